This design comes from an exercise in tuning for small area, a short achievable clock period and few clock cycles per item on the open sky130 flow, not from production work. The RTL was checked by simulation tests, not by an equivalence proof against the original design. The runs stand in the order in which they began. Some may have run side by side, so a run need not build on the results above it, and the first need not be the original design. The series may have gaps, and a smaller design here may also do less where the tests do not look.

File: flow/design.v
`default_nettype none
module sram_control 
    #(parameter N=8) (
    clk, 
    reset,
    start,
    write_op,
    read_data,
    write_data_in,
    mem_addr_in,
    finished,
    write_enable,         
    read_data_reg,
    write_data_out,    
    mem_addr_out      
    );
    input logic clk;
    input logic reset;
    input logic start;
    input logic write_op;
    input logic [N-1:0] read_data;           
    input logic [N-1:0] write_data_in;       
    input logic [N-1:0] mem_addr_in;         
    output logic finished;
    output logic write_enable;               
    output logic [N-1:0] read_data_reg;      
    output logic [N-1:0] write_data_out;     
    output logic [N-1:0] mem_addr_out;       
    logic read_reg_en;                       
    logic [5:0] state;
    localparam [5:0] idle           = 6'b000_000;
    localparam [5:0] write_state    = 6'b001_010;
    localparam [5:0] read_state     = 6'b010_000;
    localparam [5:0] wait_read      = 6'b011_100;
    localparam [5:0] done           = 6'b100_001;
    assign finished = state[0];
    assign write_enable = state[1];
    assign read_reg_en = state[2];
    assign write_data_out = write_data_in;
    assign mem_addr_out = mem_addr_in;
    always_ff @(posedge clk or posedge reset) begin
        if (reset) read_data_reg <= 0;
        else if (read_reg_en)
            read_data_reg <= read_data;        
    end
    always_ff @(posedge clk or posedge reset) begin
        if (reset) state <= idle;                        
        else begin
            case(state)      
                idle: begin 
                        if (start && write_op)
                            state <= write_state;        
                        else if (start && !write_op)
                            state <= read_state;         
                end
                write_state: state <= done;
                read_state: state <= wait_read;          
                wait_read: state <= done;
                done: state <= idle;
                default: state <= idle;
            endcase    
        end
    end
endmodule
module decrypted_ram_control 
    #(parameter N=8,                     
        parameter M=5,                   
        parameter CHAR_MAX=122,          
        parameter CHAR_MIN=97,           
        parameter CHAR_SPACE=32)         
    (
    clk, 
    reset,
    start,
    write_data_in,
    mem_addr_in,
    finished,
    data_invalid,
    write_enable,
    write_data_out,    
    mem_addr_out      
    );
    input logic clk;
    input logic reset;
    input logic start;
    input logic [N-1:0] write_data_in;       
    input logic [M-1:0] mem_addr_in;         
    output logic finished;                   
    output logic data_invalid;               
    output logic write_enable;               
    output logic [N-1:0] write_data_out;     
    output logic [M-1:0] mem_addr_out;       
    logic check_data;                        
    logic [3:0] state;
    localparam [3:0] idle           = 4'b00_00;
    localparam [3:0] write_state    = 4'b01_00;
    localparam [3:0] check_write    = 4'b10_10;
    localparam [3:0] done           = 4'b11_01;
    assign finished = state[0];
    assign check_data = state[1];
    assign write_data_out = write_data_in;
    assign mem_addr_out = mem_addr_in;
    assign write_enable = 1'b1;              
    always_ff @(posedge clk or posedge reset) begin
        if (reset) data_invalid <= 0;
        else if (check_data) begin
            data_invalid <= (write_data_in > CHAR_MAX) ||        
                            (write_data_in < CHAR_MIN) &&        
                            (write_data_in != CHAR_SPACE);       
        end   
    end
    always_ff @(posedge clk or posedge reset) begin
        if (reset) state <= idle;    
        else begin
            case(state)      
                idle: begin 
                        if (start)
                            state <= write_state;        
                end   
                write_state: state <= check_write;
                check_write: state <= done;              
                done: state <= idle;
                default: state <= idle;         
            endcase    
        end
    end
endmodule
module initialize_sram 
    #(parameter N = 8) (
    clk,
    reset,
    start,
    finished,
    sram_fsm_finished,
    sram_fsm_start,
    write_sram,
    sram_addr,
    sram_write_data
    );
    input logic clk;
    input logic reset;
    input logic start;
    output logic finished;
    input logic sram_fsm_finished;
    output logic sram_fsm_start;
    output logic write_sram;
    output logic [N-1:0] sram_addr;
    output logic [N-1:0] sram_write_data;
    logic max_tick;                
    logic [N-1:0] addr_counter;
    logic counter_en;
    logic counter_reset;
    counter_to_max #(
        .MAX_COUNT(8'hFF), 
        .N(8)
        ) 
        i_counter (
            .clk(clk), 
            .reset(counter_reset),
            .en(counter_en),                     
            .max_tick(max_tick),                 
            .out_count(addr_counter)
        );
    logic [7:0] state;
    localparam [7:0] idle           = 8'b000_00100;
    localparam [7:0] fill_sram      = 8'b001_11000;
    localparam [7:0] wait_fill      = 8'b011_01000;
    localparam [7:0] incr_counter   = 8'b010_00010;
    localparam [7:0] done           = 8'b100_00001;
    assign finished = state[0];
    assign counter_en = state[1];
    assign counter_reset = state[2];           
    assign write_sram = state[3];
    assign sram_fsm_start = state[4];
    always_ff @(posedge clk or posedge reset) begin
        if (reset) sram_addr <= 0;
        else sram_addr <= addr_counter;   
    end
    always_ff @(posedge clk or posedge reset) begin
        if (reset) sram_write_data <= 0;
        else sram_write_data <= addr_counter;         
    end
    always_ff @(posedge clk or posedge reset) begin
        if (reset) state <= idle;    
        else begin
            case (state)      
                idle: begin 
                        if (start)
                            state <= fill_sram;
                end
                fill_sram: state <= wait_fill;
                wait_fill: begin
                    if (sram_fsm_finished && max_tick)          
                        state <= done;                           
                    else if (sram_fsm_finished)
                        state <= incr_counter;                   
                end
                incr_counter: state <= fill_sram;               
                done: state <= idle;
                default: state <= idle;     
            endcase    
        end
    end
endmodule
module sram_swap_control
    #(parameter N = 8) (
    clk, 
    reset,
    start,
    finished,
    addr_select, 
    data_select,   
    sram_write,        
    sram_fsm_finished,
    read_data, 
    sram_fsm_start,
    write_data,
    si_reg,
    sj_reg
    );
    input logic clk; 
    input logic reset;
    input logic start;
    output logic finished;
    output logic addr_select;            
    output logic data_select;            
    output logic sram_write;             
    input logic sram_fsm_finished;
    input logic [N-1:0] read_data;       
    output logic sram_fsm_start;
    output logic [N-1:0] write_data;             
    output logic [N-1:0] si_reg, sj_reg;        
    logic si_reg_en, sj_reg_en;          
    logic [10:0] state;
    localparam idle             = 11'b0000_00_00_00_0;
    localparam read_si          = 11'b0001_00_10_00_0;
    localparam wait_read_si     = 11'b0010_01_00_00_0;
    localparam read_sj          = 11'b0011_00_10_01_0;
    localparam wait_read_sj     = 11'b0100_10_00_01_0;
    localparam swap_1           = 11'b0101_00_11_01_0;          
    localparam wait_swap_1      = 11'b0110_00_01_01_0;
    localparam swap_2           = 11'b0111_00_11_10_0;          
    localparam wait_swap_2      = 11'b1000_00_01_10_0;
    localparam done             = 11'b1111_00_00_00_1;
    assign finished = state[0];
    assign addr_select = state[1];
    assign data_select = state[2];
    assign sram_write = state[3];
    assign sram_fsm_start = state[4];
    assign si_reg_en = state[5];
    assign sj_reg_en = state[6];
    always_ff @(posedge clk or posedge reset) begin
        if (reset) si_reg <= 0;
        else if (si_reg_en)
            si_reg <= read_data;  
    end
    always_ff @(posedge clk or posedge reset) begin
        if (reset) sj_reg <= 0;
        else if (sj_reg_en)
            sj_reg <= read_data;
    end
    always_comb begin
        case (data_select)
            0: write_data <= si_reg;
            1: write_data <= sj_reg;
        endcase     
    end
    always_ff @(posedge clk or posedge reset) begin
        if (reset) state <= idle;    
        else begin
            case (state)      
                idle: begin 
                    if (start)
                        state <= read_si;
                end
                read_si: state <= wait_read_si;
                wait_read_si: begin
                    if (sram_fsm_finished)
                        state <= read_sj;
                end
                read_sj: state <= wait_read_sj;
                wait_read_sj: begin
                    if (sram_fsm_finished)
                        state <= swap_1;
                end
                swap_1: state <= wait_swap_1;
                wait_swap_1: begin
                    if (sram_fsm_finished)
                        state <= swap_2;
                end
                swap_2: state <= wait_swap_2;
                wait_swap_2: begin
                    if (sram_fsm_finished)
                        state <= done;
                end
                done: state <= idle;            
                default: state <= idle;
            endcase    
        end
    end
endmodule
module control_swap (
    clk,
    reset,
    start_task2,
    secret_key,
    done,
    memory_finish,
    memory_data,      
    sram_control_start,           
    sram_write_op,   
    address,
    sram_write_data,     
    swap_done,
    addr_select,
    swap_start_mem,             
    swap_sram_write,        
    swap_write_data,
    start_swap
    );
    input logic clk;
    input logic reset;
    input logic start_task2;
    input logic [23:0] secret_key;
    output logic done;
    input logic memory_finish;
    input logic [7:0] memory_data;               
    output logic sram_control_start;
    output logic sram_write_op;   
    output logic [7:0] address;
    output logic [7:0] sram_write_data;          
    input logic swap_done;
    input logic addr_select;
    input logic swap_start_mem;              
    input logic swap_sram_write;             
    input logic [7:0] swap_write_data;
    output logic start_swap;
    logic start_mem;
    logic swap_control;
    logic write_op;
    logic [7:0] which_key_byte;                    
    logic [7:0] counter;  
    logic [7:0] j;
    assign address = addr_select ? j : counter;
    always_comb begin
        case(swap_control)
            0: {sram_control_start, sram_write_op} = {start_mem, write_op};
            1: {sram_control_start, sram_write_op} = {swap_start_mem, swap_sram_write};
        endcase 
    end
    assign sram_write_data = swap_write_data;
    logic [11:0] state;
    localparam [11:0] idle              = 12'b00000_0000001;
    localparam [11:0] read_ram          = 12'b00100_0000010;
    localparam [11:0] wait_read         = 12'b00000_0000100;
    localparam [11:0] add_all           = 12'b10010_0001000;
    localparam [11:0] wait_done         = 12'b10000_0010000;
    localparam [11:0] done_encoding     = 12'b00001_0100000;
    localparam [11:0] add_i             = 12'b00000_1000000;
    assign swap_control = state[11];
    assign write_op = state[10];
    assign start_mem = state[9];
    assign start_swap = state[8];
    assign done = state[7];
    always_comb begin
     case(counter%3)
        0: which_key_byte = secret_key[23:16];
        1: which_key_byte = secret_key[15:8];
        2: which_key_byte = secret_key[7:0];
        default: which_key_byte = 8'hFF;         
     endcase
    end
    always_ff @(posedge clk or posedge reset) begin
        if (reset) begin
        state <= idle;
        counter <= 8'b0;
        j <= 8'b0;
        end
        else begin
            case(state)  
                    idle: begin 
                        if (start_task2)
                            state <= read_ram;
                        counter <= counter;
                        j <= j;
                    end
                    read_ram: begin 
                        state <= wait_read;
                        counter <= counter;
                        j <= j;
                    end
                    wait_read: begin 
                        if (memory_finish)
                            state <= add_all;
                        counter <= counter;
                        j <= j;
                    end
                    add_all: begin 
                        state <= wait_done;
                        counter <= counter;
                        j <= j + memory_data + which_key_byte;
                    end
                    wait_done: begin 
                        j <= j;
                        if(!swap_done)
                            state <= wait_done;
                        else if (swap_done &&(counter !== 255))
                            state <= add_i;
                        else 
                            state <= done_encoding;
                        counter <= counter;
                    end
                    done_encoding: begin 
                        j <= j;
                        state <= idle;       
                        counter <= counter;
                    end
                    add_i: begin
                        j <= j;
                        state <= read_ram;
                        counter <= counter + 1'b1;
                    end
                    default: begin state <= idle; j <= 0; counter <= 0; end
            endcase
        end
    end
endmodule
module decrypt_message (
    reset,
    clk,
    start,
    memory_done,
    swap_done,
    ROM_done,
    RAM_done,
    MEM_read,
    encrypted_input_ROM,
    swap_start_mem,             
    swap_sram_write,            
    Si,
    Sj,
    swap_write_data,
    swap_select_address,
    start_ROM,
    start_RAM,
    start_swap,
    sram_control_start,
    write_op,
    addr_MEM,
    addr_RAM,
    addr_ROM,
    done,
    decrypted_output_to_RAM,
    sram_write_data
    );
    input logic reset;
    input logic clk;
    input logic start;
    input logic memory_done;
    input logic swap_done;
    input logic ROM_done;
    input logic RAM_done;
    input logic [7:0] MEM_read;
    input logic [7:0] encrypted_input_ROM;
    input logic swap_start_mem;              
    input logic swap_sram_write;             
    input logic [7:0] Si;
    input logic [7:0] Sj;
    input logic [7:0] swap_write_data;
    input logic swap_select_address;
    output logic start_ROM;
    output logic start_RAM;
    output logic start_swap;
    output logic sram_control_start;
    output logic write_op;
    output logic [7:0] addr_MEM;
    output logic [4:0] addr_RAM;
    output logic [4:0] addr_ROM;
    output logic done;
    output logic [7:0] decrypted_output_to_RAM;
    output logic [7:0] sram_write_data;
    logic mux_select_address;
    logic swap_control;                      
    logic start_MEM;                         
    logic [20:0]state ;
    logic [7:0] added_value ;
    logic [7:0] i;
    logic [7:0] j;
    logic [4:0] k;
    localparam [20:0] idle          = 21'b000000_0000_0001_0000000;
    localparam [20:0] addi          = 21'b000000_0000_0010_0000000;
    localparam [20:0] readSi        = 21'b000000_0000_0100_0010000;
    localparam [20:0] wait_MEM_1    = 21'b000000_0000_1000_0000000;
    localparam [20:0] addj          = 21'b000000_0001_0000_0100010;
    localparam [20:0] wait_swap     = 21'b000000_0010_0000_0100000;
    localparam [20:0] readSiSj      = 21'b000000_0100_0000_0010001;
    localparam [20:0] wait_MEM_2    = 21'b000000_1000_0000_0000001;
    localparam [20:0] read_ROM      = 21'b000001_0000_0000_0000100;
    localparam [20:0] wait_ROM      = 21'b000010_0000_0000_0000000;
    localparam [20:0] write_RAM     = 21'b000100_0000_0000_0001000;
    localparam [20:0] wait_RAM      = 21'b001000_0000_0000_0000000;
    localparam [20:0] add_k         = 21'b010000_0000_0000_0000000;
    localparam [20:0] DONE          = 21'b100000_0000_0000_1000000;
    assign mux_select_address = state[0];
    assign start_swap = state [1];
    assign start_ROM = state[2];
    assign start_RAM = state[3];
    assign start_MEM = state[4];
    assign swap_control = state[5];
    assign done = state[6];
    assign write_op = swap_sram_write;   
    assign addr_RAM = k;
    assign addr_ROM = k;
    always_comb begin
        if(mux_select_address)
            addr_MEM = (Si+Sj);
        else if (swap_select_address)
            addr_MEM = j;    
        else
            addr_MEM = i;
    end
    always_comb begin
        case(swap_control)
            0: sram_control_start = start_MEM;           
            1: sram_control_start = swap_start_mem;      
        endcase 
    end
    always_ff @(posedge clk or posedge reset) begin
        if(reset) begin
        state <= idle; k <= 5'b0 ; i <= 8'b0; j <= 8'b0; decrypted_output_to_RAM <= 8'b0;end
        else
        case(state)   
                idle : begin 
                    if(start)
                        state <= addi;
                end
                addi  : begin 
                    state <= readSi;
                    i <= i+1;
                end
                readSi : begin 
                    state <= wait_MEM_1;
                end 
                wait_MEM_1 : begin 
                    if(memory_done)
                        state <= addj;
                end 
                addj : begin 
                    state <= wait_swap;
                    j <= j + MEM_read;
                end 
                wait_swap : begin 
                    if(swap_done)
                        state <= readSiSj;
                end 
                readSiSj : begin
                    state <= wait_MEM_2;
                end 
                wait_MEM_2 : begin 
                    if(memory_done)
                        state <= read_ROM;
                end
                read_ROM : begin 
                    state <= wait_ROM;
                end
                wait_ROM : begin 
                    decrypted_output_to_RAM <= encrypted_input_ROM ^ MEM_read;
                    if(ROM_done)
                        state <= write_RAM;
                end
                write_RAM : begin 
                    state <= wait_RAM;
                end 
                wait_RAM : begin 
                    if(RAM_done)
                        state <= add_k;
                end 
                add_k : begin 
                    if(k !== 31) begin    
                        k <= k + 1;
                        state <= addi;
                    end
                    else
                        state <= DONE;
                end 
                DONE : begin 
                    state <= idle;
                end 
            default: begin  state <= idle; k <= 5'b0 ; i <= 8'b0; j <= 8'b0; decrypted_output_to_RAM <= 8'b0; end
        endcase
    end
    assign sram_write_data = swap_write_data;
endmodule
module counter_to_max 
    #( parameter N = 8, 
        parameter MAX_COUNT = 8'hFF,     
        parameter MIN_COUNT = 8'h00)     
    (
    clk, reset,
    en,
    max_tick,
    out_count
    );
    input logic clk, reset;
    input logic en;
    output logic max_tick;
    output logic [N-1:0] out_count;
    logic [N-1:0] count_next;
    always_ff @(posedge clk, posedge reset) begin
        if (reset) out_count <= MIN_COUNT;
        else if (en) out_count <= count_next;        
    end
    assign count_next = (out_count==(MAX_COUNT)) ? MIN_COUNT : (out_count+1);
    assign max_tick = (out_count==(MAX_COUNT)) ? 1'b1 : 1'b0;        
endmodule
`default_nettype none
module master_fsm (
    clk,
	reset,
	start,
    finished,
    initialize_finished,
    initialize_start,             
    initialize_reset,
    shuffle_finished,
    shuffle_start,             
    shuffle_reset,
    compute_finished,
	data_invalid,
    compute_start,
    compute_reset,
    swap_reset,
    sram_reset,
	decr_ram_reset,
	encr_rom_reset,
    control_select,
	max_key,
	en_next_key,
	reset_key,
	key_not_found
	);
    input logic clk;
	input logic reset;
	input logic start;
    output logic finished;
    input logic initialize_finished;
    output logic initialize_start;             
    output logic initialize_reset;
    input logic shuffle_finished;
    output logic shuffle_start;             
    output logic shuffle_reset;
    input logic compute_finished;
	input logic data_invalid;
    output logic compute_start;
    output logic compute_reset;
    output logic swap_reset;
    output logic sram_reset;
	output logic decr_ram_reset;
	output logic encr_rom_reset;
    output logic [1:0] control_select;
	input logic max_key;
	output logic en_next_key;
	output logic reset_key;
	output logic key_not_found;
    logic [19:0] state;
	localparam [19:0] idle                  = 20'b0000_100_000_00_1111111_0;
	localparam [19:0] begin_initialize      = 20'b0001_000_001_01_0000000_0;
	localparam [19:0] wait_initialize       = 20'b0010_000_000_01_0000000_0;
	localparam [19:0] begin_shuffle         = 20'b0011_000_010_10_0000000_0;    
	localparam [19:0] wait_shuffle          = 20'b0100_000_000_10_0000000_0;    
	localparam [19:0] begin_compute         = 20'b0101_000_100_11_0000000_0;    
	localparam [19:0] wait_compute          = 20'b0110_000_000_11_0000000_0;    
	localparam [19:0] done_succ             = 20'b0111_000_000_00_0000000_1;
	localparam [19:0] change_key			= 20'b1000_010_000_00_1111111_0;
	localparam [19:0] done_fail				= 20'b1001_001_000_00_0000000_0;
	assign finished = state[0];
	assign initialize_reset = state[1];
	assign shuffle_reset = state[2];
	assign compute_reset = state[3];
	assign swap_reset = state[4];
    assign sram_reset = state[5];
	assign decr_ram_reset = state[6];
	assign encr_rom_reset = state[7];
	assign control_select = state[9:8];
	assign initialize_start = state[10];
	assign shuffle_start = state[11];
	assign compute_start = state[12];
	assign key_not_found = state[13];
	assign en_next_key = state[14];
	assign reset_key = state[15];
	always_ff @(posedge clk or posedge reset) begin
		if (reset) state <= idle;    
		else begin
			case (state)      
				idle: begin 
				    if (start)
						state <= begin_initialize;
				end
				begin_initialize: state <= wait_initialize;
                wait_initialize: begin					 
                    if (initialize_finished)
                        state <= begin_shuffle;
                end
                begin_shuffle: state <= wait_shuffle;
                wait_shuffle: begin						 
                    if (shuffle_finished)
                        state <= begin_compute;   
                end
				begin_compute: state <= wait_compute;
                wait_compute: begin						 
					if (data_invalid)					 
						state <= change_key;
                    else if (compute_finished)
                        state <= done_succ;				 
                end
				change_key: begin
					if (max_key)
						state <= done_fail;				 
					else 
						state <= begin_initialize;		 
				end
				done_fail: state <= done_fail;
				done_succ: state <= done_succ;   
				default: state <= idle;
			endcase    
		end
	end
endmodule
`default_nettype none
module top_level(
    clk,
    reset,
    start,
    key_start,
    sram_read_data,
    sram_write_enable,
    sram_write_data,
    sram_addr,
	ram_addr,			
	ram_write_data,		
	ram_write_enable,	
	ram_read_data,	
	rom_addr,			
	rom_read_data,
    key_not_found,
    key_found,
    secret_key_0,
    secret_key_1,
    secret_key_2,
    secret_key_3,
    secret_key_4,
    secret_key_5
	);
	input logic clk;
	input logic reset;
	input logic start;
	input logic [23:0] key_start;        
	input logic [7:0] sram_read_data;
	output logic sram_write_enable;     
	output logic [7:0] sram_write_data;
	output logic [7:0] sram_addr;  
    output logic [4:0] ram_addr;			
	output logic [7:0] ram_write_data;		
	output logic ram_write_enable;	
	input logic [7:0] ram_read_data;
    output logic [4:0] rom_addr;			
    input logic [7:0] rom_read_data;
    output logic key_not_found;
    output logic key_found;
    output logic [3:0] secret_key_0;
    output logic [3:0] secret_key_1;
    output logic [3:0] secret_key_2;
    output logic [3:0] secret_key_3;
    output logic [3:0] secret_key_4;
    output logic [3:0] secret_key_5;
    logic initialize_start;             
    logic initialize_reset;
    logic initialize_finished;
    logic initialize_sram_control_start;
    logic initialize_write_sram;
    logic [7:0] initialize_sram_addr;
    logic [7:0] initialize_sram_write_data;
    logic shuffle_start;             
    logic shuffle_reset;
    logic shuffle_finished;
    logic shuffle_sram_control_start;        
    logic shuffle_write_sram;                
    logic shuffle_start_swap;                
    logic [7:0] shuffle_sram_addr;           
    logic [7:0] shuffle_sram_write_data;     
    logic compute_start;             
    logic compute_reset;
    logic compute_finished;
    logic compute_sram_control_start;        
    logic compute_write_sram;                
    logic compute_start_swap;                
    logic [7:0] compute_sram_addr;           
    logic [7:0] compute_sram_write_data;     
    logic [1:0] control_select;
	logic sram_control_reset;
	logic sram_control_start;         
	logic sram_write_op;              
	logic [7:0] sram_write_data_in;      
	logic [7:0] sram_addr_in;        
	logic sram_finished;         
	logic [7:0] sram_read_data_reg;          
    logic encrypted_rom_control_start;
    logic encrypted_rom_control_reset;
    logic rom_finished;                     
    logic [4:0] rom_addr_in;
    logic [7:0] rom_read_data_reg;
    logic decrypted_ram_control_start;
    logic decrypted_ram_control_reset;
    logic ram_finished;
    logic ram_data_invalid;    
    logic [4:0] ram_addr_in;
    logic [7:0] ram_write_data_in;
    logic swap_reset;
    logic swap_start;
    logic swap_finished;
    logic swap_addr_select;                      
    logic swap_data_select;                      
    logic swap_sram_write;                       
    logic swap_sram_fsm_start;                   
    logic [7:0] swap_write_data;                 
    logic [7:0] swap_si_reg, swap_sj_reg;        
    logic reset_key;
    logic en_next_key;
    logic max_key;
    logic [24:0] secret_key; 
    assign secret_key_0 = secret_key[3:0];
    assign secret_key_1 = secret_key[7:4];
    assign secret_key_2 = secret_key[11:8];
    assign secret_key_3 = secret_key[15:12];
    assign secret_key_4 = secret_key[19:16];
    assign secret_key_5 = secret_key[23:20];
    master_fsm master_fsm0 (
        .clk(clk),
        .reset(reset),
        .start(start),
        .finished(key_found),
        .initialize_finished(initialize_finished),
        .initialize_start(initialize_start),             
        .initialize_reset(initialize_reset),
        .shuffle_finished(shuffle_finished),
        .shuffle_start(shuffle_start),             
        .shuffle_reset(shuffle_reset),
        .compute_finished(compute_finished),
        .compute_start(compute_start),
        .compute_reset(compute_reset),
        .data_invalid(ram_data_invalid),
        .swap_reset(swap_reset),
        .sram_reset(sram_control_reset),
        .decr_ram_reset(decrypted_ram_control_reset),
	    .encr_rom_reset(encrypted_rom_control_reset),
        .max_key(max_key),
	    .en_next_key(en_next_key),
	    .reset_key(reset_key),
	    .key_not_found(key_not_found),
        .control_select(control_select)
    );
    initialize_sram #(
        .N(8) 
        )
        initialize_stage (
            .clk(clk),
            .reset(initialize_reset),
            .start(initialize_start),
            .finished(initialize_finished),
            .sram_fsm_finished(sram_finished),
            .sram_fsm_start(initialize_sram_control_start),
            .write_sram(initialize_write_sram),
            .sram_addr(initialize_sram_addr),
            .sram_write_data(initialize_sram_write_data)
        );
    control_swap shuffle_stage (           
        .clk(clk),
        .reset(shuffle_reset),
        .start_task2(shuffle_start),
        .secret_key(secret_key[23:0]),                       
        .done(shuffle_finished),
        .memory_finish(sram_finished),
        .memory_data(sram_read_data_reg),      
        .sram_control_start(shuffle_sram_control_start),           
        .sram_write_op(shuffle_write_sram),   
        .address(shuffle_sram_addr),
        .sram_write_data(shuffle_sram_write_data),     
        .swap_done(swap_finished),
        .addr_select(swap_addr_select),
        .swap_start_mem(swap_sram_fsm_start),             
        .swap_sram_write(swap_sram_write),        
        .swap_write_data(swap_write_data),
        .start_swap(shuffle_start_swap)  
    );
    decrypt_message compute_stage (
        .clk(clk),
        .reset(compute_reset),
        .start(compute_start),
        .done(compute_finished),   
        .memory_done(sram_finished),                         
        .MEM_read(sram_read_data_reg),                       
        .sram_control_start(compute_sram_control_start),     
        .write_op(compute_write_sram),                       
        .addr_MEM(compute_sram_addr),                        
        .sram_write_data(compute_sram_write_data),
        .swap_done(swap_finished),                   
        .swap_start_mem(swap_sram_fsm_start),        
        .swap_sram_write(swap_sram_write),           
        .Si(swap_si_reg),                            
        .Sj(swap_sj_reg),                            
        .swap_select_address(swap_addr_select),      
        .swap_write_data(swap_write_data),            
        .start_swap(compute_start_swap),             
        .ROM_done(rom_finished),                     
        .encrypted_input_ROM(rom_read_data_reg),     
        .start_ROM(encrypted_rom_control_start),     
        .addr_ROM(rom_addr_in),                      
        .RAM_done(ram_finished),                     
        .start_RAM(decrypted_ram_control_start),     
        .addr_RAM(ram_addr_in),                      
        .decrypted_output_to_RAM(ram_write_data_in)  
    );
	sram_control sram_control0 (
		.clk(clk),
		.reset(sram_control_reset),
		.start(sram_control_start),                
		.write_op(sram_write_op),                  
		.read_data(sram_read_data),                
		.write_data_in(sram_write_data_in),        
		.mem_addr_in(sram_addr_in),                
		.finished(sram_finished),                  
		.write_enable(sram_write_enable),          
		.read_data_reg(sram_read_data_reg),        
		.write_data_out(sram_write_data),          
		.mem_addr_out(sram_addr)                   
	);
    always_comb begin
        case(control_select)
            2'b00: {sram_control_start, sram_write_op, sram_write_data_in, sram_addr_in} = {1'b0,1'b0,8'hAA,8'hBB};
            2'b01: {sram_control_start, sram_write_op, sram_write_data_in, sram_addr_in} = {initialize_sram_control_start, initialize_write_sram, initialize_sram_write_data, initialize_sram_addr};
            2'b10: {sram_control_start, sram_write_op, sram_write_data_in, sram_addr_in} = {shuffle_sram_control_start, shuffle_write_sram, shuffle_sram_write_data, shuffle_sram_addr};
            2'b11: {sram_control_start, sram_write_op, sram_write_data_in, sram_addr_in} = {compute_sram_control_start, compute_write_sram, compute_sram_write_data, compute_sram_addr};
        endcase  
    end
    decrypted_ram_control #(
        .N(8),       
        .M(5),       
        .CHAR_MAX(122),      
        .CHAR_MIN(97),       
        .CHAR_SPACE(32)      
        )
        decrypted_ram_control_instance (
            .clk(clk), 
            .reset(decrypted_ram_control_reset),
            .start(decrypted_ram_control_start),     
            .write_data_in(ram_write_data_in),       
            .mem_addr_in(ram_addr_in),               
            .finished(ram_finished),                 
            .data_invalid(ram_data_invalid),         
            .write_enable(ram_write_enable),         
            .write_data_out(ram_write_data),         
            .mem_addr_out (ram_addr)                 
        );
    sram_control encrypted_rom_control (
		.clk(clk),
		.reset(encrypted_rom_control_reset),
		.start(encrypted_rom_control_start),         
		.write_op(1'b0),                             
		.read_data(rom_read_data),                   
		.mem_addr_in(rom_addr_in),                   
		.finished(rom_finished),                     
		.read_data_reg(rom_read_data_reg),           
		.mem_addr_out(rom_addr)                      
	);
    sram_swap_control #(
        .N(8)
        )
        sram_swap_control0 (
            .clk(clk),                               
            .reset(swap_reset),                      
            .start(swap_start),                      
            .finished(swap_finished),                
            .addr_select(swap_addr_select),          
            .data_select(swap_data_select),          
            .sram_write(swap_sram_write),            
            .sram_fsm_finished(sram_finished),       
            .read_data(sram_read_data_reg),          
            .sram_fsm_start(swap_sram_fsm_start),    
            .write_data(swap_write_data),            
            .si_reg(swap_si_reg),                    
            .sj_reg(swap_sj_reg)                     
        );
    always_comb begin
        case(control_select[0])      
            0: swap_start = shuffle_start_swap;      
            1: swap_start = compute_start_swap;      
        endcase  
    end
    localparam [24:0] MAX_KEY = 25'b0_01000000_00000000_00000000;
    always_ff @(posedge clk) begin
        if (reset_key) secret_key <= {1'b0, key_start};
        else if (en_next_key) secret_key <= max_key ? {1'b0, key_start} : (secret_key + 1'b1);
    end
    assign max_key = (secret_key == MAX_KEY);
endmodule
File: flow/run.sh
#!/bin/bash
# synth_recipe.tcl (not shown) runs the flow's synth.tcl, then flattens the netlist and writes it again
# the make line also repeats each setting of config.mk as NAME=value (left out here)
make -C /OpenROAD-flow-scripts/flow DESIGN_CONFIG=/design/flow/config.mk WORK_HOME=/design/flow/orfs CLKGATE_MAP_FILE= SYNTH_SCRIPT=/design/flow/synth_recipe.tcl finish
File: flow/config.mk
export PLATFORM = sky130hd
export DESIGN_NAME = top_level
export DESIGN_NICKNAME = top_level
export VERILOG_FILES = /design/flow/design.v
export SDC_FILE = /design/flow/constraint.sdc
export NUM_CORES = 4
export LEC_CHECK = 0
export CAP_MARGIN = 20
export CORE_MARGIN = 2
export CORE_UTILIZATION = 40
export SLEW_MARGIN = 20
File: flow/constraint.sdc
create_clock -name core_clock -period 10.0 [get_ports {clk}]
set_input_delay 2.0000 -clock core_clock [delete_from_list [all_inputs] [get_ports {clk}]]
set_output_delay 2.0000 -clock core_clock [all_outputs]
set_load 0.01 [all_outputs]
==> results.txt, run 1 <==
* Status: no timing/DRC/antenna violations
* CTS H-tree depth at 4
* Cts repair resizes at 0
* WP data arrival at 8.74 ns
* Die height at 174 um
* Ys Warns at 11
* Min-Delay Path Class: register to async pin
* Slowest-stage cell, CP: dfrtp_1
* Crit path max fanout at 17
* Gr usage total at 19.8%
* Sink Count at 187
* Share of cells above drive strength 1 at 8.26%
* Postcts setup bufs at 0
* Slew Limit Fails at 0
* Vias in the first global route at 9,072
* Post-synth EDFFs at 24
* CTS clk-pin slew, worst paths at 0.07 ns
* Vias per cell at 5.50
* Post-synthesis cell count at 1,258
* Biggest register: secret_key
* First-pass GRT wire length at 48.2 mm
* Count of cell types in the netlist at 89
* Final setup TNS at 0 ns
* Fraction of registers with async set or reset after synthesis at 86.6%
* Ant diodes at 0
* Period minus WS final at 8.44 ns
* Top Registers: secret_key x25, compute_stage.state x17, master_fsm0.state x14
* Post-DRT Antenna Nets at 0
* Final Hold Vio Count at 0
* Total CTS buffers at 17
* Quantity of I/O buffers inserted on ports at 103
* Clk latency of the worst-skew pair at 0.44 ns
* Mapped Avg Cell Area at 9.21 um^2
* Most frequent cells in the layout: 157 x dfrtp_1, 132 x nand2_1, 105 x nor2_1, 103 x clkdlybuf4s50_1, 88 x o21ai_0
* Mapped Nets at 1,351
* Ys flop type: dfrtp_1
* Layout area overhead at 14.6%
* Placer Congestion at 0.916
* Slew of the pin with the lowest slew margin at 1.08 ns
* CP endpoint kind: register
* First DRT Iteration DRCs at 669
* Die ar. at 30,300 um^2
* CTS Root Cell: clkbuf_16
* Sequential element share of the synthesized area at 41.4%
* DRC viols at 0
* GR met1 Demand/Resource at 27.0%
* IO Pins at 113
* Placed inst area at 12,700 um^2
* Remaining Overflow, GRT at 0
* CP Class: register to register
* Hold buffer count at cts at 0
* TritonCTS clock tree: yes
* Crit path launch type: register
* Largest stage delay on the critical path at 0.67 ns
* Clk buf depth at 2
* Met2 usage at 31.3%
* Yosys reg bits at 187
* Final period util at 84.4%
* M3 GR Usage at 4.07%
* Drt wl/cell at 17.4 um
* Slew headroom at 28.2%
* GRT Max-Usage Layer: met2
* Effective utilization at floorplan at 40.5%
* Clk_skew at 0.0141 ns
* Std-Cell Rows at 62
* Final wirelength at 29.6 mm
* Via count at 9,380
* Number of max-cap violations at 0
* Unrepaired setup endpoints after global routing: false
* Max reg flops at 25
* WP data required at 10.31 ns
* NumNets Final at 1,402
* DRT Pass-1 Iters at 6
* Design Area, Final at 13,300 um^2
* Synthesized cell area at 11,600 um^2
* Core ar. at 28,600 um^2
* Most common cell after layout, fill and taps aside: dfrtp_1
* Fmax at 119 MHz
* Post-DP HPWL at 22.0 mm
* Final setup viols at 0
* Initial antenna violation count at 0
* Die Wd at 174 um
* Largest net degree at the start of global routing at 77
## final cells by class
class / count / area (um^2)
clock buffers: 20 / 460
clock inverters: 10 / 93.8
fillers: 2756 / 15300
inverters: 69 / 264
multi-input cells: 927 / 6120
flip-flops and latches: 187 / 4800
well taps: 384 / 480
repair buffers: 107 / 1060
## metal layers
layer / routed length, um / vias to the layer above / part of all wire, %
li1: - / 4558 / -
met1: 13800 / 4531 / 47
met2: 13500 / 253 / 46
met3: 1450 / 38 / 4.9
met4: 845 / 0 / 2.9
met5: 0 / - / 0
## cell families after synthesis
group / share of synthesized area, %
AO/OA/AOI/OAI: 14.9
XOR/XNOR: 4.91
adder cells (fa/ha/maj): 5.18
buffers and inverters: 5.81
flip-flops: 41.4
multiplexers: 5.86
other: 0.0324
AND/OR/NAND/NOR: 21.9
## synthesized netlist by cell type (5+ instances only)
master,count,share of area [%]
or2_2,14,0.76
buf_4,32,2.1
a31oi_1,8,0.43
edfxtp_1,24,6.2
or3_1,5,0.27
a21oi_1,54,2.3
and2_1,9,0.49
o211ai_1,13,0.84
nor4_1,16,0.86
a21o_1,8,0.52
nor2b_1,16,0.86
nor3b_1,7,0.45
nand4b_1,6,0.45
nand3b_1,9,0.58
o21ai_0,88,3.8
ha_1,32,3.5
a22oi_1,6,0.39
nand4_1,19,1.0
dfstp_2,5,1.1
mux2_2,35,3.4
fa_1,10,1.7
and3_1,17,0.92
nor3_1,32,1.4
o31ai_1,5,0.32
nor2_1,105,3.4
or4_1,9,0.58
a211oi_1,9,0.58
dfrtp_1,157,34
nand3_1,51,2.2
nor4b_1,6,0.45
xor2_1,27,2.0
inv_1,66,2.1
o22ai_1,5,0.27
xnor2_1,38,2.9
a22o_1,16,1.2
o21bai_1,9,0.58
nand2_1,132,4.3
nand2b_1,15,0.81
clkbuf_1,34,1.1
a221o_1,6,0.52
mux2i_1,27,2.3
## per-stage QoR
| stage | worst slack, ns | utilization, % | cells | hold WS, ns |
|---|---|---|---|---|
| floorplan | 2.61 | - | 1258 | 0.178 |
| finish | 1.56 | 46.4 | 1704 | 0.221 |
| global route | 0.982 | 46.4 | 1704 | 0.266 |
| CTS | 1.66 | 46.4 | 1704 | 0.249 |
| global placement | 1.80 | 44.4 | 1674 | 0.241 |
| detailed placement | 1.68 | 44.4 | 1674 | 0.242 |
## worst max-delay path: cells and delay by family (launching register included)
kind,cells,cell delay [ns]
compound gates,15,3.53
fa+ha+maj,5,2.00
mux,1,0.37
buf+inv,3,0.22
xor+xnor,1,0.23
flops,1,0.67
simple gates,6,1.30
## path summary, 6_finish.rpt
check / slack (ns) / cells after the start / end / startpoint
worst max-delay path: 1.56 / 31 / shuffle_stage.j[7] / shuffle_stage.counter[6]
min in group core_clock: 0.43 / 0 / initialize_stage.sram_write_data[5] / initialize_stage.i_counter.out_count[5]
worst min-delay path: 0.22 / 1 / initialize_stage.i_counter.out_count[5] / initialize_stage.state[2]
max in group asynchronous: 7.74 / 2 / master_fsm0.state[15] / reset
worst max register to register: 1.56 / 31 / shuffle_stage.j[7] / shuffle_stage.counter[6]
worst min register to register: 0.22 / 1 / initialize_stage.i_counter.out_count[5] / initialize_stage.state[2]
Testbench counts, summed over its fixed seeds: cycles 2,677,902, keys 408.
Power of run 1 is not shown: the default activity estimate is doubtful for this run.
==> inputs of run 2 (changes only) <==
==> flow/design.v (replaced) <==
`default_nettype none
module top_level(
    clk,
    reset,
    start,
    key_start,
    sram_read_data,
    sram_write_enable,
    sram_write_data,
    sram_addr,
    ram_addr,
    ram_write_data,
    ram_write_enable,
    ram_read_data,
    rom_addr,
    rom_read_data,
    key_not_found,
    key_found,
    secret_key_0,
    secret_key_1,
    secret_key_2,
    secret_key_3,
    secret_key_4,
    secret_key_5
    );
    input  logic clk;
    input  logic reset;
    input  logic start;
    input  logic [23:0] key_start;
    input  logic [7:0] sram_read_data;
    output logic sram_write_enable;
    output logic [7:0] sram_write_data;
    output logic [7:0] sram_addr;
    output logic [4:0] ram_addr;
    output logic [7:0] ram_write_data;
    output logic ram_write_enable;
    input  logic [7:0] ram_read_data;
    output logic [4:0] rom_addr;
    input  logic [7:0] rom_read_data;
    output logic key_not_found;
    output logic key_found;
    output logic [3:0] secret_key_0;
    output logic [3:0] secret_key_1;
    output logic [3:0] secret_key_2;
    output logic [3:0] secret_key_3;
    output logic [3:0] secret_key_4;
    output logic [3:0] secret_key_5;
    localparam [2:0] ST_IDLE  = 3'b000;
    localparam [2:0] ST_INIT  = 3'b001;
    localparam [2:0] ST_KSA   = 3'b010;
    localparam [2:0] ST_PRGA  = 3'b011;
    localparam [2:0] ST_FOUND = 3'b100;
    localparam [2:0] ST_FAIL  = 3'b101;
    logic [2:0]  st;
    logic [22:0] key;        
    logic [8:0]  ctr;        
    logic [3:0]  ph;         
    logic [1:0]  km;         
    logic [7:0]  j, si, sj;
    logic        h2;         
    logic [7:0]  rd;         
    logic [7:0]  romr;       
    logic [7:0]  a_r, wd_r;
    logic        we_r;
    assign sram_addr = a_r;
    assign sram_write_data = wd_r;
    assign sram_write_enable = we_r;
    assign secret_key_0 = key[3:0];
    assign secret_key_1 = key[7:4];
    assign secret_key_2 = key[11:8];
    assign secret_key_3 = key[15:12];
    assign secret_key_4 = key[19:16];
    assign secret_key_5 = {1'b0, key[22:20]};
    assign key_found = (st == ST_FOUND);
    assign key_not_found = (st == ST_FAIL);
    logic [7:0] plain;
    assign plain = rd ^ romr;
    assign rom_addr = ctr[4:0];
    assign ram_addr = ctr[4:0];
    assign ram_write_data = plain;
    assign ram_write_enable = (st == ST_PRGA) && (ph == 4'd9);
    logic plain_ok;
    assign plain_ok = (plain >= 8'd97 && plain <= 8'd122) || plain == 8'd32;
    logic [8:0] ctr_inc;
    assign ctr_inc = ctr + 9'd1;
    logic [7:0] ctr_m2;
    assign ctr_m2 = ctr[7:0] - 8'd2;
    logic [7:0] kbyte;
    always_comb begin
        case (km)
            2'd0: kbyte = {1'b0, key[22:16]};
            2'd1: kbyte = key[15:8];
            default: kbyte = key[7:0];
        endcase
    end
    logic h1;                        
    assign h1 = (j == ctr[7:0]);
    logic eq2;                       
    assign eq2 = (j == ctr_m2);
    logic [7:0] si_new;
    assign si_new = h1 ? si : rd;
    logic last_blk;                  
    assign last_blk = ctr[8] & ctr[0];
    logic m_ge1, m_ge2;
    assign m_ge1 = (ctr != 9'd0);
    assign m_ge2 = ctr[8] | (ctr[7:1] != 7'd0);
    always_ff @(posedge clk or posedge reset) begin
        if (reset) st <= ST_IDLE;
        else begin
            case (st)
                ST_IDLE: if (start) st <= ST_INIT;
                ST_INIT: if (ctr[7:0] == 8'd255) st <= ST_KSA;
                ST_KSA:  if (ph == 4'd2 && last_blk) st <= ST_PRGA;
                ST_PRGA: if (ph == 4'd9) begin
                    if (!plain_ok) st <= key[22] ? ST_FAIL : ST_INIT;
                    else if (ctr[4:0] == 5'd31) st <= ST_FOUND;
                end
                default: st <= st;
            endcase
        end
    end
    always_ff @(posedge clk) begin
        rd <= sram_read_data;
        romr <= rom_read_data;
    end
    always_ff @(posedge clk) begin
        case (st)
            ST_IDLE: begin
                key <= key_start[22:0];
                ctr <= 9'd0;
                a_r <= 8'd0;
                wd_r <= 8'd0;
                we_r <= start;
            end
            ST_INIT: begin
                a_r <= ctr_inc[7:0];
                wd_r <= ctr_inc[7:0];
                we_r <= (ctr[7:0] != 8'd255);
                ctr <= (ctr[7:0] == 8'd255) ? 9'd0 : ctr_inc;
                ph <= 4'd0;
                km <= 2'd0;
                j <= 8'd0;
                si <= 8'd0;      
                sj <= 8'd255;    
            end
            ST_KSA: begin
                case (ph)
                    4'd0: begin
                        a_r <= j;
                        wd_r <= si;
                        we_r <= m_ge1 && !last_blk;
                        if (m_ge2) sj <= h2 ? sj : rd;    
                        ph <= 4'd1;
                    end
                    4'd1: begin
                        a_r <= ctr_m2;
                        wd_r <= sj;
                        we_r <= m_ge2 && !(eq2 && !last_blk);
                        h2 <= eq2;
                        ph <= 4'd2;
                    end
                    default: begin
                        si <= si_new;
                        j <= j + kbyte + si_new;
                        km <= (km == 2'd2) ? 2'd0 : km + 2'd1;
                        ph <= 4'd0;
                        we_r <= 1'b0;
                        if (last_blk) begin
                            a_r <= 8'd1;
                            ctr <= 9'd0;
                            j <= 8'd0;
                        end else begin
                            a_r <= ctr_inc[7:0];
                            ctr <= ctr_inc;
                        end
                    end
                endcase
            end
            ST_PRGA: begin
                case (ph)
                    4'd2: begin
                        j <= j + rd;
                        si <= rd;
                        a_r <= j + rd;
                        wd_r <= rd;
                        we_r <= 1'b1;
                    end
                    4'd5: begin
                        wd_r <= rd;
                        a_r <= {2'd0, ctr[5:0] + 6'd1};
                        we_r <= 1'b1;
                    end
                    4'd6: begin
                        a_r <= si + wd_r;
                        we_r <= 1'b0;
                    end
                    4'd9: begin
                        if (!plain_ok) begin
                            key <= key + 23'd1;
                            ctr <= 9'd0;
                            a_r <= 8'd0;
                            wd_r <= 8'd0;
                            we_r <= 1'b1;
                        end else begin
                            ctr <= ctr_inc;
                            a_r <= {2'd0, ctr[5:0] + 6'd2};
                            we_r <= 1'b0;
                        end
                    end
                    default: we_r <= 1'b0;
                endcase
                ph <= (ph == 4'd9) ? 4'd0 : ph + 4'd1;
            end
            default: begin
                we_r <= 1'b0;
            end
        endcase
    end
endmodule
==> run 2 against run 1 <==
Effect of this change: non-clock buffer count increased by 3; cell count decreased by 40%; utilization increased by 3.2 points; synthesized area decreased by 41%; critical path type is now register to output port; cell area decreased by 38%; worst setup slack improved by 3.7 ns; die area decreased by 41%; first-iteration DRC count decreased by 35%; critical path depth decreased by 27; routed wire length decreased by 31%; highest routed layer unchanged; hold slack improved by 0.41 ns; synthesized cell count decreased by 43%.
==> results.txt, run 2 <==
* Largest net degree at the start of global routing at 59
* Post-DRT Antenna Nets at 0
* Status: no timing/DRC/antenna violations
* Slew Limit Fails at 0
* Share of cells above drive strength 1 at 5.29%
* Crit path max fanout at 11
* Clk_skew at 0.00848 ns
* Ys Warns at 1
* Post-DP HPWL at 15.7 mm
* Placer Congestion at 0.965
* TritonCTS clock tree: yes
* Unrepaired setup endpoints after global routing: false
* Quantity of I/O buffers inserted on ports at 102
* CP endpoint kind: output port
* Top-count cell post-synth: nand2_1
* WP data required at 8.00 ns
* Final wirelength at 20.5 mm
* Sequential element share of the synthesized area at 41.1%
* Sink Count at 99
* Most frequent cells in the layout: 102 x clkdlybuf4s50_1, 81 x nand2_1, 79 x edfxtp_1, 56 x o21ai_0, 45 x nor2_1
* Fmax at 213 MHz
* Ant diodes at 0
* Synth top area cells: edfxtp_1 35%, ha_1 5.5%, xnor2_1 5.2%
* Top Registers: key x23, ctr x9
* Final setup viols at 0
* Final Hold Vio Count at 0
* Std-Cell Rows at 47
* Design Area, Final at 8230 um^2
* Hold buffer count at cts at 0
* Min-Delay Path Class: register to register
* Biggest register: key
* Die height at 134 um
* CTS clk-pin slew, worst paths at 0.07 ns
* Slew headroom at 39.5%
* CP Class: register to output port
* Die Wd at 134 um
* Effective utilization at floorplan at 40.9%
* Vias in the first global route at 5,612
* Core ar. at 16,600 um^2
* IO Pins at 113
* Layout area overhead at 21.2%
* Clk buf depth at 2
* Postcts setup bufs at 0
* Mapped Nets at 803
* CTS Root Cell: clkbuf_16
* Slew of the pin with the lowest slew margin at 0.903 ns
* Most common cell after layout, fill and taps aside: clkdlybuf4s50_1
* Post-synthesis cell count at 712
* Proportion of netlist area held by the largest area contributor at 35.0%
* DRC viols at 0
* Final period util at 46.9%
* Final setup TNS at 0 ns
* CTS H-tree depth at 3
* DRT Pass-1 Iters at 6
* Cts repair resizes at 0
* Via count at 5,606
* Initial antenna violation count at 0
* First DRT Iteration DRCs at 437
* Max reg flops at 23
* Synthesized cell area at 6790 um^2
* Drt wl/cell at 20.2 um
* WP data arrival at 2.69 ns
* Period minus WS final at 4.69 ns
* First-pass GRT wire length at 31.7 mm
* Count of cell types in the netlist at 66
* Yosys reg bits at 99
* Worst hold slack at 0.629 ns
* Cell taking the most area after synthesis: edfxtp_1
* Fraction of registers with async set or reset after synthesis at 3.03%
* Mapped Avg Cell Area at 9.53 um^2
* Crit path launch type: register
* Placed inst area at 7920 um^2
* Vias per cell at 5.53
* NumNets Final at 880
* Clk latency of the worst-skew pair at 0.36 ns
* Remaining Overflow, GRT at 0
* Ys flop type: edfxtp_1
* Total CTS buffers at 9
* Commonest cells in the netlist: 81 x nand2_1, 79 x edfxtp_1, 56 x o21ai_0
* Die ar. at 18,000 um^2
* Post-synth EDFFs at 79
* Number of max-cap violations at 0
* Gr usage total at 23.1%
[run 2: changes by cell type in the layout (fill, tap and decap cells not counted), sizes merged, moves of 13 or more]
cell and delta:
dfrtp -154, nor2 -58, edfxtp +55, nand2 -52, nand3 -37, mux2 -35, inv -30, o21ai -23
a21oi -19, dfxtp +16, nor3 -16, or2 -15, nor4 -14, mux2i -13
[run 2: layout make-up]
type,count,area (um^2)
Multi-Input combinational cell,532,3630
Timing Repair Buffer,110,1080
Tap cell,220,275
Clock buffer,12,279
Inverter,37,139
Clock inverter,4,27.5
Fill cell,1549,8360
Sequential cell,99,2790
[run 2: cells by family (layout without fill, tap and decap cells)]
family / Yosys count / after routing / synth area share, %
other cells: 1 / 1 / 0.0553
flops: 99 / 99 / 41.1
mux: 15 / 15 / 2.23
compound gates: 174 / 174 / 15.8
xor+xnor: 75 / 75 / 9.96
simple gates: 227 / 227 / 16.7
fa+ha+maj: 40 / 40 / 8.48
buf+inv: 81 / 163 / 5.72
[run 2: path summary, 6_finish.rpt]
path,from,end,slack (ns),cells after the start
setup / recovery,st[1],ram_write_enable,5.31,4
hold / removal,km[0],km[0],0.63,1
setup reg to reg,ctr[0],j[7],5.91,17
hold reg to reg,km[0],km[0],0.63,1
max in group asynchronous,reset,st[1],8.07,2
min in group asynchronous,reset,st[2],1.80,2
[run 2: stage by stage]
stage	setup WS (ns)	instances	util, %
2_1_floorplan	6.57	712	-
3_3_place_gp	5.76	997	47.7
3_5_place_dp	5.72	998	47.8
4_1_cts	5.32	1014	49.6
5_1_grt	5.20	1014	49.6
6_report	5.31	1014	49.6
[run 2: routing by layer]
metal,wire [um],track usage (%),vias up
met5,0,0,-
met4,537,8.30,0
met3,1200,4.20,37
met2,9670,37.0,211
met1,9120,31.5,2674
li1,-,-,2684
[run 2: worst max-delay path: stages, from the launching register on]
cell,delay [ns]
dfrtp_1,0.59
inv_1,0.26
or2_2,0.36
nor2_1,0.46
clkdlybuf4s50_1,0.65
Testbench counts for the RTL of run 2, summed over its fixed seeds: cycles 439,518, keys 408.
Power of run 2 is not shown: the default activity estimate is doubtful for this run.
==> inputs of run 3 (changes only) <==
==> flow/design.v (replaced) <==
`default_nettype none
module top_level(
    clk,
    reset,
    start,
    key_start,
    sram_read_data,
    sram_write_enable,
    sram_write_data,
    sram_addr,
    ram_addr,
    ram_write_data,
    ram_write_enable,
    ram_read_data,
    rom_addr,
    rom_read_data,
    key_not_found,
    key_found,
    secret_key_0,
    secret_key_1,
    secret_key_2,
    secret_key_3,
    secret_key_4,
    secret_key_5
    );
    input  logic clk;
    input  logic reset;
    input  logic start;
    input  logic [23:0] key_start;
    input  logic [7:0] sram_read_data;
    output logic sram_write_enable;
    output logic [7:0] sram_write_data;
    output logic [7:0] sram_addr;
    output logic [4:0] ram_addr;
    output logic [7:0] ram_write_data;
    output logic ram_write_enable;
    input  logic [7:0] ram_read_data;
    output logic [4:0] rom_addr;
    input  logic [7:0] rom_read_data;
    output logic key_not_found;
    output logic key_found;
    output logic [3:0] secret_key_0;
    output logic [3:0] secret_key_1;
    output logic [3:0] secret_key_2;
    output logic [3:0] secret_key_3;
    output logic [3:0] secret_key_4;
    output logic [3:0] secret_key_5;
    localparam [2:0] ST_IDLE = 3'd0;
    localparam [2:0] ST_INIT = 3'd1;
    localparam [2:0] ST_KSA  = 3'd2;
    localparam [2:0] ST_PRGA = 3'd3;
    localparam [2:0] ST_DONE = 3'd4;
    logic [2:0]  st;
    logic        found, fail;
    logic [22:0] key;        
    logic [8:0]  ctr;        
    logic [3:0]  ph;         
    logic [1:0]  km;         
    logic [7:0]  j, jk, si, sj;
    logic        h1r, h2;    
    logic [7:0]  rd;         
    logic [7:0]  ramd;       
    logic [4:0]  nr;         
    logic        ramwe;
    logic [7:0]  a_r, wd_r;
    logic        we_r;
    assign sram_addr = a_r;
    assign sram_write_data = wd_r;
    assign sram_write_enable = we_r;
    assign rom_addr = nr;
    assign ram_addr = nr;
    assign ram_write_data = ramd;
    assign ram_write_enable = ramwe;
    assign key_found = found;
    assign key_not_found = fail;
    assign secret_key_0 = key[3:0];
    assign secret_key_1 = key[7:4];
    assign secret_key_2 = key[11:8];
    assign secret_key_3 = key[15:12];
    assign secret_key_4 = key[19:16];
    assign secret_key_5 = {1'b0, key[22:20]};
    logic in_ksa, in_prga;
    assign in_ksa = (st == ST_KSA);
    assign in_prga = (st == ST_PRGA);
    logic plain_ok;
    assign plain_ok = (ramd >= 8'd97 && ramd <= 8'd122) || ramd == 8'd32;
    logic [8:0] ctr_inc;
    assign ctr_inc = ctr + 9'd1;
    logic [7:0] ctr_m2;
    assign ctr_m2 = ctr[7:0] - 8'd2;
    logic [7:0] kbyte;
    always_comb begin
        case (km)
            2'd0: kbyte = {1'b0, key[22:16]};
            2'd1: kbyte = key[15:8];
            2'd2: kbyte = key[7:0];
            default: kbyte = 8'd0;
        endcase
    end
    logic eq2;                       
    assign eq2 = (j == ctr_m2);
    logic [7:0] si_new;              
    assign si_new = h1r ? si : rd;
    logic [7:0] j_new;
    assign j_new = jk + si_new;
    logic blk256, last_blk;
    assign blk256 = ctr[8] & ~ctr[0];
    assign last_blk = ctr[8] & ctr[0];    
    logic m_ge1, m_ge2;
    assign m_ge1 = (ctr != 9'd0);
    assign m_ge2 = ctr[8] | (ctr[7:1] != 7'd0);
    always_ff @(posedge clk or posedge reset) begin
        if (reset) begin
            st <= ST_IDLE;
            found <= 1'b0;
            fail <= 1'b0;
        end else begin
            case (st)
                ST_IDLE: if (start) st <= ST_INIT;
                ST_INIT: if (ctr == 9'd255) st <= ST_KSA;
                ST_KSA:  if (ph == 4'd2 && last_blk) st <= ST_PRGA;
                ST_PRGA: begin
                    if (ph == 4'd0 && ramwe && nr == 5'd31) begin
                        st <= ST_DONE;
                        found <= 1'b1;
                    end
                    if (ph == 4'd11 && !plain_ok) begin
                        if (key[22]) begin
                            st <= ST_DONE;
                            fail <= 1'b1;
                        end else st <= ST_INIT;
                    end
                end
                default: st <= st;
            endcase
        end
    end
    always_ff @(posedge clk) begin
        rd <= sram_read_data;
        ramd <= sram_read_data ^ rom_read_data;
        jk <= j + kbyte;
        h1r <= in_ksa && (j == ctr[7:0]);
    end
    always_ff @(posedge clk) begin
        ramwe <= 1'b0;
        case (st)
            ST_IDLE: begin
                key <= key_start[22:0];
                ctr <= 9'h1ff;
                we_r <= 1'b0;
            end
            ST_INIT: begin
                a_r <= ctr_inc[7:0];
                wd_r <= ctr_inc[7:0];
                we_r <= (ctr != 9'd255);
                ctr <= (ctr == 9'd255) ? 9'd0 : ctr_inc;
                ph <= 4'd0;
                km <= 2'd0;
                j <= 8'd0;
                si <= 8'd0;      
                sj <= 8'd255;    
            end
            ST_KSA: begin
                case (ph)
                    4'd0: begin
                        a_r <= j;
                        wd_r <= si;
                        we_r <= m_ge1 && !last_blk;
                        if (m_ge2) sj <= h2 ? sj : rd;    
                        ph <= 4'd1;
                    end
                    4'd1: begin
                        a_r <= ctr_m2;
                        wd_r <= sj;
                        we_r <= m_ge2 && !(eq2 && !last_blk);
                        h2 <= eq2;
                        ph <= 4'd2;
                    end
                    default: begin
                        a_r <= ctr_inc[7:0];
                        we_r <= 1'b0;
                        si <= si_new;
                        if (blk256) begin
                            j <= 8'd0;
                            km <= 2'd3;
                        end else begin
                            j <= j_new;
                            if (!last_blk) km <= (km == 2'd2) ? 2'd0 : km + 2'd1;
                        end
                        if (last_blk) begin
                            ctr <= 9'd0;
                            ph <= 4'd3;
                        end else begin
                            ctr <= ctr_inc;
                            ph <= 4'd0;
                        end
                    end
                endcase
            end
            ST_PRGA: begin
                case (ph)
                    4'd2: begin
                        si <= rd;
                        j <= j_new;
                        we_r <= 1'b0;
                    end
                    4'd3: begin
                        a_r <= j;
                        wd_r <= si;
                        we_r <= 1'b1;
                        nr <= ctr[4:0];
                    end
                    4'd6: begin
                        sj <= rd;
                        we_r <= 1'b0;
                    end
                    4'd7: begin
                        a_r <= ctr_inc[7:0];
                        wd_r <= sj;
                        we_r <= 1'b1;
                    end
                    4'd8: begin
                        a_r <= si + sj;
                        we_r <= 1'b0;
                        ctr <= ctr_inc;
                    end
                    4'd11: begin
                        if (!plain_ok) begin
                            key <= key + 23'd1;
                            ctr <= 9'h1ff;
                            we_r <= 1'b0;
                        end else begin
                            a_r <= ctr_inc[7:0];
                            we_r <= 1'b0;
                            ramwe <= 1'b1;
                        end
                    end
                    default: we_r <= 1'b0;
                endcase
                ph <= (ph == 4'd11) ? 4'd0 : ph + 4'd1;
            end
            default: begin
                we_r <= 1'b0;
            end
        endcase
    end
endmodule
==> run 3 against run 2 <==
Effect of this change: maximum frequency is 31% higher; critical path type unchanged; global-route usage fell by 2.7 points; still clean; critical endpoint is now secret_key_2[0]; cell area increased by 6.4%.
==> results.txt, run 3 <==
* Status: no timing/DRC/antenna violations
* Ys Warns at 1
* Biggest register: key
* Sink Count at 116
* Fraction of registers with async set or reset after synthesis at 4.31%
* CTS clk-pin slew, worst paths at 0.06 ns
* Delay-heaviest family, CP: buffers and inverters
* Final period util at 35.7%
* Sequential element share of the synthesized area at 45.5%
* Proportion of netlist area held by the largest area contributor at 36.0%
* Crit path max fanout at 5
* Most common cell after layout, fill and taps aside: clkdlybuf4s50_1
* Total CTS buffers at 17
* Post-synthesis cell count at 691
* WP data arrival at 1.57 ns
* Commonest cells in the netlist: 84 x edfxtp_1, 66 x nand2_1, 55 x o21ai_0
* Std-Cell Rows at 48
* Max reg flops at 23
* Drt wl/cell at 18.0 um
* Mapped Avg Cell Area at 10.1 um^2
* Number of max-cap violations at 0
* Final wirelength at 18.3 mm
* Final Hold Vio Count at 0
* Post-DP HPWL at 13.8 mm
* Synth top area cells: edfxtp_1 36%, dfxtp_1 7.7%, ha_1 5.9%
* Final setup TNS at 0 ns
* Initial antenna violation count at 0
* CTS H-tree depth at 4
* Cell taking the most area after synthesis: edfxtp_1
* DRT Pass-1 Iters at 5
* Gr usage total at 20.4%
* Period minus WS final at 3.57 ns
* Slew of the pin with the lowest slew margin at 1.02 ns
* Cts repair resizes at 0
* Vias in the first global route at 5,529
* Largest net degree at the start of global routing at 54
* Layout area overhead at 25.0%
* Fmax at 280 MHz
* CP Class: register to output port
* Ant diodes at 0
* Postcts setup bufs at 0
* Top-count cell post-synth: edfxtp_1
* Post-DRT Antenna Nets at 0
* Worst Path Buf+Inv at 1
* Ordered cell list for the critical path: clkdlybuf4s50_1
* Most frequent cells in the layout: 102 x clkdlybuf4s50_1, 84 x edfxtp_1, 66 x nand2_1, 54 x o21ai_0, 43 x inv_1
* Unrepaired setup endpoints after global routing: false
* Count of cell types in the netlist at 70
* Clk latency of the worst-skew pair at 0.42 ns
* Die height at 136 um
* Hold buffer count at cts at 0
* Mapped Nets at 778
* Synthesized cell area at 7000 um^2
* Min-Delay Path Class: register to register
* Placer Congestion at 0.931
* TritonCTS clock tree: yes
* WP data required at 8.00 ns
* Largest stage delay on the critical path at 0.63 ns
* CTS Root Cell: clkbuf_16
* DRC viols at 0
* First-pass GRT wire length at 29.2 mm
* Final setup viols at 0
* CP endpoint kind: output port
* Core ar. at 17,200 um^2
* Clk_skew at 0.0138 ns
* IO Pins at 113
* Share of cells above drive strength 1 at 8.20%
* Quantity of I/O buffers inserted on ports at 102
* Vias per cell at 5.50
* Die ar. at 18,600 um^2
* Clk buf depth at 2
* Post-synth EDFFs at 84
* Yosys reg bits at 116
* Die Wd at 136 um
* Effective utilization at floorplan at 40.7%
* Slew Limit Fails at 0
* Slew headroom at 31.6%
* Crit path launch type: register
* First DRT Iteration DRCs at 489
* Via count at 5,601
* Slowest-stage cell, CP: clkdlybuf4s50_1
* NumNets Final at 867
* Remaining Overflow, GRT at 0
* Ys flop type: edfxtp_1
* Top Registers: key x23, ctr x9
[run 3: path summary, 6_finish.rpt]
| check | start | end | slack (ns) | depth (start not counted) |
|---|---|---|---|---|
| worst min-delay path | found | found | 0.46 | 1 |
| min in group asynchronous | reset | fail | 1.78 | 2 |
| worst max-delay path | key[8] | secret_key_2[0] | 6.43 | 1 |
| worst min register to register | found | found | 0.46 | 1 |
| worst max register to register | ph[3] | ctr[7] | 6.88 | 4 |
| max in group asynchronous | reset | st[1] | 8.06 | 2 |
[run 3: worst reg2reg max path, delay by kind of cell (launching register included)]
family	cells	cell delay, ns
AO/OA/AOI/OAI	1	0.69
AND/OR/NAND/NOR	2	1.15
flip-flops	1	0.72
buffers and inverters	1	0.28
[run 3: logic make-up after synthesis]
kind of cell | count (synthesis) | share of synthesized area (%)
mux | 16 | 2.40
xor+xnor | 70 | 8.76
compound gates | 168 | 15.9
simple gates | 203 | 15.6
fa+ha+maj | 36 | 6.76
buf+inv | 81 | 5.01
other cells | 1 | 0.0536
flops | 116 | 45.5
[run 3: routing by layer]
layer  GRT usage [%]  vias to the layer above  share of wire, %
met5               0                        -                 0
met4            7.64                        0               2.2
met3            4.70                       25               6.3
met2            31.9                      189                47
met1            27.6                     2695                44
li1                -                     2692                 -
[run 3: per-stage QoR]
stage	cells	setup slack, ns	area, um^2	hold WS, ns	util, %
3_5_place_dp	986	6.85	8170	0.456	47.6
5_1_grt	1018	6.37	8750	0.483	51.0
3_3_place_gp	986	6.81	8160	0.450	47.5
4_1_cts	1018	6.40	8750	0.467	51.0
2_1_floorplan	691	6.77	7000	0.421	-
6_report	1018	6.43	8750	0.462	51.0
[run 3: cell type report]
cell class                 count  area (um^2)
timing repair buffer         107         1060
fill                        1593         8420
clock inverter                 7         42.5
sequential                   116         3190
inverter                      44          165
tap                          225          282
clock buffer                  25          539
multi-input combinational    494         3480
Testbench counts for the RTL of run 3, summed over its fixed seeds: cycles 442,596, keys 408.
Power of run 3 is not shown: the default activity estimate is doubtful for this run.
==> inputs of run 4 (changes only) <==
==> flow/flow/run.sh (new file) <==
#!/bin/bash
# The standard layout, with the port buffers made from the smallest buffer
# cell instead of the flow's default choice.
set -euo pipefail
export BUFFER_PORTS_ARGS="-buffer_cell sky130_fd_sc_hd__buf_1"
bash standard.sh > standard_make.log 2>&1
==> flow/standard.sh (new file) <==
#!/bin/bash
# synth_recipe.tcl (not shown) runs the flow's synth.tcl, then flattens the netlist and writes it again
# the make line also repeats each setting of config.mk as NAME=value (left out here)
make -C /OpenROAD-flow-scripts/flow DESIGN_CONFIG=/design/flow/config.mk WORK_HOME=/design/flow/orfs CLKGATE_MAP_FILE= SYNTH_SCRIPT=/design/flow/synth_recipe.tcl "${@:-finish}"
removed: flow/run.sh
==> run 4 against run 3 <==
Effect of this change: synthesized area is the same; non-clock buffer count grew 1; utilization shrank 3.5 points; register-to-register slack gained 0.31 ns; maximum frequency grew 12%; cell count is essentially flat; synthesized cell count is the same; die area is the same; clock skew shrank 0.0025 ns; sequential cell count is the same; worst setup slack gained 0.39 ns; sequential share of layout area grew 2.7 points; largest cell class unchanged; highest routed layer unchanged.
==> results.txt, run 4 <==
* IO Pins at 113
* Largest stage delay on the critical path at 0.54 ns
* Ant diodes at 0
* Post-Layout Cell Count at 1,019
* Post-synthesis cell count at 691
* Synth top area cells: edfxtp_1 36%, dfxtp_1 7.7%, ha_1 5.9%
* First DRT Iteration DRCs at 498
* CTS Root Cell: clkbuf_16
* Total CTS buffers at 17
* Top-count cell post-synth: edfxtp_1
* Status: no timing/DRC/antenna violations
* Worst hold slack at 0.465 ns
* Share of cells above drive strength 1 at 8.31%
* Sink Count at 116
* First-pass GRT wire length at 28.6 mm
* TritonCTS clock tree: yes
* Count of cell types in the netlist at 70
* CTS H-tree depth at 4
* CTS clk-pin slew, worst paths at 0.06 ns
* Sequential element share of the synthesized area at 45.5%
* Design Area, Final at 8140 um^2
* Slowest-stage cell, CP: edfxtp_1
* Clk buf depth at 2
* DRT Pass-1 Iters at 6
* WP data arrival at 1.18 ns
* CP Class: register to output port
* Slew Limit Fails at 0
* Placer Congestion at 0.915
* Die height at 136 um
* Largest net degree at the start of global routing at 54
* Ordered cell list for the critical path: buf_1
* Delay-heaviest family, CP: flip-flops
* Cts repair resizes at 0
* Crit path max fanout at 5
* Most common cell after layout, fill and taps aside: buf_1
* Ys Warns at 1
* Clk_skew at 0.0112 ns
* Cell taking the most area after synthesis: edfxtp_1
* Period minus WS final at 3.18 ns
* Via count at 5,677
* Initial antenna violation count at 0
* Number of max-cap violations at 0
* Final wirelength at 18.3 mm
* Top Registers: key x23, ctr x9
* Yosys reg bits at 116
* Gr usage total at 20.1%
* CP endpoint kind: output port
* Min-Delay Path Class: register to register
* Max reg flops at 23
* Postcts setup bufs at 0
* Mapped Nets at 778
* Placed inst area at 7530 um^2
* Clk latency of the worst-skew pair at 0.43 ns
* Post-synth EDFFs at 84
* Biggest register: key
* DP Cell Count at 987
* Core ar. at 17,200 um^2
* Synthesized cell area at 7000 um^2
* Std-Cell Rows at 48
* Vias per cell at 5.57
* Effective utilization at floorplan at 40.7%
* Die Wd at 136 um
* Remaining Overflow, GRT at 0
* Final period util at 31.8%
* Ys flop type: edfxtp_1
* NumNets Final at 868
* Die ar. at 18,600 um^2
* Slew headroom at 36.3%
* Fraction of registers with async set or reset after synthesis at 4.31%
* DRC viols at 0
* Post-DRT Antenna Nets at 0
* Final setup TNS at 0 ns
* Commonest cells in the netlist: 84 x edfxtp_1, 66 x nand2_1, 55 x o21ai_0
* Fmax at 315 MHz
* Hold buffer count at cts at 0
* Most frequent cells in the layout: 102 x buf_1, 84 x edfxtp_1, 66 x nand2_1, 54 x o21ai_0, 43 x inv_1
* Final Hold Vio Count at 0
* Worst Path Buf+Inv at 1
* Layout area overhead at 16.4%
* Crit path launch type: register
* Post-DP HPWL at 13.6 mm
* Final setup viols at 0
* Drt wl/cell at 17.9 um
* Unrepaired setup endpoints after global routing: false
* Proportion of netlist area held by the largest area contributor at 36.0%
* WP data required at 8.00 ns
* Slew of the pin with the lowest slew margin at 0.951 ns
* Vias in the first global route at 5,458
* Mapped Avg Cell Area at 10.1 um^2
* Quantity of I/O buffers inserted on ports at 102
## run 4: stage by stage
stage               util (%)  setup WS, ns
floorplan                  -          6.77
global placement        43.9          7.24
detailed placement      43.9          7.21
CTS                     47.4          6.81
global route            47.4          6.76
finish                  47.4          6.82
## run 4: logic make-up after synthesis
logic type	Yosys count	share of synthesized area, %
buffers and inverters	81	5.01
DFF	116	45.5
other	1	0.0536
xor gates and xnor gates	70	8.76
AOI/OAI and AO/OA	168	15.9
and+or+nand+nor	203	15.6
muxes	16	2.40
adders and majority gates	36	6.76
## run 4: final timing paths
check / slack [ns] / endpoint / cells past startpoint / start
setup / recovery: 6.82 / secret_key_2[0] / 1 / key[8]
hold / removal: 0.47 / found / 1 / found
setup reg to reg: 7.19 / jk[6] / 11 / km[1]
hold reg to reg: 0.47 / found / 1 / found
max in group asynchronous: 8.39 / st[2] / 2 / reset
min in group asynchronous: 1.44 / fail / 2 / reset
## run 4: cell type report
class / instances / area (um^2)
fillers: 1674 / 9030
multi-input cells: 494 / 3470
flip-flops and latches: 116 / 3190
clock buffers: 27 / 578
repair buffers: 108 / 428
well taps: 225 / 282
inverters: 44 / 165
clock inverters: 5 / 31.3
## run 4: layer usage
layer	wire length [um]	GRT usage (%)
met1	7990	25.9
met4	303	7.35
met2	8810	33.1
met5	0	0
met3	1160	4.55
Power of run 4 is not shown: the default activity estimate is doubtful for this run.
==> inputs of run 5 (changes only) <==
--- a/flow/design.v
+++ b/flow/design.v
@@ -53,13 +53,11 @@
     logic [2:0]  st;
     logic        found, fail;
-    logic [22:0] key;        
+    logic [23:0] key;
     logic [8:0]  ctr;        
     logic [3:0]  ph;         
-    logic [1:0]  km;         
     logic [7:0]  j, jk, si, sj;
     logic        h1r, h2;    
     logic [7:0]  rd;         
     logic [7:0]  ramd;       
-    logic [4:0]  nr;         
     logic        ramwe;
     logic [7:0]  a_r, wd_r;
@@ -68,6 +66,6 @@
     assign sram_write_data = wd_r;
     assign sram_write_enable = we_r;
-    assign rom_addr = nr;
-    assign ram_addr = nr;
+    assign rom_addr = ctr[4:0];
+    assign ram_addr = ctr[4:0];
     assign ram_write_data = ramd;
     assign ram_write_enable = ramwe;
@@ -79,8 +77,7 @@
     assign secret_key_3 = key[15:12];
     assign secret_key_4 = key[19:16];
-    assign secret_key_5 = {1'b0, key[22:20]};
-    logic in_ksa, in_prga;
+    assign secret_key_5 = key[23:20];
+    logic in_ksa;
     assign in_ksa = (st == ST_KSA);
-    assign in_prga = (st == ST_PRGA);
     logic plain_ok;
     assign plain_ok = (ramd >= 8'd97 && ramd <= 8'd122) || ramd == 8'd32;
@@ -89,13 +86,4 @@
     logic [7:0] ctr_m2;
     assign ctr_m2 = ctr[7:0] - 8'd2;
-    logic [7:0] kbyte;
-    always_comb begin
-        case (km)
-            2'd0: kbyte = {1'b0, key[22:16]};
-            2'd1: kbyte = key[15:8];
-            2'd2: kbyte = key[7:0];
-            default: kbyte = 8'd0;
-        endcase
-    end
     logic eq2;                       
     assign eq2 = (j == ctr_m2);
@@ -110,4 +98,15 @@
     assign m_ge1 = (ctr != 9'd0);
     assign m_ge2 = ctr[8] | (ctr[7:1] != 7'd0);
+    logic key_step, key_carry;
+    assign key_step = ctr[8] & ~(ctr[1] & ctr[0]);
+    always_comb begin
+        case (ctr[1:0])
+            2'd0: key_carry = (key[15:0] == 16'hffff);
+            2'd1: key_carry = (key[15:8] == 8'hff);
+            default: key_carry = 1'b1;
+        endcase
+    end
+    logic [23:0] key_rot;
+    assign key_rot = {key[15:0], key[23:16] + {7'd0, key_carry & ~in_ksa}};
     always_ff @(posedge clk or posedge reset) begin
         if (reset) begin
@@ -120,14 +119,13 @@
                 ST_INIT: if (ctr == 9'd255) st <= ST_KSA;
                 ST_KSA:  if (ph == 4'd2 && last_blk) st <= ST_PRGA;
-                ST_PRGA: begin
-                    if (ph == 4'd0 && ramwe && nr == 5'd31) begin
-                        st <= ST_DONE;
-                        found <= 1'b1;
-                    end
-                    if (ph == 4'd11 && !plain_ok) begin
+                ST_PRGA: if (ph == 4'd12) begin
+                    if (!plain_ok) begin
                         if (key[22]) begin
                             st <= ST_DONE;
                             fail <= 1'b1;
                         end else st <= ST_INIT;
+                    end else if (ctr[4:0] == 5'd31) begin
+                        st <= ST_DONE;
+                        found <= 1'b1;
                     end
                 end
@@ -139,13 +137,15 @@
         rd <= sram_read_data;
         ramd <= sram_read_data ^ rom_read_data;
-        jk <= j + kbyte;
+        jk <= j + (key[23:16] & {8{in_ksa & ~last_blk}});
         h1r <= in_ksa && (j == ctr[7:0]);
+        ramwe <= (st == ST_PRGA) && (ph == 4'd11);
     end
     always_ff @(posedge clk) begin
-        ramwe <= 1'b0;
         case (st)
             ST_IDLE: begin
-                key <= key_start[22:0];
+                key <= key_start;
                 ctr <= 9'h1ff;
+                a_r <= ctr_inc[7:0];
+                wd_r <= ctr_inc[7:0];
                 we_r <= 1'b0;
             end
@@ -155,6 +155,6 @@
                 we_r <= (ctr != 9'd255);
                 ctr <= (ctr == 9'd255) ? 9'd0 : ctr_inc;
+                if (key_step) key <= key_rot;
                 ph <= 4'd0;
-                km <= 2'd0;
                 j <= 8'd0;
                 si <= 8'd0;      
@@ -179,16 +179,12 @@
                     default: begin
                         a_r <= ctr_inc[7:0];
+                        wd_r <= sj;
                         we_r <= 1'b0;
                         si <= si_new;
-                        if (blk256) begin
-                            j <= 8'd0;
-                            km <= 2'd3;
-                        end else begin
-                            j <= j_new;
-                            if (!last_blk) km <= (km == 2'd2) ? 2'd0 : km + 2'd1;
-                        end
+                        key <= key_rot;
+                        j <= blk256 ? 8'd0 : j_new;
                         if (last_blk) begin
                             ctr <= 9'd0;
-                            ph <= 4'd3;
+                            ph <= 4'd4;
                         end else begin
                             ctr <= ctr_inc;
@@ -199,46 +195,40 @@
             end
             ST_PRGA: begin
+                a_r <= ctr_inc[7:0];
+                wd_r <= sj;
+                we_r <= 1'b0;
                 case (ph)
-                    4'd2: begin
+                    4'd3: begin
                         si <= rd;
                         j <= j_new;
-                        we_r <= 1'b0;
-                    end
-                    4'd3: begin
+                    end
+                    4'd4: begin
                         a_r <= j;
                         wd_r <= si;
                         we_r <= 1'b1;
-                        nr <= ctr[4:0];
-                    end
-                    4'd6: begin
+                    end
+                    4'd7: begin
                         sj <= rd;
-                        we_r <= 1'b0;
-                    end
-                    4'd7: begin
-                        a_r <= ctr_inc[7:0];
-                        wd_r <= sj;
+                    end
+                    4'd8: begin
                         we_r <= 1'b1;
                     end
-                    4'd8: begin
+                    4'd9: begin
                         a_r <= si + sj;
-                        we_r <= 1'b0;
-                        ctr <= ctr_inc;
-                    end
-                    4'd11: begin
+                    end
+                    4'd12: begin
                         if (!plain_ok) begin
-                            key <= key + 23'd1;
-                            ctr <= 9'h1ff;
-                            we_r <= 1'b0;
+                            ctr <= 9'h1fc;
                         end else begin
-                            a_r <= ctr_inc[7:0];
-                            we_r <= 1'b0;
-                            ramwe <= 1'b1;
+                            ctr <= ctr_inc;
                         end
                     end
-                    default: we_r <= 1'b0;
+                    default: ;
                 endcase
-                ph <= (ph == 4'd11) ? 4'd0 : ph + 4'd1;
+                ph <= (ph == 4'd12) ? 4'd0 : ph + 4'd1;
             end
             default: begin
+                a_r <= ctr_inc[7:0];
+                wd_r <= ctr_inc[7:0];
                 we_r <= 1'b0;
             end
==> run 5 against run 4 <==
Effect of this change: clock-buffer cell count shrank 18; sequential share of layout area grew 0.24 points; routed wire length shrank 7.9%; clock skew grew 0.0017 ns; synthesized cell count shrank 6.2%; non-clock buffer count grew 2; cell count shrank 6.9%; critical path depth is the same; global-route usage shrank 0.26 points; via count shrank 8.5%; sequential cell count shrank 6; cell area shrank 11%.
==> results.txt, run 5 <==
* Slew headroom at 36.4%
* CP Class: register to output port
* Count of cell types in the netlist at 68
* Sink Count at 110
* Clk_skew at 0.0129 ns
* Largest net degree at the start of global routing at 47
* Fmax at 300 MHz
* Crit path max fanout at 16
* Largest stage delay on the critical path at 0.76 ns
* Final setup viols at 0
* First DRT Iteration DRCs at 487
* Die ar. at 17,100 um^2
* Cts repair resizes at 0
* Max reg flops at 24
* Unrepaired setup endpoints after global routing: false
* Final wirelength at 16.8 mm
* Clk latency of the worst-skew pair at 0.37 ns
* Number of max-cap violations at 0
* Final period util at 33.4%
* Effective utilization at floorplan at 40.7%
* Period minus WS final at 3.34 ns
* Postcts setup bufs at 0
* CTS Root Cell: clkbuf_16
* Std-Cell Rows at 46
* Yosys reg bits at 110
* Ys Warns at 1
* Core ar. at 15,800 um^2
* Biggest register: key
* Via count at 5,194
* CTS H-tree depth at 3
* Synth top area cells: edfxtp_1 29%, dfxtp_1 13%, ha_1 6.8%
* Die Wd at 131 um
* Slew of the pin with the lowest slew margin at 0.950 ns
* Final Hold Vio Count at 0
* First-pass GRT wire length at 25.9 mm
* Commonest cells in the netlist: 71 x nor2_1, 62 x edfxtp_1, 43 x dfxtp_1
* Delay-heaviest family, CP: flip-flops
* TritonCTS clock tree: yes
* Sequential element share of the synthesized area at 44.2%
* Proportion of netlist area held by the largest area contributor at 28.9%
* Vias in the first global route at 4,931
* Layout area overhead at 12.3%
* Initial antenna violation count at 0
* Post-DP HPWL at 12.4 mm
* CTS clk-pin slew, worst paths at 0.08 ns
* Min-Delay Path Class: register to register
* Cell taking the most area after synthesis: edfxtp_1
* Fill cell count at 1,542
* Placer Congestion at 0.895
* NumNets Final at 817
* Final setup TNS at 0 ns
* WP data required at 8.00 ns
* Ys flop type: edfxtp_1
* Share of cells above drive strength 1 at 7.78%
* Most common cell after layout, fill and taps aside: buf_1
* Crit path launch type: register
* Die height at 131 um
* Most frequent cells in the layout: 104 x buf_1, 68 x nor2_1, 62 x edfxtp_1, 43 x dfxtp_1, 42 x a21oi_1
* Multi-input gate area at 3290 um^2
* Post-synth EDFFs at 62
* Reg area at 2850 um^2
* Mapped Avg Cell Area at 9.93 um^2
* Quantity of I/O buffers inserted on ports at 104
* Synthesized cell area at 6440 um^2
* Remaining Overflow, GRT at 0
* Post-synthesis cell count at 648
* Hold buffer count at cts at 0
* Ant diodes at 0
* IO Pins at 113
* Worst Path Buf+Inv at 1
* DRC viols at 0
* Total CTS buffers at 9
* Gr usage total at 19.8%
* Ordered cell list for the critical path: buf_1
* Clk buf depth at 2
* DRT Pass-1 Iters at 7
* WP data arrival at 1.34 ns
* Drt wl/cell at 17.7 um
* Slew Limit Fails at 0
* Fraction of registers with async set or reset after synthesis at 4.55%
* CP endpoint kind: output port
* Post-DRT Antenna Nets at 0
* Mapped Nets at 737
* Vias per cell at 5.47
* Status: no timing/DRC/antenna violations
* Top-count cell post-synth: nor2_1
* Slowest-stage cell, CP: edfxtp_1
* Top Registers: key x24, ctr x9
run 5: changes by cell type after synthesis, moves of 7 or more:
cell / delta
inv_1: -15
mux2_2: +18
nand2b_1: +9
edfxtp_1: -22
nor2b_1: +7
a22o_1: -10
nand2_1: -36
o21ai_0: -35
a21oi_1: +21
dfxtp_1: +16
and2_1: +7
or2_2: -10
xnor2_1: -17
nor2_1: +30
run 5: metrics by stage:
step	cell area (um^2)	hold WS (ns)	instances	utilization (%)	setup slack, ns
2_1_floorplan	6440	0.506	648	-	7.25
3_3_place_gp	6930	0.452	932	43.8	6.94
3_5_place_dp	6940	0.467	933	43.9	6.85
4_1_cts	7220	0.481	949	45.6	6.67
5_1_grt	7230	0.509	949	45.7	6.54
6_report	7230	0.478	949	45.7	6.66
run 5: per-layer routing:
layer  up-vias  part of all wire [%]  track usage [%]
li1       2482                     -                -
met3        32                   5.4             2.97
met5         -                     0                0
met1      2500                    45             26.7
met2       180                    47             32.1
met4         0                   2.5             8.26
run 5: cell type report:
| type | count | share of cell area, % |
|---|---|---|
| repair buffers | 110 | 6.02 |
| well taps | 216 | 3.74 |
| flip-flops and latches | 110 | 39.4 |
| inverters | 28 | 1.45 |
| clock inverters | 7 | 0.762 |
| clock buffers | 9 | 3.12 |
| multi-input cells | 469 | 45.5 |
run 5: final timing paths:
path                              from          end  slack, ns  depth (start not counted)
worst max-delay path            ctr[3]  rom_addr[3]       6.66                          1
worst min-delay path              fail         fail       0.48                          1
worst max register to register  ctr[0]        jk[6]       6.76                          9
worst min register to register    fail         fail       0.48                          1
max in group asynchronous        reset        st[1]       8.33                          2
min in group asynchronous        reset        st[0]       1.49                          2
run 5: cells by family after synthesis:
family	count (synthesis)	share of synthesized area, %
buffers and inverters	69	4.92
and+or+nand+nor	207	16.1
xor gates and xnor gates	51	6.94
AOI/OAI and AO/OA	135	13.7
DFF	110	44.2
muxes	38	6.38
adders and majority gates	38	7.74
run 5: worst register-to-register path: cells and delay by family (launching register included):
kind / cells / cell delay [ns]
flip-flops: 1 / 0.65
AO/OA/AOI/OAI: 2 / 0.39
adder cells (fa/ha/maj): 1 / 0.28
AND/OR/NAND/NOR: 6 / 1.88
Testbench counts for the RTL of run 5, summed over its fixed seeds: cycles 445,143, keys 408.
Power of run 5 is not shown: the default activity estimate is doubtful for this run.
==> inputs of run 6 (changes only) <==
--- a/flow/design.v
+++ b/flow/design.v
@@ -58,4 +58,5 @@
     logic [7:0]  j, jk, si, sj;
     logic        h1r, h2;    
+    logic        kmask;      
     logic [7:0]  rd;         
     logic [7:0]  ramd;       
@@ -137,5 +138,6 @@
         rd <= sram_read_data;
         ramd <= sram_read_data ^ rom_read_data;
-        jk <= j + (key[23:16] & {8{in_ksa & ~last_blk}});
+        kmask <= in_ksa & ~last_blk;
+        jk <= j + (key[23:16] & {8{kmask}});
         h1r <= in_ksa && (j == ctr[7:0]);
         ramwe <= (st == ST_PRGA) && (ph == 4'd11);
==> flow/flow/run.sh (replaced) <==
#!/bin/bash
# The standard layout, with the port buffers made from the smallest buffer
# cell, and timing repair aiming for 7.1 ns of setup slack at the 10 ns clock.
set -euo pipefail
export BUFFER_PORTS_ARGS="-buffer_cell sky130_fd_sc_hd__buf_1"
export SETUP_SLACK_MARGIN=7.1
bash standard.sh > standard_make.log 2>&1
==> run 6 against run 5 <==
Effect of this change: non-clock buffer count increased by 37; highest routed layer unchanged; largest cell class unchanged; global-route usage decreased by 0.086 points; maximum frequency increased by 11%.
==> results.txt, run 6 <==
* Crit path launch type: register
* Number of max-cap violations at 0
* Final setup viols at 0
* R2r startpoint: ph[0]
* Ys Warns at 1
* CP endpoint kind: output port
* Cell taking the most area after synthesis: edfxtp_1
* Worst Path Buf+Inv at 1
* Top Registers: key x24, ctr x9
* Hold Crit Start: found
* Quantity of I/O buffers inserted on ports at 104
* Gr usage total at 19.8%
* Slew headroom at 27.5%
* Vias per cell at 5.45
* Most frequent cells in the layout: 73 x buf_1, 62 x edfxtp_1, 51 x nor2_1, 50 x a21oi_1, 42 x buf_4
* Period minus WS final at 3.02 ns
* Fmax at 332 MHz
* Initial antenna violation count at 0
* CTS H-tree depth at 3
* Top-count cell post-synth: edfxtp_1
* Largest net degree at the start of global routing at 37
* DP Worst Slack at 6.97 ns
* Clk buf depth at 2
* Clk latency of the worst-skew pair at 0.36 ns
* Via count at 5,306
* Largest stage delay on the critical path at 0.49 ns
* Slew Limit Fails at 0
* Crit path max fanout at 3
* Synth top area cells: edfxtp_1 29%, dfxtp_1 14%, ha_1 6.8%
* Final Hold Vio Count at 0
* Final wirelength at 17.0 mm
* Clk_skew at 0.00788 ns
* Worst hold slack at 0.474 ns
* Die Wd at 131 um
* Mapped Nets at 725
* Fraction of registers with async set or reset after synthesis at 4.50%
* NumNets Final at 842
* Ant diodes at 0
* Post-DP HPWL at 12.4 mm
* WP data required at 8.00 ns
* Synthesized cell area at 6480 um^2
* Post-synthesis cell count at 636
* First-pass GRT wire length at 27.2 mm
* Biggest register: key
* WP data arrival at 1.02 ns
* DRC viols at 0
* Drt wl/cell at 17.5 um
* Die ar. at 17,200 um^2
* Most common cell after layout, fill and taps aside: buf_1
* Min-Delay Path Class: register to register
* TritonCTS clock tree: yes
* Remaining Overflow, GRT at 0
* Share of cells above drive strength 1 at 16.2%
* Ordered cell list for the critical path: buf_1
* Layout area overhead at 17.4%
* Vias in the first global route at 5,291
* Core ar. at 15,900 um^2
* Delay-heaviest family, CP: flip-flops
* Setup ws final at 6.98 ns
* Hold buffer count at cts at 0
* Fin util at 47.9%
* Mapped Avg Cell Area at 10.2 um^2
* Std-Cell Rows at 46
* Yosys reg bits at 111
* Placer Congestion at 0.877
* Post-synth EDFFs at 62
* Commonest cells in the netlist: 62 x edfxtp_1, 55 x nor2_1, 50 x a21oi_1
* Crit path launch: ctr[1]
* Proportion of netlist area held by the largest area contributor at 28.7%
* Final setup TNS at 0 ns
* Die height at 131 um
* Effective utilization at floorplan at 40.8%
* Count of cell types in the netlist at 71
* Sink Count at 111
* IO Pins at 113
* CTS Root Cell: clkbuf_16
* Final period util at 30.2%
* Ys flop type: edfxtp_1
* DRT Pass-1 Iters at 5
* Max reg flops at 24
* Slowest-stage cell, CP: edfxtp_1
* CP Class: register to output port
* Sequential element share of the synthesized area at 44.2%
* Post-DRT Antenna Nets at 0
* Status: no timing/DRC/antenna violations
* Slew of the pin with the lowest slew margin at 1.09 ns
* Total CTS buffers at 9
* CTS clk-pin slew, worst paths at 0.08 ns
* Unrepaired setup endpoints after global routing: true
* First DRT Iteration DRCs at 432
-- run 6: through the flow --
step | area [um^2] | instances
floorplan | 6480 | 636
global placement | 6950 | 919
detailed placement | 6960 | 919
CTS | 7480 | 964
global route | 7610 | 974
finish | 7610 | 974
-- run 6: per-layer routing --
layer / part of all wire, % / track usage, %
met3: 5.6 / 3.74
met4: 2.2 / 7.55
met2: 48 / 32.8
met5: 0 / 0
met1: 44 / 25.6
-- run 6: final timing paths --
path,endpoint,slack [ns],cells after the start
worst max-delay path,rom_addr[1],6.98,1
worst min-delay path,found,0.47,1
worst max register to register,ctr[2],7.26,5
min in group asynchronous,st[1],1.50,2
max in group asynchronous,fail,8.32,2
worst min register to register,found,0.47,1
-- run 6: final cells by class --
class,instances,area [um^2]
Fill cell,1524,8270
Timing Repair Buffer,147,762
Clock inverter,6,51.3
Inverter,26,97.6
Multi-Input combinational cell,458,3330
Clock buffer,10,230
Tap cell,216,270
Sequential cell,111,2870
-- run 6: kinds of logic (layout without fill, tap and decap cells) --
| kind of cell | after synthesis | in the layout | share of synthesized area (%) |
|---|---|---|---|
| AOI/OAI and AO/OA | 140 | 140 | 13.9 |
| buffers and inverters | 67 | 189 | 5.04 |
| and+or+nand+nor | 187 | 187 | 15.4 |
| DFF | 111 | 111 | 44.2 |
| muxes | 38 | 38 | 6.35 |
| xor gates and xnor gates | 55 | 55 | 7.43 |
| adders and majority gates | 38 | 38 | 7.68 |
-- run 6: what timing repair did --
| item | in CTS | in global routing |
|---|---|---|
| buffers inserted | 29 | 10 |
| pin swaps | 0 | 1 |
| endpoints found under the hold margin | 0 | 0 |
| gates resized for setup | 10 | 36 |
| setup endpoints to repair | 47 | 64 |
Testbench counts for the RTL of run 6, summed over its fixed seeds: cycles 445,143, keys 408.
Power of run 6 is not shown: the default activity estimate is doubtful for this run.
==> inputs of run 7 (changes only) <==
==> flow/flow/run.sh (replaced) <==
#!/bin/bash
# The standard layout, with the port buffers made from the smallest buffer
# cell instead of the flow's default choice.
set -euo pipefail
export BUFFER_PORTS_ARGS="-buffer_cell sky130_fd_sc_hd__buf_1"
bash standard.sh > standard_make.log 2>&1
--- a/flow/config.mk
+++ b/flow/config.mk
@@ -9,3 +9,4 @@
 export CORE_MARGIN = 2
 export CORE_UTILIZATION = 40
+export CTS_BUF_LIST = sky130_fd_sc_hd__clkbuf_8
 export SLEW_MARGIN = 20
==> run 7 against run 6 <==
Effect of this change: via count fell by 3.0%; routed wire length fell by 2.3%; still clean on timing, DRC and antenna; cell area fell by 5.9%; worst setup slack got worse by 0.40 ns.
==> results.txt, run 7 <==
* Crit Reg-Reg Endpoint: ctr[3]
* Post-synthesis adder-cell area fraction at 7.68%
* CP Class: register to output port
* Remaining Overflow, GRT at 0
* Simple-gate share of the synthesized area at 15.4%
* Area fraction in compound gates after synthesis at 13.9%
* CTS Root Cell: clkbuf_8
* Clk_skew at 0.00825 ns
* Via count at 5,146
* Effective utilization at floorplan at 40.8%
* Clk buf depth at 2
* Core ar. at 15,900 um^2
* CTS H-tree depth at 3
* Largest family of logic cells by synthesized area: simple AND/OR/NAND/NOR gates
* Critical path endpoint: ram_addr[3]
* Post-DP HPWL at 12.5 mm
* Initial antenna violation count at 0
* Largest net degree at the start of global routing at 37
* WP data required at 8.00 ns
* Slew of the pin with the lowest slew margin at 1.02 ns
* Vias per cell at 5.50
* Clk latency of the worst-skew pair at 0.40 ns
* Unrepaired setup endpoints after global routing: false
* Worst hold slack at 0.472 ns
* Gr usage total at 19.3%
* Ordered cell list for the critical path: buf_1
* Synth top area cells: edfxtp_1 29%, dfxtp_1 14%, ha_1 6.8%
* Drt wl/cell at 17.8 um
* Fill cell count at 1,561
* R2r startpoint: ctr[0]
* Crit path launch: ctr[3]
* Mapped Nets at 725
* Largest stage delay on the critical path at 0.81 ns
* DRT Pass-1 Iters at 5
* NumNets Final at 804
* Reg2Reg Depth at 11
* Sequential element share of the synthesized area at 44.2%
* Top Registers: key x24, ctr x9
* Final setup TNS at 0 ns
* Total CTS buffers at 9
* Slew Limit Fails at 0
* Final period util at 34.1%
* Max reg flops at 24
* IO Pins at 113
* Slew headroom at 31.8%
* Ant diodes at 0
* Post-synthesis cell count at 636
* Number of max-cap violations at 0
* Ys flop type: edfxtp_1
* Die ar. at 17,200 um^2
* Die Wd at 131 um
* Vias in the first global route at 5,154
* Most common cell after layout, fill and taps aside: buf_1
* Min-Delay Path Class: register to register
* CP Depth at 1
* Post-DRT Antenna Nets at 0
* Sink Count at 111
* Flop2flop setup slack at 7.08 ns
* Commonest cells in the netlist: 62 x edfxtp_1, 55 x nor2_1, 50 x a21oi_1
* Placer Congestion at 0.873
* TritonCTS clock tree: yes
* Cell taking the most area after synthesis: edfxtp_1
* Share of cells above drive strength 1 at 5.83%
* Ys Warns at 1
* Yosys reg bits at 111
* Count of cell types in the netlist at 71
* First-pass GRT wire length at 26.6 mm
* Final wirelength at 16.6 mm
* Slowest-stage cell, CP: edfxtp_1
* Synthesized cell area at 6480 um^2
* Die height at 131 um
* Status: no timing/DRC/antenna violations
* Fmax at 293 MHz
* Postcts setup bufs at 0
* Hold buffer count at cts at 0
* Biggest register: key
* Top-count cell post-synth: edfxtp_1
* CP endpoint kind: output port
* Most frequent cells in the layout: 104 x buf_1, 62 x edfxtp_1, 53 x nor2_1, 50 x a21oi_1, 44 x dfxtp_1
* Cts repair resizes at 0
* Delay-heaviest family, CP: flip-flops
* Final Hold Vio Count at 0
* Proportion of netlist area held by the largest area contributor at 28.7%
* Hold Crit Start: found
* Mapped Avg Cell Area at 10.2 um^2
* First DRT Iteration DRCs at 382
* WP data arrival at 1.41 ns
* Quantity of I/O buffers inserted on ports at 104
* Final setup viols at 0
* Layout area overhead at 10.4%
* CTS clk-pin slew, worst paths at 0.10 ns
* DRC viols at 0
* Fraction of registers with async set or reset after synthesis at 4.50%
* Std-Cell Rows at 46
* Worst Path Buf+Inv at 1
* Synth Area in XOR/XNOR at 7.43%
* Crit path max fanout at 16
* Period minus WS final at 3.41 ns
* Mux contribution to synthesized area at 6.35%
* Crit path launch type: register
* Post-synth EDFFs at 62
## run 7: cell type report
class	instances	area, um^2	area share, %
clock inverter	7	71.3	0.996
inverter	26	97.6	1.36
sequential	111	2870	40.1
multi-input combinational	458	3300	46.1
tap	216	270	3.77
timing repair buffer	109	428	5.98
clock buffer	9	124	1.73
## run 7: cell families (layout without fill, tap and decap cells)
| group | Yosys count | in the layout |
|---|---|---|
| xor+xnor | 55 | 55 |
| fa+ha+maj | 38 | 38 |
| buf+inv | 67 | 151 |
| mux | 38 | 38 |
| simple gates | 187 | 187 |
| flops | 111 | 111 |
| compound gates | 140 | 140 |
## run 7: worst min path at each step
stage,end,cells after the start
after floorplan,sj[7],1
after global placement,fail,1
after detailed placement,found,1
after CTS,found,1
after global routing,found,1
final,found,1
## run 7: through the flow
step / std cells / utilization (%) / setup WS [ns] / instance area (um^2)
global placement: 920 / 43.8 / 6.96 / 6960
floorplan: 636 / - / 7.09 / 6480
global route: 936 / 45.1 / 6.52 / 7160
finish: 936 / 45.1 / 6.59 / 7160
detailed placement: 920 / 43.8 / 6.93 / 6960
CTS: 936 / 45.1 / 6.58 / 7160
## run 7: metal layers
| layer | GRT usage [%] | vias to the layer above | wire (um) |
|---|---|---|---|
| met5 | 0 | - | 0 |
| met1 | 24.6 | 2481 | 7390 |
| met2 | 31.9 | 181 | 7880 |
| li1 | - | 2450 | - |
| met4 | 8.39 | 0 | 435 |
| met3 | 3.82 | 34 | 946 |
Power of run 7 is not shown: the default activity estimate is doubtful for this run.
==> inputs of run 8 (changes only) <==
--- a/flow/design.v
+++ b/flow/design.v
@@ -62,4 +62,5 @@
     logic [7:0]  ramd;       
     logic        ramwe;
+    logic [4:0]  nr;         
     logic [7:0]  a_r, wd_r;
     logic        we_r;
@@ -67,6 +68,6 @@
     assign sram_write_data = wd_r;
     assign sram_write_enable = we_r;
-    assign rom_addr = ctr[4:0];
-    assign ram_addr = ctr[4:0];
+    assign rom_addr = nr;
+    assign ram_addr = nr;
     assign ram_write_data = ramd;
     assign ram_write_enable = ramwe;
@@ -142,4 +143,5 @@
         h1r <= in_ksa && (j == ctr[7:0]);
         ramwe <= (st == ST_PRGA) && (ph == 4'd11);
+        nr <= ctr[4:0];
     end
     always_ff @(posedge clk) begin
==> flow/flow/run.sh (replaced) <==
#!/bin/bash
# The standard layout, with the port buffers made from the smallest buffer
# cell, and timing repair aiming for 7.05 ns of setup slack at the 10 ns clock.
set -euo pipefail
export BUFFER_PORTS_ARGS="-buffer_cell sky130_fd_sc_hd__buf_1"
export SETUP_SLACK_MARGIN=7.05
bash standard.sh > standard_make.log 2>&1
--- a/flow/config.mk
+++ b/flow/config.mk
@@ -9,4 +9,3 @@
 export CORE_MARGIN = 2
 export CORE_UTILIZATION = 40
-export CTS_BUF_LIST = sky130_fd_sc_hd__clkbuf_8
 export SLEW_MARGIN = 20
==> run 8 against run 7 <==
Effect of this change: cell area up 8.3%; clock-buffer cell count up 13; maximum frequency up 13%; non-clock buffer count up 29; still clean; sequential share of layout area down 1.6 points; synthesized cell count down 3.9%; via count down 0.97%; first-iteration DRC count down 2.1%; utilization up 5.6 points; die area down 2.4%.
==> results.txt, run 8 <==
* Status: no timing/DRC/antenna violations
* First-pass GRT wire length at 25.5 mm
* Sequential element share of the synthesized area at 46.9%
* CTS clk-pin slew, worst paths at 0.05 ns
* Largest stage delay on the critical path at 0.44 ns
* Count of cell types in the netlist at 60
* Number of max-cap violations at 0
* Most frequent cells in the layout: 73 x buf_1, 62 x edfxtp_1, 51 x nor2_1, 42 x dfxtp_1, 35 x ha_1
* Crit path launch: key[5]
* IO Pins at 113
* Ordered cell list for the critical path: clkbuf_2
* Biggest register: key
* Slew headroom at 34.5%
* Fmax at 331 MHz
* Layout area overhead at 22.7%
* Vias per cell at 5.31
* Quantity of I/O buffers inserted on ports at 104
* Post-synthesis cell count at 611
* NumNets Final at 824
* Ys flop type: edfxtp_1
* Die Wd at 130 um
* CP Class: register to output port
* Ys Warns at 1
* DRT Pass-1 Iters at 7
* Commonest cells in the netlist: 62 x edfxtp_1, 53 x nor2_1, 49 x dfxtp_1
* DRC viols at 0
* Slew Limit Fails at 0
* Max reg flops at 24
* Proportion of netlist area held by the largest area contributor at 29.4%
* Worst Path Buf+Inv at 1
* Core ar. at 15,300 um^2
* Hold buffer count at cts at 0
* Largest net degree at the start of global routing at 52
* Reg area at 2980 um^2
* Slowest-stage cell, CP: edfxtp_1
* Effective utilization at floorplan at 41.3%
* Hold Crit Start: found
* Std-Cell Rows at 45
* TritonCTS clock tree: yes
* R2r startpoint: ph[0]
* Remaining Overflow, GRT at 0
* Cell taking the most area after synthesis: edfxtp_1
* Post-synth EDFFs at 62
* Initial antenna violation count at 0
* Top-count cell post-synth: edfxtp_1
* Delay-heaviest family, CP: flip-flops
* DP Worst Slack at 6.80 ns
* Drt wl/cell at 17.0 um
* Sink Count at 116
* WP data required at 8.00 ns
* Final setup viols at 0
* Yosys reg bits at 116
* Most common cell after layout, fill and taps aside: buf_1
* CP endpoint kind: output port
* Final Hold Vio Count at 0
* Share of cells above drive strength 1 at 18.4%
* Ant diodes at 0
* Placer Congestion at 0.911
* Clk_skew at 0.00653 ns
* WP data arrival at 1.02 ns
* Min-Delay Path Class: register to register
* Post-DRT Antenna Nets at 0
* CTS Root Cell: clkbuf_16
* Synth top area cells: edfxtp_1 29%, dfxtp_1 16%, ha_1 6.9%
* Design Area, Final at 7750 um^2
* Mapped Avg Cell Area at 10.3 um^2
* Final period util at 30.2%
* Final setup TNS at 0 ns
* First DRT Iteration DRCs at 374
* Total CTS buffers at 17
* Clk latency of the worst-skew pair at 0.42 ns
* Crit path max fanout at 2
* Slew of the pin with the lowest slew margin at 0.973 ns
* Mapped Nets at 700
* Clk buf depth at 2
* Setup ws final at 6.98 ns
* Final wirelength at 16.3 mm
* Unrepaired setup endpoints after global routing: true
* Die height at 130 um
* Fill cell count at 1,471
* Top Registers: key x24, ctr x9
* Crit path launch type: register
* Synthesized cell area at 6320 um^2
* Placed inst area at 6870 um^2
* CTS H-tree depth at 4
* Vias in the first global route at 4,919
* Gr usage total at 19.9%
* Multi-input gate area at 3140 um^2
* Via count at 5,096
* Fraction of registers with async set or reset after synthesis at 4.31%
* Die ar. at 16,800 um^2
* Post-DP HPWL at 11.6 mm
* Period minus WS final at 3.02 ns
==> run 8: through the flow <==
step,std cells,hold WS (ns),util [%]
finish,959,0.470,50.6
CTS,947,0.483,49.7
floorplan,611,0.406,-
detailed placement,896,0.471,44.8
global placement,896,0.455,44.8
global route,959,0.487,50.6
==> run 8: what timing repair did <==
| item | 4_1_cts | 5_1_grt |
|---|---|---|
| buffers inserted | 19 | 12 |
| gates resized for setup | 15 | 30 |
| endpoints found under the setup margin | 53 | 42 |
==> run 8: final timing paths <==
| kind | endpoint | slack [ns] | depth (start not counted) |
|---|---|---|---|
| setup / recovery | secret_key_1[1] | 6.98 | 1 |
| hold / removal | found | 0.47 | 1 |
| setup reg to reg | ctr[0] | 7.24 | 5 |
| hold reg to reg | found | 0.47 | 1 |
| max in group asynchronous | st[2] | 8.37 | 2 |
| min in group asynchronous | st[1] | 1.45 | 2 |
==> run 8: cells by family (layout without fill, tap and decap cells) <==
kind of cell    Yosys count  count (layout)  synth area share [%]
mux                      30              30                  5.26
fa+ha+maj                38              38                  7.88
simple gates            190             190                  15.5
flops                   116             116                  46.9
buf+inv                  61             198                  4.00
xor+xnor                 54              54                  7.48
compound gates          122             122                  12.9
==> run 8: final cells by class <==
cell class                      count  area share [%]
Inverter                           28            1.36
Timing Repair Buffer              138            8.91
Multi-Input combinational cell    434            40.5
Tap cell                          211            3.40
Sequential cell                   116            38.4
Clock buffer                       22            5.73
Clock inverter                     10            1.71
==> run 8: layer usage <==
metal / wire length [um] / up-vias / global-route usage, %
li1: - / 2454 / -
met1: 7280 / 2439 / 26.4
met2: 7750 / 168 / 31.4
met3: 931 / 35 / 4.92
met4: 378 / 0 / 7.84
met5: 0 / - / 0
Testbench counts for the RTL of run 8, summed over its fixed seeds: cycles 445,143, keys 408.
Power of run 8 is not shown: the default activity estimate is doubtful for this run.
==> inputs of run 9 (changes only) <==
--- a/flow/config.mk
+++ b/flow/config.mk
@@ -8,4 +8,4 @@
 export CAP_MARGIN = 20
 export CORE_MARGIN = 2
-export CORE_UTILIZATION = 40
+export CORE_UTILIZATION = 55
 export SLEW_MARGIN = 20
==> run 9 against run 8 <==
Effect of this change: worst setup slack got worse by 0.0070 ns; critical endpoint is now secret_key_4[3]; still clean on timing, DRC and antenna; die area decreased by 26%; utilization grew 17 points; via count rose by 1.7%; critical path type unchanged; register-to-register slack lost 0.12 ns.
==> results.txt, run 9 <==
* Status: no timing/DRC/antenna violations
* Unrepaired setup endpoints after global routing: true
* Post-synthesis cell count at 611
* Fraction of registers with async set or reset after synthesis at 4.31%
* WP data arrival at 1.03 ns
* Post-DRT Antenna Nets at 0
* Crit path launch type: register
* Most common cell after layout, fill and taps aside: buf_1
* Slew Limit Fails at 0
* Largest stage delay on the critical path at 0.45 ns
* Quantity of I/O buffers inserted on ports at 104
* Gr usage total at 26.7%
* Count of cell types in the netlist at 60
* Hold buffer count at cts at 0
* Initial antenna violation count at 0
* Die height at 111 um
* CTS clk-pin slew, worst paths at 0.05 ns
* Total CTS buffers at 17
* Vias per cell at 5.79
* Final Hold Vio Count at 0
* TritonCTS clock tree: yes
* Post-DP HPWL at 11.5 mm
* Final setup viols at 0
* CP endpoint kind: output port
* DRT Pass-1 Iters at 5
* Mapped Avg Cell Area at 10.3 um^2
* Commonest cells in the netlist: 62 x edfxtp_1, 53 x nor2_1, 49 x dfxtp_1
* Max reg flops at 24
* Sink Count at 116
* Final setup TNS at 0 ns
* Synthesized cell area at 6320 um^2
* Drt wl/cell at 18.5 um
* Effective utilization at floorplan at 55.8%
* Delay-heaviest family, CP: flip-flops
* First-pass GRT wire length at 25.7 mm
* Die Wd at 111 um
* Ordered cell list for the critical path: clkbuf_2
* Clk latency of the worst-skew pair at 0.42 ns
* Min-Delay Path Class: register to register
* Ant diodes at 0
* Placed inst area at 6800 um^2
* Hold path depth at 1
* Cell taking the most area after synthesis: edfxtp_1
* Slew headroom at 36.6%
* Slowest-stage cell, CP: edfxtp_1
* CTS Root Cell: clkbuf_16
* Proportion of netlist area held by the largest area contributor at 29.4%
* Layout area overhead at 20.7%
* Die ar. at 12,400 um^2
* Largest net degree at the start of global routing at 52
* Remaining Overflow, GRT at 0
* Reg2Reg Depth at 9
* Sequential element share of the synthesized area at 46.9%
* Placer Congestion at 0.863
* Clk buf depth at 2
* Post-synth EDFFs at 62
* Ys Warns at 1
* DRC viols at 0
* Top Registers: key x24, ctr x9
* Final period util at 30.3%
* Slew of the pin with the lowest slew margin at 0.944 ns
* CP Depth at 1
* Synth top area cells: edfxtp_1 29%, dfxtp_1 16%, ha_1 6.9%
* Most frequent cells in the layout: 76 x buf_1, 62 x edfxtp_1, 51 x nor2_1, 43 x dfxtp_1, 37 x buf_4
* Ys flop type: edfxtp_1
* NumNets Final at 828
* Share of cells above drive strength 1 at 18.6%
* Number of max-cap violations at 0
* Via count at 5,185
* Period minus WS final at 3.03 ns
* Core ar. at 11,300 um^2
* Final wirelength at 16.5 mm
* Biggest register: key
* Mapped Nets at 700
* WP data required at 8.00 ns
* Top-count cell post-synth: edfxtp_1
* Worst Path Buf+Inv at 1
* Vias in the first global route at 4,972
* First DRT Iteration DRCs at 345
* CTS H-tree depth at 4
* Std-Cell Rows at 39
* Yosys reg bits at 116
* CP Class: register to output port
* IO Pins at 113
* Fill cell count at 875
* Fmax at 330 MHz
* Clk_skew at 0.00608 ns
* Design Area, Final at 7630 um^2
* Crit path max fanout at 2
run 9: logic make-up (layout without fill, tap and decap cells):
kind of cell    count (synthesis)  in the layout  share of synthesized area [%]
compound gates                122            122                           12.9
xor+xnor                       54             54                           7.48
fa+ha+maj                      38             38                           7.88
buf+inv                        61            201                           4.00
flops                         116            116                           46.9
mux                            30             30                           5.26
simple gates                  190            191                           15.5
run 9: what timing repair did:
action	4_1_cts	5_1_grt
resized for setup	10	30
buffers inserted	21	11
cloned	0	1
pin swaps	0	1
setup endpoints to repair	37	70
run 9: path summary, 6_finish.rpt:
check	to	slack (ns)	start
worst max-delay path	secret_key_4[3]	6.97	key[19]
worst min-delay path	fail	0.47	fail
worst max register to register	j[7]	7.12	h1r
worst min register to register	fail	0.47	fail
max in group asynchronous	st[2]	8.37	reset
min in group asynchronous	found	1.44	reset
run 9: worst register-to-register path: cells and delay by family (launching register included):
kind / cells / cell delay (ns)
AO/OA/AOI/OAI: 5 / 1.10
adder cells (fa/ha/maj): 1 / 0.28
flip-flops: 1 / 0.58
AND/OR/NAND/NOR: 1 / 0.18
multiplexers: 1 / 0.37
buffers and inverters: 1 / 0.08
run 9: layer usage:
metal	up-vias	part of all wire (%)	wire [um]	GRT usage, %
li1	2464	-	-	-
met1	2474	45	7410	35.9
met2	207	46	7580	41.5
met3	40	6.3	1040	5.80
met4	0	3.2	526	11.9
met5	-	0	0	0
run 9: through the flow:
| stage | setup slack (ns) | cells | utilization [%] | hold WS [ns] |
|---|---|---|---|---|
| after floorplan | 7.08 | 611 | - | 0.406 |
| after CTS | 6.99 | 883 | 66.3 | 0.480 |
| after detailed placement | 6.78 | 830 | 60.1 | 0.464 |
| after global routing | 6.92 | 895 | 67.4 | 0.495 |
| final | 6.97 | 895 | 67.4 | 0.473 |
| after global placement | 6.83 | 829 | 59.9 | 0.452 |
run 9: cell type report:
cell class / instances / area, um^2 / share of cell area, %
tap: 143 / 179 / 2.34
clock inverter: 5 / 26.3 / 0.344
inverter: 28 / 105 / 1.38
clock buffer: 27 / 503 / 6.59
multi-input combinational: 435 / 3140 / 41.1
timing repair buffer: 141 / 703 / 9.21
sequential: 116 / 2980 / 39.0
Power of run 9 is not shown: the default activity estimate is doubtful for this run.
==> inputs of run 10 (changes only) <==
--- a/flow/design.v
+++ b/flow/design.v
@@ -62,5 +62,4 @@
     logic [7:0]  ramd;       
     logic        ramwe;
-    logic [4:0]  nr;         
     logic [7:0]  a_r, wd_r;
     logic        we_r;
@@ -68,6 +67,6 @@
     assign sram_write_data = wd_r;
     assign sram_write_enable = we_r;
-    assign rom_addr = nr;
-    assign ram_addr = nr;
+    assign rom_addr = ctr[4:0];
+    assign ram_addr = ctr[4:0];
     assign ram_write_data = ramd;
     assign ram_write_enable = ramwe;
@@ -143,5 +142,4 @@
         h1r <= in_ksa && (j == ctr[7:0]);
         ramwe <= (st == ST_PRGA) && (ph == 4'd11);
-        nr <= ctr[4:0];
     end
     always_ff @(posedge clk) begin
==> flow/flow/run.sh (replaced) <==
#!/bin/bash
# The standard layout, with the port buffers made from the smallest buffer
# cell, and timing repair aiming for 6.95 ns of setup slack at the 10 ns clock.
set -euo pipefail
export BUFFER_PORTS_ARGS="-buffer_cell sky130_fd_sc_hd__buf_1"
export SETUP_SLACK_MARGIN=6.95
bash standard.sh > standard_make.log 2>&1
--- a/flow/config.mk
+++ b/flow/config.mk
@@ -8,4 +8,4 @@
 export CAP_MARGIN = 20
 export CORE_MARGIN = 2
-export CORE_UTILIZATION = 55
+export CORE_UTILIZATION = 40
 export SLEW_MARGIN = 20
==> run 10 against run 9 <==
Effect of this change: maximum frequency is 0.77% higher; cell area is 4.0% lower; die area is 39% higher; synthesized area is 2.5% higher; via count hardly changed; sequential cell count is 5 lower; synthesized cell count is 4.1% higher; clock-buffer cell count is 16 lower; critical path type unchanged; largest cell class unchanged; highest routed layer unchanged.
==> results.txt, run 10 <==
* Status: no timing/DRC/antenna violations
* Ys flop type: edfxtp_1
* Slowest-stage cell, CP: edfxtp_1
* Fill cell count at 1,552
* Drt wl/cell at 17.7 um
* Crit path max fanout at 5
* Count of cell types in the netlist at 71
* First-pass GRT wire length at 26.7 mm
* DRT Pass-1 Iters at 6
* Final period util at 30.0%
* Crit Reg-Reg Endpoint: ctr[3]
* Met1 Wirelength at 7.47 mm
* Proportion of netlist area held by the largest area contributor at 28.7%
* Post-synth EDFFs at 62
* Slew of the pin with the lowest slew margin at 1.07 ns
* Final wirelength at 16.7 mm
* Vias per cell at 5.48
* Die ar. at 17,200 um^2
* CTS H-tree depth at 3
* Mapped Nets at 725
* Largest stage delay on the critical path at 0.48 ns
* Worst Path Buf+Inv at 1
* CTS Root Cell: clkbuf_16
* Die height at 131 um
* Total CTS buffers at 9
* Number of max-cap violations at 0
* Period minus WS final at 3.00 ns
* Flop2flop setup slack at 7.22 ns
* Top Registers: key x24, ctr x9
* Min-Delay Path Class: register to register
* Top-count cell post-synth: edfxtp_1
* Slew headroom at 28.9%
* Mapped Avg Cell Area at 10.2 um^2
* Slew Limit Fails at 0
* Core ar. at 15,900 um^2
* Die Wd at 131 um
* Final setup TNS at 0 ns
* Routed wire length on met2 at 7.98 mm
* Delay-heaviest family, CP: flip-flops
* Crit path launch type: register
* R2r startpoint: ctr[1]
* WP data arrival at 1.00 ns
* Max reg flops at 24
* Post-synthesis cell count at 636
* Clk buf depth at 2
* Critical path endpoint: secret_key_5[1]
* Quantity of I/O buffers inserted on ports at 104
* Yosys reg bits at 111
* Clk_skew at 0.0119 ns
* Clk latency of the worst-skew pair at 0.36 ns
* Commonest cells in the netlist: 62 x edfxtp_1, 55 x nor2_1, 50 x a21oi_1
* Cell taking the most area after synthesis: edfxtp_1
* TritonCTS clock tree: yes
* Ant diodes at 0
* NumNets Final at 813
* DR top layer: met4
* Std-Cell Rows at 46
* Effective utilization at floorplan at 40.8%
* DRC viols at 0
* Biggest register: key
* Via count at 5,181
* Final Hold Vio Count at 0
* Ys Warns at 1
* Met3 routed WL at 986 um
* Vias in the first global route at 5,089
* Sink Count at 111
* Most frequent cells in the layout: 104 x buf_1, 62 x edfxtp_1, 53 x nor2_1, 50 x a21oi_1, 44 x dfxtp_1
* Synth top area cells: edfxtp_1 29%, dfxtp_1 14%, ha_1 6.8%
* CP Class: register to output port
* First DRT Iteration DRCs at 396
* Fin util at 46.1%
* Initial antenna violation count at 0
* Share of cells above drive strength 1 at 7.13%
* CP endpoint kind: output port
* CTS clk-pin slew, worst paths at 0.07 ns
* Fraction of registers with async set or reset after synthesis at 4.50%
* Post-DRT Antenna Nets at 0
* Synthesized cell area at 6480 um^2
* CP Depth at 1
* Ordered cell list for the critical path: buf_1
* Fmax at 333 MHz
* WP data required at 8.00 ns
* Crit path launch: key[21]
* Gr usage total at 19.4%
* Post-DP HPWL at 12.5 mm
* Remaining Overflow, GRT at 0
* Most common cell after layout, fill and taps aside: buf_1
* IO Pins at 113
* Unrepaired setup endpoints after global routing: false
* Hold Crit Start: found
* Sequential element share of the synthesized area at 44.2%
* Placer Congestion at 0.873
* Final setup viols at 0
* Largest net degree at the start of global routing at 37
* Layout area overhead at 13.1%
* Reg2Reg Depth at 12
[run 10: changes by cell type after synthesis, sizes merged, moves of 5 or more]
| cell | previous run | this run |
|---|---|---|
| buf | 11 | 32 |
| a211oi | 2 | 7 |
| a21oi | 28 | 51 |
| dfxtp | 49 | 44 |
| nor3 | 19 | 13 |
| a31oi | 0 | 6 |
| nand2b | 6 | 13 |
| nor2b | 12 | 7 |
| mux2i | 4 | 13 |
| or3 | 10 | 5 |
| clkbuf | 22 | 9 |
| xor2 | 30 | 37 |
| xnor2 | 24 | 18 |
[run 10: final cells by class]
cell class	count	area, um^2	area share (%)
tap	216	270	3.69
sequential	111	2870	39.1
multi-input combinational	458	3310	45.1
inverter	26	97.6	1.33
timing repair buffer	118	495	6.76
clock inverter	5	37.5	0.512
clock buffer	11	254	3.47
[run 10: metrics by stage]
stage | setup slack (ns) | instance area [um^2] | std cells | hold WS [ns]
4_1_cts | 6.97 | 7310 | 943 | 0.469
5_1_grt | 6.96 | 7330 | 945 | 0.500
3_3_place_gp | 6.96 | 6960 | 920 | 0.453
6_report | 7.00 | 7330 | 945 | 0.466
2_1_floorplan | 7.09 | 6480 | 636 | 0.503
3_5_place_dp | 6.93 | 6960 | 920 | 0.452
[run 10: cells by family after synthesis]
family	synth area share (%)
xor+xnor	7.43
simple gates	15.4
compound gates	13.9
fa+ha+maj	7.68
flops	44.2
buf+inv	5.04
mux	6.35
[run 10: worst min path at each step]
stage / to / cells past startpoint
2_1_floorplan: sj[7] / 1
3_3_place_gp: fail / 1
3_5_place_dp: found / 1
4_1_cts: found / 1
5_1_grt: found / 1
6_report: found / 1
[run 10: layer usage]
metal	up-vias	global-route usage, %
met5	-	0
met4	0	6.28
met3	24	3.74
met2	190	32.3
met1	2496	25.4
li1	2471	-
[run 10: repair_timing]
item                                    4_1_cts  5_1_grt
endpoints found under the setup margin       12        9
hold buffers                                  0        0
gates resized for setup                       0        1
endpoints found under the hold margin         0        0
buffers inserted                              7        2
pin swaps                                     0        0
Testbench counts for the RTL of run 10, summed over its fixed seeds: cycles 445,143, keys 408.
Power of run 10 is not shown: the default activity estimate is doubtful for this run.
==> inputs of run 11 (changes only) <==
--- a/flow/config.mk
+++ b/flow/config.mk
@@ -9,3 +9,4 @@
 export CORE_MARGIN = 2
 export CORE_UTILIZATION = 40
+export CTS_CLUSTER_SIZE = 30
 export SLEW_MARGIN = 20
==> run 11 against run 10 <==
Effect of this change: highest routed layer unchanged; global-route usage unchanged; critical path depth unchanged; register-to-register slack about the same; sequential share of layout area unchanged; sequential cell count unchanged; via count unchanged; cell count unchanged; synthesized cell count unchanged; critical path type unchanged.
==> results.txt, run 11 <==
* Hold path depth at 1
* Clk latency of the worst-skew pair at 0.36 ns
* Slew Limit Fails at 0
* Final setup viols at 0
* Proportion of netlist area held by the largest area contributor at 28.7%
* Commonest cells in the netlist: 62 x edfxtp_1, 55 x nor2_1, 50 x a21oi_1
* Clk_skew at 0.0119 ns
* First-pass GRT wire length at 26.7 mm
* Final Hold Vio Count at 0
* Final wirelength at 16.7 mm
* Post-synth EDFFs at 62
* Flop2flop setup slack at 7.22 ns
* NumNets Final at 813
* Post-DP HPWL at 12.5 mm
* Final setup TNS at 0 ns
* Unrepaired setup endpoints after global routing: false
* Ys flop type: edfxtp_1
* Vias in the first global route at 5,089
* Fill cell count at 1,552
* Reg2Reg Depth at 12
* Total CTS buffers at 9
* Multi-input gate area at 3310 um^2
* Hold Path End: found
* Crit Reg-Reg Endpoint: ctr[3]
* Area fraction in compound gates after synthesis at 13.9%
* CTS clk-pin slew, worst paths at 0.07 ns
* Ant diodes at 0
* Fmax at 333 MHz
* Most common cell after layout, fill and taps aside: buf_1
* CP Depth at 1
* WP data arrival at 1.00 ns
* Ys Warns at 1
* Most frequent cells in the layout: 104 x buf_1, 62 x edfxtp_1, 53 x nor2_1, 50 x a21oi_1, 44 x dfxtp_1
* Hold buffer count at cts at 0
* Period minus WS final at 3.00 ns
* Crit path launch type: register
* Top Registers: key x24, ctr x9
* Core ar. at 15,900 um^2
* Die ar. at 17,200 um^2
* Synthesized cell area at 6480 um^2
* Initial antenna violation count at 0
* Worst hold slack at 0.466 ns
* WP data required at 8.00 ns
* Delay-heaviest family, CP: flip-flops
* Placer Congestion at 0.873
* Synth top area cells: edfxtp_1 29%, dfxtp_1 14%, ha_1 6.8%
* Mapped Nets at 725
* CP Class: register to output port
* Yosys reg bits at 111
* Crit path max fanout at 5
* Fraction of registers with async set or reset after synthesis at 4.50%
* Status: no timing/DRC/antenna violations
* TritonCTS clock tree: yes
* Largest stage delay on the critical path at 0.48 ns
* Mux contribution to synthesized area at 6.35%
* Post-synthesis adder-cell area fraction at 7.68%
* Synth Area in XOR/XNOR at 7.43%
* Drt wl/cell at 17.7 um
* Slew headroom at 28.9%
* Worst Path Buf+Inv at 1
* Largest net degree at the start of global routing at 37
* Die height at 131 um
* Simple-gate share of the synthesized area at 15.4%
* Share of cells above drive strength 1 at 7.13%
* DRC viols at 0
* IO Pins at 113
* First DRT Iteration DRCs at 396
* Cell taking the most area after synthesis: edfxtp_1
* Count of cell types in the netlist at 71
* Gr usage total at 19.4%
* Mapped Avg Cell Area at 10.2 um^2
* Vias per cell at 5.48
* DRT Pass-1 Iters at 6
* R2r startpoint: ctr[1]
* Post-synthesis cell count at 636
* Largest family of logic cells by synthesized area: simple AND/OR/NAND/NOR gates
* Clk buf depth at 2
* Slowest-stage cell, CP: edfxtp_1
* Number of max-cap violations at 0
* Die Wd at 131 um
* Max reg flops at 24
* Remaining Overflow, GRT at 0
* CTS H-tree depth at 3
* Slew of the pin with the lowest slew margin at 1.07 ns
* Sink Count at 111
* Biggest register: key
* Reg area at 2870 um^2
* CTS Root Cell: clkbuf_16
* Final period util at 30.0%
* Hold Crit Start: found
* Sequential element share of the synthesized area at 44.2%
* Quantity of I/O buffers inserted on ports at 104
* CP endpoint kind: output port
* Ordered cell list for the critical path: buf_1
* Effective utilization at floorplan at 40.8%
* Via count at 5,181
* Post-DRT Antenna Nets at 0
* Top-count cell post-synth: edfxtp_1
* Min-Delay Path Class: register to register
* Layout area overhead at 13.1%
* Std-Cell Rows at 46
## run 11: timing repair
item	CTS	global route
buffers inserted	7	2
pin swaps	0	0
gates resized for setup	0	1
setup endpoints to repair	12	9
## run 11: worst max path at each step
stage,startpoint,endpoint,slack [ns]
4_1_cts,key[18],secret_key_4[2],6.97
3_3_place_gp,start,st[1],6.96
2_1_floorplan,start,st[1],7.09
5_1_grt,key[23],secret_key_5[3],6.96
6_report,key[21],secret_key_5[1],7.00
3_5_place_dp,start,st[1],6.93
## run 11: kinds of logic after synthesis
group | after synthesis
compound gates | 140
xor+xnor | 55
fa+ha+maj | 38
buf+inv | 67
flops | 111
mux | 38
simple gates | 187
## run 11: metal layers
metal / vias up / global-route usage, % / wire [um]
met5: - / 0 / 0
met4: 0 / 6.28 / 302
met3: 24 / 3.74 / 986
met2: 190 / 32.3 / 7980
met1: 2496 / 25.4 / 7470
li1: 2471 / - / -
## run 11: area by class of cell
class | count | share of cell area (%)
inverter | 26 | 1.33
clock buffer | 11 | 3.47
multi-input combinational | 458 | 45.1
timing repair buffer | 118 | 6.76
tap | 216 | 3.69
clock inverter | 5 | 0.512
sequential | 111 | 39.1
## run 11: worst reg2reg max path: cells and delay by family, from the launching register on
family	cells	cell delay (ns)
fa+ha+maj	2	0.45
flops	1	0.47
simple gates	5	1.01
buf+inv	2	0.28
compound gates	3	0.42
## run 11: stage by stage
step	util [%]	worst slack (ns)	std cells	area (um^2)
2_1_floorplan	-	7.09	636	6480
3_3_place_gp	43.8	6.96	920	6960
3_5_place_dp	43.8	6.93	920	6960
4_1_cts	46.0	6.97	943	7310
5_1_grt	46.1	6.96	945	7330
6_report	46.1	7.00	945	7330
Power of run 11 is not shown: the default activity estimate is doubtful for this run.
==> inputs of run 12 (changes only) <==
--- a/flow/design.v
+++ b/flow/design.v
@@ -56,9 +56,9 @@
     logic [8:0]  ctr;        
     logic [3:0]  ph;         
-    logic [7:0]  j, jk, si, sj;
+    logic [7:0]  j, si, sj;
     logic        h1r, h2;    
     logic        kmask;      
     logic [7:0]  rd;         
-    logic [7:0]  ramd;       
+    logic        romx;       
     logic        ramwe;
     logic [7:0]  a_r, wd_r;
@@ -69,5 +69,5 @@
     assign rom_addr = ctr[4:0];
     assign ram_addr = ctr[4:0];
-    assign ram_write_data = ramd;
+    assign ram_write_data = rd;
     assign ram_write_enable = ramwe;
     assign key_found = found;
@@ -82,5 +82,5 @@
     assign in_ksa = (st == ST_KSA);
     logic plain_ok;
-    assign plain_ok = (ramd >= 8'd97 && ramd <= 8'd122) || ramd == 8'd32;
+    assign plain_ok = (rd >= 8'd97 && rd <= 8'd122) || rd == 8'd32;
     logic [8:0] ctr_inc;
     assign ctr_inc = ctr + 9'd1;
@@ -92,5 +92,5 @@
     assign si_new = h1r ? si : rd;
     logic [7:0] j_new;
-    assign j_new = jk + si_new;
+    assign j_new = j + (key[23:16] & {8{kmask}}) + si_new;
     logic blk256, last_blk;
     assign blk256 = ctr[8] & ~ctr[0];
@@ -136,9 +136,8 @@
     end
     always_ff @(posedge clk) begin
-        rd <= sram_read_data;
-        ramd <= sram_read_data ^ rom_read_data;
+        romx <= (st == ST_PRGA) && (ph == 4'd10);
+        rd <= sram_read_data ^ (rom_read_data & {8{romx}});
         kmask <= in_ksa & ~last_blk;
-        jk <= j + (key[23:16] & {8{kmask}});
-        h1r <= in_ksa && (j == ctr[7:0]);
+        h1r <= in_ksa && m_ge1 && (j == ctr[7:0]);
         ramwe <= (st == ST_PRGA) && (ph == 4'd11);
     end
@@ -160,6 +159,4 @@
                 ph <= 4'd0;
                 j <= 8'd0;
-                si <= 8'd0;      
-                sj <= 8'd255;    
             end
             ST_KSA: begin
@@ -169,5 +166,5 @@
                         wd_r <= si;
                         we_r <= m_ge1 && !last_blk;
-                        if (m_ge2) sj <= h2 ? sj : rd;    
+                        sj <= h2 ? sj : rd;    
                         ph <= 4'd1;
                     end
@@ -175,6 +172,6 @@
                         a_r <= ctr_m2;
                         wd_r <= sj;
-                        we_r <= m_ge2 && !(eq2 && !last_blk);
-                        h2 <= eq2;
+                        we_r <= m_ge2 && !eq2;    
+                        h2 <= eq2 && m_ge2;
                         ph <= 4'd2;
                     end
--- a/flow/config.mk
+++ b/flow/config.mk
@@ -9,4 +9,3 @@
 export CORE_MARGIN = 2
 export CORE_UTILIZATION = 40
-export CTS_CLUSTER_SIZE = 30
 export SLEW_MARGIN = 20
==> run 12 against run 11 <==
Effect of this change: first-iteration DRC count grew 23%; non-clock buffer count fell by 3; synthesized area decreased by 11%; sequential cell count is 15 lower; cell area fell by 9.2%; clock-buffer cell count up 1; critical path type unchanged; routed wire length down 9.5%; synthesized cell count shrank 13%; critical endpoint is now ram_write_data[1]; largest cell class unchanged; clock skew fell by 0.0035 ns; cell count is 12% lower; global-route usage rose by 0.28 points; register-to-register slack got worse by 0.22 ns.
==> results.txt, run 12 <==
* Mapped Nets at 641
* CTS Root Cell: clkbuf_16
* Final Hold Vio Count at 0
* Slew headroom at 43.3%
* Area fraction in compound gates after synthesis at 13.9%
* Final setup viols at 0
* Effective utilization at floorplan at 41.4%
* Post-DRT Antenna Nets at 0
* Number of max-cap violations at 0
* DRC viols at 0
* Most common cell after layout, fill and taps aside: buf_1
* Post-synth EDFFs at 62
* Die ar. at 15,400 um^2
* Vias in the first global route at 4,462
* Status: no timing/DRC/antenna violations
* CP endpoint kind: output port
* IO Pins at 113
* Post-synthesis cell count at 553
* Layout area overhead at 15.1%
* TritonCTS clock tree: yes
* Max reg flops at 24
* Delay-heaviest family, CP: flip-flops
* Fraction of registers with async set or reset after synthesis at 5.21%
* Ys Warns at 1
* R2r startpoint: h1r
* Sink Count at 96
* DRT Pass-1 Iters at 5
* Die height at 124 um
* Fmax at 328 MHz
* Period minus WS final at 3.05 ns
* Ant diodes at 0
* Mux contribution to synthesized area at 6.75%
* Proportion of netlist area held by the largest area contributor at 32.2%
* CTS H-tree depth at 3
* Quantity of I/O buffers inserted on ports at 104
* CP Class: register to output port
* Crit path launch type: register
* Unrepaired setup endpoints after global routing: true
* First DRT Iteration DRCs at 488
* NumNets Final at 731
* Core ar. at 14,000 um^2
* Via count at 4,647
* Top Registers: key x24, ctr x9
* Mapped Avg Cell Area at 10.5 um^2
* Synth Area in XOR/XNOR at 7.87%
* Sequential element share of the synthesized area at 44.4%
* Die Wd at 124 um
* Total CTS buffers at 9
* Slew of the pin with the lowest slew margin at 0.850 ns
* Clk latency of the worst-skew pair at 0.35 ns
* Vias per cell at 5.61
* Reg2Reg Depth at 9
* Final setup TNS at 0 ns
* Crit Reg-Reg Endpoint: j[7]
* Ordered cell list for the critical path: buf_1
* Commonest cells in the netlist: 62 x edfxtp_1, 39 x nor2_1, 33 x nand2_1
* First-pass GRT wire length at 23.9 mm
* Yosys reg bits at 96
* Cell taking the most area after synthesis: edfxtp_1
* Most frequent cells in the layout: 104 x buf_1, 62 x edfxtp_1, 34 x nor2_1, 33 x nand2_1
* Drt wl/cell at 18.3 um
* WP data required at 8.00 ns
* Gr usage total at 19.7%
* Slowest-stage cell, CP: dfxtp_1
* Std-Cell Rows at 43
* Initial antenna violation count at 0
* Top-count cell post-synth: edfxtp_1
* Hold buffer count at cts at 0
* Clk buf depth at 2
* Min-Delay Path Class: register to register
* Hold path depth at 1
* CTS clk-pin slew, worst paths at 0.07 ns
* Synth top area cells: edfxtp_1 32%, dfxtp_1 10%, ha_1 6.1%
* Count of cell types in the netlist at 65
* Clk_skew at 0.00839 ns
* Slew Limit Fails at 0
* WP data arrival at 1.05 ns
* Simple-gate share of the synthesized area at 13.3%
* Post-synthesis adder-cell area fraction at 9.17%
* Hold Path End: fail
* Final period util at 30.5%
* Share of cells above drive strength 1 at 11.7%
* Biggest register: key
* Largest net degree at the start of global routing at 31
* Fin util at 47.6%
* Hold Crit Start: fail
* Largest family of logic cells by synthesized area: compound AO/OA/AOI/OAI gates
* Placer Congestion at 0.930
* Crit path max fanout at 6
* Largest stage delay on the critical path at 0.50 ns
* Worst Path Buf+Inv at 1
* Remaining Overflow, GRT at 0
* Synthesized cell area at 5780 um^2
* Post-DP HPWL at 11.4 mm
* Ys flop type: edfxtp_1
* Final wirelength at 15.1 mm
* Flop2flop setup slack at 7.00 ns
## run 12: cell families (layout without fill, tap and decap cells)
family	after synthesis	count (layout)
DFF	96	96
buffers and inverters	61	156
muxes	35	35
and+or+nand+nor	151	151
xor gates and xnor gates	52	52
AOI/OAI and AO/OA	121	121
adders and majority gates	37	37
## run 12: worst max path at each step
| stage | from | depth (start not counted) | slack (ns) | end |
|---|---|---|---|---|
| global route | h1r | 9 | 6.85 | j[7] |
| floorplan | start | 4 | 7.10 | st[0] |
| finish | rd[1] | 1 | 6.95 | ram_write_data[1] |
| global placement | h1r | 11 | 6.90 | j[7] |
| CTS | h1r | 11 | 6.96 | j[7] |
| detailed placement | h1r | 11 | 6.83 | j[7] |
## run 12: metrics by stage
stage          hold slack, ns  worst slack, ns  area, um^2  instances
2_1_floorplan           0.460             7.10        5780        553
3_3_place_gp            0.463             6.90        6250        804
3_5_place_dp            0.466             6.83        6260        804
4_1_cts                 0.481             6.96        6610        827
5_1_grt                 0.488             6.85        6660        828
6_report                0.477             6.95        6660        828
## run 12: timing repair
item                                   4_1_cts  5_1_grt
endpoints found under the hold margin        0        0
gates resized for setup                      1        8
setup buffers                                7        1
pin swaps                                    0        1
setup endpoints to repair                   15       12
## run 12: per-layer routing
layer / vias up / GRT usage [%] / share of wire (%)
met1: 2229 / 26.5 / 44
met3: 19 / 4.68 / 8.0
li1: 2188 / - / -
met2: 211 / 31.4 / 47
met5: - / 0 / 0
met4: 0 / 6.08 / 1.3
## run 12: final cells by class
cell class / count / area [um^2]
Clock inverter: 4 / 55.1
Inverter: 25 / 93.8
Fill cell: 1372 / 7330
Multi-Input combinational cell: 396 / 2990
Timing Repair Buffer: 115 / 473
Sequential cell: 96 / 2570
Tap cell: 180 / 225
Clock buffer: 12 / 246
Testbench counts for the RTL of run 12, summed over its fixed seeds: cycles 445,143, keys 408.
Power of run 12 is not shown: the default activity estimate is doubtful for this run.
==> inputs of run 13 (changes only) <==
--- a/flow/design.v
+++ b/flow/design.v
@@ -56,5 +56,5 @@
     logic [8:0]  ctr;        
     logic [3:0]  ph;         
-    logic [7:0]  j, si, sj;
+    logic [7:0]  j, jk, si, sj;
     logic        h1r, h2;    
     logic        kmask;      
@@ -92,5 +92,5 @@
     assign si_new = h1r ? si : rd;
     logic [7:0] j_new;
-    assign j_new = j + (key[23:16] & {8{kmask}}) + si_new;
+    assign j_new = jk + si_new;
     logic blk256, last_blk;
     assign blk256 = ctr[8] & ~ctr[0];
@@ -139,5 +139,6 @@
         rd <= sram_read_data ^ (rom_read_data & {8{romx}});
         kmask <= in_ksa & ~last_blk;
-        h1r <= in_ksa && m_ge1 && (j == ctr[7:0]);
+        jk <= j + (key[23:16] & {8{kmask}});
+        h1r <= in_ksa && (j == ctr[7:0]);
         ramwe <= (st == ST_PRGA) && (ph == 4'd11);
     end
@@ -159,4 +160,6 @@
                 ph <= 4'd0;
                 j <= 8'd0;
+                si <= 8'd0;      
+                sj <= 8'd255;    
             end
             ST_KSA: begin
@@ -166,5 +169,5 @@
                         wd_r <= si;
                         we_r <= m_ge1 && !last_blk;
-                        sj <= h2 ? sj : rd;    
+                        if (m_ge2) sj <= h2 ? sj : rd;    
                         ph <= 4'd1;
                     end
@@ -172,6 +175,6 @@
                         a_r <= ctr_m2;
                         wd_r <= sj;
-                        we_r <= m_ge2 && !eq2;    
-                        h2 <= eq2 && m_ge2;
+                        we_r <= m_ge2 && !(eq2 && !last_blk);
+                        h2 <= eq2;
                         ph <= 4'd2;
                     end
==> run 13 against run 12 <==
Effect of this change: first-iteration DRC count fell by 25%; sequential share of layout area fell by 0.53 points; sequential cell count rose by 8; still clean; largest cell class unchanged.
==> results.txt, run 13 <==
* Most common cell after layout, fill and taps aside: buf_1
* Post-synthesis cell count at 623
* Number of max-cap violations at 0
* Fraction of registers with async set or reset after synthesis at 4.81%
* Final wirelength at 15.8 mm
* Effective utilization at floorplan at 41.1%
* Crit path max fanout at 6
* Via count at 4,974
* Synth Area in XOR/XNOR at 7.79%
* Flop2flop setup slack at 7.18 ns
* Sequential element share of the synthesized area at 43.3%
* Proportion of netlist area held by the largest area contributor at 29.6%
* Max reg flops at 24
* Worst hold slack at 0.465 ns
* Delay-heaviest family, CP: flip-flops
* NumNets Final at 800
* Simple-gate share of the synthesized area at 16.3%
* Yosys reg bits at 104
* Ordered cell list for the critical path: buf_1
* Crit path launch type: register
* Sink Count at 104
* Status: no timing/DRC/antenna violations
* Die Wd at 129 um
* Design Area, Final at 7170 um^2
* Share of cells above drive strength 1 at 10.5%
* Top-count cell post-synth: edfxtp_1
* Cell taking the most area after synthesis: edfxtp_1
* Std-Cell Rows at 45
* Top Registers: key x24, ctr x9
* Largest stage delay on the critical path at 0.46 ns
* Min-Delay Path Class: register to register
* Most frequent cells in the layout: 104 x buf_1, 62 x edfxtp_1, 53 x nor2_1, 46 x nand2_1
* Quantity of I/O buffers inserted on ports at 104
* Die ar. at 16,800 um^2
* TritonCTS clock tree: yes
* Final setup TNS at 0 ns
* Slowest-stage cell, CP: dfxtp_1
* CTS H-tree depth at 3
* Synthesized cell area at 6290 um^2
* Total CTS buffers at 9
* Final setup viols at 0
* Ys Warns at 1
* Placer Congestion at 0.946
* First DRT Iteration DRCs at 366
* Post-synthesis adder-cell area fraction at 7.91%
* Fill cell count at 1,512
* Fmax at 334 MHz
* Initial antenna violation count at 0
* Largest family of logic cells by synthesized area: simple AND/OR/NAND/NOR gates
* WP data required at 8.00 ns
* DRT Pass-1 Iters at 7
* Final Hold Vio Count at 0
* First-pass GRT wire length at 25.1 mm
* Die height at 129 um
* CTS Root Cell: clkbuf_16
* Core ar. at 15,300 um^2
* Unrepaired setup endpoints after global routing: false
* Placed inst area at 6730 um^2
* Ys flop type: edfxtp_1
* Ant diodes at 0
* Post-synth EDFFs at 62
* Count of cell types in the netlist at 74
* Largest net degree at the start of global routing at 51
* CP endpoint kind: output port
* Mux contribution to synthesized area at 4.99%
* Clk latency of the worst-skew pair at 0.36 ns
* Final period util at 29.9%
* DRC viols at 0
* Mapped Nets at 712
* WP data arrival at 0.99 ns
* Drt wl/cell at 17.1 um
* Worst Path Buf+Inv at 1
* IO Pins at 113
* CTS clk-pin slew, worst paths at 0.07 ns
* Remaining Overflow, GRT at 0
* Mapped Avg Cell Area at 10.1 um^2
* Commonest cells in the netlist: 62 x edfxtp_1, 55 x nor2_1, 47 x nand2_1
* Post-DP HPWL at 11.7 mm
* Area fraction in compound gates after synthesis at 14.2%
* Slew of the pin with the lowest slew margin at 1.08 ns
* Synth top area cells: edfxtp_1 30%, dfxtp_1 12%, ha_1 7.0%
* Slew Limit Fails at 0
* Clk buf depth at 2
* CP Class: register to output port
* Vias per cell at 5.37
* Vias in the first global route at 4,798
* Layout area overhead at 13.9%
* Slew headroom at 27.7%
* Gr usage total at 19.4%
* Post-DRT Antenna Nets at 0
* Period minus WS final at 2.99 ns
* Clk_skew at 0.0133 ns
* Biggest register: key
-- run 13: changes by cell type after synthesis, moves of 7 or more --
cell,before,now
nand2_1,33,47
ha_1,28,35
xnor2_1,28,37
nor2b_1,5,16
mux2_2,31,23
dfxtp_1,29,37
clkbuf_1,21,12
nor2_1,39,55
-- run 13: repair_timing --
item / CTS / global route
hold buffers: 0 / 0
setup buffers: 8 / 4
endpoints found under the hold margin: 0 / 0
gates resized for setup: 1 / 2
setup endpoints to repair: 13 / 12
-- run 13: routing by layer --
| layer | track usage, % | share of wire, % | vias to the layer above |
|---|---|---|---|
| li1 | - | - | 2408 |
| met1 | 26.3 | 45 | 2337 |
| met2 | 30.1 | 45 | 199 |
| met3 | 4.67 | 7.0 | 30 |
| met4 | 7.78 | 3.0 | 0 |
| met5 | 0 | 0 | - |
-- run 13: worst paths after layout --
check | depth (start not counted) | end | from
min | 1 | fail | fail
max in group asynchronous | 2 | st[1] | reset
min reg2reg | 1 | fail | fail
max reg2reg | 12 | st[1] | ctr[1]
max | 1 | ram_write_data[2] | rd[2]
min in group asynchronous | 2 | found | reset
-- run 13: layout make-up --
| cell class | count | area, um^2 | share of cell area (%) |
|---|---|---|---|
| inverter | 26 | 97.6 | 1.36 |
| clock buffer | 10 | 239 | 3.33 |
| timing repair buffer | 119 | 503 | 7.02 |
| multi-input combinational | 451 | 3240 | 45.2 |
| sequential | 104 | 2730 | 38.1 |
| tap | 211 | 264 | 3.68 |
| clock inverter | 6 | 97.6 | 1.36 |
-- run 13: stage by stage --
step,instances,setup WS (ns),utilization [%]
after floorplan,623,7.01,-
after global placement,899,6.83,43.9
after detailed placement,899,6.79,44.0
after CTS,923,6.97,46.6
after global routing,927,6.95,46.8
final,927,7.01,46.8
-- run 13: cells by family (layout without fill, tap and decap cells) --
family / count (synthesis) / after routing
AND/OR/NAND/NOR: 199 / 199
buffers and inverters: 68 / 161
XOR/XNOR: 56 / 56
flip-flops: 104 / 104
AO/OA/AOI/OAI: 130 / 130
multiplexers: 28 / 28
adder cells (fa/ha/maj): 38 / 38
Testbench counts for the RTL of run 13, summed over its fixed seeds: cycles 445,143, keys 408.
Power of run 13 is not shown: the default activity estimate is doubtful for this run.
==> inputs of run 14 (changes only) <==
--- a/flow/design.v
+++ b/flow/design.v
@@ -56,5 +56,5 @@
     logic [8:0]  ctr;        
     logic [3:0]  ph;         
-    logic [7:0]  j, jk, si, sj;
+    logic [7:0]  j, si, sj;
     logic        h1r, h2;    
     logic        kmask;      
@@ -92,5 +92,5 @@
     assign si_new = h1r ? si : rd;
     logic [7:0] j_new;
-    assign j_new = jk + si_new;
+    assign j_new = j + (key[23:16] & {8{kmask}}) + si_new;
     logic blk256, last_blk;
     assign blk256 = ctr[8] & ~ctr[0];
@@ -139,6 +139,5 @@
         rd <= sram_read_data ^ (rom_read_data & {8{romx}});
         kmask <= in_ksa & ~last_blk;
-        jk <= j + (key[23:16] & {8{kmask}});
-        h1r <= in_ksa && (j == ctr[7:0]);
+        h1r <= in_ksa && m_ge1 && (j == ctr[7:0]);
         ramwe <= (st == ST_PRGA) && (ph == 4'd11);
     end
@@ -160,6 +159,4 @@
                 ph <= 4'd0;
                 j <= 8'd0;
-                si <= 8'd0;      
-                sj <= 8'd255;    
             end
             ST_KSA: begin
@@ -169,5 +166,5 @@
                         wd_r <= si;
                         we_r <= m_ge1 && !last_blk;
-                        if (m_ge2) sj <= h2 ? sj : rd;    
+                        sj <= h2 ? sj : rd;    
                         ph <= 4'd1;
                     end
@@ -175,6 +172,6 @@
                         a_r <= ctr_m2;
                         wd_r <= sj;
-                        we_r <= m_ge2 && !(eq2 && !last_blk);
-                        h2 <= eq2;
+                        we_r <= m_ge2 && !eq2;    
+                        h2 <= eq2 && m_ge2;
                         ph <= 4'd2;
                     end
==> flow/flow/run.sh (replaced) <==
#!/bin/bash
# The standard layout, with the port buffers made from the smallest buffer
# cell, and timing repair aiming for 7.0 ns of setup slack at the 10 ns clock.
set -euo pipefail
export BUFFER_PORTS_ARGS="-buffer_cell sky130_fd_sc_hd__buf_1"
export SETUP_SLACK_MARGIN=7.0
bash standard.sh > standard_make.log 2>&1
==> run 14 against run 13 <==
Effect of this change: still clean on timing, DRC and antenna; die area decreased by 7.9%; non-clock buffer count increased by 3; cell count decreased by 9.9%; hold slack improved by 0.012 ns; critical endpoint is now ram_write_data[7].
==> results.txt, run 14 <==
* Status: no timing/DRC/antenna violations
* Ant diodes at 0
* Slew headroom at 42.3%
* Mux contribution to synthesized area at 6.75%
* Die height at 124 um
* Core ar. at 14,000 um^2
* CP Depth at 1
* Gr usage total at 19.7%
* Count of cell types in the netlist at 65
* Post-DP HPWL at 11.4 mm
* Slew Limit Fails at 0
* Sink Count at 96
* Largest stage delay on the critical path at 0.45 ns
* Worst Path Buf+Inv at 1
* Crit Reg-Reg Endpoint: a_r[4]
* Std-Cell Rows at 43
* Delay-heaviest family, CP: flip-flops
* Min-Delay Path Class: register to register
* CTS Root Cell: clkbuf_16
* Mapped Nets at 641
* CTS clk-pin slew, worst paths at 0.07 ns
* NumNets Final at 738
* Clk buf depth at 2
* Share of cells above drive strength 1 at 13.7%
* Synth top area cells: edfxtp_1 32%, dfxtp_1 10%, ha_1 6.1%
* Top Registers: key x24, ctr x9
* Fill cell count at 1,369
* Die ar. at 15,400 um^2
* Simple-gate share of the synthesized area at 13.3%
* Clk latency of the worst-skew pair at 0.35 ns
* Quantity of I/O buffers inserted on ports at 104
* Via count at 4,665
* CTS H-tree depth at 3
* Initial antenna violation count at 0
* Hold Crit Start: fail
* Synthesized cell area at 5780 um^2
* R2r startpoint: st[0]
* Period minus WS final at 2.99 ns
* Design Area, Final at 6720 um^2
* DRC viols at 0
* DP Worst Slack at 6.83 ns
* Top-count cell post-synth: edfxtp_1
* Yosys reg bits at 96
* Crit path max fanout at 5
* Synth Area in XOR/XNOR at 7.87%
* Crit path launch: rd[7]
* WP data arrival at 0.99 ns
* Remaining Overflow, GRT at 0
* Met2 usage at 31.4%
* Ordered cell list for the critical path: buf_1
* Commonest cells in the netlist: 62 x edfxtp_1, 39 x nor2_1, 33 x nand2_1
* Effective utilization at floorplan at 41.4%
* Critical path endpoint: ram_write_data[7]
* Most common cell after layout, fill and taps aside: buf_1
* Drt wl/cell at 18.3 um
* TritonCTS clock tree: yes
* Post-synthesis adder-cell area fraction at 9.17%
* CP endpoint kind: output port
* Largest family of logic cells by synthesized area: compound AO/OA/AOI/OAI gates
* Biggest register: key
* Cell taking the most area after synthesis: edfxtp_1
* Max reg flops at 24
* Fmax at 334 MHz
* GR met1 Demand/Resource at 26.5%
* Crit path launch type: register
* Area fraction in compound gates after synthesis at 13.9%
* Fraction of registers with async set or reset after synthesis at 5.21%
* Slowest-stage cell, CP: dfxtp_1
* Ys flop type: edfxtp_1
* Post-synthesis cell count at 553
* First DRT Iteration DRCs at 438
* Post-DRT Antenna Nets at 0
* Number of max-cap violations at 0
* Most frequent cells in the layout: 103 x buf_1, 62 x edfxtp_1, 35 x nor2_1, 33 x nand2_1
* Post-synth EDFFs at 62
* Reg2Reg Depth at 4
* GRT Max-Usage Layer: met2
* Final wirelength at 15.3 mm
* Slew of the pin with the lowest slew margin at 0.866 ns
* Largest net degree at the start of global routing at 31
* Final setup TNS at 0 ns
* Flop2flop setup slack at 7.12 ns
* Die Wd at 124 um
* DRT Pass-1 Iters at 8
* Mapped Avg Cell Area at 10.5 um^2
* Vias in the first global route at 4,471
* M3 GR Usage at 4.68%
* Unrepaired setup endpoints after global routing: false
* Total CTS buffers at 9
* CP Class: register to output port
* First-pass GRT wire length at 24.0 mm
* Proportion of netlist area held by the largest area contributor at 32.2%
* Placed inst area at 6260 um^2
* Layout area overhead at 16.2%
* IO Pins at 113
* Final Hold Vio Count at 0
* Clk_skew at 0.00737 ns
* Ys Warns at 1
* Vias per cell at 5.59
* WP data required at 8.00 ns
* Setup ws final at 7.01 ns
* Placer Congestion at 0.930
* Final setup viols at 0
* Final period util at 29.9%
* Sequential element share of the synthesized area at 44.4%
[run 14: cell count changes after synthesis, sizes merged, moves of 6 or more]
cell,previous run,this run
buf,28,15
clkbuf,14,21
dfxtp,37,29
fa,3,9
ha,35,28
mux2,24,32
nand2,47,33
nor2,56,39
nor2b,16,5
xnor2,37,28
[run 14: kinds of logic (layout without fill, tap and decap cells)]
group / count (synthesis) / after routing
buffers and inverters: 61 / 163
adders and majority gates: 37 / 37
DFF: 96 / 96
xor gates and xnor gates: 52 / 52
muxes: 35 / 35
and+or+nand+nor: 151 / 151
AOI/OAI and AO/OA: 121 / 121
[run 14: metal layers]
metal | share of wire [%] | vias to the layer above
met5 | 0 | -
met4 | 1.5 | 0
met3 | 7.5 | 19
met2 | 47 | 205
met1 | 44 | 2239
li1 | - | 2202
[run 14: worst min path at each step]
stage	depth (start not counted)	slack (ns)	endpoint
CTS	1	0.48	fail
global placement	1	0.46	fail
global route	1	0.49	fail
detailed placement	1	0.47	fail
finish	1	0.48	fail
floorplan	2	0.46	wd_r[3]
[run 14: through the flow]
stage,hold slack [ns],utilization [%],std cells
5_1_grt,0.488,48.1,835
3_3_place_gp,0.463,44.7,804
4_1_cts,0.481,47.4,829
6_report,0.477,48.1,835
2_1_floorplan,0.460,-,553
3_5_place_dp,0.466,44.7,804
[run 14: area by class of cell]
cell class	instances	area [um^2]	share of cell area [%]
Sequential cell	96	2580	38.4
Timing Repair Buffer	122	527	7.84
Clock buffer	12	246	3.67
Multi-Input combinational cell	396	3000	44.6
Inverter	25	93.8	1.40
Clock inverter	4	55.1	0.819
Tap cell	180	225	3.35
[run 14: timing repair]
action	4_1_cts	5_1_grt
resized for setup	5	12
pin swaps	0	2
hold buffers	0	0
setup endpoints to repair	23	20
buffers inserted	9	6
Testbench counts for the RTL of run 14, summed over its fixed seeds: cycles 445,143, keys 408.
Power of run 14 is not shown: the default activity estimate is doubtful for this run.
==> inputs of run 15 (changes only) <==
==> flow/flow/run.sh (replaced) <==
#!/bin/bash
# The standard layout, with the port buffers made from the smallest buffer
# cell, and timing repair aiming for 6.95 ns of setup slack at the 10 ns clock.
set -euo pipefail
export BUFFER_PORTS_ARGS="-buffer_cell sky130_fd_sc_hd__buf_1"
export SETUP_SLACK_MARGIN=6.95
bash standard.sh > standard_make.log 2>&1
--- a/flow/config.mk
+++ b/flow/config.mk
@@ -8,4 +8,4 @@
 export CAP_MARGIN = 20
 export CORE_MARGIN = 2
-export CORE_UTILIZATION = 40
+export CORE_UTILIZATION = 60
 export SLEW_MARGIN = 20
==> run 15 against run 14 <==
Effect of this change: still clean on timing, DRC and antenna; worst setup slack worse by 0.030 ns; via count is 0.54% lower; clock skew is 0.0067 ns higher; cell area is 3.0% lower; synthesized cell count stayed put.
==> results.txt, run 15 <==
* Fill cell count at 750
* Slew of the pin with the lowest slew margin at 0.862 ns
* Crit path launch: key[19]
* Ys flop type: edfxtp_1
* WP data arrival at 1.02 ns
* Ordered cell list for the critical path: clkbuf_2
* Delay-heaviest family, CP: flip-flops
* Biggest register: key
* Slowest-stage cell, CP: edfxtp_1
* Post-Layout Cell Count at 784
* Initial antenna violation count at 0
* CP endpoint kind: output port
* Routed wire length on met2 at 6.80 mm
* IO Pins at 113
* Fmax at 331 MHz
* Clk buf depth at 2
* Drt wl/cell at 18.3 um
* Largest net degree at the start of global routing at 31
* Most frequent cells in the layout: 101 x buf_1, 62 x edfxtp_1, 36 x nor2_1, 33 x nand2_1
* Die ar. at 10,400 um^2
* Post-synth EDFFs at 62
* Vias per cell at 5.92
* Worst Path Buf+Inv at 1
* Count of cell types in the netlist at 65
* Multi-input gate area at 2970 um^2
* Crit path max fanout at 5
* Reg area at 2570 um^2
* Proportion of netlist area held by the largest area contributor at 32.2%
* Met1 Wirelength at 6.02 mm
* TritonCTS clock tree: yes
* Core ar. at 9280 um^2
* Status: no timing/DRC/antenna violations
* R2r startpoint: h1r
* Min-Delay Path Class: register to register
* Placer Congestion at 0.914
* Std-Cell Rows at 35
* Crit path launch type: register
* Total CTS buffers at 9
* Yosys reg bits at 96
* Via count at 4,640
* DRT Pass-1 Iters at 5
* Top Registers: key x24, ctr x9
* Clk latency of the worst-skew pair at 0.37 ns
* Ant diodes at 0
* CTS clk-pin slew, worst paths at 0.11 ns
* Setup ws final at 6.98 ns
* Largest stage delay on the critical path at 0.48 ns
* Number of max-cap violations at 0
* Fraction of registers with async set or reset after synthesis at 5.21%
* Die Wd at 102 um
* DP Worst Slack at 6.92 ns
* Cell taking the most area after synthesis: edfxtp_1
* Period minus WS final at 3.02 ns
* Sink Count at 96
* Final Hold Vio Count at 0
* Gr usage total at 28.4%
* First DRT Iteration DRCs at 272
* DP Cell Count at 755
* Most common cell after layout, fill and taps aside: buf_1
* Effective utilization at floorplan at 62.3%
* Flop2flop setup slack at 7.05 ns
* Mapped Avg Cell Area at 10.5 um^2
* Post-DP HPWL at 10.8 mm
* Hold Crit Start: fail
* Final setup viols at 0
* Max reg flops at 24
* Slew headroom at 42.3%
* DRC viols at 0
* Unrepaired setup endpoints after global routing: true
* NumNets Final at 738
* Reg2Reg Depth at 9
* Die height at 102 um
* Met3 routed WL at 1.17 mm
* CP Class: register to output port
* Layout area overhead at 12.7%
* Post-DRT Antenna Nets at 0
* Crit Reg-Reg Endpoint: j[7]
* Design Area, Final at 6520 um^2
* Final wirelength at 14.3 mm
* Sequential element share of the synthesized area at 44.4%
* Post-synthesis cell count at 553
* Ys Warns at 1
* Hold Path End: fail
* Quantity of I/O buffers inserted on ports at 104
* Share of cells above drive strength 1 at 13.4%
* Vias in the first global route at 4,358
* CTS Root Cell: clkbuf_8
* First-pass GRT wire length at 22.4 mm
* Remaining Overflow, GRT at 0
* WP data required at 8.00 ns
* Mapped Nets at 641
* Clk_skew at 0.0141 ns
* Hold path depth at 1
* Placed inst area at 6210 um^2
* Synthesized cell area at 5780 um^2
* Synth top area cells: edfxtp_1 32%, dfxtp_1 10%, ha_1 6.1%
* Final setup TNS at 0 ns
* Commonest cells in the netlist: 62 x edfxtp_1, 39 x nor2_1, 33 x nand2_1
* CTS H-tree depth at 3
* DR top layer: met4
* Slew Limit Fails at 0
* Final period util at 30.2%
* Top-count cell post-synth: edfxtp_1
[run 15: cell counts after synthesis]
No cell type changed its count.
[run 15: layout make-up]
cell class                 instances  area share [%]
clock buffer                      10            2.11
clock inverter                     6           0.768
inverter                          25            1.44
multi-input combinational        396            45.5
sequential                        96            39.5
tap                              129            2.48
timing repair buffer             122            8.23
[run 15: worst max path at each step]
stage / to / cells past startpoint
2_1_floorplan: st[0] / 4
3_3_place_gp: st[0] / 5
3_5_place_dp: ctr[7] / 11
4_1_cts: ram_write_data[4] / 1
5_1_grt: j[7] / 11
6_report: secret_key_4[3] / 1
[run 15: metrics by stage]
stage	hold WS (ns)	util, %
final	0.470	70.2
after global routing	0.506	70.2
after CTS	0.473	69.7
after detailed placement	0.453	66.9
after global placement	0.450	66.7
after floorplan	0.460	-
[run 15: layer usage]
layer | track usage (%) | vias to the layer above
li1 | - | 2200
met1 | 38.6 | 2177
met2 | 45.4 | 226
met3 | 7.05 | 37
met4 | 8.51 | 0
met5 | 0 | -
[run 15: repair_timing]
item,CTS,global route
endpoints found under the setup margin,20,14
resized for setup,2,10
buffers inserted,9,4
hold buffers,0,0
[run 15: cell families after synthesis]
group	share of synthesized area (%)
muxes	6.75
DFF	44.4
AOI/OAI and AO/OA	13.9
buffers and inverters	4.67
xor gates and xnor gates	7.87
adders and majority gates	9.17
and+or+nand+nor	13.3
Power of run 15 is not shown: the default activity estimate is doubtful for this run.
==> inputs of run 16 (changes only) <==
==> flow/flow/run.sh (replaced) <==
#!/bin/bash
# The standard layout, with the port buffers made from the smallest buffer
# cell, and timing repair aiming for 7.0 ns of setup slack at the 10 ns clock.
set -euo pipefail
export BUFFER_PORTS_ARGS="-buffer_cell sky130_fd_sc_hd__buf_1"
export SETUP_SLACK_MARGIN=7.0
bash standard.sh > standard_make.log 2>&1
--- a/flow/config.mk
+++ b/flow/config.mk
@@ -8,4 +8,4 @@
 export CAP_MARGIN = 20
 export CORE_MARGIN = 2
-export CORE_UTILIZATION = 60
+export CORE_UTILIZATION = 75
 export SLEW_MARGIN = 20
==> run 16 against run 15 <==
Effect of this change: synthesized cell count unchanged; cell area grew 1.1%; register-to-register slack got worse by 0.03 ns; sequential share of layout area decreased by 0.36 points; worst setup slack improved by 0.0066 ns; still clean on timing, DRC and antenna; synthesized area did not move; critical path type unchanged; first-iteration DRC count rose by 100%; cell count is 2.6% lower; die area down 19%.
==> results.txt, run 16 <==
* Yosys reg bits at 96
* Clk_skew at 0.0181 ns
* Top Registers: key x24, ctr x9
* Largest stage delay on the critical path at 0.47 ns
* Biggest register: key
* DP Worst Slack at 6.89 ns
* DRT Pass-1 Iters at 8
* CP Depth at 1
* R2r startpoint: h1r
* Post-synthesis cell count at 553
* Crit path launch type: register
* Crit path max fanout at 5
* Final Hold Vio Count at 0
* Gr usage total at 37.3%
* Post-DP HPWL at 11.0 mm
* Final wirelength at 16.5 mm
* First DRT Iteration DRCs at 549
* Top-count cell post-synth: edfxtp_1
* Commonest cells in the netlist: 62 x edfxtp_1, 39 x nor2_1, 33 x nand2_1
* Slew Limit Fails at 0
* Post-DRT Antenna Nets at 0
* Ant diodes at 0
* Worst Path Buf+Inv at 1
* Unrepaired setup endpoints after global routing: true
* Share of cells above drive strength 1 at 15.3%
* Most common cell after layout, fill and taps aside: buf_1
* First-pass GRT wire length at 24.3 mm
* Fraction of registers with async set or reset after synthesis at 5.21%
* Clk buf depth at 2
* CP Class: register to output port
* Final setup viols at 0
* Setup ws final at 6.98 ns
* TritonCTS clock tree: yes
* Period minus WS final at 3.02 ns
* Crit Reg-Reg Endpoint: j[7]
* Remaining Overflow, GRT at 0
* IO Pins at 113
* Final setup TNS at 0 ns
* Slew of the pin with the lowest slew margin at 1.14 ns
* Mapped Nets at 641
* Most frequent cells in the layout: 101 x buf_1, 62 x edfxtp_1, 34 x nor2_1, 33 x nand2_1
* Std-Cell Rows at 32
* Slowest-stage cell, CP: dfxtp_1
* Layout area overhead at 14.0%
* Clk latency of the worst-skew pair at 0.37 ns
* CP endpoint kind: output port
* Slew headroom at 23.3%
* Multi-input gate area at 2980 um^2
* Die height at 91.8 um
* Placer Congestion at 1.06
* Synth top area cells: edfxtp_1 32%, dfxtp_1 10%, ha_1 6.1%
* Quantity of I/O buffers inserted on ports at 104
* Synthesized cell area at 5780 um^2
* CTS H-tree depth at 3
* Reg area at 2580 um^2
* Count of cell types in the netlist at 65
* Die ar. at 8430 um^2
* Sequential element share of the synthesized area at 44.4%
* Fill cell count at 413
* Final period util at 30.2%
* Reg2Reg Depth at 9
* Flop2flop setup slack at 7.02 ns
* Number of max-cap violations at 0
* Post-synth EDFFs at 62
* Fmax at 331 MHz
* Ys flop type: edfxtp_1
* Vias in the first global route at 4,738
* Status: no timing/DRC/antenna violations
* Proportion of netlist area held by the largest area contributor at 32.2%
* Ordered cell list for the critical path: buf_1
* Effective utilization at floorplan at 76.0%
* NumNets Final at 745
* Drt wl/cell at 21.7 um
* Hold Path End: fail
* Core ar. at 7610 um^2
* CTS clk-pin slew, worst paths at 0.11 ns
* WP data required at 8.00 ns
* Hold Crit Start: fail
* Vias per cell at 6.60
* Largest net degree at the start of global routing at 31
* Hold path depth at 1
* CTS Root Cell: clkbuf_8
* Fin util at 86.7%
* Max reg flops at 24
* WP data arrival at 1.02 ns
* Total CTS buffers at 9
* Delay-heaviest family, CP: flip-flops
* Sink Count at 96
* Via count at 5,042
* Mapped Avg Cell Area at 10.5 um^2
* Cell taking the most area after synthesis: edfxtp_1
* Initial antenna violation count at 0
* Min-Delay Path Class: register to register
* Die Wd at 91.8 um
* DRC viols at 0
* Ys Warns at 1
## run 16: cell counts after synthesis
Identical to the previous run, type by type.
## run 16: cell families after synthesis
family / synth area share, %
and+or+nand+nor: 13.3
AOI/OAI and AO/OA: 13.9
DFF: 44.4
buffers and inverters: 4.67
xor gates and xnor gates: 7.87
adders and majority gates: 9.17
muxes: 6.75
## run 16: final cells by class
type	count	area share (%)
clock inverter	6	1.35
timing repair buffer	129	8.83
inverter	25	1.42
clock buffer	10	2.09
multi-input combinational	396	45.2
tap	102	1.94
sequential	96	39.1
## run 16: routing by layer
layer  up-vias  GRT usage, %  part of all wire, %
li1       2212             -                    -
met1      2352          48.9                   36
met2       412          62.7                   49
met3        66          5.51                   11
met4         0          15.0                  3.9
met5         -             0                    0
## run 16: worst max path at each step
stage	from	to
after floorplan	start	st[0]
final	rd[7]	ram_write_data[7]
after detailed placement	h1r	j[7]
after global placement	start	st[0]
after CTS	key[19]	secret_key_4[3]
after global routing	st[1]	key[7]
## run 16: through the flow
| step | area, um^2 | hold slack [ns] | std cells |
|---|---|---|---|
| 2_1_floorplan | 5780 | 0.460 | 553 |
| 3_3_place_gp | 6150 | 0.449 | 726 |
| 3_5_place_dp | 6150 | 0.456 | 726 |
| 4_1_cts | 6470 | 0.480 | 753 |
| 5_1_grt | 6590 | 0.504 | 764 |
| 6_report | 6590 | 0.477 | 764 |
## run 16: repair_timing
action                                  in CTS  in global routing
endpoints found under the setup margin      26                 21
resized for setup                            7                 12
endpoints found under the hold margin        0                  0
buffers inserted                            11                 11
hold buffers                                 0                  0
pin swaps                                    0                  1
Power of run 16 is not shown: the default activity estimate is doubtful for this run.
==> inputs of run 17 (changes only) <==
--- a/flow/config.mk
+++ b/flow/config.mk
@@ -8,4 +8,4 @@
 export CAP_MARGIN = 20
 export CORE_MARGIN = 2
-export CORE_UTILIZATION = 75
+export CORE_UTILIZATION = 60
 export SLEW_MARGIN = 20
==> run 17 against run 16 <==
Effect of this change: still clean; maximum frequency down 0.62%; cell count increased by 4.1%; non-clock buffer count is 4 higher; synthesized cell count stayed put; critical path depth unchanged; clock-buffer cell count unchanged; global-route usage decreased by 8.7 points; utilization decreased by 15 points; critical path type unchanged.
==> results.txt, run 17 <==
* Biggest register: key
* Share of cells above drive strength 1 at 16.1%
* Delay-heaviest family, CP: flip-flops
* M3 GR Usage at 7.11%
* Final setup TNS at 0 ns
* TritonCTS clock tree: yes
* Die ar. at 10,400 um^2
* Post-synthesis adder-cell area fraction at 9.17%
* Slew of the pin with the lowest slew margin at 0.868 ns
* CTS Root Cell: clkbuf_8
* Drt wl/cell at 18.4 um
* Status: no timing/DRC/antenna violations
* CP endpoint kind: output port
* CP Class: register to output port
* CTS clk-pin slew, worst paths at 0.10 ns
* Most frequent cells in the layout: 96 x buf_1, 62 x edfxtp_1, 36 x nor2_1, 33 x nand2_1
* Post-DP HPWL at 10.8 mm
* Min-Delay Path Class: register to register
* Commonest cells in the netlist: 62 x edfxtp_1, 39 x nor2_1, 33 x nand2_1
* Mux contribution to synthesized area at 6.75%
* Std-Cell Rows at 35
* Yosys reg bits at 96
* Final Hold Vio Count at 0
* DRT Pass-1 Iters at 5
* Mapped Nets at 641
* Crit path max fanout at 5
* Slew headroom at 41.9%
* Synth top area cells: edfxtp_1 32%, dfxtp_1 10%, ha_1 6.1%
* DRC viols at 0
* Fill cell count at 738
* Number of max-cap violations at 0
* Post-synth EDFFs at 62
* GRT Max-Usage Layer: met2
* Crit path launch type: register
* Largest net degree at the start of global routing at 31
* Gr usage total at 28.6%
* Proportion of netlist area held by the largest area contributor at 32.2%
* Mapped Avg Cell Area at 10.5 um^2
* Layout area overhead at 14.4%
* CTS H-tree depth at 3
* Vias in the first global route at 4,393
* Slowest-stage cell, CP: edfxtp_1
* Fraction of registers with async set or reset after synthesis at 5.21%
* Sequential element share of the synthesized area at 44.4%
* WP data arrival at 1.04 ns
* NumNets Final at 749
* Clk_skew at 0.0102 ns
* Post-synthesis cell count at 553
* Top Registers: key x24, ctr x9
* WP data required at 8.00 ns
* Largest family of logic cells by synthesized area: compound AO/OA/AOI/OAI gates
* Quantity of I/O buffers inserted on ports at 104
* Final period util at 30.4%
* Ordered cell list for the critical path: clkbuf_2
* First DRT Iteration DRCs at 302
* Met2 usage at 45.5%
* Unrepaired setup endpoints after global routing: true
* Most common cell after layout, fill and taps aside: buf_1
* Slew Limit Fails at 0
* Clk latency of the worst-skew pair at 0.37 ns
* Vias per cell at 5.86
* Period minus WS final at 3.04 ns
* Remaining Overflow, GRT at 0
* Clk buf depth at 2
* First-pass GRT wire length at 22.5 mm
* Ant diodes at 0
* Core ar. at 9280 um^2
* Total CTS buffers at 9
* Via count at 4,657
* Effective utilization at floorplan at 62.3%
* Initial antenna violation count at 0
* IO Pins at 113
* Die height at 102 um
* Post-DRT Antenna Nets at 0
* Die Wd at 102 um
* Area fraction in compound gates after synthesis at 13.9%
* Ys Warns at 1
* Simple-gate share of the synthesized area at 13.3%
* Cell taking the most area after synthesis: edfxtp_1
* GR met1 Demand/Resource at 38.6%
* Worst Path Buf+Inv at 1
* Count of cell types in the netlist at 65
* Max reg flops at 24
* Final setup viols at 0
* Final wirelength at 14.6 mm
* Fmax at 329 MHz
* Placer Congestion at 0.914
* Largest stage delay on the critical path at 0.49 ns
* Synthesized cell area at 5780 um^2
* Synth Area in XOR/XNOR at 7.87%
* Top-count cell post-synth: edfxtp_1
* Ys flop type: edfxtp_1
* Sink Count at 96
==> run 17: cell counts after synthesis <==
No cell type changed its count.
==> run 17: final timing paths <==
kind | startpoint | endpoint | slack [ns] | depth (start not counted)
setup / recovery | key[19] | secret_key_4[3] | 6.96 | 1
hold / removal | fail | fail | 0.47 | 1
setup reg to reg | h1r | j[7] | 7.08 | 9
hold reg to reg | fail | fail | 0.47 | 1
max in group asynchronous | reset | st[2] | 8.34 | 2
min in group asynchronous | reset | fail | 1.50 | 2
==> run 17: cells by family (layout without fill, tap and decap cells) <==
family                   Yosys count  in the layout
AND/OR/NAND/NOR                  151            151
AO/OA/AOI/OAI                    121            121
multiplexers                      35             35
adder cells (fa/ha/maj)           37             37
XOR/XNOR                          52             52
buffers and inverters             61            174
flip-flops                        96             96
==> run 17: what timing repair did <==
action,in CTS,in global routing
resized for setup,7,16
setup endpoints to repair,31,27
hold buffers,0,0
buffers inserted,14,10
pin swaps,0,1
==> run 17: area by class of cell <==
| class | count | area, um^2 | area share [%] |
|---|---|---|---|
| inverter | 25 | 93.8 | 1.42 |
| multi-input combinational | 396 | 2970 | 44.8 |
| clock inverter | 6 | 50.0 | 0.756 |
| clock buffer | 10 | 138 | 2.08 |
| tap | 129 | 161 | 2.44 |
| sequential | 96 | 2590 | 39.1 |
| timing repair buffer | 133 | 626 | 9.45 |
==> run 17: metal layers <==
| layer | vias up | share of wire [%] |
|---|---|---|
| met5 | - | 0 |
| met4 | 0 | 2.4 |
| li1 | 2215 | - |
| met2 | 231 | 47 |
| met3 | 34 | 8.7 |
| met1 | 2177 | 41 |
==> run 17: per-stage QoR <==
step	cells	hold WS, ns	setup slack [ns]	utilization (%)	cell area (um^2)
5_1_grt	795	0.506	6.90	71.3	6620
3_5_place_dp	755	0.453	6.92	66.9	6210
2_1_floorplan	553	0.460	7.10	-	5780
4_1_cts	785	0.473	6.96	70.1	6510
6_report	795	0.471	6.96	71.3	6620
3_3_place_gp	754	0.450	6.97	66.7	6190
Power of run 17 is not shown: the default activity estimate is doubtful for this run.
==> inputs of run 18 (changes only) <==
==> flow/flow/run.sh (replaced) <==
#!/bin/bash
# The standard layout, with the port buffers made from the smallest buffer
# cell, and timing repair aiming for 6.95 ns of setup slack at the 10 ns clock.
set -euo pipefail
export BUFFER_PORTS_ARGS="-buffer_cell sky130_fd_sc_hd__buf_1"
export SETUP_SLACK_MARGIN=6.95
bash standard.sh > standard_make.log 2>&1
--- a/flow/config.mk
+++ b/flow/config.mk
@@ -9,3 +9,4 @@
 export CORE_MARGIN = 2
 export CORE_UTILIZATION = 60
+export PLACE_DENSITY = 0.75
 export SLEW_MARGIN = 20
==> run 18 against run 17 <==
Effect of this change: sequential share of layout area increased by 0.51 points; clock skew grew 0.0086 ns; synthesized area unchanged; die area unchanged; utilization fell by 1.1 points; critical path type unchanged; largest cell class unchanged; hold slack improved by 0.0046 ns; routed wire length shrank 1.1%; register-to-register slack about the same; highest routed layer unchanged.
==> results.txt, run 18 <==
* Status: no timing/DRC/antenna violations
* Top Registers: key x24, ctr x9
* Post-Layout Cell Count at 781
* Via count at 4,725
* Max reg flops at 24
* First-pass GRT wire length at 23.1 mm
* Vias in the first global route at 4,557
* Slew headroom at 25.8%
* Crit Reg-Reg Endpoint: j[7]
* Clk latency of the worst-skew pair at 0.37 ns
* Delay-heaviest family, CP: flip-flops
* CP Class: register to output port
* Final Hold Vio Count at 0
* Initial antenna violation count at 0
* Drt wl/cell at 18.5 um
* WP data required at 8.00 ns
* CTS Root Cell: clkbuf_8
* GRT Max-Usage Layer: met2
* Final setup viols at 0
* Hold Path End: found
* Fmax at 327 MHz
* GR met1 Demand/Resource at 39.0%
* Sink Count at 96
* Hold path depth at 1
* Proportion of netlist area held by the largest area contributor at 32.2%
* Final wirelength at 14.5 mm
* CP endpoint kind: output port
* WP data arrival at 1.06 ns
* Unrepaired setup endpoints after global routing: true
* Core ar. at 9280 um^2
* Clk buf depth at 2
* Remaining Overflow, GRT at 0
* Sequential element share of the synthesized area at 44.4%
* Mapped Avg Cell Area at 10.5 um^2
* Met2 usage at 47.9%
* Most common cell after layout, fill and taps aside: buf_1
* Synth top area cells: edfxtp_1 32%, dfxtp_1 10%, ha_1 6.1%
* Clk_skew at 0.0188 ns
* DP Cell Count at 754
* Fraction of registers with async set or reset after synthesis at 5.21%
* Ant diodes at 0
* Ys flop type: edfxtp_1
* Die Wd at 102 um
* Gr usage total at 29.0%
* Worst Path Buf+Inv at 1
* NumNets Final at 735
* Die height at 102 um
* Total CTS buffers at 9
* Reg2Reg Depth at 11
* Yosys reg bits at 96
* Period minus WS final at 3.06 ns
* DRT Pass-1 Iters at 5
* Ys Warns at 1
* Slowest-stage cell, CP: edfxtp_1
* Layout area overhead at 12.7%
* Slew of the pin with the lowest slew margin at 1.10 ns
* Largest net degree at the start of global routing at 31
* Count of cell types in the netlist at 65
* Ordered cell list for the critical path: buf_1
* Commonest cells in the netlist: 62 x edfxtp_1, 39 x nor2_1, 33 x nand2_1
* Hold Crit Start: found
* Std-Cell Rows at 35
* First DRT Iteration DRCs at 366
* Final setup TNS at 0 ns
* Top-count cell post-synth: edfxtp_1
* Crit path max fanout at 5
* Number of max-cap violations at 0
* Post-synthesis cell count at 553
* Min-Delay Path Class: register to register
* Setup ws final at 6.94 ns
* CTS H-tree depth at 3
* TritonCTS clock tree: yes
* Flop2flop setup slack at 7.09 ns
* Biggest register: key
* IO Pins at 113
* CTS clk-pin slew, worst paths at 0.11 ns
* Placer Congestion at 0.980
* DP Worst Slack at 6.94 ns
* Final period util at 30.6%
* Quantity of I/O buffers inserted on ports at 104
* Cell taking the most area after synthesis: edfxtp_1
* Mapped Nets at 641
* Post-DP HPWL at 10.7 mm
* Post-DRT Antenna Nets at 0
* Post-synth EDFFs at 62
* DRC viols at 0
* Die ar. at 10,400 um^2
* M3 GR Usage at 4.86%
* Synthesized cell area at 5780 um^2
* Largest stage delay on the critical path at 0.51 ns
* Crit path launch type: register
* Most frequent cells in the layout: 104 x buf_1, 62 x edfxtp_1, 35 x nor2_1, 33 x nand2_1
* Hold buffer count at cts at 0
* Effective utilization at floorplan at 62.3%
* Vias per cell at 6.05
* R2r startpoint: si[1]
* Slew Limit Fails at 0
* Share of cells above drive strength 1 at 12.4%
-- run 18: final cells by class --
type | count | area [um^2]
Multi-Input combinational cell | 396 | 2970
Fill cell | 733 | 2770
Sequential cell | 96 | 2580
Timing Repair Buffer | 119 | 503
Tap cell | 129 | 161
Clock buffer | 11 | 153
Inverter | 25 | 93.8
Clock inverter | 5 | 61.3
-- run 18: how the worst max path moves through the flow --
stage	start	to	slack (ns)	cells after the start
3_3_place_gp	start	st[0]	6.97	5
5_1_grt	si[1]	j[7]	6.91	11
4_1_cts	key[18]	secret_key_4[2]	6.95	1
6_report	key[18]	secret_key_4[2]	6.94	1
2_1_floorplan	start	st[0]	7.10	4
3_5_place_dp	h1r	j[7]	6.94	11
-- run 18: kinds of logic (layout without fill, tap and decap cells) --
kind of cell / after synthesis / count (layout) / synth area share, %
DFF: 96 / 96 / 44.4
adders and majority gates: 37 / 37 / 9.17
xor gates and xnor gates: 52 / 52 / 7.87
muxes: 35 / 35 / 6.75
and+or+nand+nor: 151 / 151 / 13.3
buffers and inverters: 61 / 160 / 4.67
AOI/OAI and AO/OA: 121 / 121 / 13.9
-- run 18: repair_timing --
action / in CTS / in global routing
pin swaps: 0 / 0
setup buffers: 9 / 2
gates resized for setup: 2 / 9
endpoints found under the hold margin: 0 / 0
setup endpoints to repair: 14 / 12
-- run 18: metrics by stage --
step	cell area (um^2)	hold slack, ns	utilization (%)
floorplan	5780	0.460	-
global placement	6190	0.453	66.7
detailed placement	6190	0.454	66.7
CTS	6480	0.478	69.8
global route	6520	0.500	70.2
finish	6520	0.475	70.2
-- run 18: layer usage --
| metal | vias up | part of all wire, % |
|---|---|---|
| met5 | - | 0 |
| met4 | 0 | 2.1 |
| met3 | 28 | 8.3 |
| met2 | 264 | 50 |
| met1 | 2238 | 40 |
| li1 | 2195 | - |
Power of run 18 is not shown: the default activity estimate is doubtful for this run.
==> inputs of run 19 (changes only) <==
--- a/flow/config.mk
+++ b/flow/config.mk
@@ -8,5 +8,4 @@
 export CAP_MARGIN = 20
 export CORE_MARGIN = 2
-export CORE_UTILIZATION = 60
-export PLACE_DENSITY = 0.75
+export CORE_UTILIZATION = 65
 export SLEW_MARGIN = 20
==> run 19 against run 18 <==
Effect of this change: largest cell class unchanged; synthesized area is the same; critical path type unchanged; still clean on timing, DRC and antenna; die area fell by 7.4%; utilization up 4.6 points; first-iteration DRC count increased by 6.6%; cell area decreased by 0.42%; maximum frequency rose by 0.78%.
==> results.txt, run 19 <==
* Status: no timing/DRC/antenna violations
* Final wirelength at 15.1 mm
* Cell taking the most area after synthesis: edfxtp_1
* Initial antenna violation count at 0
* CTS H-tree depth at 3
* Top-count cell post-synth: edfxtp_1
* Layout area overhead at 12.2%
* Fill cell count at 633
* Sink Count at 96
* WP data arrival at 1.03 ns
* Mapped Avg Cell Area at 10.5 um^2
* Final period util at 30.3%
* Ordered cell list for the critical path: buf_1
* Gr usage total at 31.5%
* Max reg flops at 24
* WP data required at 8.00 ns
* Total CTS buffers at 9
* Yosys reg bits at 96
* Mapped Nets at 641
* Reg area at 2580 um^2
* CTS Root Cell: clkbuf_8
* Remaining Overflow, GRT at 0
* R2r startpoint: h1r
* Proportion of netlist area held by the largest area contributor at 32.2%
* Std-Cell Rows at 34
* Die ar. at 9670 um^2
* Hold buffer count at cts at 0
* Fmax at 330 MHz
* Hold Crit Start: fail
* Clk buf depth at 2
* Final setup TNS at 0 ns
* Flop2flop setup slack at 7.09 ns
* Slew of the pin with the lowest slew margin at 0.829 ns
* Number of max-cap violations at 0
* TritonCTS clock tree: yes
* CP Class: register to output port
* First-pass GRT wire length at 23.5 mm
* Die Wd at 98.3 um
* Most frequent cells in the layout: 104 x buf_1, 62 x edfxtp_1, 37 x nor2_1, 33 x nand2_1
* Largest net degree at the start of global routing at 31
* Ys flop type: edfxtp_1
* Worst hold slack at 0.477 ns
* Fraction of registers with async set or reset after synthesis at 5.21%
* Hold path depth at 1
* Unrepaired setup endpoints after global routing: true
* First DRT Iteration DRCs at 390
* IO Pins at 113
* Period minus WS final at 3.03 ns
* Sequential element share of the synthesized area at 44.4%
* Largest stage delay on the critical path at 0.48 ns
* Post-DRT Antenna Nets at 0
* Multi-input gate area at 2970 um^2
* Delay-heaviest family, CP: flip-flops
* Post-DP HPWL at 11.3 mm
* Most common cell after layout, fill and taps aside: buf_1
* Effective utilization at floorplan at 66.7%
* Final Hold Vio Count at 0
* Count of cell types in the netlist at 65
* Slew headroom at 44.5%
* DRT Pass-1 Iters at 7
* Core ar. at 8680 um^2
* Vias in the first global route at 4,577
* Clk_skew at 0.0134 ns
* Quantity of I/O buffers inserted on ports at 104
* DRC viols at 0
* Synth top area cells: edfxtp_1 32%, dfxtp_1 10%, ha_1 6.1%
* Synthesized cell area at 5780 um^2
* Vias per cell at 6.26
* Commonest cells in the netlist: 62 x edfxtp_1, 39 x nor2_1, 33 x nand2_1
* Die height at 98.3 um
* Crit Reg-Reg Endpoint: j[7]
* Slew Limit Fails at 0
* Hold Path End: fail
* Top Registers: key x24, ctr x9
* Ant diodes at 0
* Crit path max fanout at 5
* Reg2Reg Depth at 11
* Min-Delay Path Class: register to register
* Via count at 4,765
* Slowest-stage cell, CP: edfxtp_1
* Clk latency of the worst-skew pair at 0.38 ns
* Post-synthesis cell count at 553
* Placer Congestion at 0.914
* Ys Warns at 1
* Final setup viols at 0
* Worst Path Buf+Inv at 1
* NumNets Final at 736
* Crit path launch type: register
* CP endpoint kind: output port
* CTS clk-pin slew, worst paths at 0.11 ns
* Drt wl/cell at 19.8 um
* Post-synth EDFFs at 62
* Share of cells above drive strength 1 at 12.7%
* Biggest register: key
==> run 19: cell counts after synthesis <==
Identical to the previous run, type by type.
==> run 19: kinds of logic (layout without fill, tap and decap cells) <==
family	Yosys count	after routing	share of synthesized area (%)
compound gates	121	121	13.9
xor+xnor	52	52	7.87
fa+ha+maj	37	37	9.17
buf+inv	61	161	4.67
flops	96	96	44.4
mux	35	35	6.75
simple gates	151	151	13.3
==> run 19: metrics by stage <==
| step | util, % | cell area, um^2 | instances | setup WS (ns) |
|---|---|---|---|---|
| final | 74.8 | 6490 | 761 | 6.97 |
| after global routing | 74.8 | 6490 | 761 | 6.88 |
| after CTS | 74.1 | 6430 | 757 | 6.95 |
| after detailed placement | 71.0 | 6160 | 732 | 6.92 |
| after global placement | 71.0 | 6160 | 732 | 6.97 |
| after floorplan | - | 5780 | 553 | 7.10 |
==> run 19: per-layer routing <==
| metal | global-route usage [%] | vias to the layer above | share of wire, % |
|---|---|---|---|
| met3 | 4.22 | 34 | 7.8 |
| met1 | 42.0 | 2265 | 40 |
| met5 | 0 | - | 0 |
| met4 | 12.3 | 0 | 3.0 |
| li1 | - | 2207 | - |
| met2 | 52.5 | 259 | 50 |
==> run 19: worst max path at each step <==
stage / end / cells after the start / startpoint
2_1_floorplan: st[0] / 4 / start
3_3_place_gp: st[0] / 5 / start
3_5_place_dp: j[7] / 11 / h1r
4_1_cts: ram_write_data[1] / 1 / rd[1]
5_1_grt: j[7] / 11 / h1r
6_report: secret_key_4[3] / 1 / key[19]
==> run 19: final cells by class <==
| type | count | area share, % |
|---|---|---|
| clock inverter | 6 | 0.964 |
| tap | 108 | 2.08 |
| sequential | 96 | 39.7 |
| inverter | 25 | 1.45 |
| timing repair buffer | 120 | 7.87 |
| multi-input combinational | 396 | 45.8 |
| clock buffer | 10 | 2.12 |
==> run 19: timing repair <==
item,in CTS,in global routing
endpoints found under the hold margin,0,0
resized for setup,1,8
setup buffers,9,4
setup endpoints to repair,13,9
Power of run 19 is not shown: the default activity estimate is doubtful for this run.

-- afterwards: timing with drivers on the ports --
In the flow no input, the clock included, has a driving cell. The finished layouts below were timed again as built, in two steps.
Step 1 assumes that a clkbuf_16 drives the clock port and a buf_2 every other input.
Step 2 also shifts input and output timing later by t, the mid clock arrival at the registers, as if the neighbouring blocks saw the same clock.
Three values: ideal, step 1, step 2; two values: the first two.
run | shift t [ns] | setup WS [ns] | worst setup path at the end | worst register clock-pin slew, ns
run 1 | 0.479 | 1.565 / 1.565 / 1.565 | register to register | 0.07 / 0.07
run 2 | 0.398 | 5.314 / 5.271 / 5.669 | register to output | 0.07 / 0.07
run 3 | 0.451 | 6.431 / 6.391 / 6.842 | register to output | 0.06 / 0.06
run 4 | 0.462 | 6.821 / 6.779 / 7.188 | register to register | 0.06 / 0.06
run 5 | 0.398 | 6.662 / 6.623 / 6.757 | register to register | 0.08 / 0.08
run 6 | 0.393 | 6.985 / 6.946 / 6.933 | input to register | 0.08 / 0.08
run 7 | 0.427 | 6.588 / 6.553 / 6.943 | input to register | 0.11 / 0.11
run 8 | 0.457 | 6.979 / 6.940 / 6.866 | input to register | 0.06 / 0.06
run 9 | 0.453 | 6.972 / 6.934 / 6.897 | input to register | 0.05 / 0.05
run 10 | 0.391 | 6.995 / 6.958 / 6.932 | input to register | 0.08 / 0.08
run 11 | 0.391 | 6.995 / 6.958 / 6.932 | input to register | 0.08 / 0.08
run 12 | 0.390 | 6.951 / 6.909 / 6.918 | input to register | 0.07 / 0.07
run 13 | 0.394 | 7.010 / 6.969 / 6.807 | input to register | 0.08 / 0.08
run 14 | 0.393 | 7.006 / 6.964 / 6.915 | input to register | 0.07 / 0.07
run 15 | 0.399 | 6.976 / 6.942 / 6.942 | input to register | 0.11 / 0.11
run 16 | 0.389 | 6.982 / 6.951 / 6.979 | input to register | 0.11 / 0.11
run 17 | 0.398 | 6.963 / 6.928 / 6.959 | input to register | 0.10 / 0.10
run 18 | 0.399 | 6.944 / 6.909 / 6.945 | input to register | 0.11 / 0.11
run 19 | 0.406 | 6.967 / 6.936 / 6.964 | input to register | 0.11 / 0.11
After both steps setup and hold are still met in every run listed. The setup slack of run 13, which loses most, moves by -0.041 ns with the drivers and by -0.203 ns with both steps.
